From an optimization exercise on the open Yosys and OpenROAD flow, aimed at small area and a short achievable clock period; shortcuts taken in it are not production practice. At most, simulation tests tie the RTL to the original design; equivalence was not proved. Order is by start time. A run may have started before the one above it ended, and the first run may already hold edits. Not every run is shown, and edits may drop behaviour that the tests do not exercise. No functional check of the RTL was part of runs 2 and 3.

--- flow/design.v ---
`timescale 1ns / 1ps
module ved_64x64(clk,a,b,result);
  input clk;
  input [63:0] a,b;
  output reg [127:0] result;
  wire [63:0] temp0,temp1,temp2,temp3;
  wire [65:0] temp4,temp5;
  wire [63:0] temp6;
  ved_32x32 m0(a[31:0],b[31:0],temp0);
  ved_32x32 m1(a[63:32],b[31:0],temp1);
  ved_32x32 m2(a[31:0],b[63:32],temp2);
  ved_32x32 m3(a[63:32],b[63:32],temp3);
  adder_66bit a0({2'b00,temp1},{2'b00,temp2},temp4);
  adder_66bit a1(temp4,{2'b00,32'h00000000,temp0[63:32]},temp5);
  adder_64bit a2(temp3,{2'b00,28'h0000000,temp5[65:32]},temp6);
  always @ (posedge clk)
  begin
  result[31:0] = temp0[31:0];
  result[63:32] = temp5[31:0];
  result[127:64] = temp6;
  end
endmodule
module ved_32x32(a,b,result);
  input [31:0] a,b;
  output [63:0] result;
  wire [63:0] result;
  wire [31:0] temp0,temp1,temp2,temp3;
  wire [33:0] temp4,temp5;
  wire [31:0] temp6;
  ved_16x16 m0(a[15:0],b[15:0],temp0);
  ved_16x16 m1(a[31:16],b[15:0],temp1);
  ved_16x16 m2(a[15:0],b[31:16],temp2);
  ved_16x16 m3(a[31:16],b[31:16],temp3);
  adder_34bit a0({2'b00,temp1},{2'b00,temp2},temp4);
  adder_34bit a1(temp4,{2'b00,16'h0000,temp0[31:16]},temp5);
  adder_32bit a2(temp3,{2'b00,12'h000,temp5[33:16]},temp6);
  assign result[15:0]= temp0[15:0];
  assign result[31:16] = temp5[15:0];
  assign result[63:32] = temp6;
endmodule
module ved_16x16(a,b,result);
  input [15:0] a,b;
  output [31:0] result;
  wire [31:0] result;
  wire [15:0] temp0,temp1,temp2,temp3;
  wire [17:0] temp4,temp5;
  wire [15:0] temp6;
  ved_8x8 m0(a[7:0],b[7:0],temp0);
  ved_8x8 m1(a[15:8],b[7:0],temp1);
  ved_8x8 m2(a[7:0],b[15:8],temp2);
  ved_8x8 m3(a[15:8],b[15:8],temp3);
  adder_18bit a0({2'b00,temp1},{2'b00,temp2},temp4);
  adder_18bit a1(temp4,{10'b0000000000,temp0[15:8]},temp5);
  adder_16bit a2(temp3,{6'b000000,temp5[17:8]},temp6);
  assign result[7:0] = temp0[7:0];
  assign result[15:8] = temp5[7:0];
  assign result[31:16] = temp6;
endmodule
module ved_8x8(a,b,result);
  input [7:0] a,b;
  output [15:0] result;
  wire [15:0] result;
  wire [7:0] temp0,temp1,temp2,temp3;
  wire [9:0] temp4,temp5;
  wire [7:0] temp6;
  ved_4x4 m0(a[3:0],b[3:0],temp0);
  ved_4x4 m1(a[7:4],b[3:0],temp1);
  ved_4x4 m2(a[3:0],b[7:4],temp2);
  ved_4x4 m3(a[7:4],b[7:4],temp3);
  adder_10bit a0({2'b00,temp1},{2'b00,temp2},temp4);
  adder_10bit a1(temp4,{6'b000000,temp0[7:4]},temp5);
  adder_8bit a2(temp3,{2'b00,temp5[9:4]},temp6);
  assign result[3:0] = temp0[3:0];
  assign result[7:4] = temp5[3:0];
  assign result[15:8] = temp6;
endmodule
module ved_4x4(a,b,result);
  input [3:0] a,b;
  output [7:0] result;
  wire [7:0] result;
  wire [3:0] temp0,temp1,temp2,temp3;
  wire [5:0] temp4,temp5;
  wire [3:0] temp6;
  ved_2x2 m0(a[1:0],b[1:0],temp0);
  ved_2x2 m1(a[3:2],b[1:0],temp1);
  ved_2x2 m2(a[1:0],b[3:2],temp2);
  ved_2x2 m3(a[3:2],b[3:2],temp3);
  adder_6bit a0({2'b00,temp1},{2'b00,temp2},temp4);
  adder_6bit a1(temp4,{4'b0000,temp0[3:2]},temp5);
  adder_4bit a2(temp3,temp5[5:2],temp6);
  assign result[1:0] = temp0[1:0];
  assign result[3:2] = temp5[1:0];
  assign result[7:4] = temp6;
endmodule
module ved_2x2(a,b,result);
  input [1:0] a,b;
  output [3:0] result;
  wire [3:0] w;
  assign result[0] = a[0] & b[0];
  assign w[0] = a[1] & b[0];
  assign w[1] = a[0] & b[1];
  assign w[2] = a[1] & b[1];
  half_adder ha0(w[0],w[1],result[1],w[3]);
  half_adder ha1(w[2],w[3],result[2],result[3]);
endmodule
module adder_66bit(a,b,s);
  input [65:0] a,b;
  output [65:0] s;
  wire [65:0] s;
  assign s = a + b;
endmodule
module adder_64bit(a,b,s);
  input [63:0] a,b;
  output [63:0] s;
  wire [63:0] s;
  assign s = a + b;
endmodule
module adder_34bit(a,b,s);
  input [33:0] a,b;
  output [33:0] s;
  wire [33:0] s;
  assign s = a + b;
endmodule
module adder_32bit(a,b,s);
  input [31:0] a,b;
  output [31:0] s;
  wire [31:0] s;
  assign s = a + b;
endmodule
module adder_18bit(a,b,s);
  input [17:0] a,b;
  output [17:0] s;
  wire [17:0] s;
  assign s = a + b;
endmodule
module adder_16bit(a,b,s);
  input [15:0] a,b;
  output [15:0] s;
  wire [15:0] s;
  assign s = a + b;
endmodule
module adder_10bit(a,b,s);
  input [9:0] a,b;
  output [9:0] s;
  wire [9:0] s;
  assign s = a + b;
endmodule
module adder_8bit(a,b,s);
  input [7:0] a,b;
  output [7:0] s;
  wire [7:0] s;
  assign s = a + b;
endmodule 
module adder_6bit(a,b,s);
  input [5:0] a,b;
  output [5:0] s;
  wire [5:0] s;
  assign s = a + b;
endmodule
module adder_4bit(a,b,s);
  input [3:0] a,b;
  output [3:0] s;
  wire [3:0] s;
  assign s = a + b;
endmodule
module half_adder(a,b,s,co);
  input a,b;
  output s,co;
  assign s = a ^ b;
  assign co = a & b;
endmodule
--- flow/run.sh ---
#!/bin/bash
# synth_recipe.tcl (not shown) runs the flow's synth.tcl, then flattens the netlist and writes it again
# the make line also repeats each setting of config.mk as NAME=value (left out here)
make -C /OpenROAD-flow-scripts/flow DESIGN_CONFIG=/design/flow/config.mk WORK_HOME=/design/flow/orfs CLKGATE_MAP_FILE= SYNTH_SCRIPT=/design/flow/synth_recipe.tcl finish
--- flow/config.mk ---
export PLATFORM = sky130hd
export DESIGN_NAME = ved_64x64
export DESIGN_NICKNAME = ved_64x64
export VERILOG_FILES = /design/flow/design.v
export SDC_FILE = /design/flow/constraint.sdc
export NUM_CORES = 4
export LEC_CHECK = 0
export CAP_MARGIN = 20
export CORE_MARGIN = 2
export CORE_UTILIZATION = 40
export SLEW_MARGIN = 20
--- flow/constraint.sdc ---
create_clock -name core_clock -period 24.0 [get_ports {clk}]
set_input_delay 4.8000 -clock core_clock [delete_from_list [all_inputs] [get_ports {clk}]]
set_output_delay 4.8000 -clock core_clock [all_outputs]
set_load 0.01 [all_outputs]
==> run_results.csv, run 1 <==
group,metric,value,unit
global_routing,grt_antenna_before_repair,134,
placed_design,place_hpwl,555,mm
sta,timing.final.crit_period,23130,ps
worst_setup_path,critical_path.max_fanout,6,
die,dieArea,549000,um^2
die,core-area,541000,um^2
clock_tree,cts_max_path_buffers,3,
routing,vias_per_cell,5.26,
clock_tree,cts_made_buffers,21,
sta,hold_viol_final,0,
logic_synthesis,synth.yosys.seq_area_share,0.0118,
logic_synthesis,yosys_register_bits,128,
global_routing,largest_net_degree_at_the_start_of_global_routing,63,
die,num_io_pins,257,
worst_setup_path,worst-endpoint-required,24540,ps
hold_path,hold_path.startpoint,"b[0]",
logic_synthesis,post_synth_inst_count,26000,
layout,post_route_cells_drive_above_1_share,0.0487,
die,die_h,741,um
status,outcome,"finished clean",
worst_setup_path,critPathCaptureType,"register",
logic_synthesis,number_of_enable_flip_flop_cells_after_synthesis,0,
layout,fin_nets,34000,
flow_run,max_cap_violations,0,
global_routing,groute.usage.overall,0.238,
worst_setup_path,setup.worst_path.class,"in -> reg",
routing,first_pass_iters,12,
placed_design,place.gp.congestion,0.926,
clock_tree,cts_root_buf,"sky130_fd_sc_hd__clkbuf_16",
routing,wl_per_cell,19.7,um
hold_path,holdCritPathClass,"in -> reg",
sta,report.final.setup_viol,0,
die,initial_utilization,0.402,
sta,slew_headroom,0.235,
layout,layout.cells.most_common,"sky130_fd_sc_hd__ha_1",
global_routing,via_count_of_the_first_global_routing_pass,178000,
hold_path,worst_hold_path.endpoint,"result[0]",
global_routing,globalRouteOverflowTotal,0,
layout,multi_input_comb_area,201000,um^2
sta,finalCritPeriodShare,0.964,
logic_synthesis,ys.warnings.count,1,
layout,commonest_non_fill_non_tap_cells_in_the_layout,"6164 x sky130_fd_sc_hd__ha_1, 3606 x sky130_fd_sc_hd__and2_1, 2963 x sky130_fd_sc_hd__inv_1",
layout,syn2layout_area_growth,7.58,%
hold_path,min_delay_path_depth,2,
placed_design,port_buffers,256,
layout,register_area,2560,um^2
sta,worstMarginPinSlew,1140,ps
logic_synthesis,postSynthAreaPerCell,8.36,um^2
global_routing,grt_first_pass_wirelength,1020,mm
clock_tree,htree_levels,4,
clock_tree,cts_sinks,128,
die,num_rows,270,
layout,layout.filler_cells,54200,
routing,num_vias,176000,
clock_tree,clkTransAtPathRegs,70,ps
layout,largest_register_ff_count,128,
logic_synthesis,synth_cell_types,100,
routing,drt_iter0_drc,9561,
sta,finalSetupTns,0,ps
sta,maxClockFrequency,43.2,MHz
worst_setup_path,setup.worst_path.start_class,"input pin",
die,die_w,741,um
routing,route.detailed.drc,0,
sta,finalMaxSlewViolations,0,
worst_setup_path,slowest_delay,560,ps
logic_synthesis,yosys_most_used_dff,"sky130_fd_sc_hd__dfxtp_1",
worst_setup_path,data_arrival_critical_path,23670,ps
worst_setup_path,timing.critical_path.mode_cell,"sky130_fd_sc_hd__ha_1",
routing,wl,662,mm
routing,ant_nets,0,
logic_synthesis,async_reset_ff_frac,0,
clock_tree,tritoncts,"built",
worst_setup_path,crit_slowest_cell,"sky130_fd_sc_hd__fa_1",
logic_synthesis,mappedNetlistArea,217000,um^2
metrics by stage:
stage	worst slack (ps)	hold WS (ps)	util	cell area (um^2)	cells
after floorplan	995	5100	-	217000	26000
after global placement	-1120	5110	0.429	232000	33400
after detailed placement	-1130	5110	0.429	232000	33400
after CTS	16.8	4430	0.430	233000	33500
after global routing	-106	4500	0.432	234000	33500
final	867	4500	0.432	234000	33600
final cells by class:
type,count,share of cell area
inverters,2963,0.0476
repair buffers,1179,0.0405
diodes,72,0.000770
multi-input cells,22000,0.859
flip-flops and latches,128,0.0110
clock inverters,8,0.000535
well taps,7208,0.0386
clock buffers,24,0.00238
per-layer routing:
layer / GRT usage / part of all wire
met1: 0.323 / 0.46
met5: 0 / 0.00020
met4: 0.0708 / 0.034
met2: 0.403 / 0.46
met3: 0.0164 / 0.044
worst max path at each step:
stage / startpoint / to / slack [ps]
finish: a[1] / result[127] / 870
global route: a[1] / result[125] / -110
global placement: a[1] / result[101] / -1120
CTS: a[1] / result[127] / 20
floorplan: b[0] / result[125] / 1000
detailed placement: a[1] / result[101] / -1130
cell families (layout without fill, tap and decap cells):
group                    Yosys count  in the layout  synth area share
adder cells (fa/ha/maj)         7591           7591             0.486
AND/OR/NAND/NOR                 6409           6409             0.165
AO/OA/AOI/OAI                   4633           4633             0.135
buffers and inverters           3902           4174            0.0675
XOR/XNOR                        3334           3334             0.134
flip-flops                       128            128            0.0118
multiplexers                      11             11          0.000518
other                              0             72                 0
timing repair:
| item | 4_1_cts | 5_1_grt |
|---|---|---|
| hold buffers | 0 | 0 |
| pin swaps | 2 | 42 |
| cloned | 0 | 3 |
| endpoints found under the setup margin | 27 | 56 |
| buffers inserted | 2 | 8 |
| gates resized for setup | 9 | 178 |
synth_stat cells (all sizes together) (20+ instances only):
cell type,number,area share
and3,74,0.0022
nor3,272,0.0064
nand4,61,0.0018
a21oi,1864,0.043
or2,26,0.00077
a211oi,46,0.0017
ha,6169,0.36
o21a,173,0.0060
and2,3609,0.10
nand2b,71,0.0020
nand3,206,0.0047
o211ai,32,0.0011
inv,2963,0.051
a31oi,44,0.0013
o21bai,554,0.019
a21o,1328,0.046
fa,1422,0.13
xnor2,2222,0.090
o41ai,20,0.00081
o21ai,382,0.0088
or3,39,0.0012
clkbuf,926,0.016
nor2,588,0.010
xor2,1112,0.045
nand3b,76,0.0026
dfxtp,128,0.012
nor4,28,0.00090
nor2b,242,0.0070
nor3b,26,0.00092
nand2,1041,0.018
worst max-delay path, delay by kind of cell:
family,cells,cell delay [ps]
buf+inv,15,2040
simple gates,22,4180
compound gates,32,5540
xor+xnor,8,980
mux,1,220
fa+ha+maj,17,5840
Power of run 1 is left out: the tool's default activity adds up to more than one toggle a clock period on the data nets, which glitch-free logic cannot reach.
--- run 2: outline of the changes from run 1 ---
flow/design.v: 171 -> 10768 lines; modules unchanged: 0
  ved_64x64: edited, 21 -> 10757 lines, shown in part
  mfa: new, 4 lines
  mha: new, 4 lines
  mbsel: new, 3 lines
  removed: ved_32x32, ved_16x16, ved_8x8, ved_4x4, ved_2x2, adder_66bit, adder_64bit, adder_34bit, adder_32bit, adder_18bit, adder_16bit, adder_10bit, adder_8bit, adder_6bit, adder_4bit, half_adder
  code outside the modules changed too, not shown
==> module ved_64x64, changes in run 2, first 85 of 10776 lines <==
@@ -1,21 +1,10757 @@
-module ved_64x64(clk,a,b,result);
+module ved_64x64(clk, a, b, result);
   input clk;
-  input [63:0] a,b;
+  input [63:0] a, b;
   output reg [127:0] result;
-  wire [63:0] temp0,temp1,temp2,temp3;
-  wire [65:0] temp4,temp5;
-  wire [63:0] temp6;
-  ved_32x32 m0(a[31:0],b[31:0],temp0);
-  ved_32x32 m1(a[63:32],b[31:0],temp1);
-  ved_32x32 m2(a[31:0],b[63:32],temp2);
-  ved_32x32 m3(a[63:32],b[63:32],temp3);
-  adder_66bit a0({2'b00,temp1},{2'b00,temp2},temp4);
-  adder_66bit a1(temp4,{2'b00,32'h00000000,temp0[63:32]},temp5);
-  adder_64bit a2(temp3,{2'b00,28'h0000000,temp5[65:32]},temp6);
-  always @ (posedge clk)
-  begin
-  result[31:0] = temp0[31:0];
-  result[63:32] = temp5[31:0];
-  result[127:64] = temp6;
-  end
+  wire one0;
+  wire two0;
+  wire neg0;
+  wire bp_0_0;
+  wire bp_0_1;
+  wire bp_0_2;
+  wire bp_0_3;
+  wire bp_0_4;
+  wire bp_0_5;
+  wire bp_0_6;
+  wire bp_0_7;
+  wire bp_0_8;
+  wire bp_0_9;
+  wire bp_0_10;
+  wire bp_0_11;
+  wire bp_0_12;
+  wire bp_0_13;
+  wire bp_0_14;
+  wire bp_0_15;
+  wire bp_0_16;
+  wire bp_0_17;
+  wire bp_0_18;
+  wire bp_0_19;
+  wire bp_0_20;
+  wire bp_0_21;
+  wire bp_0_22;
+  wire bp_0_23;
+  wire bp_0_24;
+  wire bp_0_25;
+  wire bp_0_26;
+  wire bp_0_27;
+  wire bp_0_28;
+  wire bp_0_29;
+  wire bp_0_30;
+  wire bp_0_31;
+  wire bp_0_32;
+  wire bp_0_33;
+  wire bp_0_34;
+  wire bp_0_35;
+  wire bp_0_36;
+  wire bp_0_37;
+  wire bp_0_38;
+  wire bp_0_39;
+  wire bp_0_40;
+  wire bp_0_41;
+  wire bp_0_42;
+  wire bp_0_43;
+  wire bp_0_44;
+  wire bp_0_45;
+  wire bp_0_46;
+  wire bp_0_47;
+  wire bp_0_48;
+  wire bp_0_49;
+  wire bp_0_50;
+  wire bp_0_51;
+  wire bp_0_52;
+  wire bp_0_53;
+  wire bp_0_54;
+  wire bp_0_55;
+  wire bp_0_56;
+  wire bp_0_57;
+  wire bp_0_58;
==> module mfa as of run 2 <==
module mfa(input a, input b, input c, output s, output co);
  assign s = a ^ b ^ c;
  assign co = (a & b) | (a & c) | (b & c);
endmodule
==> module mha as of run 2 <==
module mha(input a, input b, output s, output co);
  assign s = a ^ b;
  assign co = a & b;
endmodule
==> module mbsel as of run 2 <==
module mbsel(input one, input two, input neg, input x, input y, output pp);
  assign pp = ((one & x) | (two & y)) ^ neg;
endmodule
--- a/flow/config.mk
+++ b/flow/config.mk
@@ -9,3 +9,4 @@
 export CORE_MARGIN = 2
 export CORE_UTILIZATION = 40
 export SLEW_MARGIN = 20
+export SYNTH_HIERARCHICAL = 1
==> run 2 against run 1 <==
Still clean on timing, DRC and antenna. Utilization up 1.4 points. First-iteration DRC count up 10%. Sequential share of layout area up 1.3 points. Synthesized area down 55%. Via count down 52%. Final area down 54%. Worst setup slack better by 7000 ps. Synthesized cell count down 69%.
==> run_results.csv, run 2 <==
group,metric,value,unit
die,die_w,496,um
logic_synthesis,postSynthAreaPerCell,12.2,um^2
clock_tree,cts_hold_repair.buffers,0,
die,initial_utilization,0.402,
sta,finalMaxSlewViolations,0,
logic_synthesis,synth_area_leaders,"sky130_fd_sc_hd__fa_1 41%, sky130_fd_sc_hd__a22oi_2 26%, sky130_fd_sc_hd__xnor2_1 19%",
layout,share_of_the_core_filled_with_cells,0.446,
worst_setup_path,setup.worst_path.start_class,"input pin",
die,die_h,496,um
sta,finalCritPeriodShare,0.673,
clock_tree,htree_levels,4,
routing,route.detailed.drc,0,
clock_tree,cts_root_buf,"sky130_fd_sc_hd__clkbuf_16",
die,core-area,241000,um^2
clock_tree,clkTransAtPathRegs,100,ps
clock_tree,tritoncts,"built",
global_routing,grt_antenna_before_repair,30,
logic_synthesis,mappedNetlistArea,96800,um^2
layout,layout.filler_cells,22300,
global_routing,via_count_of_the_first_global_routing_pass,90800,
sta,hold_viol_final,0,
hold_path,hold_path.startpoint,"a[0]",
layout,post_route_cells_drive_above_1_share,0.307,
die,dieArea,246000,um^2
worst_setup_path,data_arrival_critical_path,16660,ps
layout,largest_register_ff_count,128,
logic_synthesis,synth_cell_types,74,
worst_setup_path,crit_slowest_cell,"sky130_fd_sc_hd__a211oi_1",
clock_tree,cts_max_path_buffers,2,
sta,slew_headroom,0.0903,
logic_synthesis,ys.warnings.count,7,
worst_setup_path,setup.worst_path.class,"in -> reg",
worst_setup_path,critical_path.max_fanout,40,
routing,wl_per_cell,45.0,um
worst_setup_path,path_delay_family,"adder cells",
logic_synthesis,post_synth_inst_count,7942,
logic_synthesis,async_reset_ff_frac,0,
layout,fin_nets,10800,
routing,ant_nets,0,
placed_design,place_hpwl,365,mm
clock_tree,cts.repair.resized,0,
status,outcome,"finished clean",
logic_synthesis,synth_largest_type_area_fraction,0.410,
sta,timing.final.crit_period,16160,ps
routing,drt_iter0_drc,10600,
global_routing,grt_first_pass_wirelength,726,mm
sta,rsz0062_at_grt,"false",
logic_synthesis,synthMostInstantiatedCell,"sky130_fd_sc_hd__xnor2_1",
routing,wl,526,mm
global_routing,groute.usage.overall,0.425,
placed_design,port_buffers,256,
hold_path,worst_hold_path.endpoint,"result[0]",
clock_tree,post-cts-setup-buffers,0,
sta,maxClockFrequency,61.9,MHz
clock_tree,cts_sinks,128,
die,num_rows,180,
sta,report.final.setup_viol,0,
layout,syn2layout_area_growth,10.8,%
worst_setup_path,timing.critical_path.mode_cell,"sky130_fd_sc_hd__fa_1",
routing,vias_per_cell,7.21,
logic_synthesis,synth.yosys.seq_area_share,0.0265,
routing,num_vias,84300,
hold_path,min_delay_path_depth,5,
worst_setup_path,worst-endpoint-required,24510,ps
global_routing,largest_net_degree_at_the_start_of_global_routing,65,
layout,layout.cells.most_common,"sky130_fd_sc_hd__xnor2_1",
worst_setup_path,path_buf_inv,5,
worst_setup_path,slowest_delay,980,ps
worst_setup_path,critPathCaptureType,"register",
logic_synthesis,number_of_enable_flip_flop_cells_after_synthesis,0,
hold_path,holdCritPathClass,"in -> reg",
flow_run,max_cap_violations,0,
routing,first_pass_iters,7,
logic_synthesis,synthDominantAreaCellType,"sky130_fd_sc_hd__fa_1",
sta,worstMarginPinSlew,1360,ps
logic_synthesis,yosys_most_used_dff,"sky130_fd_sc_hd__dfxtp_1",
logic_synthesis,netlist_top_cells_count,"2126 x sky130_fd_sc_hd__xnor2_1, 2016 x sky130_fd_sc_hd__a22oi_2, 1984 x sky130_fd_sc_hd__fa_1",
placed_design,place.gp.congestion,1.07,
layout,commonest_non_fill_non_tap_cells_in_the_layout,"2126 x sky130_fd_sc_hd__xnor2_1, 2016 x sky130_fd_sc_hd__a22oi_2, 1984 x sky130_fd_sc_hd__fa_1",
die,num_io_pins,257,
global_routing,globalRouteOverflowTotal,0,
logic_synthesis,yosys_register_bits,128,
sta,finalSetupTns,0,ps
clock_tree,cts_made_buffers,17,
run 2: changes by cell type in the layout (fill, tap and decap cells not counted), sizes merged, moves of 244 or more:
cell    change
buf       -588
a22oi    +2006
nor3      -244
fa        +562
xor2     -1032
ha       -5980
nor2      -493
and2     -3571
a21oi    -1621
o21bai    -502
inv      -2853
nand2     -842
a21o     -1273
run 2: layer usage:
layer / global-route usage / vias up / share of wire
met5: 0.00367 / - / 0.00052
met4: 0.354 / 26 / 0.10
met3: 0.153 / 2694 / 0.13
met2: 0.631 / 7573 / 0.43
met1: 0.489 / 43900 / 0.34
li1: - / 30000 / -
run 2: final cells by class:
| type | count | area (um^2) | share of cell area |
|---|---|---|---|
| Multi-Input combinational cell | 7606 | 94300 | 0.880 |
| Clock inverter | 13 | 130 | 0.00121 |
| Tap cell | 3185 | 3990 | 0.0372 |
| Timing Repair Buffer | 616 | 5340 | 0.0498 |
| Sequential cell | 128 | 2560 | 0.0239 |
| Antenna cell | 22 | 55.1 | 0.000513 |
| Clock buffer | 19 | 433 | 0.00404 |
| Inverter | 105 | 394 | 0.00368 |
run 2: tightest hold or removal path, stage by stage:
cell                      delay (ps)
sky130_fd_sc_hd__buf_4           240
sky130_fd_sc_hd__buf_4           320
sky130_fd_sc_hd__nand2_1         110
sky130_fd_sc_hd__ha_1            140
sky130_fd_sc_hd__xnor2_1          70
run 2: kinds of logic after synthesis:
| logic type | count (synthesis) | synth area share |
|---|---|---|
| XOR/XNOR | 2206 | 0.200 |
| AO/OA/AOI/OAI | 2643 | 0.301 |
| flip-flops | 128 | 0.0265 |
| AND/OR/NAND/NOR | 584 | 0.0299 |
| adder cells (fa/ha/maj) | 2173 | 0.435 |
| buffers and inverters | 208 | 0.00817 |
run 2: worst max-delay path by stage:
| stage | startpoint | to | slack, ps | cells past startpoint |
|---|---|---|---|---|
| after CTS | b[25] | result[119] | 8460 | 28 |
| after global placement | b[25] | result[119] | 7880 | 28 |
| after global routing | b[25] | result[119] | 7980 | 28 |
| after floorplan | b[25] | result[119] | 6300 | 26 |
| after detailed placement | b[25] | result[119] | 7860 | 28 |
| final | b[25] | result[119] | 7840 | 28 |
run 2: Yosys stat by module, one instance, submodules excluded:
module     flops+latches  area [um^2]
mbsel                  0         21.3
mfa                    0         20.0
mha                    0         12.5
ved_64x64            128        13400
run 2: metrics by stage:
stage	cell area, um^2	hold slack, ps	setup WS (ps)	cells
after floorplan	96800	4900	6300	7942
after global placement	107000	5540	7880	11600
after detailed placement	107000	5530	7860	11600
after CTS	107000	5110	8460	11700
after global routing	107000	5170	7980	11700
final	107000	5180	7840	11700
Power of run 2 is left out for the same reason.
## Run 3: large edit since run 2, in outline
flow/design.v: 10768 -> 9502 lines; modules unchanged: 0
  ved_64x64: edited, 10757 -> 9478 lines, shown in part
  booth_enc: new, 5 lines
  booth_enc0: new, 5 lines
  booth_sel: new, 3 lines
  fa: new, 4 lines
  ha: new, 4 lines
  final_adder: new, 3 lines
  removed: mfa, mha, mbsel
==> module ved_64x64, changes in run 3, first 112 of 7668 lines <==
@@ -2,9 +2,12 @@
   input clk;
   input [63:0] a, b;
   output reg [127:0] result;
-  wire one0;
-  wire two0;
-  wire neg0;
+  wire one0_0;
+  wire two0_0;
+  wire neg0_0;
+  wire one0_1;
+  wire two0_1;
+  wire neg0_1;
   wire bp_0_0;
   wire bp_0_1;
   wire bp_0_2;
@@ -71,9 +74,12 @@
   wire bp_0_63;
   wire bp_0_64;
   wire sn0;
-  wire one1;
-  wire two1;
-  wire neg1;
+  wire one1_0;
+  wire two1_0;
+  wire neg1_0;
+  wire one1_1;
+  wire two1_1;
+  wire neg1_1;
   wire bp_1_0;
   wire bp_1_1;
   wire bp_1_2;
@@ -140,9 +146,12 @@
   wire bp_1_63;
   wire bp_1_64;
   wire sn1;
-  wire one2;
-  wire two2;
-  wire neg2;
+  wire one2_0;
+  wire two2_0;
+  wire neg2_0;
+  wire one2_1;
+  wire two2_1;
+  wire neg2_1;
   wire bp_2_0;
   wire bp_2_1;
   wire bp_2_2;
@@ -209,9 +218,12 @@
   wire bp_2_63;
   wire bp_2_64;
   wire sn2;
-  wire one3;
-  wire two3;
-  wire neg3;
+  wire one3_0;
+  wire two3_0;
+  wire neg3_0;
+  wire one3_1;
+  wire two3_1;
+  wire neg3_1;
   wire bp_3_0;
   wire bp_3_1;
   wire bp_3_2;
@@ -278,9 +290,12 @@
   wire bp_3_63;
   wire bp_3_64;
   wire sn3;
-  wire one4;
-  wire two4;
-  wire neg4;
+  wire one4_0;
+  wire two4_0;
+  wire neg4_0;
+  wire one4_1;
+  wire two4_1;
+  wire neg4_1;
   wire bp_4_0;
   wire bp_4_1;
   wire bp_4_2;
@@ -347,9 +362,12 @@
   wire bp_4_63;
   wire bp_4_64;
   wire sn4;
-  wire one5;
-  wire two5;
-  wire neg5;
+  wire one5_0;
+  wire two5_0;
+  wire neg5_0;
+  wire one5_1;
+  wire two5_1;
+  wire neg5_1;
   wire bp_5_0;
   wire bp_5_1;
   wire bp_5_2;
@@ -416,9 +434,12 @@
   wire bp_5_63;
   wire bp_5_64;
   wire sn5;
-  wire one6;
-  wire two6;
-  wire neg6;
+  wire one6_0;
+  wire two6_0;
+  wire neg6_0;
+  wire one6_1;
+  wire two6_1;
+  wire neg6_1;
   wire bp_6_0;
   wire bp_6_1;
   wire bp_6_2;
==> module booth_enc as of run 3 <==
module booth_enc(input b2, input b1, input b0, output one, output two, output neg);
  assign one = b1 ^ b0;
  assign two = (b2 & ~b1 & ~b0) | (~b2 & b1 & b0);
  assign neg = b2;
endmodule
==> module booth_enc0 as of run 3 <==
module booth_enc0(input b2, input b1, output one, output two, output neg);
  assign one = b1;
  assign two = b2 & ~b1;
  assign neg = b2;
endmodule
==> module booth_sel as of run 3 <==
module booth_sel(input one, input two, input neg, input [2:0] x, input [2:0] y, output [2:0] pp);
  assign pp = ((x & {3{one}}) | (y & {3{two}})) ^ {3{neg}};
endmodule
==> module fa as of run 3 <==
module fa(input a, input b, input c, output s, output co);
  assign s = a ^ b ^ c;
  assign co = (a & b) | (a & c) | (b & c);
endmodule
==> module ha as of run 3 <==
module ha(input a, input b, output s, output co);
  assign s = a ^ b;
  assign co = a & b;
endmodule
==> module final_adder as of run 3 <==
module final_adder #(parameter W = 8) (input [W-1:0] x, input [W-1:0] y, output [W-1:0] s);
  assign s = x + y;
endmodule
removed: flow/run.sh
==> flow/flow/run.sh (new file) <==
#!/bin/bash
# Own layout flow: the standard ORFS flow (standard.sh, unchanged synthesis),
# with repair_timing asked to reach extra setup slack so that it sizes the
# critical paths. The clock, I/O delays and SDC are the standard flow's, unchanged.
set -euo pipefail
MARGIN=11
bash standard.sh SETUP_SLACK_MARGIN=$MARGIN finish > orfs_flow.log 2>&1
==> flow/standard.sh (new file) <==
#!/bin/bash
# synth_recipe.tcl (not shown) runs the flow's synth.tcl, then flattens the netlist and writes it again
# the make line also repeats each setting of config.mk as NAME=value (left out here)
make -C /OpenROAD-flow-scripts/flow DESIGN_CONFIG=/design/flow/config.mk WORK_HOME=/design/flow/orfs CLKGATE_MAP_FILE= SYNTH_SCRIPT=/design/flow/synth_recipe.tcl "${@:-finish}"
==> run 3 against run 2 <==
Sequential cell count unchanged. Global-route usage increased by 0.40 points. Routed wire length decreased by 0.87%. Fmax increased by 23%. Count of clock-buffer cells in the layout decreased by 2. Die area decreased by 5.0%. Final area decreased by 1.5%. Highest routed layer unchanged.
==> run_results.csv, run 3 <==
group,metric,value,unit
status,outcome,"finished clean",
layout,multi_input_comb_area,90000,um^2
sta,timing.final.crit_period,13160,ps
logic_synthesis,synth_area_leaders,"sky130_fd_sc_hd__fa_1 43%, sky130_fd_sc_hd__xnor2_1 21%, sky130_fd_sc_hd__a22oi_1 11%",
routing,wl,521,mm
sta,finalSetupTns,0,ps
sta,report.final.setup_viol,0,
global_routing,globalRouteOverflowTotal,0,
sta,rsz0062_at_grt,"true",
layout,layout.filler_cells,20900,
routing,wl_per_cell,44.4,um
sta,finalMaxSlewViolations,0,
worst_setup_path,worst-endpoint-required,24380,ps
routing,route.detailed.drc,0,
logic_synthesis,ys.warnings.count,7,
sta,slew_headroom,0.225,
worst_setup_path,critPathCaptureType,"register",
worst_setup_path,critical_path.max_fanout,31,
clock_tree,cts_root_buf,"sky130_fd_sc_hd__clkbuf_16",
logic_synthesis,yosys_register_bits,128,
clock_tree,cts_hold_repair.buffers,0,
global_routing,grt_antenna_before_repair,24,
worst_setup_path,setup.worst_path.class,"in -> reg",
clock_tree,clkTransAtPathRegs,70,ps
die,die_h,483,um
worst_setup_path,critPathCapture,"result[124]",
global_routing,groute.usage.overall,0.429,
die,num_rows,175,
layout,post_route_cells_drive_above_1_share,0.171,
clock_tree,tritoncts,"built",
layout,register_area,2560,um^2
logic_synthesis,number_of_enable_flip_flop_cells_after_synthesis,0,
logic_synthesis,yosys_most_used_dff,"sky130_fd_sc_hd__dfxtp_1",
layout,largest_register_ff_count,128,
layout,syn2layout_area_growth,15.0,%
logic_synthesis,postSynthAreaPerCell,11.3,um^2
sta,maxClockFrequency,76.0,MHz
global_routing,grt_first_pass_wirelength,712,mm
placed_design,place.detailed.instances,11600,
die,num_io_pins,257,
logic_synthesis,synth_cell_types,79,
logic_synthesis,synth.yosys.seq_area_share,0.0279,
clock_tree,cts_made_buffers,17,
flow_run,max_cap_violations,0,
worst_setup_path,data_arrival_critical_path,13540,ps
routing,ant_nets,0,
die,core-area,228000,um^2
global_routing,via_count_of_the_first_global_routing_pass,90600,
clock_tree,cts_sinks,128,
logic_synthesis,synthDominantAreaCellType,"sky130_fd_sc_hd__fa_1",
sta,worstMarginPinSlew,1160,ps
placed_design,port_buffers,256,
routing,first_pass_iters,10,
clock_tree,htree_levels,4,
die,initial_utilization,0.403,
global_routing,largest_net_degree_at_the_start_of_global_routing,58,
routing,vias_per_cell,7.51,
layout,layout.cells.most_common,"sky130_fd_sc_hd__xnor2_1",
routing,drt_iter0_drc,14600,
sta,hold_viol_final,0,
logic_synthesis,mappedNetlistArea,91800,um^2
placed_design,place_hpwl,331,mm
layout,commonest_non_fill_non_tap_cells_in_the_layout,"2145 x sky130_fd_sc_hd__xnor2_1, 1957 x sky130_fd_sc_hd__fa_1, 1344 x sky130_fd_sc_hd__a22oi_1",
logic_synthesis,synth_largest_type_area_fraction,0.433,
clock_tree,cts_max_path_buffers,2,
logic_synthesis,netlist_top_cells_count,"2154 x sky130_fd_sc_hd__xnor2_1, 1985 x sky130_fd_sc_hd__fa_1, 1344 x sky130_fd_sc_hd__a22oi_1",
worst_setup_path,setup.worst_path.start_class,"input pin",
logic_synthesis,async_reset_ff_frac,0,
layout,finish.cell_count_without_fillers,11700,
sta,finalCritPeriodShare,0.548,
hold_path,holdCritPathClass,"in -> reg",
logic_synthesis,synthMostInstantiatedCell,"sky130_fd_sc_hd__xnor2_1",
worst_setup_path,critPathLaunch,"b[43]",
logic_synthesis,post_synth_inst_count,8147,
routing,num_vias,88200,
die,dieArea,233000,um^2
layout,fin_nets,11000,
die,die_w,483,um
placed_design,place.gp.congestion,1.04,
==> run 3: cell count changes after synthesis, sizes merged, moves of 17 or more <==
| cell | before | now |
|---|---|---|
| clkbuf | 96 | 49 |
| nand2b | 37 | 74 |
| buf | 7 | 85 |
| nand2 | 199 | 320 |
| xnor2 | 2126 | 2154 |
| nand3 | 42 | 25 |
| xor2 | 80 | 115 |
| a21oi | 243 | 212 |
| nor2b | 39 | 13 |
| o21ai | 143 | 117 |
| o22ai | 31 | 68 |
==> run 3: metal layers <==
| layer | vias to the layer above | global-route usage | share of wire | wire length, um |
|---|---|---|---|---|
| met2 | 9603 | 0.591 | 0.40 | 207000 |
| met3 | 3333 | 0.217 | 0.17 | 87600 |
| met1 | 44500 | 0.492 | 0.32 | 168000 |
| met4 | 28 | 0.357 | 0.11 | 58400 |
| li1 | 30700 | - | - | - |
| met5 | - | 0.00776 | 0.00082 | 429 |
==> run 3: cells by family after synthesis <==
| family | synth area share |
|---|---|
| flip-flops | 0.0279 |
| AO/OA/AOI/OAI | 0.247 |
| XOR/XNOR | 0.216 |
| buffers and inverters | 0.0136 |
| adder cells (fa/ha/maj) | 0.458 |
| AND/OR/NAND/NOR | 0.0368 |
| other | 0.0000408 |
==> run 3: metrics by stage <==
| stage | utilization | cell area, um^2 | hold slack, ps | worst slack [ps] |
|---|---|---|---|---|
| 6_report | 0.463 | 106000 | 5090 | 10840 |
| 5_1_grt | 0.463 | 106000 | 5100 | 10830 |
| 4_1_cts | 0.456 | 104000 | 5060 | 10970 |
| 3_5_place_dp | 0.442 | 101000 | 5540 | 8240 |
| 3_3_place_gp | 0.442 | 101000 | 5540 | 8140 |
| 2_1_floorplan | - | 91900 | 5100 | 11010 |
==> run 3: layout make-up <==
type | count | share of cell area
Tap cell | 3009 | 0.0357
Clock inverter | 15 | 0.00160
Clock buffer | 17 | 0.00403
Inverter | 110 | 0.00391
Sequential cell | 128 | 0.0243
Timing Repair Buffer | 658 | 0.0777
Antenna cell | 23 | 0.000545
Multi-Input combinational cell | 7777 | 0.852
==> run 3: worst min-delay path by stage <==
stage / from / to / slack, ps / cells past startpoint
CTS: b[63] / result[127] / 5060 / 5
global placement: result[27] / result[27] / 5540 / 1
detailed placement: result[126] / result[126] / 5540 / 1
finish: b[63] / result[127] / 5090 / 5
global route: b[63] / result[127] / 5100 / 5
floorplan: result[0] / result[0] / 5100 / 0
==> run 3: critical path, stage by stage <==
cell                       delay [ps]
sky130_fd_sc_hd__buf_16           250
sky130_fd_sc_hd__buf_16           280
sky130_fd_sc_hd__nand2_1          140
sky130_fd_sc_hd__o22ai_4          150
sky130_fd_sc_hd__buf_6            410
sky130_fd_sc_hd__a22oi_1          200
sky130_fd_sc_hd__xnor2_1          180
sky130_fd_sc_hd__fa_1             870
sky130_fd_sc_hd__fa_1             770
sky130_fd_sc_hd__fa_1             810
sky130_fd_sc_hd__fa_1             630
sky130_fd_sc_hd__fa_1             450
sky130_fd_sc_hd__fa_1             520
sky130_fd_sc_hd__ha_1             590
sky130_fd_sc_hd__nand4_1          390
sky130_fd_sc_hd__nor4_2           510
sky130_fd_sc_hd__inv_1             80
sky130_fd_sc_hd__o21ai_0          300
sky130_fd_sc_hd__a211oi_1         150
sky130_fd_sc_hd__o21ai_0          350
sky130_fd_sc_hd__a21oi_1          160
sky130_fd_sc_hd__o21ai_1          130
sky130_fd_sc_hd__xor2_1           310
==> run 3: modules after synthesis (local to each module, per instance), excerpt <==
| module | cells | flip-flops and latches | area, um^2 | copies in the design |
|---|---|---|---|---|
| ha | 1 | 0 | 12.5 | 62 |
| fa | 1 | 0 | 20.0 | 1984 |
| booth_sel | 6 | 0 | 53.8 | 672 |
| booth_enc | 5 | 0 | 38.8 | 62 |
| ved_64x64 | 398 | 128 | 4070 | 1 |
| booth_enc0 | 3 | 0 | 28.8 | 2 |
==> run 3: repair_timing <==
action,CTS,global route
gates resized for setup,464,236
pin swaps,19,23
buffers inserted,31,41
cloned,22,21
endpoints found under the setup margin,70,34
Power of run 3 is left out for the same reason.
==> run 4, diff against run 3 <==
--- a/flow/design.v
+++ b/flow/design.v
@@ -9497,6 +9497,2437 @@
   assign s = a ^ b;
   assign co = a & b;
 endmodule
-module final_adder #(parameter W = 8) (input [W-1:0] x, input [W-1:0] y, output [W-1:0] s);
-  assign s = x + y;
+module final_adder #(parameter W = 128) (input [W-1:0] x, input [W-1:0] y, output [W-1:0] s);
+  wire g0_0;
+  wire p0_0;
+  wire g0_1;
+  wire p0_1;
+  wire g0_2;
+  wire p0_2;
+  wire g0_3;
+  wire p0_3;
+  wire g0_4;
+  wire p0_4;
+  wire g0_5;
+  wire p0_5;
+  wire g0_6;
+  wire p0_6;
+  wire g0_7;
+  wire p0_7;
+  wire g0_8;
+  wire p0_8;
+  wire g0_9;
+  wire p0_9;
+  wire g0_10;
+  wire p0_10;
+  wire g0_11;
+  wire p0_11;
+  wire g0_12;
+  wire p0_12;
+  wire g0_13;
+  wire p0_13;
+  wire g0_14;
+  wire p0_14;
+  wire g0_15;
+  wire p0_15;
+  wire g0_16;
+  wire p0_16;
+  wire g0_17;
+  wire p0_17;
+  wire g0_18;
+  wire p0_18;
+  wire g0_19;
+  wire p0_19;
+  wire g0_20;
+  wire p0_20;
+  wire g0_21;
+  wire p0_21;
+  wire g0_22;
+  wire p0_22;
+  wire g0_23;
+  wire p0_23;
+  wire g0_24;
+  wire p0_24;
+  wire g0_25;
+  wire p0_25;
+  wire g0_26;
+  wire p0_26;
+  wire g0_27;
+  wire p0_27;
+  wire g0_28;
+  wire p0_28;
+  wire g0_29;
+  wire p0_29;
+  wire g0_30;
+  wire p0_30;
+  wire g0_31;
+  wire p0_31;
+  wire g0_32;
+  wire p0_32;
+  wire g0_33;
+  wire p0_33;
+  wire g0_34;
+  wire p0_34;
+  wire g0_35;
+  wire p0_35;
+  wire g0_36;
+  wire p0_36;
+  wire g0_37;
+  wire p0_37;
+  wire g0_38;
+  wire p0_38;
+  wire g0_39;
+  wire p0_39;
+  wire g0_40;
+  wire p0_40;
+  wire g0_41;
+  wire p0_41;
+  wire g0_42;
+  wire p0_42;
+  wire g0_43;
+  wire p0_43;
+  wire g0_44;
+  wire p0_44;
+  wire g0_45;
+  wire p0_45;
+  wire g0_46;
+  wire p0_46;
+  wire g0_47;
+  wire p0_47;
+  wire g0_48;
+  wire p0_48;
+  wire g0_49;
+  wire p0_49;
+  wire g0_50;
+  wire p0_50;
+  wire g0_51;
+  wire p0_51;
+  wire g0_52;
+  wire p0_52;
+  wire g0_53;
+  wire p0_53;
+  wire g0_54;
+  wire p0_54;
+  wire g0_55;
+  wire p0_55;
+  wire g0_56;
+  wire p0_56;
+  wire g0_57;
+  wire p0_57;
+  wire g0_58;
+  wire p0_58;
+  wire g0_59;
+  wire p0_59;
+  wire g0_60;
+  wire p0_60;
+  wire g0_61;
+  wire p0_61;
+  wire g0_62;
+  wire p0_62;
+  wire g0_63;
+  wire p0_63;
+  wire g0_64;
+  wire p0_64;
+  wire g0_65;
+  wire p0_65;
+  wire g0_66;
+  wire p0_66;
+  wire g0_67;
+  wire p0_67;
+  wire g0_68;
+  wire p0_68;
+  wire g0_69;
+  wire p0_69;
+  wire g0_70;
+  wire p0_70;
+  wire g0_71;
+  wire p0_71;
+  wire g0_72;
+  wire p0_72;
+  wire g0_73;
+  wire p0_73;
+  wire g0_74;
+  wire p0_74;
+  wire g0_75;
+  wire p0_75;
+  wire g0_76;
+  wire p0_76;
+  wire g0_77;
+  wire p0_77;
+  wire g0_78;
+  wire p0_78;
+  wire g0_79;
+  wire p0_79;
+  wire g0_80;
+  wire p0_80;
+  wire g0_81;
+  wire p0_81;
+  wire g0_82;
+  wire p0_82;
+  wire g0_83;
+  wire p0_83;
+  wire g0_84;
+  wire p0_84;
+  wire g0_85;
+  wire p0_85;
+  wire g0_86;
+  wire p0_86;
+  wire g0_87;
+  wire p0_87;
+  wire g0_88;
+  wire p0_88;
+  wire g0_89;
+  wire p0_89;
+  wire g0_90;
+  wire p0_90;
+  wire g0_91;
+  wire p0_91;
+  wire g0_92;
+  wire p0_92;
+  wire g0_93;
+  wire p0_93;
+  wire g0_94;
+  wire p0_94;
+  wire g0_95;
+  wire p0_95;
+  wire g0_96;
+  wire p0_96;
+  wire g0_97;
+  wire p0_97;
+  wire g0_98;
+  wire p0_98;
+  wire g0_99;
+  wire p0_99;
+  wire g0_100;
+  wire p0_100;
+  wire g0_101;
+  wire p0_101;
+  wire g0_102;
+  wire p0_102;
+  wire g0_103;
+  wire p0_103;
+  wire g0_104;
+  wire p0_104;
+  wire g0_105;
+  wire p0_105;
+  wire g0_106;
+  wire p0_106;
+  wire g0_107;
+  wire p0_107;
+  wire g0_108;
+  wire p0_108;
+  wire g0_109;
+  wire p0_109;
+  wire g0_110;
+  wire p0_110;
+  wire g0_111;
+  wire p0_111;
+  wire g0_112;
+  wire p0_112;
+  wire g0_113;
+  wire p0_113;
+  wire g0_114;
+  wire p0_114;
+  wire g0_115;
+  wire p0_115;
+  wire g0_116;
+  wire p0_116;
+  wire g0_117;
+  wire p0_117;
+  wire g0_118;
+  wire p0_118;
+  wire g0_119;
+  wire p0_119;
+  wire g0_120;
+  wire p0_120;
+  wire g0_121;
+  wire p0_121;
+  wire g0_122;
+  wire p0_122;
+  wire g0_123;
+  wire p0_123;
+  wire g0_124;
+  wire p0_124;
+  wire g0_125;
+  wire p0_125;
+  wire g0_126;
+  wire p0_126;
+  wire g0_127;
+  wire p0_127;
+  wire g1_1;
+  wire p1_1;
+  wire g1_3;
+  wire p1_3;
+  wire g1_5;
+  wire p1_5;
+  wire g1_7;
+  wire p1_7;
+  wire g1_9;
+  wire p1_9;
+  wire g1_11;
+  wire p1_11;
+  wire g1_13;
+  wire p1_13;
+  wire g1_15;
+  wire p1_15;
+  wire g1_17;
+  wire p1_17;
+  wire g1_19;
+  wire p1_19;
+  wire g1_21;
+  wire p1_21;
+  wire g1_23;
+  wire p1_23;
+  wire g1_25;
+  wire p1_25;
+  wire g1_27;
+  wire p1_27;
+  wire g1_29;
+  wire p1_29;
+  wire g1_31;
+  wire p1_31;
+  wire g1_33;
+  wire p1_33;
+  wire g1_35;
+  wire p1_35;
+  wire g1_37;
+  wire p1_37;
+  wire g1_39;
+  wire p1_39;
+  wire g1_41;
+  wire p1_41;
+  wire g1_43;
+  wire p1_43;
+  wire g1_45;
+  wire p1_45;
+  wire g1_47;
+  wire p1_47;
+  wire g1_49;
+  wire p1_49;
+  wire g1_51;
+  wire p1_51;
+  wire g1_53;
+  wire p1_53;
+  wire g1_55;
+  wire p1_55;
+  wire g1_57;
+  wire p1_57;
+  wire g1_59;
+  wire p1_59;
+  wire g1_61;
+  wire p1_61;
+  wire g1_63;
+  wire p1_63;
+  wire g1_65;
+  wire p1_65;
+  wire g1_67;
+  wire p1_67;
+  wire g1_69;
+  wire p1_69;
+  wire g1_71;
+  wire p1_71;
+  wire g1_73;
+  wire p1_73;
+  wire g1_75;
+  wire p1_75;
+  wire g1_77;
+  wire p1_77;
+  wire g1_79;
+  wire p1_79;
+  wire g1_81;
+  wire p1_81;
+  wire g1_83;
+  wire p1_83;
+  wire g1_85;
+  wire p1_85;
+  wire g1_87;
+  wire p1_87;
+  wire g1_89;
+  wire p1_89;
+  wire g1_91;
+  wire p1_91;
+  wire g1_93;
+  wire p1_93;
+  wire g1_95;
+  wire p1_95;
+  wire g1_97;
+  wire p1_97;
+  wire g1_99;
+  wire p1_99;
+  wire g1_101;
+  wire p1_101;
+  wire g1_103;
+  wire p1_103;
+  wire g1_105;
+  wire p1_105;
+  wire g1_107;
+  wire p1_107;
+  wire g1_109;
+  wire p1_109;
+  wire g1_111;
+  wire p1_111;
+  wire g1_113;
+  wire p1_113;
+  wire g1_115;
+  wire p1_115;
+  wire g1_117;
+  wire p1_117;
+  wire g1_119;
+  wire p1_119;
+  wire g1_121;
+  wire p1_121;
+  wire g1_123;
+  wire p1_123;
+  wire g1_125;
+  wire p1_125;
+  wire g1_127;
+  wire p1_127;
+  wire g2_2;
+  wire p2_2;
+  wire g2_3;
+  wire p2_3;
+  wire g2_6;
+  wire p2_6;
+  wire g2_7;
+  wire p2_7;
+  wire g2_10;
+  wire p2_10;
+  wire g2_11;
+  wire p2_11;
+  wire g2_14;
+  wire p2_14;
+  wire g2_15;
+  wire p2_15;
+  wire g2_18;
+  wire p2_18;
+  wire g2_19;
+  wire p2_19;
+  wire g2_22;
+  wire p2_22;
+  wire g2_23;
+  wire p2_23;
+  wire g2_26;
+  wire p2_26;
+  wire g2_27;
+  wire p2_27;
+  wire g2_30;
+  wire p2_30;
+  wire g2_31;
+  wire p2_31;
+  wire g2_34;
+  wire p2_34;
+  wire g2_35;
+  wire p2_35;
+  wire g2_38;
+  wire p2_38;
+  wire g2_39;
+  wire p2_39;
+  wire g2_42;
+  wire p2_42;
+  wire g2_43;
+  wire p2_43;
+  wire g2_46;
+  wire p2_46;
+  wire g2_47;
+  wire p2_47;
+  wire g2_50;
+  wire p2_50;
+  wire g2_51;
+  wire p2_51;
+  wire g2_54;
+  wire p2_54;
+  wire g2_55;
+  wire p2_55;
+  wire g2_58;
+  wire p2_58;
+  wire g2_59;
+  wire p2_59;
+  wire g2_62;
+  wire p2_62;
+  wire g2_63;
+  wire p2_63;
+  wire g2_66;
+  wire p2_66;
+  wire g2_67;
+  wire p2_67;
+  wire g2_70;
+  wire p2_70;
+  wire g2_71;
+  wire p2_71;
+  wire g2_74;
+  wire p2_74;
+  wire g2_75;
+  wire p2_75;
+  wire g2_78;
+  wire p2_78;
+  wire g2_79;
+  wire p2_79;
+  wire g2_82;
+  wire p2_82;
+  wire g2_83;
+  wire p2_83;
+  wire g2_86;
+  wire p2_86;
+  wire g2_87;
+  wire p2_87;
+  wire g2_90;
+  wire p2_90;
+  wire g2_91;
+  wire p2_91;
+  wire g2_94;
+  wire p2_94;
+  wire g2_95;
+  wire p2_95;
+  wire g2_98;
+  wire p2_98;
+  wire g2_99;
+  wire p2_99;
+  wire g2_102;
+  wire p2_102;
+  wire g2_103;
+  wire p2_103;
+  wire g2_106;
+  wire p2_106;
+  wire g2_107;
+  wire p2_107;
+  wire g2_110;
+  wire p2_110;
+  wire g2_111;
+  wire p2_111;
+  wire g2_114;
+  wire p2_114;
+  wire g2_115;
+  wire p2_115;
+  wire g2_118;
+  wire p2_118;
+  wire g2_119;
+  wire p2_119;
+  wire g2_122;
+  wire p2_122;
+  wire g2_123;
+  wire p2_123;
+  wire g2_126;
+  wire p2_126;
+  wire g2_127;
+  wire p2_127;
+  wire g3_4;
+  wire p3_4;
+  wire g3_5;
+  wire p3_5;
+  wire g3_6;
+  wire p3_6;
+  wire g3_7;
+  wire p3_7;
+  wire g3_12;
+  wire p3_12;
+  wire g3_13;
+  wire p3_13;
+  wire g3_14;
+  wire p3_14;
+  wire g3_15;
+  wire p3_15;
+  wire g3_20;
+  wire p3_20;
+  wire g3_21;
+  wire p3_21;
+  wire g3_22;
+  wire p3_22;
+  wire g3_23;
+  wire p3_23;
+  wire g3_28;
+  wire p3_28;
+  wire g3_29;
+  wire p3_29;
+  wire g3_30;
+  wire p3_30;
+  wire g3_31;
+  wire p3_31;
+  wire g3_36;
+  wire p3_36;
+  wire g3_37;
+  wire p3_37;
+  wire g3_38;
+  wire p3_38;
+  wire g3_39;
+  wire p3_39;
+  wire g3_44;
+  wire p3_44;
+  wire g3_45;
+  wire p3_45;
+  wire g3_46;
+  wire p3_46;
+  wire g3_47;
+  wire p3_47;
+  wire g3_52;
+  wire p3_52;
+  wire g3_53;
+  wire p3_53;
+  wire g3_54;
+  wire p3_54;
+  wire g3_55;
+  wire p3_55;
+  wire g3_60;
+  wire p3_60;
+  wire g3_61;
+  wire p3_61;
+  wire g3_62;
+  wire p3_62;
+  wire g3_63;
+  wire p3_63;
+  wire g3_68;
+  wire p3_68;
+  wire g3_69;
+  wire p3_69;
+  wire g3_70;
+  wire p3_70;
+  wire g3_71;
+  wire p3_71;
+  wire g3_76;
+  wire p3_76;
+  wire g3_77;
+  wire p3_77;
+  wire g3_78;
+  wire p3_78;
+  wire g3_79;
+  wire p3_79;
+  wire g3_84;
+  wire p3_84;
+  wire g3_85;
+  wire p3_85;
+  wire g3_86;
+  wire p3_86;
+  wire g3_87;
+  wire p3_87;
+  wire g3_92;
+  wire p3_92;
+  wire g3_93;
+  wire p3_93;
+  wire g3_94;
+  wire p3_94;
+  wire g3_95;
+  wire p3_95;
+  wire g3_100;
+  wire p3_100;
+  wire g3_101;
+  wire p3_101;
+  wire g3_102;
+  wire p3_102;
+  wire g3_103;
+  wire p3_103;
+  wire g3_108;
+  wire p3_108;
+  wire g3_109;
+  wire p3_109;
+  wire g3_110;
+  wire p3_110;
+  wire g3_111;
+  wire p3_111;
+  wire g3_116;
+  wire p3_116;
+  wire g3_117;
+  wire p3_117;
+  wire g3_118;
+  wire p3_118;
+  wire g3_119;
+  wire p3_119;
+  wire g3_124;
+  wire p3_124;
+  wire g3_125;
+  wire p3_125;
+  wire g3_126;
+  wire p3_126;
+  wire g3_127;
+  wire p3_127;
+  wire g4_8;
+  wire p4_8;
+  wire g4_9;
+  wire p4_9;
+  wire g4_10;
+  wire p4_10;
+  wire g4_11;
+  wire p4_11;
+  wire g4_12;
+  wire p4_12;
+  wire g4_13;
+  wire p4_13;
+  wire g4_14;
+  wire p4_14;
+  wire g4_15;
+  wire p4_15;
+  wire g4_24;
+  wire p4_24;
+  wire g4_25;
+  wire p4_25;
+  wire g4_26;
+  wire p4_26;
+  wire g4_27;
+  wire p4_27;
+  wire g4_28;
+  wire p4_28;
+  wire g4_29;
+  wire p4_29;
+  wire g4_30;
+  wire p4_30;
+  wire g4_31;
+  wire p4_31;
+  wire g4_40;
+  wire p4_40;
+  wire g4_41;
+  wire p4_41;
+  wire g4_42;
+  wire p4_42;
+  wire g4_43;
+  wire p4_43;
+  wire g4_44;
+  wire p4_44;
+  wire g4_45;
+  wire p4_45;
+  wire g4_46;
+  wire p4_46;
+  wire g4_47;
+  wire p4_47;
+  wire g4_56;
+  wire p4_56;
+  wire g4_57;
+  wire p4_57;
+  wire g4_58;
+  wire p4_58;
+  wire g4_59;
+  wire p4_59;
+  wire g4_60;
+  wire p4_60;
+  wire g4_61;
+  wire p4_61;
+  wire g4_62;
+  wire p4_62;
+  wire g4_63;
+  wire p4_63;
+  wire g4_72;
+  wire p4_72;
+  wire g4_73;
+  wire p4_73;
+  wire g4_74;
+  wire p4_74;
+  wire g4_75;
+  wire p4_75;
+  wire g4_76;
+  wire p4_76;
+  wire g4_77;
+  wire p4_77;
+  wire g4_78;
+  wire p4_78;
+  wire g4_79;
+  wire p4_79;
+  wire g4_88;
+  wire p4_88;
+  wire g4_89;
+  wire p4_89;
+  wire g4_90;
+  wire p4_90;
+  wire g4_91;
+  wire p4_91;
+  wire g4_92;
+  wire p4_92;
+  wire g4_93;
+  wire p4_93;
+  wire g4_94;
+  wire p4_94;
+  wire g4_95;
+  wire p4_95;
+  wire g4_104;
+  wire p4_104;
+  wire g4_105;
+  wire p4_105;
+  wire g4_106;
+  wire p4_106;
+  wire g4_107;
+  wire p4_107;
+  wire g4_108;
+  wire p4_108;
+  wire g4_109;
+  wire p4_109;
+  wire g4_110;
+  wire p4_110;
+  wire g4_111;
+  wire p4_111;
+  wire g4_120;
+  wire p4_120;
+  wire g4_121;
+  wire p4_121;
+  wire g4_122;
+  wire p4_122;
+  wire g4_123;
+  wire p4_123;
+  wire g4_124;
+  wire p4_124;
+  wire g4_125;
+  wire p4_125;
+  wire g4_126;
+  wire p4_126;
+  wire g4_127;
+  wire p4_127;
+  wire g5_16;
+  wire p5_16;
+  wire g5_17;
+  wire p5_17;
+  wire g5_18;
+  wire p5_18;
+  wire g5_19;
+  wire p5_19;
+  wire g5_20;
+  wire p5_20;
+  wire g5_21;
+  wire p5_21;
+  wire g5_22;
+  wire p5_22;
+  wire g5_23;
+  wire p5_23;
+  wire g5_24;
+  wire p5_24;
+  wire g5_25;
+  wire p5_25;
+  wire g5_26;
+  wire p5_26;
+  wire g5_27;
+  wire p5_27;
+  wire g5_28;
+  wire p5_28;
+  wire g5_29;
+  wire p5_29;
+  wire g5_30;
+  wire p5_30;
+  wire g5_31;
+  wire p5_31;
+  wire g5_48;
+  wire p5_48;
+  wire g5_49;
+  wire p5_49;
+  wire g5_50;
+  wire p5_50;
+  wire g5_51;
+  wire p5_51;
+  wire g5_52;
+  wire p5_52;
+  wire g5_53;
+  wire p5_53;
+  wire g5_54;
+  wire p5_54;
+  wire g5_55;
+  wire p5_55;
+  wire g5_56;
+  wire p5_56;
+  wire g5_57;
+  wire p5_57;
+  wire g5_58;
+  wire p5_58;
+  wire g5_59;
+  wire p5_59;
+  wire g5_60;
+  wire p5_60;
+  wire g5_61;
+  wire p5_61;
+  wire g5_62;
+  wire p5_62;
+  wire g5_63;
+  wire p5_63;
+  wire g5_80;
+  wire p5_80;
+  wire g5_81;
+  wire p5_81;
+  wire g5_82;
+  wire p5_82;
+  wire g5_83;
+  wire p5_83;
+  wire g5_84;
+  wire p5_84;
+  wire g5_85;
+  wire p5_85;
+  wire g5_86;
+  wire p5_86;
+  wire g5_87;
+  wire p5_87;
+  wire g5_88;
+  wire p5_88;
+  wire g5_89;
+  wire p5_89;
+  wire g5_90;
+  wire p5_90;
+  wire g5_91;
+  wire p5_91;
+  wire g5_92;
+  wire p5_92;
+  wire g5_93;
+  wire p5_93;
+  wire g5_94;
+  wire p5_94;
+  wire g5_95;
+  wire p5_95;
+  wire g5_112;
+  wire p5_112;
+  wire g5_113;
+  wire p5_113;
+  wire g5_114;
+  wire p5_114;
+  wire g5_115;
+  wire p5_115;
+  wire g5_116;
+  wire p5_116;
+  wire g5_117;
+  wire p5_117;
+  wire g5_118;
+  wire p5_118;
+  wire g5_119;
+  wire p5_119;
+  wire g5_120;
+  wire p5_120;
+  wire g5_121;
+  wire p5_121;
+  wire g5_122;
+  wire p5_122;
+  wire g5_123;
+  wire p5_123;
+  wire g5_124;
+  wire p5_124;
+  wire g5_125;
+  wire p5_125;
+  wire g5_126;
+  wire p5_126;
+  wire g5_127;
+  wire p5_127;
+  wire g6_32;
+  wire p6_32;
+  wire g6_33;
+  wire p6_33;
+  wire g6_34;
+  wire p6_34;
+  wire g6_35;
+  wire p6_35;
+  wire g6_36;
+  wire p6_36;
+  wire g6_37;
+  wire p6_37;
+  wire g6_38;
+  wire p6_38;
+  wire g6_39;
+  wire p6_39;
+  wire g6_40;
+  wire p6_40;
+  wire g6_41;
+  wire p6_41;
+  wire g6_42;
+  wire p6_42;
+  wire g6_43;
+  wire p6_43;
+  wire g6_44;
+  wire p6_44;
+  wire g6_45;
+  wire p6_45;
+  wire g6_46;
+  wire p6_46;
+  wire g6_47;
+  wire p6_47;
+  wire g6_48;
+  wire p6_48;
+  wire g6_49;
+  wire p6_49;
+  wire g6_50;
+  wire p6_50;
+  wire g6_51;
+  wire p6_51;
+  wire g6_52;
+  wire p6_52;
+  wire g6_53;
+  wire p6_53;
+  wire g6_54;
+  wire p6_54;
+  wire g6_55;
+  wire p6_55;
+  wire g6_56;
+  wire p6_56;
+  wire g6_57;
+  wire p6_57;
+  wire g6_58;
+  wire p6_58;
+  wire g6_59;
+  wire p6_59;
+  wire g6_60;
+  wire p6_60;
+  wire g6_61;
+  wire p6_61;
+  wire g6_62;
+  wire p6_62;
+  wire g6_63;
+  wire p6_63;
+  wire g6_96;
+  wire p6_96;
+  wire g6_97;
+  wire p6_97;
+  wire g6_98;
+  wire p6_98;
+  wire g6_99;
+  wire p6_99;
+  wire g6_100;
+  wire p6_100;
+  wire g6_101;
+  wire p6_101;
+  wire g6_102;
+  wire p6_102;
+  wire g6_103;
+  wire p6_103;
+  wire g6_104;
+  wire p6_104;
+  wire g6_105;
+  wire p6_105;
+  wire g6_106;
+  wire p6_106;
+  wire g6_107;
+  wire p6_107;
+  wire g6_108;
+  wire p6_108;
+  wire g6_109;
+  wire p6_109;
+  wire g6_110;
+  wire p6_110;
+  wire g6_111;
+  wire p6_111;
+  wire g6_112;
+  wire p6_112;
+  wire g6_113;
+  wire p6_113;
+  wire g6_114;
+  wire p6_114;
+  wire g6_115;
+  wire p6_115;
+  wire g6_116;
+  wire p6_116;
+  wire g6_117;
+  wire p6_117;
+  wire g6_118;
+  wire p6_118;
+  wire g6_119;
+  wire p6_119;
+  wire g6_120;
+  wire p6_120;
+  wire g6_121;
+  wire p6_121;
+  wire g6_122;
+  wire p6_122;
+  wire g6_123;
+  wire p6_123;
+  wire g6_124;
+  wire p6_124;
+  wire g6_125;
+  wire p6_125;
+  wire g6_126;
+  wire p6_126;
+  wire g6_127;
+  wire p6_127;
+  wire g7_64;
+  wire p7_64;
+  wire g7_65;
+  wire p7_65;
+  wire g7_66;
+  wire p7_66;
+  wire g7_67;
+  wire p7_67;
+  wire g7_68;
+  wire p7_68;
+  wire g7_69;
+  wire p7_69;
+  wire g7_70;
+  wire p7_70;
+  wire g7_71;
+  wire p7_71;
+  wire g7_72;
+  wire p7_72;
+  wire g7_73;
+  wire p7_73;
+  wire g7_74;
+  wire p7_74;
+  wire g7_75;
+  wire p7_75;
+  wire g7_76;
+  wire p7_76;
+  wire g7_77;
+  wire p7_77;
+  wire g7_78;
+  wire p7_78;
+  wire g7_79;
+  wire p7_79;
+  wire g7_80;
+  wire p7_80;
+  wire g7_81;
+  wire p7_81;
+  wire g7_82;
+  wire p7_82;
+  wire g7_83;
+  wire p7_83;
+  wire g7_84;
+  wire p7_84;
+  wire g7_85;
+  wire p7_85;
+  wire g7_86;
+  wire p7_86;
+  wire g7_87;
+  wire p7_87;
+  wire g7_88;
+  wire p7_88;
+  wire g7_89;
+  wire p7_89;
+  wire g7_90;
+  wire p7_90;
+  wire g7_91;
+  wire p7_91;
+  wire g7_92;
+  wire p7_92;
+  wire g7_93;
+  wire p7_93;
+  wire g7_94;
+  wire p7_94;
+  wire g7_95;
+  wire p7_95;
+  wire g7_96;
+  wire p7_96;
+  wire g7_97;
+  wire p7_97;
+  wire g7_98;
+  wire p7_98;
+  wire g7_99;
+  wire p7_99;
+  wire g7_100;
+  wire p7_100;
+  wire g7_101;
+  wire p7_101;
+  wire g7_102;
+  wire p7_102;
+  wire g7_103;
+  wire p7_103;
+  wire g7_104;
+  wire p7_104;
+  wire g7_105;
+  wire p7_105;
+  wire g7_106;
+  wire p7_106;
+  wire g7_107;
+  wire p7_107;
+  wire g7_108;
+  wire p7_108;
+  wire g7_109;
+  wire p7_109;
+  wire g7_110;
+  wire p7_110;
+  wire g7_111;
+  wire p7_111;
+  wire g7_112;
+  wire p7_112;
+  wire g7_113;
+  wire p7_113;
+  wire g7_114;
+  wire p7_114;
+  wire g7_115;
+  wire p7_115;
+  wire g7_116;
+  wire p7_116;
+  wire g7_117;
+  wire p7_117;
+  wire g7_118;
+  wire p7_118;
+  wire g7_119;
+  wire p7_119;
+  wire g7_120;
+  wire p7_120;
+  wire g7_121;
+  wire p7_121;
+  wire g7_122;
+  wire p7_122;
+  wire g7_123;
+  wire p7_123;
+  wire g7_124;
+  wire p7_124;
+  wire g7_125;
+  wire p7_125;
+  wire g7_126;
+  wire p7_126;
+  wire g7_127;
+  wire p7_127;
+  assign g0_0 = x[0] & y[0];
+  assign p0_0 = x[0] ^ y[0];
+  assign g0_1 = x[1] & y[1];
+  assign p0_1 = x[1] ^ y[1];
+  assign g0_2 = x[2] & y[2];
+  assign p0_2 = x[2] ^ y[2];
+  assign g0_3 = x[3] & y[3];
+  assign p0_3 = x[3] ^ y[3];
+  assign g0_4 = x[4] & y[4];
+  assign p0_4 = x[4] ^ y[4];
+  assign g0_5 = x[5] & y[5];
+  assign p0_5 = x[5] ^ y[5];
+  assign g0_6 = x[6] & y[6];
+  assign p0_6 = x[6] ^ y[6];
+  assign g0_7 = x[7] & y[7];
+  assign p0_7 = x[7] ^ y[7];
+  assign g0_8 = x[8] & y[8];
+  assign p0_8 = x[8] ^ y[8];
+  assign g0_9 = x[9] & y[9];
+  assign p0_9 = x[9] ^ y[9];
+  assign g0_10 = x[10] & y[10];
+  assign p0_10 = x[10] ^ y[10];
+  assign g0_11 = x[11] & y[11];
+  assign p0_11 = x[11] ^ y[11];
+  assign g0_12 = x[12] & y[12];
+  assign p0_12 = x[12] ^ y[12];
+  assign g0_13 = x[13] & y[13];
+  assign p0_13 = x[13] ^ y[13];
+  assign g0_14 = x[14] & y[14];
+  assign p0_14 = x[14] ^ y[14];
+  assign g0_15 = x[15] & y[15];
+  assign p0_15 = x[15] ^ y[15];
+  assign g0_16 = x[16] & y[16];
+  assign p0_16 = x[16] ^ y[16];
+  assign g0_17 = x[17] & y[17];
+  assign p0_17 = x[17] ^ y[17];
+  assign g0_18 = x[18] & y[18];
+  assign p0_18 = x[18] ^ y[18];
+  assign g0_19 = x[19] & y[19];
+  assign p0_19 = x[19] ^ y[19];
+  assign g0_20 = x[20] & y[20];
+  assign p0_20 = x[20] ^ y[20];
+  assign g0_21 = x[21] & y[21];
+  assign p0_21 = x[21] ^ y[21];
+  assign g0_22 = x[22] & y[22];
+  assign p0_22 = x[22] ^ y[22];
+  assign g0_23 = x[23] & y[23];
+  assign p0_23 = x[23] ^ y[23];
+  assign g0_24 = x[24] & y[24];
+  assign p0_24 = x[24] ^ y[24];
+  assign g0_25 = x[25] & y[25];
+  assign p0_25 = x[25] ^ y[25];
+  assign g0_26 = x[26] & y[26];
+  assign p0_26 = x[26] ^ y[26];
+  assign g0_27 = x[27] & y[27];
+  assign p0_27 = x[27] ^ y[27];
+  assign g0_28 = x[28] & y[28];
+  assign p0_28 = x[28] ^ y[28];
+  assign g0_29 = x[29] & y[29];
+  assign p0_29 = x[29] ^ y[29];
+  assign g0_30 = x[30] & y[30];
+  assign p0_30 = x[30] ^ y[30];
+  assign g0_31 = x[31] & y[31];
+  assign p0_31 = x[31] ^ y[31];
+  assign g0_32 = x[32] & y[32];
+  assign p0_32 = x[32] ^ y[32];
+  assign g0_33 = x[33] & y[33];
+  assign p0_33 = x[33] ^ y[33];
+  assign g0_34 = x[34] & y[34];
+  assign p0_34 = x[34] ^ y[34];
+  assign g0_35 = x[35] & y[35];
+  assign p0_35 = x[35] ^ y[35];
+  assign g0_36 = x[36] & y[36];
+  assign p0_36 = x[36] ^ y[36];
+  assign g0_37 = x[37] & y[37];
+  assign p0_37 = x[37] ^ y[37];
+  assign g0_38 = x[38] & y[38];
+  assign p0_38 = x[38] ^ y[38];
+  assign g0_39 = x[39] & y[39];
+  assign p0_39 = x[39] ^ y[39];
+  assign g0_40 = x[40] & y[40];
+  assign p0_40 = x[40] ^ y[40];
+  assign g0_41 = x[41] & y[41];
+  assign p0_41 = x[41] ^ y[41];
+  assign g0_42 = x[42] & y[42];
+  assign p0_42 = x[42] ^ y[42];
+  assign g0_43 = x[43] & y[43];
+  assign p0_43 = x[43] ^ y[43];
+  assign g0_44 = x[44] & y[44];
+  assign p0_44 = x[44] ^ y[44];
+  assign g0_45 = x[45] & y[45];
+  assign p0_45 = x[45] ^ y[45];
+  assign g0_46 = x[46] & y[46];
+  assign p0_46 = x[46] ^ y[46];
+  assign g0_47 = x[47] & y[47];
+  assign p0_47 = x[47] ^ y[47];
+  assign g0_48 = x[48] & y[48];
+  assign p0_48 = x[48] ^ y[48];
+  assign g0_49 = x[49] & y[49];
+  assign p0_49 = x[49] ^ y[49];
+  assign g0_50 = x[50] & y[50];
+  assign p0_50 = x[50] ^ y[50];
+  assign g0_51 = x[51] & y[51];
+  assign p0_51 = x[51] ^ y[51];
+  assign g0_52 = x[52] & y[52];
+  assign p0_52 = x[52] ^ y[52];
+  assign g0_53 = x[53] & y[53];
+  assign p0_53 = x[53] ^ y[53];
+  assign g0_54 = x[54] & y[54];
+  assign p0_54 = x[54] ^ y[54];
+  assign g0_55 = x[55] & y[55];
+  assign p0_55 = x[55] ^ y[55];
+  assign g0_56 = x[56] & y[56];
+  assign p0_56 = x[56] ^ y[56];
+  assign g0_57 = x[57] & y[57];
+  assign p0_57 = x[57] ^ y[57];
+  assign g0_58 = x[58] & y[58];
+  assign p0_58 = x[58] ^ y[58];
+  assign g0_59 = x[59] & y[59];
+  assign p0_59 = x[59] ^ y[59];
+  assign g0_60 = x[60] & y[60];
+  assign p0_60 = x[60] ^ y[60];
+  assign g0_61 = x[61] & y[61];
+  assign p0_61 = x[61] ^ y[61];
+  assign g0_62 = x[62] & y[62];
+  assign p0_62 = x[62] ^ y[62];
+  assign g0_63 = x[63] & y[63];
+  assign p0_63 = x[63] ^ y[63];
+  assign g0_64 = x[64] & y[64];
+  assign p0_64 = x[64] ^ y[64];
+  assign g0_65 = x[65] & y[65];
+  assign p0_65 = x[65] ^ y[65];
+  assign g0_66 = x[66] & y[66];
+  assign p0_66 = x[66] ^ y[66];
+  assign g0_67 = x[67] & y[67];
+  assign p0_67 = x[67] ^ y[67];
+  assign g0_68 = x[68] & y[68];
+  assign p0_68 = x[68] ^ y[68];
+  assign g0_69 = x[69] & y[69];
+  assign p0_69 = x[69] ^ y[69];
+  assign g0_70 = x[70] & y[70];
+  assign p0_70 = x[70] ^ y[70];
+  assign g0_71 = x[71] & y[71];
+  assign p0_71 = x[71] ^ y[71];
+  assign g0_72 = x[72] & y[72];
+  assign p0_72 = x[72] ^ y[72];
+  assign g0_73 = x[73] & y[73];
+  assign p0_73 = x[73] ^ y[73];
+  assign g0_74 = x[74] & y[74];
+  assign p0_74 = x[74] ^ y[74];
+  assign g0_75 = x[75] & y[75];
+  assign p0_75 = x[75] ^ y[75];
+  assign g0_76 = x[76] & y[76];
+  assign p0_76 = x[76] ^ y[76];
+  assign g0_77 = x[77] & y[77];
+  assign p0_77 = x[77] ^ y[77];
+  assign g0_78 = x[78] & y[78];
+  assign p0_78 = x[78] ^ y[78];
+  assign g0_79 = x[79] & y[79];
+  assign p0_79 = x[79] ^ y[79];
+  assign g0_80 = x[80] & y[80];
+  assign p0_80 = x[80] ^ y[80];
+  assign g0_81 = x[81] & y[81];
+  assign p0_81 = x[81] ^ y[81];
+  assign g0_82 = x[82] & y[82];
+  assign p0_82 = x[82] ^ y[82];
+  assign g0_83 = x[83] & y[83];
+  assign p0_83 = x[83] ^ y[83];
+  assign g0_84 = x[84] & y[84];
+  assign p0_84 = x[84] ^ y[84];
+  assign g0_85 = x[85] & y[85];
+  assign p0_85 = x[85] ^ y[85];
+  assign g0_86 = x[86] & y[86];
+  assign p0_86 = x[86] ^ y[86];
+  assign g0_87 = x[87] & y[87];
+  assign p0_87 = x[87] ^ y[87];
+  assign g0_88 = x[88] & y[88];
+  assign p0_88 = x[88] ^ y[88];
+  assign g0_89 = x[89] & y[89];
+  assign p0_89 = x[89] ^ y[89];
+  assign g0_90 = x[90] & y[90];
+  assign p0_90 = x[90] ^ y[90];
+  assign g0_91 = x[91] & y[91];
+  assign p0_91 = x[91] ^ y[91];
+  assign g0_92 = x[92] & y[92];
+  assign p0_92 = x[92] ^ y[92];
+  assign g0_93 = x[93] & y[93];
+  assign p0_93 = x[93] ^ y[93];
+  assign g0_94 = x[94] & y[94];
+  assign p0_94 = x[94] ^ y[94];
+  assign g0_95 = x[95] & y[95];
+  assign p0_95 = x[95] ^ y[95];
+  assign g0_96 = x[96] & y[96];
+  assign p0_96 = x[96] ^ y[96];
+  assign g0_97 = x[97] & y[97];
+  assign p0_97 = x[97] ^ y[97];
+  assign g0_98 = x[98] & y[98];
+  assign p0_98 = x[98] ^ y[98];
+  assign g0_99 = x[99] & y[99];
+  assign p0_99 = x[99] ^ y[99];
+  assign g0_100 = x[100] & y[100];
+  assign p0_100 = x[100] ^ y[100];
+  assign g0_101 = x[101] & y[101];
+  assign p0_101 = x[101] ^ y[101];
+  assign g0_102 = x[102] & y[102];
+  assign p0_102 = x[102] ^ y[102];
+  assign g0_103 = x[103] & y[103];
+  assign p0_103 = x[103] ^ y[103];
+  assign g0_104 = x[104] & y[104];
+  assign p0_104 = x[104] ^ y[104];
+  assign g0_105 = x[105] & y[105];
+  assign p0_105 = x[105] ^ y[105];
+  assign g0_106 = x[106] & y[106];
+  assign p0_106 = x[106] ^ y[106];
+  assign g0_107 = x[107] & y[107];
+  assign p0_107 = x[107] ^ y[107];
+  assign g0_108 = x[108] & y[108];
+  assign p0_108 = x[108] ^ y[108];
+  assign g0_109 = x[109] & y[109];
+  assign p0_109 = x[109] ^ y[109];
+  assign g0_110 = x[110] & y[110];
+  assign p0_110 = x[110] ^ y[110];
+  assign g0_111 = x[111] & y[111];
+  assign p0_111 = x[111] ^ y[111];
+  assign g0_112 = x[112] & y[112];
+  assign p0_112 = x[112] ^ y[112];
+  assign g0_113 = x[113] & y[113];
+  assign p0_113 = x[113] ^ y[113];
+  assign g0_114 = x[114] & y[114];
+  assign p0_114 = x[114] ^ y[114];
+  assign g0_115 = x[115] & y[115];
+  assign p0_115 = x[115] ^ y[115];
+  assign g0_116 = x[116] & y[116];
+  assign p0_116 = x[116] ^ y[116];
+  assign g0_117 = x[117] & y[117];
+  assign p0_117 = x[117] ^ y[117];
+  assign g0_118 = x[118] & y[118];
+  assign p0_118 = x[118] ^ y[118];
+  assign g0_119 = x[119] & y[119];
+  assign p0_119 = x[119] ^ y[119];
+  assign g0_120 = x[120] & y[120];
+  assign p0_120 = x[120] ^ y[120];
+  assign g0_121 = x[121] & y[121];
+  assign p0_121 = x[121] ^ y[121];
+  assign g0_122 = x[122] & y[122];
+  assign p0_122 = x[122] ^ y[122];
+  assign g0_123 = x[123] & y[123];
+  assign p0_123 = x[123] ^ y[123];
+  assign g0_124 = x[124] & y[124];
+  assign p0_124 = x[124] ^ y[124];
+  assign g0_125 = x[125] & y[125];
+  assign p0_125 = x[125] ^ y[125];
+  assign g0_126 = x[126] & y[126];
+  assign p0_126 = x[126] ^ y[126];
+  assign g0_127 = x[127] & y[127];
+  assign p0_127 = x[127] ^ y[127];
+  assign g1_1 = g0_1 | (p0_1 & g0_0);
+  assign p1_1 = p0_1 & p0_0;
+  assign g1_3 = g0_3 | (p0_3 & g0_2);
+  assign p1_3 = p0_3 & p0_2;
+  assign g1_5 = g0_5 | (p0_5 & g0_4);
+  assign p1_5 = p0_5 & p0_4;
+  assign g1_7 = g0_7 | (p0_7 & g0_6);
+  assign p1_7 = p0_7 & p0_6;
+  assign g1_9 = g0_9 | (p0_9 & g0_8);
+  assign p1_9 = p0_9 & p0_8;
+  assign g1_11 = g0_11 | (p0_11 & g0_10);
+  assign p1_11 = p0_11 & p0_10;
+  assign g1_13 = g0_13 | (p0_13 & g0_12);
+  assign p1_13 = p0_13 & p0_12;
+  assign g1_15 = g0_15 | (p0_15 & g0_14);
+  assign p1_15 = p0_15 & p0_14;
+  assign g1_17 = g0_17 | (p0_17 & g0_16);
+  assign p1_17 = p0_17 & p0_16;
+  assign g1_19 = g0_19 | (p0_19 & g0_18);
+  assign p1_19 = p0_19 & p0_18;
+  assign g1_21 = g0_21 | (p0_21 & g0_20);
+  assign p1_21 = p0_21 & p0_20;
+  assign g1_23 = g0_23 | (p0_23 & g0_22);
+  assign p1_23 = p0_23 & p0_22;
+  assign g1_25 = g0_25 | (p0_25 & g0_24);
+  assign p1_25 = p0_25 & p0_24;
+  assign g1_27 = g0_27 | (p0_27 & g0_26);
+  assign p1_27 = p0_27 & p0_26;
+  assign g1_29 = g0_29 | (p0_29 & g0_28);
+  assign p1_29 = p0_29 & p0_28;
+  assign g1_31 = g0_31 | (p0_31 & g0_30);
+  assign p1_31 = p0_31 & p0_30;
+  assign g1_33 = g0_33 | (p0_33 & g0_32);
+  assign p1_33 = p0_33 & p0_32;
+  assign g1_35 = g0_35 | (p0_35 & g0_34);
+  assign p1_35 = p0_35 & p0_34;
+  assign g1_37 = g0_37 | (p0_37 & g0_36);
+  assign p1_37 = p0_37 & p0_36;
+  assign g1_39 = g0_39 | (p0_39 & g0_38);
+  assign p1_39 = p0_39 & p0_38;
+  assign g1_41 = g0_41 | (p0_41 & g0_40);
+  assign p1_41 = p0_41 & p0_40;
+  assign g1_43 = g0_43 | (p0_43 & g0_42);
+  assign p1_43 = p0_43 & p0_42;
+  assign g1_45 = g0_45 | (p0_45 & g0_44);
+  assign p1_45 = p0_45 & p0_44;
+  assign g1_47 = g0_47 | (p0_47 & g0_46);
+  assign p1_47 = p0_47 & p0_46;
+  assign g1_49 = g0_49 | (p0_49 & g0_48);
+  assign p1_49 = p0_49 & p0_48;
+  assign g1_51 = g0_51 | (p0_51 & g0_50);
+  assign p1_51 = p0_51 & p0_50;
+  assign g1_53 = g0_53 | (p0_53 & g0_52);
+  assign p1_53 = p0_53 & p0_52;
+  assign g1_55 = g0_55 | (p0_55 & g0_54);
+  assign p1_55 = p0_55 & p0_54;
+  assign g1_57 = g0_57 | (p0_57 & g0_56);
+  assign p1_57 = p0_57 & p0_56;
+  assign g1_59 = g0_59 | (p0_59 & g0_58);
+  assign p1_59 = p0_59 & p0_58;
+  assign g1_61 = g0_61 | (p0_61 & g0_60);
+  assign p1_61 = p0_61 & p0_60;
+  assign g1_63 = g0_63 | (p0_63 & g0_62);
+  assign p1_63 = p0_63 & p0_62;
+  assign g1_65 = g0_65 | (p0_65 & g0_64);
+  assign p1_65 = p0_65 & p0_64;
+  assign g1_67 = g0_67 | (p0_67 & g0_66);
+  assign p1_67 = p0_67 & p0_66;
+  assign g1_69 = g0_69 | (p0_69 & g0_68);
+  assign p1_69 = p0_69 & p0_68;
+  assign g1_71 = g0_71 | (p0_71 & g0_70);
+  assign p1_71 = p0_71 & p0_70;
+  assign g1_73 = g0_73 | (p0_73 & g0_72);
+  assign p1_73 = p0_73 & p0_72;
+  assign g1_75 = g0_75 | (p0_75 & g0_74);
+  assign p1_75 = p0_75 & p0_74;
+  assign g1_77 = g0_77 | (p0_77 & g0_76);
+  assign p1_77 = p0_77 & p0_76;
+  assign g1_79 = g0_79 | (p0_79 & g0_78);
+  assign p1_79 = p0_79 & p0_78;
+  assign g1_81 = g0_81 | (p0_81 & g0_80);
+  assign p1_81 = p0_81 & p0_80;
+  assign g1_83 = g0_83 | (p0_83 & g0_82);
+  assign p1_83 = p0_83 & p0_82;
+  assign g1_85 = g0_85 | (p0_85 & g0_84);
+  assign p1_85 = p0_85 & p0_84;
+  assign g1_87 = g0_87 | (p0_87 & g0_86);
+  assign p1_87 = p0_87 & p0_86;
+  assign g1_89 = g0_89 | (p0_89 & g0_88);
+  assign p1_89 = p0_89 & p0_88;
+  assign g1_91 = g0_91 | (p0_91 & g0_90);
+  assign p1_91 = p0_91 & p0_90;
+  assign g1_93 = g0_93 | (p0_93 & g0_92);
+  assign p1_93 = p0_93 & p0_92;
+  assign g1_95 = g0_95 | (p0_95 & g0_94);
+  assign p1_95 = p0_95 & p0_94;
+  assign g1_97 = g0_97 | (p0_97 & g0_96);
+  assign p1_97 = p0_97 & p0_96;
+  assign g1_99 = g0_99 | (p0_99 & g0_98);
+  assign p1_99 = p0_99 & p0_98;
+  assign g1_101 = g0_101 | (p0_101 & g0_100);
+  assign p1_101 = p0_101 & p0_100;
+  assign g1_103 = g0_103 | (p0_103 & g0_102);
+  assign p1_103 = p0_103 & p0_102;
+  assign g1_105 = g0_105 | (p0_105 & g0_104);
+  assign p1_105 = p0_105 & p0_104;
+  assign g1_107 = g0_107 | (p0_107 & g0_106);
+  assign p1_107 = p0_107 & p0_106;
+  assign g1_109 = g0_109 | (p0_109 & g0_108);
+  assign p1_109 = p0_109 & p0_108;
+  assign g1_111 = g0_111 | (p0_111 & g0_110);
+  assign p1_111 = p0_111 & p0_110;
+  assign g1_113 = g0_113 | (p0_113 & g0_112);
+  assign p1_113 = p0_113 & p0_112;
+  assign g1_115 = g0_115 | (p0_115 & g0_114);
+  assign p1_115 = p0_115 & p0_114;
+  assign g1_117 = g0_117 | (p0_117 & g0_116);
+  assign p1_117 = p0_117 & p0_116;
+  assign g1_119 = g0_119 | (p0_119 & g0_118);
+  assign p1_119 = p0_119 & p0_118;
+  assign g1_121 = g0_121 | (p0_121 & g0_120);
+  assign p1_121 = p0_121 & p0_120;
+  assign g1_123 = g0_123 | (p0_123 & g0_122);
+  assign p1_123 = p0_123 & p0_122;
+  assign g1_125 = g0_125 | (p0_125 & g0_124);
+  assign p1_125 = p0_125 & p0_124;
+  assign g1_127 = g0_127 | (p0_127 & g0_126);
+  assign p1_127 = p0_127 & p0_126;
+  assign g2_2 = g0_2 | (p0_2 & g1_1);
+  assign p2_2 = p0_2 & p1_1;
+  assign g2_3 = g1_3 | (p1_3 & g1_1);
+  assign p2_3 = p1_3 & p1_1;
+  assign g2_6 = g0_6 | (p0_6 & g1_5);
+  assign p2_6 = p0_6 & p1_5;
+  assign g2_7 = g1_7 | (p1_7 & g1_5);
+  assign p2_7 = p1_7 & p1_5;
+  assign g2_10 = g0_10 | (p0_10 & g1_9);
+  assign p2_10 = p0_10 & p1_9;
+  assign g2_11 = g1_11 | (p1_11 & g1_9);
+  assign p2_11 = p1_11 & p1_9;
+  assign g2_14 = g0_14 | (p0_14 & g1_13);
+  assign p2_14 = p0_14 & p1_13;
+  assign g2_15 = g1_15 | (p1_15 & g1_13);
+  assign p2_15 = p1_15 & p1_13;
+  assign g2_18 = g0_18 | (p0_18 & g1_17);
+  assign p2_18 = p0_18 & p1_17;
+  assign g2_19 = g1_19 | (p1_19 & g1_17);
+  assign p2_19 = p1_19 & p1_17;
+  assign g2_22 = g0_22 | (p0_22 & g1_21);
+  assign p2_22 = p0_22 & p1_21;
+  assign g2_23 = g1_23 | (p1_23 & g1_21);
+  assign p2_23 = p1_23 & p1_21;
+  assign g2_26 = g0_26 | (p0_26 & g1_25);
+  assign p2_26 = p0_26 & p1_25;
+  assign g2_27 = g1_27 | (p1_27 & g1_25);
+  assign p2_27 = p1_27 & p1_25;
+  assign g2_30 = g0_30 | (p0_30 & g1_29);
+  assign p2_30 = p0_30 & p1_29;
+  assign g2_31 = g1_31 | (p1_31 & g1_29);
+  assign p2_31 = p1_31 & p1_29;
+  assign g2_34 = g0_34 | (p0_34 & g1_33);
+  assign p2_34 = p0_34 & p1_33;
+  assign g2_35 = g1_35 | (p1_35 & g1_33);
+  assign p2_35 = p1_35 & p1_33;
+  assign g2_38 = g0_38 | (p0_38 & g1_37);
+  assign p2_38 = p0_38 & p1_37;
+  assign g2_39 = g1_39 | (p1_39 & g1_37);
+  assign p2_39 = p1_39 & p1_37;
+  assign g2_42 = g0_42 | (p0_42 & g1_41);
+  assign p2_42 = p0_42 & p1_41;
+  assign g2_43 = g1_43 | (p1_43 & g1_41);
+  assign p2_43 = p1_43 & p1_41;
+  assign g2_46 = g0_46 | (p0_46 & g1_45);
+  assign p2_46 = p0_46 & p1_45;
+  assign g2_47 = g1_47 | (p1_47 & g1_45);
+  assign p2_47 = p1_47 & p1_45;
+  assign g2_50 = g0_50 | (p0_50 & g1_49);
+  assign p2_50 = p0_50 & p1_49;
+  assign g2_51 = g1_51 | (p1_51 & g1_49);
+  assign p2_51 = p1_51 & p1_49;
+  assign g2_54 = g0_54 | (p0_54 & g1_53);
+  assign p2_54 = p0_54 & p1_53;
+  assign g2_55 = g1_55 | (p1_55 & g1_53);
+  assign p2_55 = p1_55 & p1_53;
+  assign g2_58 = g0_58 | (p0_58 & g1_57);
+  assign p2_58 = p0_58 & p1_57;
+  assign g2_59 = g1_59 | (p1_59 & g1_57);
+  assign p2_59 = p1_59 & p1_57;
+  assign g2_62 = g0_62 | (p0_62 & g1_61);
+  assign p2_62 = p0_62 & p1_61;
+  assign g2_63 = g1_63 | (p1_63 & g1_61);
+  assign p2_63 = p1_63 & p1_61;
+  assign g2_66 = g0_66 | (p0_66 & g1_65);
+  assign p2_66 = p0_66 & p1_65;
+  assign g2_67 = g1_67 | (p1_67 & g1_65);
+  assign p2_67 = p1_67 & p1_65;
+  assign g2_70 = g0_70 | (p0_70 & g1_69);
+  assign p2_70 = p0_70 & p1_69;
+  assign g2_71 = g1_71 | (p1_71 & g1_69);
+  assign p2_71 = p1_71 & p1_69;
+  assign g2_74 = g0_74 | (p0_74 & g1_73);
+  assign p2_74 = p0_74 & p1_73;
+  assign g2_75 = g1_75 | (p1_75 & g1_73);
+  assign p2_75 = p1_75 & p1_73;
+  assign g2_78 = g0_78 | (p0_78 & g1_77);
+  assign p2_78 = p0_78 & p1_77;
+  assign g2_79 = g1_79 | (p1_79 & g1_77);
+  assign p2_79 = p1_79 & p1_77;
+  assign g2_82 = g0_82 | (p0_82 & g1_81);
+  assign p2_82 = p0_82 & p1_81;
+  assign g2_83 = g1_83 | (p1_83 & g1_81);
+  assign p2_83 = p1_83 & p1_81;
+  assign g2_86 = g0_86 | (p0_86 & g1_85);
+  assign p2_86 = p0_86 & p1_85;
+  assign g2_87 = g1_87 | (p1_87 & g1_85);
+  assign p2_87 = p1_87 & p1_85;
+  assign g2_90 = g0_90 | (p0_90 & g1_89);
+  assign p2_90 = p0_90 & p1_89;
+  assign g2_91 = g1_91 | (p1_91 & g1_89);
+  assign p2_91 = p1_91 & p1_89;
+  assign g2_94 = g0_94 | (p0_94 & g1_93);
+  assign p2_94 = p0_94 & p1_93;
+  assign g2_95 = g1_95 | (p1_95 & g1_93);
+  assign p2_95 = p1_95 & p1_93;
+  assign g2_98 = g0_98 | (p0_98 & g1_97);
+  assign p2_98 = p0_98 & p1_97;
+  assign g2_99 = g1_99 | (p1_99 & g1_97);
+  assign p2_99 = p1_99 & p1_97;
+  assign g2_102 = g0_102 | (p0_102 & g1_101);
+  assign p2_102 = p0_102 & p1_101;
+  assign g2_103 = g1_103 | (p1_103 & g1_101);
+  assign p2_103 = p1_103 & p1_101;
+  assign g2_106 = g0_106 | (p0_106 & g1_105);
+  assign p2_106 = p0_106 & p1_105;
+  assign g2_107 = g1_107 | (p1_107 & g1_105);
+  assign p2_107 = p1_107 & p1_105;
+  assign g2_110 = g0_110 | (p0_110 & g1_109);
+  assign p2_110 = p0_110 & p1_109;
+  assign g2_111 = g1_111 | (p1_111 & g1_109);
+  assign p2_111 = p1_111 & p1_109;
+  assign g2_114 = g0_114 | (p0_114 & g1_113);
+  assign p2_114 = p0_114 & p1_113;
+  assign g2_115 = g1_115 | (p1_115 & g1_113);
+  assign p2_115 = p1_115 & p1_113;
+  assign g2_118 = g0_118 | (p0_118 & g1_117);
+  assign p2_118 = p0_118 & p1_117;
+  assign g2_119 = g1_119 | (p1_119 & g1_117);
+  assign p2_119 = p1_119 & p1_117;
+  assign g2_122 = g0_122 | (p0_122 & g1_121);
+  assign p2_122 = p0_122 & p1_121;
+  assign g2_123 = g1_123 | (p1_123 & g1_121);
+  assign p2_123 = p1_123 & p1_121;
+  assign g2_126 = g0_126 | (p0_126 & g1_125);
+  assign p2_126 = p0_126 & p1_125;
+  assign g2_127 = g1_127 | (p1_127 & g1_125);
+  assign p2_127 = p1_127 & p1_125;
+  assign g3_4 = g0_4 | (p0_4 & g2_3);
+  assign p3_4 = p0_4 & p2_3;
+  assign g3_5 = g1_5 | (p1_5 & g2_3);
+  assign p3_5 = p1_5 & p2_3;
+  assign g3_6 = g2_6 | (p2_6 & g2_3);
+  assign p3_6 = p2_6 & p2_3;
+  assign g3_7 = g2_7 | (p2_7 & g2_3);
+  assign p3_7 = p2_7 & p2_3;
+  assign g3_12 = g0_12 | (p0_12 & g2_11);
+  assign p3_12 = p0_12 & p2_11;
+  assign g3_13 = g1_13 | (p1_13 & g2_11);
+  assign p3_13 = p1_13 & p2_11;
+  assign g3_14 = g2_14 | (p2_14 & g2_11);
+  assign p3_14 = p2_14 & p2_11;
+  assign g3_15 = g2_15 | (p2_15 & g2_11);
+  assign p3_15 = p2_15 & p2_11;
+  assign g3_20 = g0_20 | (p0_20 & g2_19);
+  assign p3_20 = p0_20 & p2_19;
+  assign g3_21 = g1_21 | (p1_21 & g2_19);
+  assign p3_21 = p1_21 & p2_19;
+  assign g3_22 = g2_22 | (p2_22 & g2_19);
+  assign p3_22 = p2_22 & p2_19;
+  assign g3_23 = g2_23 | (p2_23 & g2_19);
+  assign p3_23 = p2_23 & p2_19;
+  assign g3_28 = g0_28 | (p0_28 & g2_27);
+  assign p3_28 = p0_28 & p2_27;
+  assign g3_29 = g1_29 | (p1_29 & g2_27);
+  assign p3_29 = p1_29 & p2_27;
+  assign g3_30 = g2_30 | (p2_30 & g2_27);
+  assign p3_30 = p2_30 & p2_27;
+  assign g3_31 = g2_31 | (p2_31 & g2_27);
+  assign p3_31 = p2_31 & p2_27;
+  assign g3_36 = g0_36 | (p0_36 & g2_35);
+  assign p3_36 = p0_36 & p2_35;
+  assign g3_37 = g1_37 | (p1_37 & g2_35);
+  assign p3_37 = p1_37 & p2_35;
+  assign g3_38 = g2_38 | (p2_38 & g2_35);
+  assign p3_38 = p2_38 & p2_35;
+  assign g3_39 = g2_39 | (p2_39 & g2_35);
+  assign p3_39 = p2_39 & p2_35;
+  assign g3_44 = g0_44 | (p0_44 & g2_43);
+  assign p3_44 = p0_44 & p2_43;
+  assign g3_45 = g1_45 | (p1_45 & g2_43);
+  assign p3_45 = p1_45 & p2_43;
+  assign g3_46 = g2_46 | (p2_46 & g2_43);
+  assign p3_46 = p2_46 & p2_43;
+  assign g3_47 = g2_47 | (p2_47 & g2_43);
+  assign p3_47 = p2_47 & p2_43;
+  assign g3_52 = g0_52 | (p0_52 & g2_51);
+  assign p3_52 = p0_52 & p2_51;
+  assign g3_53 = g1_53 | (p1_53 & g2_51);
+  assign p3_53 = p1_53 & p2_51;
+  assign g3_54 = g2_54 | (p2_54 & g2_51);
+  assign p3_54 = p2_54 & p2_51;
+  assign g3_55 = g2_55 | (p2_55 & g2_51);
+  assign p3_55 = p2_55 & p2_51;
+  assign g3_60 = g0_60 | (p0_60 & g2_59);
+  assign p3_60 = p0_60 & p2_59;
+  assign g3_61 = g1_61 | (p1_61 & g2_59);
+  assign p3_61 = p1_61 & p2_59;
+  assign g3_62 = g2_62 | (p2_62 & g2_59);
+  assign p3_62 = p2_62 & p2_59;
+  assign g3_63 = g2_63 | (p2_63 & g2_59);
+  assign p3_63 = p2_63 & p2_59;
+  assign g3_68 = g0_68 | (p0_68 & g2_67);
+  assign p3_68 = p0_68 & p2_67;
+  assign g3_69 = g1_69 | (p1_69 & g2_67);
+  assign p3_69 = p1_69 & p2_67;
+  assign g3_70 = g2_70 | (p2_70 & g2_67);
+  assign p3_70 = p2_70 & p2_67;
+  assign g3_71 = g2_71 | (p2_71 & g2_67);
+  assign p3_71 = p2_71 & p2_67;
+  assign g3_76 = g0_76 | (p0_76 & g2_75);
+  assign p3_76 = p0_76 & p2_75;
+  assign g3_77 = g1_77 | (p1_77 & g2_75);
+  assign p3_77 = p1_77 & p2_75;
+  assign g3_78 = g2_78 | (p2_78 & g2_75);
+  assign p3_78 = p2_78 & p2_75;
+  assign g3_79 = g2_79 | (p2_79 & g2_75);
+  assign p3_79 = p2_79 & p2_75;
+  assign g3_84 = g0_84 | (p0_84 & g2_83);
+  assign p3_84 = p0_84 & p2_83;
+  assign g3_85 = g1_85 | (p1_85 & g2_83);
+  assign p3_85 = p1_85 & p2_83;
+  assign g3_86 = g2_86 | (p2_86 & g2_83);
+  assign p3_86 = p2_86 & p2_83;
+  assign g3_87 = g2_87 | (p2_87 & g2_83);
+  assign p3_87 = p2_87 & p2_83;
+  assign g3_92 = g0_92 | (p0_92 & g2_91);
+  assign p3_92 = p0_92 & p2_91;
+  assign g3_93 = g1_93 | (p1_93 & g2_91);
+  assign p3_93 = p1_93 & p2_91;
+  assign g3_94 = g2_94 | (p2_94 & g2_91);
+  assign p3_94 = p2_94 & p2_91;
+  assign g3_95 = g2_95 | (p2_95 & g2_91);
+  assign p3_95 = p2_95 & p2_91;
+  assign g3_100 = g0_100 | (p0_100 & g2_99);
+  assign p3_100 = p0_100 & p2_99;
+  assign g3_101 = g1_101 | (p1_101 & g2_99);
+  assign p3_101 = p1_101 & p2_99;
+  assign g3_102 = g2_102 | (p2_102 & g2_99);
+  assign p3_102 = p2_102 & p2_99;
+  assign g3_103 = g2_103 | (p2_103 & g2_99);
+  assign p3_103 = p2_103 & p2_99;
+  assign g3_108 = g0_108 | (p0_108 & g2_107);
+  assign p3_108 = p0_108 & p2_107;
+  assign g3_109 = g1_109 | (p1_109 & g2_107);
+  assign p3_109 = p1_109 & p2_107;
+  assign g3_110 = g2_110 | (p2_110 & g2_107);
+  assign p3_110 = p2_110 & p2_107;
+  assign g3_111 = g2_111 | (p2_111 & g2_107);
+  assign p3_111 = p2_111 & p2_107;
+  assign g3_116 = g0_116 | (p0_116 & g2_115);
+  assign p3_116 = p0_116 & p2_115;
+  assign g3_117 = g1_117 | (p1_117 & g2_115);
+  assign p3_117 = p1_117 & p2_115;
+  assign g3_118 = g2_118 | (p2_118 & g2_115);
+  assign p3_118 = p2_118 & p2_115;
+  assign g3_119 = g2_119 | (p2_119 & g2_115);
+  assign p3_119 = p2_119 & p2_115;
+  assign g3_124 = g0_124 | (p0_124 & g2_123);
+  assign p3_124 = p0_124 & p2_123;
+  assign g3_125 = g1_125 | (p1_125 & g2_123);
+  assign p3_125 = p1_125 & p2_123;
+  assign g3_126 = g2_126 | (p2_126 & g2_123);
+  assign p3_126 = p2_126 & p2_123;
+  assign g3_127 = g2_127 | (p2_127 & g2_123);
+  assign p3_127 = p2_127 & p2_123;
+  assign g4_8 = g0_8 | (p0_8 & g3_7);
+  assign p4_8 = p0_8 & p3_7;
+  assign g4_9 = g1_9 | (p1_9 & g3_7);
+  assign p4_9 = p1_9 & p3_7;
+  assign g4_10 = g2_10 | (p2_10 & g3_7);
+  assign p4_10 = p2_10 & p3_7;
+  assign g4_11 = g2_11 | (p2_11 & g3_7);
+  assign p4_11 = p2_11 & p3_7;
+  assign g4_12 = g3_12 | (p3_12 & g3_7);
+  assign p4_12 = p3_12 & p3_7;
+  assign g4_13 = g3_13 | (p3_13 & g3_7);
+  assign p4_13 = p3_13 & p3_7;
+  assign g4_14 = g3_14 | (p3_14 & g3_7);
+  assign p4_14 = p3_14 & p3_7;
+  assign g4_15 = g3_15 | (p3_15 & g3_7);
+  assign p4_15 = p3_15 & p3_7;
+  assign g4_24 = g0_24 | (p0_24 & g3_23);
+  assign p4_24 = p0_24 & p3_23;
+  assign g4_25 = g1_25 | (p1_25 & g3_23);
+  assign p4_25 = p1_25 & p3_23;
+  assign g4_26 = g2_26 | (p2_26 & g3_23);
+  assign p4_26 = p2_26 & p3_23;
+  assign g4_27 = g2_27 | (p2_27 & g3_23);
+  assign p4_27 = p2_27 & p3_23;
+  assign g4_28 = g3_28 | (p3_28 & g3_23);
+  assign p4_28 = p3_28 & p3_23;
+  assign g4_29 = g3_29 | (p3_29 & g3_23);
+  assign p4_29 = p3_29 & p3_23;
+  assign g4_30 = g3_30 | (p3_30 & g3_23);
+  assign p4_30 = p3_30 & p3_23;
+  assign g4_31 = g3_31 | (p3_31 & g3_23);
+  assign p4_31 = p3_31 & p3_23;
+  assign g4_40 = g0_40 | (p0_40 & g3_39);
+  assign p4_40 = p0_40 & p3_39;
+  assign g4_41 = g1_41 | (p1_41 & g3_39);
+  assign p4_41 = p1_41 & p3_39;
+  assign g4_42 = g2_42 | (p2_42 & g3_39);
+  assign p4_42 = p2_42 & p3_39;
+  assign g4_43 = g2_43 | (p2_43 & g3_39);
+  assign p4_43 = p2_43 & p3_39;
+  assign g4_44 = g3_44 | (p3_44 & g3_39);
+  assign p4_44 = p3_44 & p3_39;
+  assign g4_45 = g3_45 | (p3_45 & g3_39);
+  assign p4_45 = p3_45 & p3_39;
+  assign g4_46 = g3_46 | (p3_46 & g3_39);
+  assign p4_46 = p3_46 & p3_39;
+  assign g4_47 = g3_47 | (p3_47 & g3_39);
+  assign p4_47 = p3_47 & p3_39;
+  assign g4_56 = g0_56 | (p0_56 & g3_55);
+  assign p4_56 = p0_56 & p3_55;
+  assign g4_57 = g1_57 | (p1_57 & g3_55);
+  assign p4_57 = p1_57 & p3_55;
+  assign g4_58 = g2_58 | (p2_58 & g3_55);
+  assign p4_58 = p2_58 & p3_55;
+  assign g4_59 = g2_59 | (p2_59 & g3_55);
+  assign p4_59 = p2_59 & p3_55;
+  assign g4_60 = g3_60 | (p3_60 & g3_55);
+  assign p4_60 = p3_60 & p3_55;
+  assign g4_61 = g3_61 | (p3_61 & g3_55);
+  assign p4_61 = p3_61 & p3_55;
+  assign g4_62 = g3_62 | (p3_62 & g3_55);
+  assign p4_62 = p3_62 & p3_55;
+  assign g4_63 = g3_63 | (p3_63 & g3_55);
+  assign p4_63 = p3_63 & p3_55;
+  assign g4_72 = g0_72 | (p0_72 & g3_71);
+  assign p4_72 = p0_72 & p3_71;
+  assign g4_73 = g1_73 | (p1_73 & g3_71);
+  assign p4_73 = p1_73 & p3_71;
+  assign g4_74 = g2_74 | (p2_74 & g3_71);
+  assign p4_74 = p2_74 & p3_71;
+  assign g4_75 = g2_75 | (p2_75 & g3_71);
+  assign p4_75 = p2_75 & p3_71;
+  assign g4_76 = g3_76 | (p3_76 & g3_71);
+  assign p4_76 = p3_76 & p3_71;
+  assign g4_77 = g3_77 | (p3_77 & g3_71);
+  assign p4_77 = p3_77 & p3_71;
+  assign g4_78 = g3_78 | (p3_78 & g3_71);
+  assign p4_78 = p3_78 & p3_71;
+  assign g4_79 = g3_79 | (p3_79 & g3_71);
+  assign p4_79 = p3_79 & p3_71;
+  assign g4_88 = g0_88 | (p0_88 & g3_87);
+  assign p4_88 = p0_88 & p3_87;
+  assign g4_89 = g1_89 | (p1_89 & g3_87);
+  assign p4_89 = p1_89 & p3_87;
+  assign g4_90 = g2_90 | (p2_90 & g3_87);
+  assign p4_90 = p2_90 & p3_87;
+  assign g4_91 = g2_91 | (p2_91 & g3_87);
+  assign p4_91 = p2_91 & p3_87;
+  assign g4_92 = g3_92 | (p3_92 & g3_87);
+  assign p4_92 = p3_92 & p3_87;
+  assign g4_93 = g3_93 | (p3_93 & g3_87);
+  assign p4_93 = p3_93 & p3_87;
+  assign g4_94 = g3_94 | (p3_94 & g3_87);
+  assign p4_94 = p3_94 & p3_87;
+  assign g4_95 = g3_95 | (p3_95 & g3_87);
+  assign p4_95 = p3_95 & p3_87;
+  assign g4_104 = g0_104 | (p0_104 & g3_103);
+  assign p4_104 = p0_104 & p3_103;
+  assign g4_105 = g1_105 | (p1_105 & g3_103);
+  assign p4_105 = p1_105 & p3_103;
+  assign g4_106 = g2_106 | (p2_106 & g3_103);
+  assign p4_106 = p2_106 & p3_103;
+  assign g4_107 = g2_107 | (p2_107 & g3_103);
+  assign p4_107 = p2_107 & p3_103;
+  assign g4_108 = g3_108 | (p3_108 & g3_103);
+  assign p4_108 = p3_108 & p3_103;
+  assign g4_109 = g3_109 | (p3_109 & g3_103);
+  assign p4_109 = p3_109 & p3_103;
+  assign g4_110 = g3_110 | (p3_110 & g3_103);
+  assign p4_110 = p3_110 & p3_103;
+  assign g4_111 = g3_111 | (p3_111 & g3_103);
+  assign p4_111 = p3_111 & p3_103;
+  assign g4_120 = g0_120 | (p0_120 & g3_119);
+  assign p4_120 = p0_120 & p3_119;
+  assign g4_121 = g1_121 | (p1_121 & g3_119);
+  assign p4_121 = p1_121 & p3_119;
+  assign g4_122 = g2_122 | (p2_122 & g3_119);
+  assign p4_122 = p2_122 & p3_119;
+  assign g4_123 = g2_123 | (p2_123 & g3_119);
+  assign p4_123 = p2_123 & p3_119;
+  assign g4_124 = g3_124 | (p3_124 & g3_119);
+  assign p4_124 = p3_124 & p3_119;
+  assign g4_125 = g3_125 | (p3_125 & g3_119);
+  assign p4_125 = p3_125 & p3_119;
+  assign g4_126 = g3_126 | (p3_126 & g3_119);
+  assign p4_126 = p3_126 & p3_119;
+  assign g4_127 = g3_127 | (p3_127 & g3_119);
+  assign p4_127 = p3_127 & p3_119;
+  assign g5_16 = g0_16 | (p0_16 & g4_15);
+  assign p5_16 = p0_16 & p4_15;
+  assign g5_17 = g1_17 | (p1_17 & g4_15);
+  assign p5_17 = p1_17 & p4_15;
+  assign g5_18 = g2_18 | (p2_18 & g4_15);
+  assign p5_18 = p2_18 & p4_15;
+  assign g5_19 = g2_19 | (p2_19 & g4_15);
+  assign p5_19 = p2_19 & p4_15;
+  assign g5_20 = g3_20 | (p3_20 & g4_15);
+  assign p5_20 = p3_20 & p4_15;
+  assign g5_21 = g3_21 | (p3_21 & g4_15);
+  assign p5_21 = p3_21 & p4_15;
+  assign g5_22 = g3_22 | (p3_22 & g4_15);
+  assign p5_22 = p3_22 & p4_15;
+  assign g5_23 = g3_23 | (p3_23 & g4_15);
+  assign p5_23 = p3_23 & p4_15;
+  assign g5_24 = g4_24 | (p4_24 & g4_15);
+  assign p5_24 = p4_24 & p4_15;
+  assign g5_25 = g4_25 | (p4_25 & g4_15);
+  assign p5_25 = p4_25 & p4_15;
+  assign g5_26 = g4_26 | (p4_26 & g4_15);
+  assign p5_26 = p4_26 & p4_15;
+  assign g5_27 = g4_27 | (p4_27 & g4_15);
+  assign p5_27 = p4_27 & p4_15;
+  assign g5_28 = g4_28 | (p4_28 & g4_15);
+  assign p5_28 = p4_28 & p4_15;
+  assign g5_29 = g4_29 | (p4_29 & g4_15);
+  assign p5_29 = p4_29 & p4_15;
+  assign g5_30 = g4_30 | (p4_30 & g4_15);
+  assign p5_30 = p4_30 & p4_15;
+  assign g5_31 = g4_31 | (p4_31 & g4_15);
+  assign p5_31 = p4_31 & p4_15;
+  assign g5_48 = g0_48 | (p0_48 & g4_47);
+  assign p5_48 = p0_48 & p4_47;
+  assign g5_49 = g1_49 | (p1_49 & g4_47);
+  assign p5_49 = p1_49 & p4_47;
+  assign g5_50 = g2_50 | (p2_50 & g4_47);
+  assign p5_50 = p2_50 & p4_47;
+  assign g5_51 = g2_51 | (p2_51 & g4_47);
+  assign p5_51 = p2_51 & p4_47;
+  assign g5_52 = g3_52 | (p3_52 & g4_47);
+  assign p5_52 = p3_52 & p4_47;
+  assign g5_53 = g3_53 | (p3_53 & g4_47);
+  assign p5_53 = p3_53 & p4_47;
+  assign g5_54 = g3_54 | (p3_54 & g4_47);
+  assign p5_54 = p3_54 & p4_47;
+  assign g5_55 = g3_55 | (p3_55 & g4_47);
+  assign p5_55 = p3_55 & p4_47;
+  assign g5_56 = g4_56 | (p4_56 & g4_47);
+  assign p5_56 = p4_56 & p4_47;
+  assign g5_57 = g4_57 | (p4_57 & g4_47);
+  assign p5_57 = p4_57 & p4_47;
+  assign g5_58 = g4_58 | (p4_58 & g4_47);
+  assign p5_58 = p4_58 & p4_47;
+  assign g5_59 = g4_59 | (p4_59 & g4_47);
+  assign p5_59 = p4_59 & p4_47;
+  assign g5_60 = g4_60 | (p4_60 & g4_47);
+  assign p5_60 = p4_60 & p4_47;
+  assign g5_61 = g4_61 | (p4_61 & g4_47);
+  assign p5_61 = p4_61 & p4_47;
+  assign g5_62 = g4_62 | (p4_62 & g4_47);
+  assign p5_62 = p4_62 & p4_47;
+  assign g5_63 = g4_63 | (p4_63 & g4_47);
+  assign p5_63 = p4_63 & p4_47;
+  assign g5_80 = g0_80 | (p0_80 & g4_79);
+  assign p5_80 = p0_80 & p4_79;
+  assign g5_81 = g1_81 | (p1_81 & g4_79);
+  assign p5_81 = p1_81 & p4_79;
+  assign g5_82 = g2_82 | (p2_82 & g4_79);
+  assign p5_82 = p2_82 & p4_79;
+  assign g5_83 = g2_83 | (p2_83 & g4_79);
+  assign p5_83 = p2_83 & p4_79;
+  assign g5_84 = g3_84 | (p3_84 & g4_79);
+  assign p5_84 = p3_84 & p4_79;
+  assign g5_85 = g3_85 | (p3_85 & g4_79);
+  assign p5_85 = p3_85 & p4_79;
+  assign g5_86 = g3_86 | (p3_86 & g4_79);
+  assign p5_86 = p3_86 & p4_79;
+  assign g5_87 = g3_87 | (p3_87 & g4_79);
+  assign p5_87 = p3_87 & p4_79;
+  assign g5_88 = g4_88 | (p4_88 & g4_79);
+  assign p5_88 = p4_88 & p4_79;
+  assign g5_89 = g4_89 | (p4_89 & g4_79);
+  assign p5_89 = p4_89 & p4_79;
+  assign g5_90 = g4_90 | (p4_90 & g4_79);
+  assign p5_90 = p4_90 & p4_79;
+  assign g5_91 = g4_91 | (p4_91 & g4_79);
+  assign p5_91 = p4_91 & p4_79;
+  assign g5_92 = g4_92 | (p4_92 & g4_79);
+  assign p5_92 = p4_92 & p4_79;
+  assign g5_93 = g4_93 | (p4_93 & g4_79);
+  assign p5_93 = p4_93 & p4_79;
+  assign g5_94 = g4_94 | (p4_94 & g4_79);
+  assign p5_94 = p4_94 & p4_79;
+  assign g5_95 = g4_95 | (p4_95 & g4_79);
+  assign p5_95 = p4_95 & p4_79;
+  assign g5_112 = g0_112 | (p0_112 & g4_111);
+  assign p5_112 = p0_112 & p4_111;
+  assign g5_113 = g1_113 | (p1_113 & g4_111);
+  assign p5_113 = p1_113 & p4_111;
+  assign g5_114 = g2_114 | (p2_114 & g4_111);
+  assign p5_114 = p2_114 & p4_111;
+  assign g5_115 = g2_115 | (p2_115 & g4_111);
+  assign p5_115 = p2_115 & p4_111;
+  assign g5_116 = g3_116 | (p3_116 & g4_111);
+  assign p5_116 = p3_116 & p4_111;
+  assign g5_117 = g3_117 | (p3_117 & g4_111);
+  assign p5_117 = p3_117 & p4_111;
+  assign g5_118 = g3_118 | (p3_118 & g4_111);
+  assign p5_118 = p3_118 & p4_111;
+  assign g5_119 = g3_119 | (p3_119 & g4_111);
+  assign p5_119 = p3_119 & p4_111;
+  assign g5_120 = g4_120 | (p4_120 & g4_111);
+  assign p5_120 = p4_120 & p4_111;
+  assign g5_121 = g4_121 | (p4_121 & g4_111);
+  assign p5_121 = p4_121 & p4_111;
+  assign g5_122 = g4_122 | (p4_122 & g4_111);
+  assign p5_122 = p4_122 & p4_111;
+  assign g5_123 = g4_123 | (p4_123 & g4_111);
+  assign p5_123 = p4_123 & p4_111;
+  assign g5_124 = g4_124 | (p4_124 & g4_111);
+  assign p5_124 = p4_124 & p4_111;
+  assign g5_125 = g4_125 | (p4_125 & g4_111);
+  assign p5_125 = p4_125 & p4_111;
+  assign g5_126 = g4_126 | (p4_126 & g4_111);
+  assign p5_126 = p4_126 & p4_111;
+  assign g5_127 = g4_127 | (p4_127 & g4_111);
+  assign p5_127 = p4_127 & p4_111;
+  assign g6_32 = g0_32 | (p0_32 & g5_31);
+  assign p6_32 = p0_32 & p5_31;
+  assign g6_33 = g1_33 | (p1_33 & g5_31);
+  assign p6_33 = p1_33 & p5_31;
+  assign g6_34 = g2_34 | (p2_34 & g5_31);
+  assign p6_34 = p2_34 & p5_31;
+  assign g6_35 = g2_35 | (p2_35 & g5_31);
+  assign p6_35 = p2_35 & p5_31;
+  assign g6_36 = g3_36 | (p3_36 & g5_31);
+  assign p6_36 = p3_36 & p5_31;
+  assign g6_37 = g3_37 | (p3_37 & g5_31);
+  assign p6_37 = p3_37 & p5_31;
+  assign g6_38 = g3_38 | (p3_38 & g5_31);
+  assign p6_38 = p3_38 & p5_31;
+  assign g6_39 = g3_39 | (p3_39 & g5_31);
+  assign p6_39 = p3_39 & p5_31;
+  assign g6_40 = g4_40 | (p4_40 & g5_31);
+  assign p6_40 = p4_40 & p5_31;
+  assign g6_41 = g4_41 | (p4_41 & g5_31);
+  assign p6_41 = p4_41 & p5_31;
+  assign g6_42 = g4_42 | (p4_42 & g5_31);
+  assign p6_42 = p4_42 & p5_31;
+  assign g6_43 = g4_43 | (p4_43 & g5_31);
+  assign p6_43 = p4_43 & p5_31;
+  assign g6_44 = g4_44 | (p4_44 & g5_31);
+  assign p6_44 = p4_44 & p5_31;
+  assign g6_45 = g4_45 | (p4_45 & g5_31);
+  assign p6_45 = p4_45 & p5_31;
+  assign g6_46 = g4_46 | (p4_46 & g5_31);
+  assign p6_46 = p4_46 & p5_31;
+  assign g6_47 = g4_47 | (p4_47 & g5_31);
+  assign p6_47 = p4_47 & p5_31;
+  assign g6_48 = g5_48 | (p5_48 & g5_31);
+  assign p6_48 = p5_48 & p5_31;
+  assign g6_49 = g5_49 | (p5_49 & g5_31);
+  assign p6_49 = p5_49 & p5_31;
+  assign g6_50 = g5_50 | (p5_50 & g5_31);
+  assign p6_50 = p5_50 & p5_31;
+  assign g6_51 = g5_51 | (p5_51 & g5_31);
+  assign p6_51 = p5_51 & p5_31;
+  assign g6_52 = g5_52 | (p5_52 & g5_31);
+  assign p6_52 = p5_52 & p5_31;
+  assign g6_53 = g5_53 | (p5_53 & g5_31);
+  assign p6_53 = p5_53 & p5_31;
+  assign g6_54 = g5_54 | (p5_54 & g5_31);
+  assign p6_54 = p5_54 & p5_31;
+  assign g6_55 = g5_55 | (p5_55 & g5_31);
+  assign p6_55 = p5_55 & p5_31;
+  assign g6_56 = g5_56 | (p5_56 & g5_31);
+  assign p6_56 = p5_56 & p5_31;
+  assign g6_57 = g5_57 | (p5_57 & g5_31);
+  assign p6_57 = p5_57 & p5_31;
+  assign g6_58 = g5_58 | (p5_58 & g5_31);
+  assign p6_58 = p5_58 & p5_31;
+  assign g6_59 = g5_59 | (p5_59 & g5_31);
+  assign p6_59 = p5_59 & p5_31;
+  assign g6_60 = g5_60 | (p5_60 & g5_31);
+  assign p6_60 = p5_60 & p5_31;
+  assign g6_61 = g5_61 | (p5_61 & g5_31);
+  assign p6_61 = p5_61 & p5_31;
+  assign g6_62 = g5_62 | (p5_62 & g5_31);
+  assign p6_62 = p5_62 & p5_31;
+  assign g6_63 = g5_63 | (p5_63 & g5_31);
+  assign p6_63 = p5_63 & p5_31;
+  assign g6_96 = g0_96 | (p0_96 & g5_95);
+  assign p6_96 = p0_96 & p5_95;
+  assign g6_97 = g1_97 | (p1_97 & g5_95);
+  assign p6_97 = p1_97 & p5_95;
+  assign g6_98 = g2_98 | (p2_98 & g5_95);
+  assign p6_98 = p2_98 & p5_95;
+  assign g6_99 = g2_99 | (p2_99 & g5_95);
+  assign p6_99 = p2_99 & p5_95;
+  assign g6_100 = g3_100 | (p3_100 & g5_95);
+  assign p6_100 = p3_100 & p5_95;
+  assign g6_101 = g3_101 | (p3_101 & g5_95);
+  assign p6_101 = p3_101 & p5_95;
+  assign g6_102 = g3_102 | (p3_102 & g5_95);
+  assign p6_102 = p3_102 & p5_95;
+  assign g6_103 = g3_103 | (p3_103 & g5_95);
+  assign p6_103 = p3_103 & p5_95;
+  assign g6_104 = g4_104 | (p4_104 & g5_95);
+  assign p6_104 = p4_104 & p5_95;
+  assign g6_105 = g4_105 | (p4_105 & g5_95);
+  assign p6_105 = p4_105 & p5_95;
+  assign g6_106 = g4_106 | (p4_106 & g5_95);
+  assign p6_106 = p4_106 & p5_95;
+  assign g6_107 = g4_107 | (p4_107 & g5_95);
+  assign p6_107 = p4_107 & p5_95;
+  assign g6_108 = g4_108 | (p4_108 & g5_95);
+  assign p6_108 = p4_108 & p5_95;
+  assign g6_109 = g4_109 | (p4_109 & g5_95);
+  assign p6_109 = p4_109 & p5_95;
+  assign g6_110 = g4_110 | (p4_110 & g5_95);
+  assign p6_110 = p4_110 & p5_95;
+  assign g6_111 = g4_111 | (p4_111 & g5_95);
+  assign p6_111 = p4_111 & p5_95;
+  assign g6_112 = g5_112 | (p5_112 & g5_95);
+  assign p6_112 = p5_112 & p5_95;
+  assign g6_113 = g5_113 | (p5_113 & g5_95);
+  assign p6_113 = p5_113 & p5_95;
+  assign g6_114 = g5_114 | (p5_114 & g5_95);
+  assign p6_114 = p5_114 & p5_95;
+  assign g6_115 = g5_115 | (p5_115 & g5_95);
+  assign p6_115 = p5_115 & p5_95;
+  assign g6_116 = g5_116 | (p5_116 & g5_95);
+  assign p6_116 = p5_116 & p5_95;
+  assign g6_117 = g5_117 | (p5_117 & g5_95);
+  assign p6_117 = p5_117 & p5_95;
+  assign g6_118 = g5_118 | (p5_118 & g5_95);
+  assign p6_118 = p5_118 & p5_95;
+  assign g6_119 = g5_119 | (p5_119 & g5_95);
+  assign p6_119 = p5_119 & p5_95;
+  assign g6_120 = g5_120 | (p5_120 & g5_95);
+  assign p6_120 = p5_120 & p5_95;
+  assign g6_121 = g5_121 | (p5_121 & g5_95);
+  assign p6_121 = p5_121 & p5_95;
+  assign g6_122 = g5_122 | (p5_122 & g5_95);
+  assign p6_122 = p5_122 & p5_95;
+  assign g6_123 = g5_123 | (p5_123 & g5_95);
+  assign p6_123 = p5_123 & p5_95;
+  assign g6_124 = g5_124 | (p5_124 & g5_95);
+  assign p6_124 = p5_124 & p5_95;
+  assign g6_125 = g5_125 | (p5_125 & g5_95);
+  assign p6_125 = p5_125 & p5_95;
+  assign g6_126 = g5_126 | (p5_126 & g5_95);
+  assign p6_126 = p5_126 & p5_95;
+  assign g6_127 = g5_127 | (p5_127 & g5_95);
+  assign p6_127 = p5_127 & p5_95;
+  assign g7_64 = g0_64 | (p0_64 & g6_63);
+  assign p7_64 = p0_64 & p6_63;
+  assign g7_65 = g1_65 | (p1_65 & g6_63);
+  assign p7_65 = p1_65 & p6_63;
+  assign g7_66 = g2_66 | (p2_66 & g6_63);
+  assign p7_66 = p2_66 & p6_63;
+  assign g7_67 = g2_67 | (p2_67 & g6_63);
+  assign p7_67 = p2_67 & p6_63;
+  assign g7_68 = g3_68 | (p3_68 & g6_63);
+  assign p7_68 = p3_68 & p6_63;
+  assign g7_69 = g3_69 | (p3_69 & g6_63);
+  assign p7_69 = p3_69 & p6_63;
+  assign g7_70 = g3_70 | (p3_70 & g6_63);
+  assign p7_70 = p3_70 & p6_63;
+  assign g7_71 = g3_71 | (p3_71 & g6_63);
+  assign p7_71 = p3_71 & p6_63;
+  assign g7_72 = g4_72 | (p4_72 & g6_63);
+  assign p7_72 = p4_72 & p6_63;
+  assign g7_73 = g4_73 | (p4_73 & g6_63);
+  assign p7_73 = p4_73 & p6_63;
+  assign g7_74 = g4_74 | (p4_74 & g6_63);
+  assign p7_74 = p4_74 & p6_63;
+  assign g7_75 = g4_75 | (p4_75 & g6_63);
+  assign p7_75 = p4_75 & p6_63;
+  assign g7_76 = g4_76 | (p4_76 & g6_63);
+  assign p7_76 = p4_76 & p6_63;
+  assign g7_77 = g4_77 | (p4_77 & g6_63);
+  assign p7_77 = p4_77 & p6_63;
+  assign g7_78 = g4_78 | (p4_78 & g6_63);
+  assign p7_78 = p4_78 & p6_63;
+  assign g7_79 = g4_79 | (p4_79 & g6_63);
+  assign p7_79 = p4_79 & p6_63;
+  assign g7_80 = g5_80 | (p5_80 & g6_63);
+  assign p7_80 = p5_80 & p6_63;
+  assign g7_81 = g5_81 | (p5_81 & g6_63);
+  assign p7_81 = p5_81 & p6_63;
+  assign g7_82 = g5_82 | (p5_82 & g6_63);
+  assign p7_82 = p5_82 & p6_63;
+  assign g7_83 = g5_83 | (p5_83 & g6_63);
+  assign p7_83 = p5_83 & p6_63;
+  assign g7_84 = g5_84 | (p5_84 & g6_63);
+  assign p7_84 = p5_84 & p6_63;
+  assign g7_85 = g5_85 | (p5_85 & g6_63);
+  assign p7_85 = p5_85 & p6_63;
+  assign g7_86 = g5_86 | (p5_86 & g6_63);
+  assign p7_86 = p5_86 & p6_63;
+  assign g7_87 = g5_87 | (p5_87 & g6_63);
+  assign p7_87 = p5_87 & p6_63;
+  assign g7_88 = g5_88 | (p5_88 & g6_63);
+  assign p7_88 = p5_88 & p6_63;
+  assign g7_89 = g5_89 | (p5_89 & g6_63);
+  assign p7_89 = p5_89 & p6_63;
+  assign g7_90 = g5_90 | (p5_90 & g6_63);
+  assign p7_90 = p5_90 & p6_63;
+  assign g7_91 = g5_91 | (p5_91 & g6_63);
+  assign p7_91 = p5_91 & p6_63;
+  assign g7_92 = g5_92 | (p5_92 & g6_63);
+  assign p7_92 = p5_92 & p6_63;
+  assign g7_93 = g5_93 | (p5_93 & g6_63);
+  assign p7_93 = p5_93 & p6_63;
+  assign g7_94 = g5_94 | (p5_94 & g6_63);
+  assign p7_94 = p5_94 & p6_63;
+  assign g7_95 = g5_95 | (p5_95 & g6_63);
+  assign p7_95 = p5_95 & p6_63;
+  assign g7_96 = g6_96 | (p6_96 & g6_63);
+  assign p7_96 = p6_96 & p6_63;
+  assign g7_97 = g6_97 | (p6_97 & g6_63);
+  assign p7_97 = p6_97 & p6_63;
+  assign g7_98 = g6_98 | (p6_98 & g6_63);
+  assign p7_98 = p6_98 & p6_63;
+  assign g7_99 = g6_99 | (p6_99 & g6_63);
+  assign p7_99 = p6_99 & p6_63;
+  assign g7_100 = g6_100 | (p6_100 & g6_63);
+  assign p7_100 = p6_100 & p6_63;
+  assign g7_101 = g6_101 | (p6_101 & g6_63);
+  assign p7_101 = p6_101 & p6_63;
+  assign g7_102 = g6_102 | (p6_102 & g6_63);
+  assign p7_102 = p6_102 & p6_63;
+  assign g7_103 = g6_103 | (p6_103 & g6_63);
+  assign p7_103 = p6_103 & p6_63;
+  assign g7_104 = g6_104 | (p6_104 & g6_63);
+  assign p7_104 = p6_104 & p6_63;
+  assign g7_105 = g6_105 | (p6_105 & g6_63);
+  assign p7_105 = p6_105 & p6_63;
+  assign g7_106 = g6_106 | (p6_106 & g6_63);
+  assign p7_106 = p6_106 & p6_63;
+  assign g7_107 = g6_107 | (p6_107 & g6_63);
+  assign p7_107 = p6_107 & p6_63;
+  assign g7_108 = g6_108 | (p6_108 & g6_63);
+  assign p7_108 = p6_108 & p6_63;
+  assign g7_109 = g6_109 | (p6_109 & g6_63);
+  assign p7_109 = p6_109 & p6_63;
+  assign g7_110 = g6_110 | (p6_110 & g6_63);
+  assign p7_110 = p6_110 & p6_63;
+  assign g7_111 = g6_111 | (p6_111 & g6_63);
+  assign p7_111 = p6_111 & p6_63;
+  assign g7_112 = g6_112 | (p6_112 & g6_63);
+  assign p7_112 = p6_112 & p6_63;
+  assign g7_113 = g6_113 | (p6_113 & g6_63);
+  assign p7_113 = p6_113 & p6_63;
+  assign g7_114 = g6_114 | (p6_114 & g6_63);
+  assign p7_114 = p6_114 & p6_63;
+  assign g7_115 = g6_115 | (p6_115 & g6_63);
+  assign p7_115 = p6_115 & p6_63;
+  assign g7_116 = g6_116 | (p6_116 & g6_63);
+  assign p7_116 = p6_116 & p6_63;
+  assign g7_117 = g6_117 | (p6_117 & g6_63);
+  assign p7_117 = p6_117 & p6_63;
+  assign g7_118 = g6_118 | (p6_118 & g6_63);
+  assign p7_118 = p6_118 & p6_63;
+  assign g7_119 = g6_119 | (p6_119 & g6_63);
+  assign p7_119 = p6_119 & p6_63;
+  assign g7_120 = g6_120 | (p6_120 & g6_63);
+  assign p7_120 = p6_120 & p6_63;
+  assign g7_121 = g6_121 | (p6_121 & g6_63);
+  assign p7_121 = p6_121 & p6_63;
+  assign g7_122 = g6_122 | (p6_122 & g6_63);
+  assign p7_122 = p6_122 & p6_63;
+  assign g7_123 = g6_123 | (p6_123 & g6_63);
+  assign p7_123 = p6_123 & p6_63;
+  assign g7_124 = g6_124 | (p6_124 & g6_63);
+  assign p7_124 = p6_124 & p6_63;
+  assign g7_125 = g6_125 | (p6_125 & g6_63);
+  assign p7_125 = p6_125 & p6_63;
+  assign g7_126 = g6_126 | (p6_126 & g6_63);
+  assign p7_126 = p6_126 & p6_63;
+  assign g7_127 = g6_127 | (p6_127 & g6_63);
+  assign p7_127 = p6_127 & p6_63;
+  assign s[0] = p0_0;
+  assign s[1] = p0_1 ^ g0_0;
+  assign s[2] = p0_2 ^ g1_1;
+  assign s[3] = p0_3 ^ g2_2;
+  assign s[4] = p0_4 ^ g2_3;
+  assign s[5] = p0_5 ^ g3_4;
+  assign s[6] = p0_6 ^ g3_5;
+  assign s[7] = p0_7 ^ g3_6;
+  assign s[8] = p0_8 ^ g3_7;
+  assign s[9] = p0_9 ^ g4_8;
+  assign s[10] = p0_10 ^ g4_9;
+  assign s[11] = p0_11 ^ g4_10;
+  assign s[12] = p0_12 ^ g4_11;
+  assign s[13] = p0_13 ^ g4_12;
+  assign s[14] = p0_14 ^ g4_13;
+  assign s[15] = p0_15 ^ g4_14;
+  assign s[16] = p0_16 ^ g4_15;
+  assign s[17] = p0_17 ^ g5_16;
+  assign s[18] = p0_18 ^ g5_17;
+  assign s[19] = p0_19 ^ g5_18;
+  assign s[20] = p0_20 ^ g5_19;
+  assign s[21] = p0_21 ^ g5_20;
+  assign s[22] = p0_22 ^ g5_21;
+  assign s[23] = p0_23 ^ g5_22;
+  assign s[24] = p0_24 ^ g5_23;
+  assign s[25] = p0_25 ^ g5_24;
+  assign s[26] = p0_26 ^ g5_25;
+  assign s[27] = p0_27 ^ g5_26;
+  assign s[28] = p0_28 ^ g5_27;
+  assign s[29] = p0_29 ^ g5_28;
+  assign s[30] = p0_30 ^ g5_29;
+  assign s[31] = p0_31 ^ g5_30;
+  assign s[32] = p0_32 ^ g5_31;
+  assign s[33] = p0_33 ^ g6_32;
+  assign s[34] = p0_34 ^ g6_33;
+  assign s[35] = p0_35 ^ g6_34;
+  assign s[36] = p0_36 ^ g6_35;
+  assign s[37] = p0_37 ^ g6_36;
+  assign s[38] = p0_38 ^ g6_37;
+  assign s[39] = p0_39 ^ g6_38;
+  assign s[40] = p0_40 ^ g6_39;
+  assign s[41] = p0_41 ^ g6_40;
+  assign s[42] = p0_42 ^ g6_41;
+  assign s[43] = p0_43 ^ g6_42;
+  assign s[44] = p0_44 ^ g6_43;
+  assign s[45] = p0_45 ^ g6_44;
+  assign s[46] = p0_46 ^ g6_45;
+  assign s[47] = p0_47 ^ g6_46;
+  assign s[48] = p0_48 ^ g6_47;
+  assign s[49] = p0_49 ^ g6_48;
+  assign s[50] = p0_50 ^ g6_49;
+  assign s[51] = p0_51 ^ g6_50;
+  assign s[52] = p0_52 ^ g6_51;
+  assign s[53] = p0_53 ^ g6_52;
+  assign s[54] = p0_54 ^ g6_53;
+  assign s[55] = p0_55 ^ g6_54;
+  assign s[56] = p0_56 ^ g6_55;
+  assign s[57] = p0_57 ^ g6_56;
+  assign s[58] = p0_58 ^ g6_57;
+  assign s[59] = p0_59 ^ g6_58;
+  assign s[60] = p0_60 ^ g6_59;
+  assign s[61] = p0_61 ^ g6_60;
+  assign s[62] = p0_62 ^ g6_61;
+  assign s[63] = p0_63 ^ g6_62;
+  assign s[64] = p0_64 ^ g6_63;
+  assign s[65] = p0_65 ^ g7_64;
+  assign s[66] = p0_66 ^ g7_65;
+  assign s[67] = p0_67 ^ g7_66;
+  assign s[68] = p0_68 ^ g7_67;
+  assign s[69] = p0_69 ^ g7_68;
+  assign s[70] = p0_70 ^ g7_69;
+  assign s[71] = p0_71 ^ g7_70;
+  assign s[72] = p0_72 ^ g7_71;
+  assign s[73] = p0_73 ^ g7_72;
+  assign s[74] = p0_74 ^ g7_73;
+  assign s[75] = p0_75 ^ g7_74;
+  assign s[76] = p0_76 ^ g7_75;
+  assign s[77] = p0_77 ^ g7_76;
+  assign s[78] = p0_78 ^ g7_77;
+  assign s[79] = p0_79 ^ g7_78;
+  assign s[80] = p0_80 ^ g7_79;
+  assign s[81] = p0_81 ^ g7_80;
+  assign s[82] = p0_82 ^ g7_81;
+  assign s[83] = p0_83 ^ g7_82;
+  assign s[84] = p0_84 ^ g7_83;
+  assign s[85] = p0_85 ^ g7_84;
+  assign s[86] = p0_86 ^ g7_85;
+  assign s[87] = p0_87 ^ g7_86;
+  assign s[88] = p0_88 ^ g7_87;
+  assign s[89] = p0_89 ^ g7_88;
+  assign s[90] = p0_90 ^ g7_89;
+  assign s[91] = p0_91 ^ g7_90;
+  assign s[92] = p0_92 ^ g7_91;
+  assign s[93] = p0_93 ^ g7_92;
+  assign s[94] = p0_94 ^ g7_93;
+  assign s[95] = p0_95 ^ g7_94;
+  assign s[96] = p0_96 ^ g7_95;
+  assign s[97] = p0_97 ^ g7_96;
+  assign s[98] = p0_98 ^ g7_97;
+  assign s[99] = p0_99 ^ g7_98;
+  assign s[100] = p0_100 ^ g7_99;
+  assign s[101] = p0_101 ^ g7_100;
+  assign s[102] = p0_102 ^ g7_101;
+  assign s[103] = p0_103 ^ g7_102;
+  assign s[104] = p0_104 ^ g7_103;
+  assign s[105] = p0_105 ^ g7_104;
+  assign s[106] = p0_106 ^ g7_105;
+  assign s[107] = p0_107 ^ g7_106;
+  assign s[108] = p0_108 ^ g7_107;
+  assign s[109] = p0_109 ^ g7_108;
+  assign s[110] = p0_110 ^ g7_109;
+  assign s[111] = p0_111 ^ g7_110;
+  assign s[112] = p0_112 ^ g7_111;
+  assign s[113] = p0_113 ^ g7_112;
+  assign s[114] = p0_114 ^ g7_113;
+  assign s[115] = p0_115 ^ g7_114;
+  assign s[116] = p0_116 ^ g7_115;
+  assign s[117] = p0_117 ^ g7_116;
+  assign s[118] = p0_118 ^ g7_117;
+  assign s[119] = p0_119 ^ g7_118;
+  assign s[120] = p0_120 ^ g7_119;
+  assign s[121] = p0_121 ^ g7_120;
+  assign s[122] = p0_122 ^ g7_121;
+  assign s[123] = p0_123 ^ g7_122;
+  assign s[124] = p0_124 ^ g7_123;
+  assign s[125] = p0_125 ^ g7_124;
+  assign s[126] = p0_126 ^ g7_125;
+  assign s[127] = p0_127 ^ g7_126;
 endmodule
--- a/flow/config.mk
+++ b/flow/config.mk
@@ -7,6 +7,6 @@
 export LEC_CHECK = 0
 export CAP_MARGIN = 20
 export CORE_MARGIN = 2
-export CORE_UTILIZATION = 40
+export CORE_UTILIZATION = 65
 export SLEW_MARGIN = 20
 export SYNTH_HIERARCHICAL = 1
==> run 4 against run 3 <==
Utilization increased by 27 points. Global-route usage grew 17 points. Die area fell by 40%. Non-clock buffer count shrank 25. Critical endpoint is now result[62]. Still clean on timing, DRC and antenna. Fmax shrank 0.79%. Synthesized cell count is 7.9% lower. Highest routed layer unchanged.
==> run_results.csv, run 4 <==
group,metric,value,unit
worst_setup_path,path_delay_family,"adder cells",
layout,layout.filler_cells,9590,
logic_synthesis,yosys_register_bits,128,
layout,post_route_cells_drive_above_1_share,0.170,
logic_synthesis,synth.yosys.seq_area_share,0.0290,
clock_tree,tritoncts,"built",
placed_design,port_buffers,256,
layout,layout.cells.most_common,"sky130_fd_sc_hd__xnor2_1",
sta,timing.final.crit_period,13260,ps
global_routing,globalRouteOverflowTotal,0,
worst_setup_path,critPathCaptureType,"register",
logic_synthesis,synth_cell_types,70,
hold_path,holdCritPathClass,"in -> reg",
worst_setup_path,worstPathCellList,"buf_4 -> buf_6 -> buf_4 -> a22oi_1 -> xnor2_1 -> fa_1 -> fa_1 -> fa_1 -> fa_1 -> fa_1 -> fa_1 -> ha_1 -> nand4_1 -> nor4_1 -> o211a_1 -> o21ai_0 -> a21oi_1 -> o21ai_1 -> a21oi_1 -> o21a_1 -> a21oi_1 -> xnor2_1",
logic_synthesis,postSynthAreaPerCell,11.8,um^2
clock_tree,cts_max_path_buffers,2,
routing,drt_iter0_drc,16600,
worst_setup_path,setup.worst_path.class,"in -> reg",
logic_synthesis,number_of_enable_flip_flop_cells_after_synthesis,0,
global_routing,grt_antenna_before_repair,19,
routing,wl_per_cell,43.3,um
clock_tree,clkTransAtPathRegs,70,ps
clock_tree,cts_hold_repair.buffers,0,
sta,report.final.setup_viol,0,
layout,syn2layout_area_growth,12.7,%
layout,fin_nets,10400,
worst_setup_path,critical_path.max_fanout,26,
die,die_h,373,um
routing,first_pass_iters,15,
worst_setup_path,data_arrival_critical_path,13690,ps
die,die_w,373,um
worst_setup_path,worst-endpoint-required,24430,ps
sta,finalCritPeriodShare,0.552,
flow_run,max_cap_violations,0,
logic_synthesis,synthDominantAreaCellType,"sky130_fd_sc_hd__fa_1",
logic_synthesis,ys.warnings.count,7,
logic_synthesis,synth_largest_type_area_fraction,0.450,
layout,commonest_non_fill_non_tap_cells_in_the_layout,"2136 x sky130_fd_sc_hd__xnor2_1, 1989 x sky130_fd_sc_hd__fa_1, 1344 x sky130_fd_sc_hd__a22oi_1",
layout,final_cell_area,99700,um^2
logic_synthesis,synth_area_leaders,"sky130_fd_sc_hd__fa_1 45%, sky130_fd_sc_hd__xnor2_1 21%, sky130_fd_sc_hd__a22oi_1 11%",
layout,share_of_the_core_filled_with_cells,0.737,
sta,worstMarginPinSlew,1220,ps
hold_path,hold_path.startpoint,"b[1]",
logic_synthesis,yosys_most_used_dff,"sky130_fd_sc_hd__dfxtp_1",
clock_tree,cts_made_buffers,17,
clock_tree,cts_sinks,128,
worst_setup_path,setup.worst_path.start_class,"input pin",
die,dieArea,139000,um^2
logic_synthesis,async_reset_ff_frac,0,
logic_synthesis,netlist_top_cells_count,"2143 x sky130_fd_sc_hd__xnor2_1, 1991 x sky130_fd_sc_hd__fa_1, 1344 x sky130_fd_sc_hd__a22oi_1",
sta,finalMaxSlewViolations,0,
logic_synthesis,mappedNetlistArea,88500,um^2
routing,route.detailed.drc,0,
clock_tree,cts_root_buf,"sky130_fd_sc_hd__clkbuf_16",
global_routing,grt_first_pass_wirelength,601,mm
die,initial_utilization,0.654,
hold_path,min_delay_path_depth,3,
sta,hold_viol_final,0,
hold_path,worst_hold_path.endpoint,"result[0]",
logic_synthesis,synthMostInstantiatedCell,"sky130_fd_sc_hd__xnor2_1",
status,outcome,"finished clean",
global_routing,via_count_of_the_first_global_routing_pass,87200,
placed_design,placed_area,96000,um^2
die,num_rows,135,
routing,num_vias,82800,
routing,wl,427,mm
worst_setup_path,timing.critical_path.mode_cell,"sky130_fd_sc_hd__fa_1",
worst_setup_path,path_buf_inv,3,
layout,largest_register_ff_count,128,
sta,rsz0062_at_grt,"false",
routing,vias_per_cell,8.38,
placed_design,place_hpwl,269,mm
global_routing,largest_net_degree_at_the_start_of_global_routing,66,
placed_design,place.gp.congestion,1.06,
sta,finalSetupTns,0,ps
worst_setup_path,slowest_delay,620,ps
die,core-area,135000,um^2
logic_synthesis,post_synth_inst_count,7501,
clock_tree,htree_levels,4,
sta,slew_headroom,0.186,
routing,ant_nets,0,
worst_setup_path,crit_slowest_cell,"sky130_fd_sc_hd__o211a_1",
sta,maxClockFrequency,75.4,MHz
die,num_io_pins,257,
global_routing,groute.usage.overall,0.601,
-- run 4: final cells by class --
cell class                 count  area, um^2  share of cell area
antenna                        7        17.5            0.000176
clock buffer                  19         433             0.00434
clock inverter                13         106             0.00107
inverter                     101         379             0.00380
multi-input combinational   7193       86700               0.869
sequential                   128        2560              0.0257
tap                         1781        2230              0.0223
timing repair buffer         633        7330              0.0735
-- run 4: how the worst max path moves through the flow --
stage,from,end,slack [ps],cells after the start
final,a[30],result[62],10740,22
after global routing,b[39],result[122],10940,29
after CTS,b[21],result[126],11000,30
after detailed placement,b[21],result[126],7860,26
after global placement,b[21],result[124],7610,26
after floorplan,b[32],result[116],11050,23
-- run 4: stage by stage --
stage | cells | setup slack [ps] | hold slack [ps]
6_report | 9875 | 10740 | 5000
4_1_cts | 9818 | 11000 | 5050
3_3_place_gp | 9744 | 7610 | 5530
5_1_grt | 9871 | 10940 | 4990
3_5_place_dp | 9746 | 7860 | 5530
2_1_floorplan | 7501 | 11050 | 5100
-- run 4: modules after synthesis (local to each module, per instance), excerpt --
| module | copies in the design | cells inside | area [um^2] | flip-flops and latches |
|---|---|---|---|---|
| booth_sel | 672 | 6 | 53.8 | 0 |
| fa | 1984 | 1 | 20.0 | 0 |
| ved_64x64 | 1 | 398 | 4070 | 128 |
| ha | 62 | 1 | 12.5 | 0 |
| booth_enc | 62 | 5 | 38.8 | 0 |
| booth_enc0 | 2 | 3 | 28.8 | 0 |
-- run 4: kinds of logic after synthesis --
group	count (synthesis)	synth area share
flops	128	0.0290
buf+inv	185	0.0116
xor+xnor	2243	0.222
other cells	1	0.0000424
simple gates	458	0.0253
compound gates	2307	0.235
fa+ha+maj	2179	0.477
-- run 4: what timing repair did --
action,in CTS,in global routing
pin swaps,21,20
gates resized for setup,277,241
setup endpoints to repair,86,60
cloned,11,24
setup buffers,29,26
hold endpoints to repair,0,0
-- run 4: routing by layer --
layer / vias up / global-route usage / part of all wire
met3: 3727 / 0.327 / 0.19
met4: 36 / 0.511 / 0.12
met2: 10100 / 0.815 / 0.39
met5: - / 0.0280 / 0.0017
li1: 28300 / - / -
met1: 40600 / 0.685 / 0.30
Power of run 4 is left out for the same reason.
==> run 5: too many edits to list; what changed since run 4 <==
flow/design.v: 11933 -> 11805 lines; modules unchanged: 6
  ved_64x64: edited, 9478 -> 9350 lines, shown in part
==> module ved_64x64, changes in run 5, first 109 of 1414 lines <==
@@ -5,9 +5,6 @@
   wire one0_0;
   wire two0_0;
   wire neg0_0;
-  wire one0_1;
-  wire two0_1;
-  wire neg0_1;
   wire bp_0_0;
   wire bp_0_1;
   wire bp_0_2;
@@ -77,9 +74,6 @@
   wire one1_0;
   wire two1_0;
   wire neg1_0;
-  wire one1_1;
-  wire two1_1;
-  wire neg1_1;
   wire bp_1_0;
   wire bp_1_1;
   wire bp_1_2;
@@ -149,9 +143,6 @@
   wire one2_0;
   wire two2_0;
   wire neg2_0;
-  wire one2_1;
-  wire two2_1;
-  wire neg2_1;
   wire bp_2_0;
   wire bp_2_1;
   wire bp_2_2;
@@ -221,9 +212,6 @@
   wire one3_0;
   wire two3_0;
   wire neg3_0;
-  wire one3_1;
-  wire two3_1;
-  wire neg3_1;
   wire bp_3_0;
   wire bp_3_1;
   wire bp_3_2;
@@ -293,9 +281,6 @@
   wire one4_0;
   wire two4_0;
   wire neg4_0;
-  wire one4_1;
-  wire two4_1;
-  wire neg4_1;
   wire bp_4_0;
   wire bp_4_1;
   wire bp_4_2;
@@ -365,9 +350,6 @@
   wire one5_0;
   wire two5_0;
   wire neg5_0;
-  wire one5_1;
-  wire two5_1;
-  wire neg5_1;
   wire bp_5_0;
   wire bp_5_1;
   wire bp_5_2;
@@ -437,9 +419,6 @@
   wire one6_0;
   wire two6_0;
   wire neg6_0;
-  wire one6_1;
-  wire two6_1;
-  wire neg6_1;
   wire bp_6_0;
   wire bp_6_1;
   wire bp_6_2;
@@ -509,9 +488,6 @@
   wire one7_0;
   wire two7_0;
   wire neg7_0;
-  wire one7_1;
-  wire two7_1;
-  wire neg7_1;
   wire bp_7_0;
   wire bp_7_1;
   wire bp_7_2;
@@ -581,9 +557,6 @@
   wire one8_0;
   wire two8_0;
   wire neg8_0;
-  wire one8_1;
-  wire two8_1;
-  wire neg8_1;
   wire bp_8_0;
   wire bp_8_1;
   wire bp_8_2;
@@ -653,9 +626,6 @@
   wire one9_0;
   wire two9_0;
   wire neg9_0;
-  wire one9_1;
-  wire two9_1;
-  wire neg9_1;
   wire bp_9_0;
   wire bp_9_1;
   wire bp_9_2;
@@ -725,9 +695,6 @@
   wire one10_0;
   wire two10_0;
   wire neg10_0;
-  wire one10_1;
-  wire two10_1;
-  wire neg10_1;
   wire bp_10_0;
   wire bp_10_1;
==> flow/flow/run.sh (replaced) <==
#!/bin/bash
# Own layout flow: the standard ORFS flow (standard.sh, unchanged synthesis),
# with two changes in how the layout is made:
#  - repair_timing is asked for 11 ns of extra setup slack, so that it sizes and
#    buffers the critical paths instead of leaving minimum-size cells;
#  - the port buffers that buffer_ports inserts on every input and output are
#    buf_2 cells (instead of the delay buffer it picks by default).
# The clock, I/O delays and SDC are the standard flow's, unchanged. ORFS writes each step's
# full log under orfs/logs/; make's own output goes to orfs_flow.log here.
set -euo pipefail
bash standard.sh SETUP_SLACK_MARGIN=11 MATCH_CELL_FOOTPRINT=0 \
  "BUFFER_PORTS_ARGS=-buffer_cell sky130_fd_sc_hd__buf_2" finish > orfs_flow.log 2>&1
==> run 5 against run 4 <==
Synthesized area decreased by 0.62%. Routed wire length increased by 2.5%. Die area decreased by 0.61%. Global-route usage increased by 1.5 points. Sequential cell count unchanged. Still clean. Synthesized cell count decreased by 0.75%. Non-clock buffer count decreased by 5. Worst setup slack improved by 9.2 ps. Final area decreased by 1.4%. Highest routed layer unchanged.
==> run_results.csv, run 5 <==
group,metric,value,unit
status,outcome,"finished clean",
clock_tree,cts_max_path_buffers,2,
hold_path,min_delay_path_depth,6,
worst_setup_path,critical_path.max_fanout,32,
clock_tree,cts_hold_repair.buffers,0,
routing,wl_per_cell,44.5,um
routing,wl,438,mm
clock_tree,cts_sinks,128,
worst_setup_path,setup.worst_path.class,"in -> reg",
global_routing,grt.met2_usage,0.820,
logic_synthesis,yosys_most_used_dff,"sky130_fd_sc_hd__dfxtp_1",
sta,hold_viol_final,0,
routing,drt_iter0_drc,16600,
logic_synthesis,synth_cell_types,80,
layout,fin_nets,10300,
clock_tree,tritoncts,"built",
routing,num_vias,84400,
worst_setup_path,crit_slowest_cell,"sky130_fd_sc_hd__buf_4",
layout,commonest_non_fill_non_tap_cells_in_the_layout,"2137 x sky130_fd_sc_hd__xnor2_1, 1990 x sky130_fd_sc_hd__fa_1, 1344 x sky130_fd_sc_hd__a22oi_1",
logic_synthesis,yosys_register_bits,128,
global_routing,via_count_of_the_first_global_routing_pass,86500,
sta,finalSetupTns,0,ps
logic_synthesis,netlist_top_cells_count,"2141 x sky130_fd_sc_hd__xnor2_1, 1991 x sky130_fd_sc_hd__fa_1, 1345 x sky130_fd_sc_hd__a22oi_1",
clock_tree,cts_root_buf,"sky130_fd_sc_hd__clkbuf_16",
clock_tree,htree_levels,4,
sta,finalMaxSlewViolations,0,
sta,maxClockFrequency,75.5,MHz
layout,share_of_the_core_filled_with_cells,0.734,
die,num_io_pins,257,
logic_synthesis,post_synth_inst_count,7445,
layout,final_cell_area,98300,um^2
logic_synthesis,synth_area_leaders,"sky130_fd_sc_hd__fa_1 45%, sky130_fd_sc_hd__xnor2_1 21%, sky130_fd_sc_hd__a22oi_1 11%",
global_routing,largest_net_degree_at_the_start_of_global_routing,65,
global_routing,grtUsageMet1,0.694,
logic_synthesis,ys.warnings.count,7,
placed_design,place_hpwl,259,mm
sta,report.final.setup_viol,0,
worst_setup_path,critPathCaptureType,"register",
sta,hold_slack,5220,ps
sta,slew_headroom,0.242,
die,initial_utilization,0.657,
hold_path,holdCritPathClass,"in -> reg",
routing,first_pass_iters,13,
placed_design,placed_area,94200,um^2
clock_tree,cts_made_buffers,17,
worst_setup_path,setup.worst_path.start_class,"input pin",
die,die_w,372,um
routing,vias_per_cell,8.58,
layout,post_route_cells_drive_above_1_share,0.181,
sta,finalCritPeriodShare,0.552,
worst_setup_path,data_arrival_critical_path,13800,ps
global_routing,grt_first_pass_wirelength,603,mm
global_routing,globalRouteOverflowTotal,0,
routing,route.detailed.drc,0,
die,core-area,134000,um^2
worst_setup_path,slowest_delay,720,ps
logic_synthesis,mappedNetlistArea,88000,um^2
global_routing,grtUsageMet3,0.384,
clock_tree,clkTransAtPathRegs,80,ps
hold_path,hold_path.startpoint,"a[62]",
logic_synthesis,async_reset_ff_frac,0,
logic_synthesis,postSynthAreaPerCell,11.8,um^2
placed_design,place.gp.congestion,1.05,
layout,largest_register_ff_count,128,
logic_synthesis,synth.yosys.seq_area_share,0.0291,
hold_path,worst_hold_path.endpoint,"result[127]",
sta,rsz0062_at_grt,"false",
logic_synthesis,synth_largest_type_area_fraction,0.453,
layout,syn2layout_area_growth,11.7,%
flow_run,max_cap_violations,0,
worst_setup_path,worst-endpoint-required,24550,ps
die,die_h,372,um
global_routing,grt_antenna_before_repair,25,
worst_setup_path,timing.critical_path.mode_cell,"sky130_fd_sc_hd__fa_1",
layout,layout.cells.most_common,"sky130_fd_sc_hd__xnor2_1",
die,num_rows,134,
logic_synthesis,synthDominantAreaCellType,"sky130_fd_sc_hd__fa_1",
placed_design,port_buffers,256,
worst_setup_path,worstPathCellList,"buf_6 -> buf_4 -> buf_6 -> xnor2_1 -> fa_1 -> fa_1 -> fa_1 -> fa_1 -> fa_1 -> fa_1 -> fa_2 -> ha_1 -> a21o_1 -> nand2_1 -> a21oi_1 -> nand3b_1 -> buf_4 -> o31ai_4 -> buf_4 -> a2111oi_4 -> o31ai_2 -> a31oi_4 -> or4_1 -> nand4_1",
sta,worstMarginPinSlew,1130,ps
global_routing,groute.usage.overall,0.616,
logic_synthesis,synthMostInstantiatedCell,"sky130_fd_sc_hd__xnor2_1",
layout,layout.filler_cells,9556,
die,dieArea,138000,um^2
sta,timing.final.crit_period,13250,ps
routing,ant_nets,0,
logic_synthesis,number_of_enable_flip_flop_cells_after_synthesis,0,
global_routing,grt_busiest_layer,"met2",
==> run 5: cell count changes after synthesis, moves of 19 or more <==
cell / delta
sky130_fd_sc_hd__nand2_1: -25
sky130_fd_sc_hd__nand2b_1: -24
sky130_fd_sc_hd__nor2_1: +19
sky130_fd_sc_hd__o22ai_2: -31
sky130_fd_sc_hd__buf_4: -33
sky130_fd_sc_hd__xor2_1: -39
==> run 5: layout make-up <==
class | count | area (um^2) | share of cell area
diodes | 29 | 72.6 | 0.000738
clock buffers | 17 | 425 | 0.00433
clock inverters | 15 | 198 | 0.00201
inverters | 108 | 405 | 0.00412
multi-input cells | 7154 | 85600 | 0.871
flip-flops and latches | 128 | 2560 | 0.0261
well taps | 1768 | 2210 | 0.0225
repair buffers | 628 | 6850 | 0.0697
==> run 5: logic make-up after synthesis <==
logic type,share of synthesized area
AOI/OAI and AO/OA,0.235
other,0.0000426
and+or+nand+nor,0.0266
adders and majority gates,0.480
buffers and inverters,0.00942
muxes,0.000469
DFF,0.0291
xor gates and xnor gates,0.219
==> run 5: metal layers <==
metal	wire, um	part of all wire
met1	131000	0.30
met2	166000	0.38
met3	86800	0.20
met4	51700	0.12
met5	2500	0.0057
==> run 5: through the flow <==
| stage | instances | setup slack (ps) |
|---|---|---|
| 6_report | 9847 | 10750 |
| 5_1_grt | 9822 | 10920 |
| 4_1_cts | 9730 | 11000 |
| 3_5_place_dp | 9678 | 8800 |
| 3_3_place_gp | 9677 | 8780 |
| 2_1_floorplan | 7445 | 11010 |
==> run 5: repair_timing <==
action,in CTS,in global routing
gates cloned,5,34
gates resized for setup,293,268
pin swaps,13,28
endpoints found under the setup margin,81,70
setup buffers,15,54
==> run 5: worst max path at each step <==
stage	slack, ps	end	depth (start not counted)	start
global route	10920	result[110]	24	b[3]
finish	10750	result[110]	24	b[47]
global placement	8780	result[116]	27	b[33]
detailed placement	8800	result[118]	26	b[33]
floorplan	11010	result[110]	22	b[50]
CTS	11000	result[110]	27	b[17]
==> run 5: modules after synthesis, one instance, submodules excluded, a selection <==
module / times used / flops+latches / area [um^2]
ha: 62 / 0 / 12.5
booth_enc0: 1 / 0 / 28.8
booth_enc: 31 / 0 / 38.8
ved_64x64: 1 / 128 / 4070
fa: 1984 / 0 / 20.0
booth_sel: 672 / 0 / 53.8
==> run 5: critical path, delay by kind of cell <==
family	cells	cell delay, ps
adder cells (fa/ha/maj)	8	4080
buffers and inverters	5	2090
AO/OA/AOI/OAI	6	1710
AND/OR/NAND/NOR	4	830
XOR/XNOR	1	200
Power of run 5 is left out for the same reason.

## afterwards: timing with drivers on the ports
How much do the figures lean on ideal ports? The routed layouts below were timed once more, with nothing changed but the port constraints.
Step 1: set_driving_cell puts a clkbuf_16 on clk and a buf_2 on each other input, an assumption about the parent block.
Step 2 also shifts input and output timing later by t, the mid clock arrival at the registers, as if the neighbouring blocks saw the same clock.
Slacks: ideal ports / drivers / drivers and shift; pairs: ideal ports / drivers.
run	shift t [ns]	setup slack, ns	latest minus earliest clock arrival (ns)	worst register clock-pin slew, ns	cell pins on the clock port's net
run 1	0.736	0.867 / 0.955 / 0.219	0.053 / 0.052	0.10 / 0.10	1
run 2	0.707	7.844 / 7.903 / 7.197	0.057 / 0.057	0.12 / 0.12	1
run 3	0.566	10.844 / 10.794 / 10.229	0.026 / 0.027	0.09 / 0.09	1
run 4	0.686	10.740 / 10.792 / 10.106	0.037 / 0.036	0.10 / 0.10	1
run 5	0.693	10.749 / 10.771 / 10.078	0.030 / 0.030	0.10 / 0.10	1
After both steps every run listed still meets setup and hold. The setup slack of run 5, which loses most, moves by +0.022 ns with the drivers and by -0.671 ns with both steps.
